This is an optimization exercise on Yosys and OpenROAD, whose aim is a short achievable clock period and few clock cycles, not a production implementation. At most, simulation tests tie the RTL to the original design; equivalence was not proved. Runs are listed by start time; runs that overlapped did not see each other's results, and the first one shown may already differ from the original design. Some runs may be left out. An edit can pass the tests and still lose a function that they never use. Only the layout flow was run in runs 1, 2, 4 and 6 to 12; the RTL was not checked for function there. No activity file was given, so power comes from the tool's default toggle rates.

File: design/flow/config.mk
export PLATFORM = sky130hd
export DESIGN_NAME = computer
export DESIGN_NICKNAME = computer
export VERILOG_FILES = /design/flow/design.v
export SDC_FILE = /design/flow/constraint.sdc
export NUM_CORES = 4
export LEC_CHECK = 0
export CAP_MARGIN = 20
export CORE_MARGIN = 2
export CORE_UTILIZATION = 40
export SLEW_MARGIN = 20
File: design/flow/constraint.sdc
create_clock -name core_clock -period 10.0 [get_ports {clk}]
set_input_delay 2.0000 -clock core_clock [delete_from_list [all_inputs] [get_ports {clk}]]
set_output_delay 2.0000 -clock core_clock [all_outputs]
set_load 0.01 [all_outputs]
File: design/flow/design.v
module execute(
    input clk,
    input [31:0] ins, pc, reg1, reg2,  
    output [4:0] wra,  
    output [31:0] result, nextpc,
    output [7:0] dm_address,
    output [31:0] dm_wdata,
    output [3:0] dm_we,
    input [31:0] dm_r_data
);
    wire [5:0] op;
    wire [4:0] shift, operation;
    wire [25:0] addr;
    wire [31:0] dpl_imm, operand2, alu_result, nonbranch, branch, mem_address;
    wire [3:0] wren;
    function [4:0] opr_gen;
        input [5:0] op;
        input [4:0] operation;
        case (op)
            6'd0:    opr_gen = operation;
            6'd1:    opr_gen = 5'd0;
            6'd4:    opr_gen = 5'd8;
            6'd5:    opr_gen = 5'd9;
            6'd6:    opr_gen = 5'd10;
            default: opr_gen = 5'h1f;
        endcase
    endfunction
    function [31:0] alu;
        input [4:0] opr, shift;
        input [31:0] operand1, operand2;
        case(opr)
            5'd0:    alu = operand1 + operand2;
            5'd1:    alu = operand1 - operand2;
            5'd8:    alu = operand1 & operand2;
            5'd9:    alu = operand1 | operand2;
            5'd10:   alu = operand1 ^ operand2;
            5'd11:   alu = ~(operand1 & operand2);
            5'd16:   alu = operand1 << shift;
            5'd17:   alu = operand1 >> shift;
            5'd18:   alu = operand1 >>> shift;
            default: alu = 32'hffffffff;
        endcase
    endfunction
    function [31:0] calc;
        input [5:0] op;
        input [31:0] alu_result, dpl_imm, dm_r_data, pc;
        case(op)
            6'd0, 6'd1, 6'd4, 6'd5, 6'd6: calc = alu_result;
            6'd3:                         calc = dpl_imm << 16;
            6'd16:                        calc = dm_r_data;
            6'd18:                        calc = {{16{dm_r_data[15]}}, dm_r_data[15:0]};
            6'd20:                        calc = {{24{dm_r_data[7]}}, dm_r_data[7:0]};
            6'd41:                        calc = pc + 32'd1;
            default:                      calc = 32'hffffffff;
        endcase
    endfunction
    function [31:0] npc;
        input [5:0] op;
        input [31:0] reg1, reg2, branch, nonbranch, addr;
        case(op)
            6'd32:        npc = (reg1 == reg2) ? branch : nonbranch;
            6'd33:        npc = (reg1 != reg2) ? branch : nonbranch;
            6'd34:        npc = (reg1 < reg2) ? branch : nonbranch;
            6'd35:        npc = (reg1 <= reg2) ? branch : nonbranch;
            6'd40, 6'd41: npc = addr;
            6'd42:        npc = reg1;
            default:      npc = nonbranch;
        endcase
    endfunction
    function [4:0] wreg;
        input [5:0] op;
        input [4:0] rt, rd;
        case(op)
            6'd0:                                              wreg = rd;
            6'd1, 6'd3, 6'd4, 6'd5, 6'd6, 6'd16, 6'd18, 6'd20: wreg = rt;
            6'd41:                                             wreg = 5'd31;
            default:                                           wreg = 5'd0;
        endcase
    endfunction
    function [3:0] wrengen;
        input [5:0] op;
        case(op)
            6'd24:   wrengen = 4'b0000;
            6'd26:   wrengen = 4'b1100;
            6'd28:   wrengen = 4'b1110;
            default: wrengen = 4'b1111;
        endcase
    endfunction
    assign op         = ins [31:26];  
    assign shift      = ins [10:6];
    assign operation  = ins [4:0];
    assign dpl_imm    = {{16{ins[15]}}, ins[15:0]};
    assign operand2   = (op == 6'd0) ? reg2 : dpl_imm;  
    assign alu_result = alu(opr_gen(op, operation), shift, reg1, operand2);
    assign mem_address = (reg1 + dpl_imm) >>> 2;
    assign wren = wrengen(op);
    assign dm_address = mem_address[7:0];
    assign dm_wdata   = reg2;
    assign dm_we      = ~wren;
    assign wra       = wreg(op, ins[20:16], ins[15:11]);
    assign result    = calc(op, alu_result, dpl_imm, dm_r_data, pc);
    assign addr      = ins[25:0];
    assign nonbranch = pc + 32'd1;
    assign branch    = nonbranch + dpl_imm;
    assign nextpc    = npc(op, reg1, reg2, branch, nonbranch, addr);
endmodule
module writeback(
    input clk, rstd,
    input [31:0] nextpc,
    output reg [31:0] pc
);
    always @(negedge rstd or posedge clk)
        begin
            if(rstd == 0) pc <= 32'h00000000;
            else pc <= nextpc;
        end
endmodule
module reg_file(
    input clk, rstd,
    input [31:0] wr,
    input [4:0] ra1, ra2, wa,
    input wren,
    output [31:0] rr1, rr2
);
    reg [31:0] rf [1:31];
    assign rr1 = (ra1 == 5'd0) ? 32'h00000000 : rf [ra1];
    assign rr2 = (ra2 == 5'd0) ? 32'h00000000 : rf [ra2];
    always @(posedge clk)
        if (wren == 0 && wa != 5'd0) rf [wa] <= wr;
endmodule
module computer(
    input clk, rstd,
    output [7:0]  imem_addr,
    input  [31:0] imem_data,
    output [7:0]  dmem_addr,
    output [31:0] dmem_wdata,
    output [3:0]  dmem_we,
    input  [31:0] dmem_rdata
);
    wire [31:0] pc, ins, reg1, reg2, result, nextpc;
    wire [4:0]  wra;
    wire [3:0]  wren;
    assign imem_addr = pc[7:0];
    assign ins = imem_data;
    execute execute_body(.clk(clk), .ins(ins), .pc(pc), .reg1(reg1), .reg2(reg2), .wra(wra), .result(result), .nextpc(nextpc),
                         .dm_address(dmem_addr), .dm_wdata(dmem_wdata), .dm_we(dmem_we), .dm_r_data(dmem_rdata));
    writeback writeback_body(.clk(clk), .rstd(rstd), .nextpc(nextpc), .pc(pc));
    reg_file rf_body(.clk(clk), .rstd(rstd), .wr(result), .ra1(ins[25:21]), .ra2(ins[20:16]), .wa(wra), .wren((~|wra)), .rr1(reg1), .rr2(reg2));
endmodule
File: design/flow/run.sh
#!/bin/bash
# synth_recipe.tcl (not shown) runs the flow's synth.tcl, then flattens the netlist and writes it again
# the make line also repeats each setting of config.mk as NAME=value (left out here)
make -C /OpenROAD-flow-scripts/flow DESIGN_CONFIG=/design/flow/config.mk WORK_HOME=/design/flow/orfs CLKGATE_MAP_FILE= SYNTH_SCRIPT=/design/flow/synth_recipe.tcl finish
==> reports/qor.csv, run 1 <==
metric;value;unit
Synth async-reset ratio;0.0313;
Fin Setup TNS;0;ns
TritonRoute pass-1 iters;6;
Clock Tree Root;clkbuf_16;
count of cell types in the netlist;97;
Multi-input gate area;0.0282;mm^2
endpoints failing setup;0;
DR WL/cell;37.2;um
Finished Layout Cells;6904;
Crit-path slowest cell;nand2b_1;
Initial DRC Count;7348;
clk_skew;0.103;ns
fin nets;5028;
area added between synthesis and finish;13.6;%
leading cell type in the layout, fill and taps excluded;edfxtp_1;
CTS buffer count;109;
Pleak;25.4;nW
Mapped Area;0.0605;mm^2
setup bufs post-CTS;0;
CP max FO;44;
RSZ-0062 raised after global routing;false;
core area;0.150;mm^2
Max Slew Vio Count;0;
H-tree Lvls;3;
via count;47200;
critical path, cell by cell;buf_6 -> nand2b_1 -> a21oi_1 -> nand3_1 -> nand3b_1 -> and2_1 -> ha_1 -> a31oi_1 -> o21ai_0 -> and2_1 -> o21a_1 -> o21ai_0 -> nor2b_1 -> xnor2_1 -> clkdlybuf4s50_1;
P per Cell Area;163;mW/mm^2
# DRC;0;
clk latency of the worst-skew pair;0.78;ns
DIE WIDTH;393;um
clk sinks;1024;
layout cells sized above 1;0.197;
Required @ worst endpoint;8.00;ns
gr ovfl total;0;
largest net degree at the start of global routing;97;
Synth Instances;4620;
Starting Density;0.403;
Die ar.;0.154;mm^2
kind of end point of the critical path;output port;
EDFF count, synth;992;
FILL cells;13500;
hold_buf cts;0;
slowest stage delay, CP;0.75;ns
FF+latch area;0.0306;mm^2
crit path kind;in -> out;
Worst-path clk slew;0.06;ns
Rel. slew slack;0.169;
die height;393;um
antenna violations before repair;11;
placed instance count;6697;
Vias per Instance;6.83;
Synth Flop Type;edfxtp_1;
fin crit period;8.88;ns
Avg Cell Area, Syn;13.1;um^2
worst-case clock buffer depth;3;
# resized after CTS;0;
Hold Fails Final Rpt;0;
outcome;complete, no violations;
CTS tree;yes;
Max Freq;0.113;GHz
I/O pin cnt;118;
most frequent cells in the layout;992 x edfxtp_1, 360 x mux4_2, 332 x mux2i_1;
Startpoint Class;primary input;
sequential fraction of the synthesis area;0.506;
FP Rows;142;
number of global-route vias before repair;44400;
Worst-Margin Slew;1.24;ns
synthesized flop and latch total;1024;
total wire length;257;mm
syn nets;4856;
port buffer count;117;
# Max-Cap Violations;0;
Overall Global Routing Usage;0.328;
Yosys warnings;3;
Worst IR Drop VDD;0.000148;V
class of the worst hold path;reg -> reg;
placer's final routability congestion estimate;1.05;
hpwl dp;180;mm
ANT nets after route;0;
first-pass GRT wire length;353;mm
crit share post-route;0.888;
WP data arrival;6.88;ns
-- state kept, by name, indices dropped and copies added, names as in the netlist --
name	count
rf_body.rf	992
writeback_body.pc	32
-- per-layer routing --
metal  wire length [um]  GRT usage  share of wire  vias up
met5                 86          0        0.00033        -
met1              96900      0.436           0.38    23800
met2             109000      0.476           0.43     3694
li1                   -          -              -    19000
met3              35400      0.111           0.14      715
met4              15300      0.166          0.059       14
-- synthesized netlist by cell type, types with 18 or more instances --
cell type | count | area (um^2)
o21a_1 | 20 | 150
a222oi_1 | 18 | 180
o211ai_1 | 52 | 390
mux4_2 | 360 | 8110
ha_1 | 168 | 2100
buf_2 | 66 | 330
mux2_2 | 59 | 664
a221oi_1 | 46 | 403
buf_4 | 38 | 285
a211o_1 | 22 | 193
a22oi_1 | 137 | 1030
a211oi_1 | 69 | 518
xnor2_1 | 86 | 753
a22o_1 | 27 | 236
nor3_1 | 68 | 340
buf_1 | 35 | 131
nand2_1 | 262 | 983
clkbuf_1 | 164 | 616
and3_1 | 22 | 138
o221ai_1 | 28 | 245
a21oi_1 | 231 | 1160
inv_1 | 133 | 499
nor2b_1 | 42 | 263
a221o_1 | 34 | 340
and2_1 | 30 | 188
nand4_1 | 46 | 288
o22ai_1 | 32 | 200
mux2i_1 | 332 | 3320
o21ai_0 | 193 | 966
nor2_1 | 306 | 1150
xor2_1 | 32 | 280
nand3_1 | 78 | 390
edfxtp_1 | 992 | 29800
a31oi_1 | 37 | 231
nand2b_1 | 34 | 213
dfrtp_1 | 32 | 801
a21o_1 | 41 | 308
-- cells by family after synthesis --
family / after synthesis / synth area share
adder cells (fa/ha/maj): 170 / 0.0354
multiplexers: 761 / 0.204
buffers and inverters: 461 / 0.0345
XOR/XNOR: 118 / 0.0171
AO/OA/AOI/OAI: 1112 / 0.127
AND/OR/NAND/NOR: 974 / 0.0760
flip-flops: 1024 / 0.506
-- area by class of cell --
class	count	share of cell area
repair buffers	380	0.0483
clock buffers	130	0.0409
diodes	5	0.000182
inverters	142	0.00776
multi-input cells	3135	0.410
flip-flops and latches	1024	0.445
well taps	2016	0.0367
clock inverters	72	0.0103
-- per-stage QoR --
| stage | utilization | setup WS, ns | hold slack [ns] | power, mW | instance area, um^2 |
|---|---|---|---|---|---|
| 4_1_cts | 0.458 | 1.16 | 0.712 | 11.1 | 68700 |
| 3_5_place_dp | 0.434 | 0.819 | 0.699 | 7.16 | 65100 |
| 3_3_place_gp | 0.434 | 0.803 | 0.687 | 7.14 | 65100 |
| 2_1_floorplan | - | 1.19 | 0.585 | 6.31 | 60500 |
| 6_report | 0.458 | 1.12 | 0.706 | 11.2 | 68700 |
| 5_1_grt | 0.458 | 0.864 | 0.751 | 11.5 | 68700 |
-- report_power, final --
group	internal [mW]	switching [mW]	leakage, nW
Clock	2.25	1.78	1.72
Sequential	4.83	0.0692	11.1
Combinational	0.792	1.45	12.6
-- worst max-delay path: cells and delay by family --
kind                       cells  cell delay, ns
AOI/OAI and AO/OA              5            1.15
xor gates and xnor gates       1            0.13
adders and majority gates      1            0.27
buffers and inverters          2            0.90
and+or+nand+nor                6            2.24
-- path summary, 6_finish.rpt --
kind,startpoint,end,slack [ns],depth (start not counted)
hold / removal,writeback_body.pc[21],writeback_body.pc[21],0.71,3
setup / recovery,imem_data[22],dmem_addr[5],1.12,15
min in group asynchronous,rstd,writeback_body.pc[3],1.67,2
max in group asynchronous,rstd,writeback_body.pc[31],7.99,2
hold reg to reg,writeback_body.pc[21],writeback_body.pc[21],0.71,3
setup reg to reg,rf_body.rf[21][1],rf_body.rf[28][31],2.74,21
==> run 2: changes to the inputs <==
==> design/flow/design.v (replaced) <==
module alu(
    input [31:0] a, b,
    input [4:0] sh,
    input s_add, s_sub, s_and, s_or, s_xor, s_nand, s_sll, s_srl, s_ones, s_const,
    input [31:0] cval,
    output [31:0] y
);
    wire [31:0] sum  = a + b;
    wire [31:0] diff = a - b;
    wire [31:0] shl  = a << sh;
    wire [31:0] shr  = a >> sh;
    assign y = ({32{s_add}}  & sum)
             | ({32{s_sub}}  & diff)
             | ({32{s_and}}  & (a & b))
             | ({32{s_or}}   & (a | b))
             | ({32{s_xor}}  & (a ^ b))
             | ({32{s_nand}} & ~(a & b))
             | ({32{s_sll}}  & shl)
             | ({32{s_srl}}  & shr)
             | ({32{s_ones}})
             | ({32{s_const}} & cval);
endmodule
module reg_file(
    input clk,
    input [4:0] ra1, ra2, wa,
    input we,
    input [31:0] wd,
    output [31:0] rr1, rr2
);
    reg [31:0] rf [1:31];
    assign rr1 = (ra1 == 5'd0) ? 32'h00000000 : rf[ra1];
    assign rr2 = (ra2 == 5'd0) ? 32'h00000000 : rf[ra2];
    always @(posedge clk)
        if (we && wa != 5'd0) rf[wa] <= wd;
endmodule
module computer(
    input clk, rstd,
    output [7:0]  imem_addr,
    input  [31:0] imem_data,
    output [7:0]  dmem_addr,
    output [31:0] dmem_wdata,
    output [3:0]  dmem_we,
    input  [31:0] dmem_rdata
);
    reg  [7:0]  fa;           
    reg  [31:0] fpc;          
    reg  [7:0]  ras;          
    reg         d_valid;
    reg  [31:0] d_ins, d_pc;
    reg  [1:0]  d_pk;         
    reg  [7:0]  d_pred8;      
    reg         e_valid, e_rw;
    reg  [4:0]  e_rd;
    reg  [31:0] e_a, e_b, e_imm, e_pcp1, e_btgt, e_pnext, e_cval;
    reg  [4:0]  e_sh;
    reg         e_fa_m, e_fa_w, e_fb_m, e_fb_w;
    reg         e_s_add, e_s_sub, e_s_and, e_s_or, e_s_xor, e_s_nand, e_s_sll, e_s_srl, e_s_ones, e_s_const;
    reg         e_load, e_cbr, e_jr, e_jal;
    reg  [1:0]  e_bop;        
    reg  [1:0]  e_ltype;      
    reg  [3:0]  e_swe;
    reg         e_mis_t, e_mis_nt;
    reg         m_rw, m_load;
    reg  [4:0]  m_rd;
    reg  [31:0] m_res, m_sdata;
    reg  [7:0]  m_daddr;
    reg  [3:0]  m_swe;
    reg  [1:0]  m_ltype;
    reg         w_rw;
    reg  [4:0]  w_rd;
    reg  [31:0] w_val;
    wire [5:0]  fop    = imem_data[31:26];
    wire        f_j    = (fop == 6'd40) || (fop == 6'd41);
    wire        f_jr   = (fop == 6'd42);
    wire        f_cbr  = (fop[5:2] == 4'b1000);
    wire        f_bt   = f_cbr && ((fop[1:0] == 2'b01) || imem_data[15]);
    wire [7:0]  fa1    = fa + 8'd1;
    wire [7:0]  f_btgt = fa1 + imem_data[7:0];
    wire [1:0]  f_pk   = f_bt ? 2'd1 : f_j ? 2'd2 : f_jr ? 2'd3 : 2'd0;
    wire [7:0]  f_next = f_bt ? f_btgt : f_j ? imem_data[7:0] : f_jr ? ras : fa1;
    assign imem_addr = fa;
    wire [5:0]  dop  = d_ins[31:26];
    wire [4:0]  d_rs = d_ins[25:21];
    wire [4:0]  d_rt = d_ins[20:16];
    wire [4:0]  d_rdf = d_ins[15:11];
    wire [4:0]  d_fn = d_ins[4:0];
    wire [31:0] d_imm = {{16{d_ins[15]}}, d_ins[15:0]};
    wire d_rtype = (dop == 6'd0);
    wire d_addi  = (dop == 6'd1);
    wire d_lui   = (dop == 6'd3);
    wire d_andi  = (dop == 6'd4);
    wire d_ori   = (dop == 6'd5);
    wire d_xori  = (dop == 6'd6);
    wire d_ld    = (dop == 6'd16) || (dop == 6'd18) || (dop == 6'd20);
    wire d_st    = (dop == 6'd24) || (dop == 6'd26) || (dop == 6'd28);
    wire d_cbr   = (dop[5:2] == 4'b1000);
    wire d_jal   = (dop == 6'd41);
    wire d_jr    = (dop == 6'd42);
    wire d_iimm  = d_addi || d_andi || d_ori || d_xori;
    wire [4:0] d_wa = d_rtype ? d_rdf : (d_iimm || d_lui || d_ld) ? d_rt : d_jal ? 5'd31 : 5'd0;
    wire d_rwr = (d_wa != 5'd0);
    wire d_use_rs = d_rtype || d_iimm || d_ld || d_st || d_cbr || d_jr;
    wire d_use_rt = d_rtype || d_st || d_cbr;
    wire [31:0] rf_a, rf_b;
    reg_file rf_body(.clk(clk), .ra1(d_rs), .ra2(d_rt), .wa(w_rd), .we(w_rw), .wd(w_val), .rr1(rf_a), .rr2(rf_b));
    wire [31:0] d_a = (w_rw && w_rd == d_rs && d_rs != 5'd0) ? w_val : rf_a;
    wire [31:0] d_b = (w_rw && w_rd == d_rt && d_rt != 5'd0) ? w_val : rf_b;
    wire [31:0] d_pcp1 = d_pc + 32'd1;
    wire [31:0] d_btgt = d_pcp1 + d_imm;
    wire [23:0] d_up   = (d_pk == 2'd1) ? d_btgt[31:8]
                       : (d_pk == 2'd2) ? {6'b0, d_ins[25:8]}
                       : (d_pk == 2'd3) ? d_pc[31:8]
                       : d_pcp1[31:8];
    wire [31:0] d_pnext = {d_up, d_pred8};
    wire stall = d_valid && e_valid && e_load && e_rw &&
                 ((d_use_rs && d_rs == e_rd) || (d_use_rt && d_rt == e_rd));
    wire [4:0] d_opr = d_rtype ? d_fn : d_addi ? 5'd0 : d_andi ? 5'd8 : d_ori ? 5'd9 : d_xori ? 5'd10 : 5'h1f;
    wire d_alu = d_rtype || d_iimm;
    wire [31:0] ea = e_fa_m ? m_res : e_fa_w ? w_val : e_a;
    wire [31:0] eb = e_fb_m ? m_res : e_fb_w ? w_val : e_b;
    wire [31:0] e_res;
    alu alu_body(.a(ea), .b(eb), .sh(e_sh),
                 .s_add(e_s_add), .s_sub(e_s_sub), .s_and(e_s_and), .s_or(e_s_or), .s_xor(e_s_xor),
                 .s_nand(e_s_nand), .s_sll(e_s_sll), .s_srl(e_s_srl), .s_ones(e_s_ones), .s_const(e_s_const),
                 .cval(e_cval), .y(e_res));
    wire [31:0] e_maddr = ea + e_imm;
    wire e_eq = (ea == eb);
    wire e_lt = (ea < eb);
    wire e_cond = (e_bop == 2'd0) ? e_eq : (e_bop == 2'd1) ? !e_eq : (e_bop == 2'd2) ? e_lt : (e_lt || e_eq);
    wire e_redir_b  = e_valid && e_cbr && (e_cond ? e_mis_t : e_mis_nt);
    wire e_redir_jr = e_valid && e_jr && (ea != e_pnext);
    wire redirect   = e_redir_b || e_redir_jr;
    wire [31:0] e_target = e_jr ? ea : e_cond ? e_btgt : e_pcp1;
    assign dmem_addr  = m_daddr;
    assign dmem_wdata = m_sdata;
    assign dmem_we    = m_swe;
    wire [31:0] m_ld = (m_ltype == 2'd0) ? dmem_rdata
                     : (m_ltype == 2'd1) ? {{16{dmem_rdata[15]}}, dmem_rdata[15:0]}
                     : {{24{dmem_rdata[7]}}, dmem_rdata[7:0]};
    wire [31:0] m_val = m_load ? m_ld : m_res;
    always @(posedge clk or negedge rstd) begin
        if (!rstd) begin
            fa <= 8'd0;
            fpc <= 32'd0;
            ras <= 8'd0;
            d_valid <= 1'b0;
            e_valid <= 1'b0;
            e_rw <= 1'b0;
            e_swe <= 4'd0;
            m_rw <= 1'b0;
            m_swe <= 4'd0;
            w_rw <= 1'b0;
        end else begin
            if (redirect) begin
                fa <= e_target[7:0];
                fpc <= e_target;
            end else if (!stall) begin
                fa <= f_next;
            end
            if (e_valid && e_jal) ras <= e_pcp1[7:0];
            if (redirect) d_valid <= 1'b0;
            else if (!stall) d_valid <= 1'b1;
            if (redirect || stall) begin
                e_valid <= 1'b0;
                e_rw <= 1'b0;
                e_swe <= 4'd0;
            end else begin
                e_valid <= d_valid;
                e_rw <= d_valid && d_rwr;
                e_swe <= !d_valid ? 4'd0 : (dop == 6'd24) ? 4'b1111 : (dop == 6'd26) ? 4'b0011 : (dop == 6'd28) ? 4'b0001 : 4'b0000;
            end
            m_rw <= e_rw;
            m_swe <= e_swe;
            w_rw <= m_rw;
        end
    end
    always @(posedge clk) begin
        if (!stall) begin
            d_ins <= imem_data;
            d_pc <= d_valid ? d_pnext : fpc;
            d_pk <= f_pk;
            d_pred8 <= f_next;
        end
        e_rd <= d_wa;
        e_a <= d_a;
        e_b <= d_iimm ? d_imm : d_b;
        e_imm <= d_imm;
        e_sh <= d_ins[10:6];
        e_pcp1 <= d_pcp1;
        e_btgt <= d_btgt;
        e_pnext <= d_pnext;
        e_mis_t <= (d_btgt != d_pnext);
        e_mis_nt <= (d_pcp1 != d_pnext);
        e_cval <= d_jal ? d_pcp1 : {d_ins[15:0], 16'h0000};
        e_fa_m <= e_rw && e_rd == d_rs;
        e_fa_w <= m_rw && m_rd == d_rs;
        e_fb_m <= !d_iimm && e_rw && e_rd == d_rt;
        e_fb_w <= !d_iimm && m_rw && m_rd == d_rt;
        e_s_add  <= d_alu && d_opr == 5'd0;
        e_s_sub  <= d_alu && d_opr == 5'd1;
        e_s_and  <= d_alu && d_opr == 5'd8;
        e_s_or   <= d_alu && d_opr == 5'd9;
        e_s_xor  <= d_alu && d_opr == 5'd10;
        e_s_nand <= d_alu && d_opr == 5'd11;
        e_s_sll  <= d_alu && d_opr == 5'd16;
        e_s_srl  <= d_alu && (d_opr == 5'd17 || d_opr == 5'd18);
        e_s_ones <= d_alu && !(d_opr == 5'd0 || d_opr == 5'd1 || d_opr == 5'd8 || d_opr == 5'd9 || d_opr == 5'd10 ||
                               d_opr == 5'd11 || d_opr == 5'd16 || d_opr == 5'd17 || d_opr == 5'd18);
        e_s_const <= d_lui || d_jal;
        e_load <= d_ld;
        e_cbr <= d_cbr;
        e_jr <= d_jr;
        e_jal <= d_jal;
        e_bop <= dop[1:0];
        e_ltype <= (dop == 6'd16) ? 2'd0 : (dop == 6'd18) ? 2'd1 : 2'd2;
        m_rd <= e_rd;
        m_res <= e_res;
        m_load <= e_load;
        m_ltype <= e_ltype;
        m_daddr <= e_maddr[9:2];
        m_sdata <= eb;
        w_rd <= m_rd;
        w_val <= m_val;
    end
endmodule
--- a/design/flow/config.mk
+++ b/design/flow/config.mk
@@ -5,7 +5,9 @@
 export SDC_FILE = /design/flow/constraint.sdc
 export NUM_CORES = 4
 export LEC_CHECK = 0
+export ABC_CLOCK_PERIOD_IN_PS = 2500
 export CAP_MARGIN = 20
 export CORE_MARGIN = 2
 export CORE_UTILIZATION = 40
+export SETUP_SLACK_MARGIN = 5
 export SLEW_MARGIN = 20
==> run 2 against run 1 <==
Die area rose by 29%. Combinational power grew to 2.7 times the previous value. Largest cell class unchanged. Sequential share of layout area up 0.72 points. Total power is 80% higher. Synthesized area up 30%.
==> reports/qor.csv, run 2 <==
metric;value;unit;change
die height;447;um;+14%
syn nets;6134;;+26%
Max Slew Vio Count;0;;unchanged
total wire length;288;mm;+12%
via count;55800;;+18%
Fin Setup TNS;0;ns;unchanged
crit path kind;reg -> reg;;
most frequent cells in the layout;1066 x edfxtp_1, 591 x mux4_2, 416 x nor2_1;;
core area;0.195;mm^2;+30%
sequential fraction of the synthesis area;0.519;;+0.0129
end of the worst register-to-register path;e_mis_t;;
largest net degree at the start of global routing;123;;+27%
placer's final routability congestion estimate;1.05;;about the same
class of the worst hold path;reg -> reg;;
top post-synthesis cells by count;1066 x edfxtp_1, 591 x mux4_2, 460 x nor2_1;;
clk_skew;0.0740;ns;-0.0294 ns
most frequent CP cell;nand4_1;;
I/O pin cnt;118;;unchanged
post-synthesis mux area share;0.230;;+0.0252
Finished Layout Cells;8758;;+27%
Synth async-reset ratio;0.0398;;+0.00851
Die ar.;0.200;mm^2;+29%
fin crit period;5.18;ns;-3.71 ns
area share of the largest cell type after synthesis;0.408;;-0.0844
slowest stage delay, CP;0.49;ns;-0.26 ns
area added between synthesis and finish;15.0;%;
kind of end point of the critical path;register;;
WP data arrival;5.89;ns;-0.99 ns
XOR/XNOR share of the synthesized area;0.0219;;+0.00479
DR WL/cell;32.8;um;-12%
CTS buffer count;160;;+47%
hold_buf cts;0;;unchanged
max FFs per register;992;;unchanged
reg2reg path depth;20;;-4.8%
largest family of logic cells by synthesized area;multiplexers;;
first-pass GRT wire length;401;mm;+14%
cell with the most instances after synthesis;edfxtp_1;;
Synth Area in Compound Gates;0.100;;-0.0263
adder-cell area share of the yosys netlist;0.0251;;-0.0103
antenna violations before repair;13;;+2
TritonRoute pass-1 iters;9;;+3
Synth Flop Type;edfxtp_1;;
FP Rows;162;;+14%
crit share post-route;0.518;;-0.371
leading cell type in the layout, fill and taps excluded;edfxtp_1;;
critical path, cell by cell;nand4_1 -> buf_4 -> nor2_4 -> nand4_1 -> xor2_2 -> inv_1 -> ha_1 -> and4_1 -> o21ai_1 -> nand2_1 -> a311o_1 -> nand4_1 -> buf_4 -> inv_2 -> xnor2_1 -> a22o_1 -> a2111oi_2 -> nand4_1 -> nor4_2 -> or4b_1;;
Pleak;31.3;nW;+23%
Worst path depth;20;;+5
number of global-route vias before repair;53900;;+21%
# Max-Cap Violations;0;;unchanged
Crit-path slowest cell;a2111oi_2;;
CP max FO;6;;-86%
port buffer count;117;;unchanged
hpwl dp;184;mm;+2.3%
ANT nets after route;0;;unchanged
delay-heaviest family, CP;simple AND/OR/NAND/NOR gates;;
Starting Density;0.402;;-0.000730
Worst IR Drop VDD;0.000197;V;+33%
Critical path buffers and inverters;4;;+2
Clock Tree Root;clkbuf_16;;
placed instance count;8351;;+25%
Rel. slew slack;0.236;;+0.0674
count of cell types in the netlist;104;;+7.2%
Worst-Margin Slew;1.15;ns;-0.0981 ns
Synth Instances;5913;;+28%
Hold Fails Final Rpt;0;;unchanged
Vias per Instance;6.37;;-6.8%
endpoints failing setup;0;;unchanged
Max Freq;0.193;GHz;+72%
Yosys top cell by area;edfxtp_1;;
Worst-path clk slew;0.06;ns;about the same
clk latency of the worst-skew pair;0.86;ns;+0.08 ns
Mapped Area;0.0784;mm^2;+30%
RSZ-0062 raised after global routing;true;;
Yosys warnings;2;;-1
hold path cells;0;;-3
layout cells sized above 1;0.249;;+0.0521
Required @ worst endpoint;10.71;ns;+2.71 ns
fin nets;6218;;+24%
largest cells by area after synthesis;edfxtp_1 41%, mux4_2 17%, dfxtp_1 9.2%, mux2i_1 3.8%, ha_1 2.4%;;
synthesized flop and latch total;1484;;+45%
Setup crit start;d_pc[2];;
Avg Cell Area, Syn;13.3;um^2;+1.3%
CTS tree;yes;;
Biggest register;rf_body.rf;;
FF-to-FF Start;d_pc[2];;
Initial DRC Count;7089;;-3.5%
clk sinks;1484;;+45%
Worst Setup EP;e_mis_t;;
gr ovfl total;0;;unchanged
Overall Global Routing Usage;0.282;;-0.0462
DIE WIDTH;447;um;+14%
P per Cell Area;224;mW/mm^2;+38%
H-tree Lvls;4;;+1
Startpoint Class;register;;
reg-to-reg slack, setup;4.82;ns;+2.08 ns
EDFF count, synth;1066;;+7.5%
worst-case clock buffer depth;3;;unchanged
# DRC;0;;unchanged
post-synthesis simple-gate area fraction;0.0735;;-0.00246
outcome;complete, no violations;;
==> run 2: logic make-up after synthesis <==
group / after synthesis
AO/OA/AOI/OAI: 1179
XOR/XNOR: 190
adder cells (fa/ha/maj): 155
buffers and inverters: 628
flip-flops: 1484
multiplexers: 1040
AND/OR/NAND/NOR: 1237
==> run 2: timing repair <==
| item | CTS | global route |
|---|---|---|
| endpoints found under the hold margin | 0 | 0 |
| gates cloned | 1 | 2 |
| gates resized for setup | 166 | 145 |
| endpoints found under the setup margin | 90 | 64 |
| buffers inserted | 61 | 44 |
| pin swaps | 24 | 48 |
==> run 2: through the flow <==
stage / power (mW) / instance area, um^2 / util / worst slack (ns) / hold WS [ns]
6_report: 20.2 / 90100 / 0.463 / 4.82 / 0.351
5_1_grt: 20.8 / 90100 / 0.463 / 4.69 / 0.355
3_3_place_gp: 13.4 / 82600 / 0.424 / 3.61 / 0.336
4_1_cts: 19.7 / 89000 / 0.457 / 4.97 / 0.349
2_1_floorplan: 11.4 / 78400 / - / 5.30 / 0.310
3_5_place_dp: 13.4 / 82600 / 0.424 / 3.53 / 0.340
==> run 2: how the worst min path moves through the flow <==
stage / slack, ns / end / from
2_1_floorplan: 0.31 / m_ltype[0] / e_ltype[0]
3_3_place_gp: 0.34 / m_load / e_load
3_5_place_dp: 0.34 / m_load / e_load
4_1_cts: 0.35 / m_load / e_load
5_1_grt: 0.35 / m_load / e_load
6_report: 0.35 / m_load / e_load
==> run 2: cell type report <==
class / count / area (um^2)
Tap cell: 2624 / 3280
Multi-Input combinational cell: 3802 / 36900
Clock buffer: 214 / 4350
Sequential cell: 1484 / 40800
Fill cell: 17100 / 105000
Timing Repair Buffer: 372 / 3270
Clock inverter: 79 / 821
Inverter: 177 / 677
Antenna cell: 6 / 15.0
==> run 2: power breakdown <==
group	internal (mW)	switching, mW
registers	7.40	0.683
clock network	3.31	2.60
logic	2.44	3.72
total	13.2	7.00
==> run 2: per-layer routing <==
| metal | up-vias | part of all wire | GRT usage | routed length [um] |
|---|---|---|---|---|
| met5 | - | 0.00016 | 0 | 45 |
| met4 | 6 | 0.064 | 0.154 | 18400 |
| met3 | 757 | 0.096 | 0.0613 | 27600 |
| met2 | 3252 | 0.46 | 0.446 | 133000 |
| met1 | 28400 | 0.38 | 0.360 | 108000 |
| li1 | 23300 | - | - | - |
==> run 3: changes to the inputs <==
--- a/design/flow/design.v
+++ b/design/flow/design.v
@@ -45,6 +45,7 @@
     reg  [7:0]  fa;           
     reg  [31:0] fpc;          
     reg  [7:0]  ras;          
+    reg  [255:0] bht;         
     reg         d_valid;
     reg  [31:0] d_ins, d_pc;
     reg  [1:0]  d_pk;         
@@ -60,6 +61,10 @@
     reg  [1:0]  e_ltype;      
     reg  [3:0]  e_swe;
     reg         e_mis_t, e_mis_nt;
+    reg         e_st;         
+    reg  [7:0]  e_pc8;
+    reg         u_we, u_flip;    
+    reg  [7:0]  u_idx;
     reg         m_rw, m_load;
     reg  [4:0]  m_rd;
     reg  [31:0] m_res, m_sdata;
@@ -73,7 +78,9 @@
     wire        f_j    = (fop == 6'd40) || (fop == 6'd41);
     wire        f_jr   = (fop == 6'd42);
     wire        f_cbr  = (fop[5:2] == 4'b1000);
-    wire        f_bt   = f_cbr && ((fop[1:0] == 2'b01) || imem_data[15]);
+    wire        f_st   = (fop[1:0] == 2'b01) || imem_data[15];    
+    wire        f_flip = bht[fa];
+    wire        f_bt   = f_cbr && (f_st ^ f_flip);
     wire [7:0]  fa1    = fa + 8'd1;
     wire [7:0]  f_btgt = fa1 + imem_data[7:0];
     wire [1:0]  f_pk   = f_bt ? 2'd1 : f_j ? 2'd2 : f_jr ? 2'd3 : 2'd0;
@@ -106,7 +113,7 @@
     wire [31:0] d_a = (w_rw && w_rd == d_rs && d_rs != 5'd0) ? w_val : rf_a;
     wire [31:0] d_b = (w_rw && w_rd == d_rt && d_rt != 5'd0) ? w_val : rf_b;
     wire [31:0] d_pcp1 = d_pc + 32'd1;
-    wire [31:0] d_btgt = d_pcp1 + d_imm;
+    wire [31:0] d_btgt = d_pc + d_imm + 32'd1;
     wire [23:0] d_up   = (d_pk == 2'd1) ? d_btgt[31:8]
                        : (d_pk == 2'd2) ? {6'b0, d_ins[25:8]}
                        : (d_pk == 2'd3) ? d_pc[31:8]
@@ -143,6 +150,8 @@
             fa <= 8'd0;
             fpc <= 32'd0;
             ras <= 8'd0;
+            bht <= 256'd0;
+            u_we <= 1'b0;
             d_valid <= 1'b0;
             e_valid <= 1'b0;
             e_rw <= 1'b0;
@@ -158,6 +167,8 @@
                 fa <= f_next;
             end
             if (e_valid && e_jal) ras <= e_pcp1[7:0];
+            u_we <= e_valid && e_cbr;
+            if (u_we) bht[u_idx] <= u_flip;
             if (redirect) d_valid <= 1'b0;
             else if (!stall) d_valid <= 1'b1;
             if (redirect || stall) begin
@@ -189,8 +200,8 @@
         e_pcp1 <= d_pcp1;
         e_btgt <= d_btgt;
         e_pnext <= d_pnext;
-        e_mis_t <= (d_btgt != d_pnext);
-        e_mis_nt <= (d_pcp1 != d_pnext);
+        e_mis_t <= (d_pk != 2'd1) && (d_ins[15:0] != 16'h0000);
+        e_mis_nt <= (d_pk == 2'd1) && (d_ins[15:0] != 16'h0000);
         e_cval <= d_jal ? d_pcp1 : {d_ins[15:0], 16'h0000};
         e_fa_m <= e_rw && e_rd == d_rs;
         e_fa_w <= m_rw && m_rd == d_rs;
@@ -208,11 +219,15 @@
                                d_opr == 5'd11 || d_opr == 5'd16 || d_opr == 5'd17 || d_opr == 5'd18);
         e_s_const <= d_lui || d_jal;
         e_load <= d_ld;
+        e_st <= (dop[1:0] == 2'b01) || d_ins[15];
+        e_pc8 <= d_pc[7:0];
         e_cbr <= d_cbr;
         e_jr <= d_jr;
         e_jal <= d_jal;
         e_bop <= dop[1:0];
         e_ltype <= (dop == 6'd16) ? 2'd0 : (dop == 6'd18) ? 2'd1 : 2'd2;
+        u_idx <= e_pc8;
+        u_flip <= e_cond ^ e_st;
         m_rd <= e_rd;
         m_res <= e_res;
         m_load <= e_load;
==> run 3 against run 2 <==
Highest routed layer unchanged. Count of clock-buffer cells in the layout increased by 33. Utilization decreased by 0.79 points. Design area increased by 9.7%. Total power increased by 6.3%. Sequential cell count increased by 275. Critical path type unchanged. Still clean on timing, DRC and antenna. Clock skew decreased by 0.037 ns. First-iteration DRC count increased by 12%. Worst setup slack improved by 0.20 ns.
==> reports/qor.csv, run 3 <==
metric;value;unit;change
Synth Flop Type;edfxtp_1;;
crit share post-route;0.497;;-0.0202
min-delay src;e_pc8[3];;
Seq pwr share;0.434;;+0.033
Max Freq;0.201;GHz;+4.1%
clock group share of total power;0.333;;+0.040
hold path cells;0;;unchanged
DR WL/cell;33.0;um;+0.59%
H-tree Lvls;4;;unchanged
Yosys warnings;2;;unchanged
Worst-path clk slew;0.06;ns;about the same
count of cell types in the netlist;91;;-13%
largest cells by area after synthesis;edfxtp_1 37%, mux4_2 16%, dfrtp_1 9.0%, dfxtp_1 8.6%, mux2i_1 3.4%;;
Worst-Margin Slew;1.33;ns;+0.180 ns
number of global-route vias before repair;59100;;+9.6%
gr ovfl total;0;;unchanged
Fin Setup TNS;0;ns;unchanged
Rel. slew slack;0.107;;-0.129
P per Cell Area;217;mW/mm^2;-3.1%
ANT nets after route;0;;unchanged
leading cell type in the layout, fill and taps excluded;edfxtp_1;;
Yosys top cell by area;edfxtp_1;;
Worst IR Drop VDD;0.000185;V;-5.8%
# DRC;0;;unchanged
outcome;complete, no violations;;
largest registers;rf_body.rf x992, bht x256;;
Startpoint Class;register;;
Synth Instances;6476;;+9.5%
Multi-input gate area;0.0381;mm^2;+3.3%
EDFF count, synth;1066;;unchanged
Synth async-reset ratio;0.180;;+0.140
RSZ-0062 raised after global routing;true;;
worst-case clock buffer depth;3;;unchanged
Initial DRC Count;7947;;+12%
NetSw;6.87;mW;-1.9%
class of the worst hold path;reg -> reg;;
final worst slack;5.03;ns;+0.202 ns
most frequent cells in the layout;1066 x edfxtp_1, 638 x mux4_2, 565 x o21ai_0;;
area share of the largest cell type after synthesis;0.365;;-0.0430
WP data arrival;5.69;ns;-0.20 ns
Required @ worst endpoint;10.71;ns;about the same
Starting Density;0.403;;+0.000594
Biggest register;rf_body.rf;;
Die ar.;0.223;mm^2;+12%
Setup crit start;e_fa_w;;
first-pass GRT wire length;441;mm;+10%
Clock Tree Root;clkbuf_16;;
FF+latch area;0.0476;mm^2;+17%
clk_skew;0.0368;ns;-0.0372 ns
Internal Power;14.6;mW;+11%
FP Rows;171;;+5.6%
top post-synthesis cells by count;1066 x edfxtp_1, 638 x mux4_2, 572 x o21ai_0;;
max FFs per register;992;;unchanged
sequential fraction of the synthesis area;0.542;;+0.0229
clk latency of the worst-skew pair;0.85;ns;about the same
Vias per Instance;6.36;;-0.19%
DP Worst Slack;3.71;ns;+0.179 ns
TritonRoute pass-1 iters;6;;-3
fin crit period;4.97;ns;-0.202 ns
syn nets;6694;;+9.1%
# Max-Cap Violations;0;;unchanged
die height;472;um;+5.7%
crit path kind;reg -> reg;;
I/O pin cnt;118;;unchanged
hpwl dp;202;mm;+9.5%
FILL cells;19100;;+12%
Pwr Total;21.4;mW;+6.3%
core area;0.217;mm^2;+12%
switching part of the total;0.321;;-0.0269
area added between synthesis and finish;12.8;%;
Logic pwr share;0.233;;-0.073
endpoints failing setup;0;;unchanged
fin nets;6711;;+7.9%
layout cells sized above 1;0.218;;-0.0312
CP max FO;19;;+13
Max Slew Vio Count;0;;unchanged
Overall Global Routing Usage;0.276;;-0.00533
antenna violations before repair;27;;+14
DIE WIDTH;472;um;+5.7%
Pleak;35.6;nW;+14%
port buffer count;117;;unchanged
total wire length;314;mm;+9.3%
kind of end point of the critical path;register;;
synthesized flop and latch total;1759;;+19%
Hold Fails Final Rpt;0;;unchanged
final core occ;0.455;;-0.00792
Mapped Area;0.0876;mm^2;+12%
cell with the most instances after synthesis;edfxtp_1;;
clk sinks;1759;;+19%
hold_buf cts;0;;unchanged
FF-to-FF Start;e_fa_w;;
largest net degree at the start of global routing;134;;+8.9%
reg2reg path depth;14;;-30%
Avg Cell Area, Syn;13.5;um^2;+2.0%
CTS buffer count;185;;+16%
CTS tree;yes;;
placer's final routability congestion estimate;1.01;;-3.7%
via count;60500;;+8.4%
run 3: cell types whose count changed after synthesis, sizes merged, moves of 16 or more:
cell | previous run | this run
nor2 | 460 | 509
nand2 | 323 | 374
inv | 172 | 143
dfrtp | 59 | 316
nand4 | 51 | 30
a21oi | 327 | 283
nand3 | 80 | 55
nor3 | 74 | 58
o21ai | 207 | 579
mux4 | 591 | 660
dfxtp | 359 | 377
mux2 | 151 | 195
o211ai | 36 | 20
a31oi | 48 | 22
run 3: worst paths after layout:
check,to,slack [ns]
worst max-delay path,fpc[31],5.03
worst min-delay path,u_idx[3],0.33
worst max register to register,fpc[31],5.03
worst min register to register,u_idx[3],0.33
max in group asynchronous,bht[125],7.21
min in group asynchronous,bht[227],1.02
run 3: cell type report:
type,count,area share
Timing Repair Buffer,294,0.0277
Antenna cell,10,0.000253
Sequential cell,1759,0.481
Clock buffer,247,0.0517
Inverter,147,0.00560
Clock inverter,96,0.0115
Multi-Input combinational cell,4106,0.386
Tap cell,2854,0.0361
run 3: cell families after synthesis:
group / after synthesis / share of synthesized area
AO/OA/AOI/OAI: 1398 / 0.0989
XOR/XNOR: 165 / 0.0165
adder cells (fa/ha/maj): 152 / 0.0221
buffers and inverters: 612 / 0.0283
flip-flops: 1759 / 0.542
multiplexers: 1154 / 0.230
AND/OR/NAND/NOR: 1236 / 0.0624
run 3: critical path, stage by stage (launching register included):
cell and delay [ns]:
dfxtp_4 0.42, clkbuf_16 0.24, mux2_2 0.35, mux2i_1 0.71, inv_1 0.54, ha_1 0.43, nor2_1 0.13, a221oi_1 0.14
o41ai_4 0.35, buf_4 0.20, mux2_2 0.42, a21oi_4 0.23, buf_12 0.14, buf_12 0.15, mux2_2 0.34
run 3: repair_timing:
action,in CTS,in global routing
cloned,1,2
resized for setup,42,37
endpoints found under the setup margin,65,50
pin swaps,2,2
buffers inserted,2,10
run 3: power groups by stage:
stage,registers [mW],clock network (mW),logic [mW]
CTS,9.28,7.23,4.88
finish,9.30,7.15,4.99
detailed placement,9.42,0,4.83
global placement,9.41,0,4.82
floorplan,9.07,0,3.21
global route,9.36,7.50,5.29
run 3: per-stage QoR:
step	hold WS (ns)	cells	area (um^2)
after floorplan	0.310	6476	87600
after global placement	0.312	9144	92100
after detailed placement	0.314	9144	92100
after CTS	0.325	9490	98500
after global routing	0.330	9503	98800
final	0.328	9513	98800
run 3: layer usage:
metal  global-route usage  part of all wire  up-vias
met4                0.127             0.053       26
li1                     -                 -    25200
met1                0.375              0.40    31300
met2                0.424              0.45     3273
met3               0.0601             0.095      674
met5                    0           0.00054        -
Testbench counts for the RTL of run 3, summed over its fixed seeds: cycles 18,174.
==> run 4: changes to the inputs <==
--- a/design/flow/design.v
+++ b/design/flow/design.v
@@ -43,7 +43,9 @@
     input  [31:0] dmem_rdata
 );
     reg  [7:0]  fa;           
-    reg  [31:0] fpc;          
+    reg         boot;         
+    reg  [31:0] r_a, r_btgt, r_pcp1;    
+    reg         r_jr, r_cond;
     reg  [7:0]  ras;          
     reg  [255:0] bht;         
     reg         d_valid;
@@ -54,7 +56,6 @@
     reg  [4:0]  e_rd;
     reg  [31:0] e_a, e_b, e_imm, e_pcp1, e_btgt, e_pnext, e_cval;
     reg  [4:0]  e_sh;
-    reg         e_fa_m, e_fa_w, e_fb_m, e_fb_w;
     reg         e_s_add, e_s_sub, e_s_and, e_s_or, e_s_xor, e_s_nand, e_s_sll, e_s_srl, e_s_ones, e_s_const;
     reg         e_load, e_cbr, e_jr, e_jal;
     reg  [1:0]  e_bop;        
@@ -110,8 +111,17 @@
     wire d_use_rt = d_rtype || d_st || d_cbr;
     wire [31:0] rf_a, rf_b;
     reg_file rf_body(.clk(clk), .ra1(d_rs), .ra2(d_rt), .wa(w_rd), .we(w_rw), .wd(w_val), .rr1(rf_a), .rr2(rf_b));
-    wire [31:0] d_a = (w_rw && w_rd == d_rs && d_rs != 5'd0) ? w_val : rf_a;
-    wire [31:0] d_b = (w_rw && w_rd == d_rt && d_rt != 5'd0) ? w_val : rf_b;
+    wire [31:0] e_res, m_val;
+    wire d_fa_e = e_rw && e_rd == d_rs;
+    wire d_fa_m = m_rw && m_rd == d_rs;
+    wire d_fa_w = w_rw && w_rd == d_rs;
+    wire d_fb_e = e_rw && e_rd == d_rt;
+    wire d_fb_m = m_rw && m_rd == d_rt;
+    wire d_fb_w = w_rw && w_rd == d_rt;
+    wire [31:0] d_a0 = d_fa_m ? m_val : d_fa_w ? w_val : rf_a;
+    wire [31:0] d_b0 = d_fb_m ? m_val : d_fb_w ? w_val : rf_b;
+    wire [31:0] d_a  = d_fa_e ? e_res : d_a0;
+    wire [31:0] d_b  = d_iimm ? d_imm : d_fb_e ? e_res : d_b0;
     wire [31:0] d_pcp1 = d_pc + 32'd1;
     wire [31:0] d_btgt = d_pc + d_imm + 32'd1;
     wire [23:0] d_up   = (d_pk == 2'd1) ? d_btgt[31:8]
@@ -123,9 +133,8 @@
                  ((d_use_rs && d_rs == e_rd) || (d_use_rt && d_rt == e_rd));
     wire [4:0] d_opr = d_rtype ? d_fn : d_addi ? 5'd0 : d_andi ? 5'd8 : d_ori ? 5'd9 : d_xori ? 5'd10 : 5'h1f;
     wire d_alu = d_rtype || d_iimm;
-    wire [31:0] ea = e_fa_m ? m_res : e_fa_w ? w_val : e_a;
-    wire [31:0] eb = e_fb_m ? m_res : e_fb_w ? w_val : e_b;
-    wire [31:0] e_res;
+    wire [31:0] ea = e_a;
+    wire [31:0] eb = e_b;
     alu alu_body(.a(ea), .b(eb), .sh(e_sh),
                  .s_add(e_s_add), .s_sub(e_s_sub), .s_and(e_s_and), .s_or(e_s_or), .s_xor(e_s_xor),
                  .s_nand(e_s_nand), .s_sll(e_s_sll), .s_srl(e_s_srl), .s_ones(e_s_ones), .s_const(e_s_const),
@@ -137,18 +146,19 @@
     wire e_redir_b  = e_valid && e_cbr && (e_cond ? e_mis_t : e_mis_nt);
     wire e_redir_jr = e_valid && e_jr && (ea != e_pnext);
     wire redirect   = e_redir_b || e_redir_jr;
-    wire [31:0] e_target = e_jr ? ea : e_cond ? e_btgt : e_pcp1;
+    wire [7:0]  e_target = e_jr ? ea[7:0] : e_cond ? e_btgt[7:0] : e_pcp1[7:0];
+    wire [31:0] fpc = boot ? 32'd0 : r_jr ? r_a : r_cond ? r_btgt : r_pcp1;
     assign dmem_addr  = m_daddr;
     assign dmem_wdata = m_sdata;
     assign dmem_we    = m_swe;
     wire [31:0] m_ld = (m_ltype == 2'd0) ? dmem_rdata
                      : (m_ltype == 2'd1) ? {{16{dmem_rdata[15]}}, dmem_rdata[15:0]}
                      : {{24{dmem_rdata[7]}}, dmem_rdata[7:0]};
-    wire [31:0] m_val = m_load ? m_ld : m_res;
+    assign m_val = m_load ? m_ld : m_res;
     always @(posedge clk or negedge rstd) begin
         if (!rstd) begin
             fa <= 8'd0;
-            fpc <= 32'd0;
+            boot <= 1'b1;
             ras <= 8'd0;
             bht <= 256'd0;
             u_we <= 1'b0;
@@ -160,9 +170,9 @@
             m_swe <= 4'd0;
             w_rw <= 1'b0;
         end else begin
+            boot <= 1'b0;
             if (redirect) begin
-                fa <= e_target[7:0];
-                fpc <= e_target;
+                fa <= e_target;
             end else if (!stall) begin
                 fa <= f_next;
             end
@@ -194,7 +204,7 @@
         end
         e_rd <= d_wa;
         e_a <= d_a;
-        e_b <= d_iimm ? d_imm : d_b;
+        e_b <= d_b;
         e_imm <= d_imm;
         e_sh <= d_ins[10:6];
         e_pcp1 <= d_pcp1;
@@ -203,10 +213,6 @@
         e_mis_t <= (d_pk != 2'd1) && (d_ins[15:0] != 16'h0000);
         e_mis_nt <= (d_pk == 2'd1) && (d_ins[15:0] != 16'h0000);
         e_cval <= d_jal ? d_pcp1 : {d_ins[15:0], 16'h0000};
-        e_fa_m <= e_rw && e_rd == d_rs;
-        e_fa_w <= m_rw && m_rd == d_rs;
-        e_fb_m <= !d_iimm && e_rw && e_rd == d_rt;
-        e_fb_w <= !d_iimm && m_rw && m_rd == d_rt;
         e_s_add  <= d_alu && d_opr == 5'd0;
         e_s_sub  <= d_alu && d_opr == 5'd1;
         e_s_and  <= d_alu && d_opr == 5'd8;
@@ -226,6 +232,11 @@
         e_jal <= d_jal;
         e_bop <= dop[1:0];
         e_ltype <= (dop == 6'd16) ? 2'd0 : (dop == 6'd18) ? 2'd1 : 2'd2;
+        r_a <= ea;
+        r_btgt <= e_btgt;
+        r_pcp1 <= e_pcp1;
+        r_jr <= e_jr;
+        r_cond <= e_cond;
         u_idx <= e_pc8;
         u_flip <= e_cond ^ e_st;
         m_rd <= e_rd;
==> design/flow/flow/run.sh (new file) <==
#!/bin/bash
set -euo pipefail
MARGIN=${MARGIN:-7}
bash standard.sh SETUP_SLACK_MARGIN=$MARGIN finish > orfs_flow.log 2>&1
==> design/flow/standard.sh (new file) <==
#!/bin/bash
# synth_recipe.tcl (not shown) runs the flow's synth.tcl, then flattens the netlist and writes it again
# the make line also repeats each setting of config.mk as NAME=value (left out here)
make -C /OpenROAD-flow-scripts/flow DESIGN_CONFIG=/design/flow/config.mk WORK_HOME=/design/flow/orfs CLKGATE_MAP_FILE= SYNTH_SCRIPT=/design/flow/synth_recipe.tcl "${@:-finish}"
--- a/design/flow/config.mk
+++ b/design/flow/config.mk
@@ -9,5 +9,4 @@
 export CAP_MARGIN = 20
 export CORE_MARGIN = 2
 export CORE_UTILIZATION = 40
-export SETUP_SLACK_MARGIN = 5
 export SLEW_MARGIN = 20
removed: design/flow/run.sh
==> run 4 against run 3 <==
Hold slack lost 0.033 ns. Utilization increased by 4.6 points. Combinational power is 37% higher. Fmax grew 34%. Synthesized area grew 0.99%. Clock power up 4.6%. Critical path depth decreased by 1. Design area increased by 11%. Final cell count increased by 6.4%. Die area grew 0.98%. Largest power group unchanged.
==> reports/qor.csv, run 4 <==
metric;value;unit;change
outcome;complete, no violations;;
Worst-Margin Slew;1.33;ns;+0.00230 ns
most frequent cells in the layout;1066 x edfxtp_1, 667 x mux4_2, 487 x o21ai_0;;
area share of the largest cell type after synthesis;0.362;;-0.00357
Initial DRC Count;9116;;+15%
# Max-Cap Violations;0;;unchanged
Yosys top cell by area;edfxtp_1;;
hold_buf cts;0;;unchanged
gr ovfl total;0;;unchanged
number of global-route vias before repair;62200;;+5.2%
Vias per Instance;6.35;;about the same
Mapped Area;0.0885;mm^2;+0.99%
EDFF count, synth;1066;;unchanged
Worst IR Drop VDD;0.000199;V;+7.6%
hpwl dp;196;mm;-2.9%
total wire length;336;mm;+7.0%
Synth Flop Type;edfxtp_1;;
layout cells sized above 1;0.354;;+0.137
CTS tree;yes;;
Yosys warnings;2;;unchanged
met3 global-route usage;0.0654;;+0.00528
Seq pwr share;0.405;;-0.029
clk latency of the worst-skew pair;0.88;ns;+0.03 ns
Rel. slew slack;0.108;;+0.00145
area added between synthesis and finish;24.2;%;
ANT nets after route;0;;unchanged
M2 GR Usage;0.446;;+0.0215
Starting Density;0.403;;about the same
DP Worst Slack;5.05;ns;+1.34 ns
kind of end point of the critical path;register;;
Internal Power;16.3;mW;+12%
largest net degree at the start of global routing;153;;+14%
Synth Instances;6530;;+0.83%
CP max FO;5;;-14
Worst-path clk slew;0.07;ns;about the same
Required @ worst endpoint;10.72;ns;about the same
clk sinks;1822;;+3.6%
reg-to-reg slack, setup;6.30;ns;+1.27 ns
Pleak;40.0;nW;+13%
Fin Setup TNS;0;ns;unchanged
sequential fraction of the synthesis area;0.549;;+0.00722
max FFs per register;992;;unchanged
GR Layer Usage met1;0.380;;+0.00459
crit path kind;reg -> reg;;
Clock Tree Root;clkbuf_16;;
fin crit period;3.70;ns;-1.27 ns
first-pass GRT wire length;465;mm;+5.3%
slowest stage delay, CP;0.53;ns;-0.18 ns
die height;474;um;+0.49%
Biggest register;rf_body.rf;;
leading cell type in the layout, fill and taps excluded;edfxtp_1;;
critical path, cell by cell;buf_8 -> buf_4 -> mux4_2 -> mux2i_4 -> o22ai_1 -> nor4_1 -> and4bb_1 -> nor4_4 -> mux2i_4 -> buf_12 -> mux2_4 -> mux2i_1 -> mux2i_1;;
Max Freq;0.270;GHz;+34%
Startpoint Class;register;;
switching part of the total;0.325;;+0.00425
# DRC;0;;unchanged
core area;0.220;mm^2;+1.1%
antenna violations before repair;21;;-22%
Crit-path slowest cell;dfrtp_4;;
Overall Global Routing Usage;0.289;;+0.0128
placer's final routability congestion estimate;0.991;;-1.8%
cell with the most instances after synthesis;edfxtp_1;;
Die ar.;0.225;mm^2;+0.98%
Logic pwr share;0.284;;+0.051
port buffer count;117;;unchanged
DR WL/cell;33.2;um;+0.60%
via count;64300;;+6.3%
largest cells by area after synthesis;edfxtp_1 36%, mux4_2 17%, dfxtp_1 11%, dfrtp_1 8.0%, o21ai_0 3.2%;;
fin nets;7208;;+7.4%
class of the worst hold path;reg -> reg;;
Avg Cell Area, Syn;13.5;um^2;+0.15%
Synth async-reset ratio;0.156;;-0.0232
H-tree Lvls;4;;unchanged
synthesized flop and latch total;1822;;+3.6%
count of cell types in the netlist;92;;+1.1%
largest registers;rf_body.rf x992, bht x256;;
clk_skew;0.0919;ns;+0.0551 ns
I/O pin cnt;118;;unchanged
delay-heaviest family, CP;multiplexers;;
clock group share of total power;0.310;;-0.023
Hold Fails Final Rpt;0;;unchanged
top post-synthesis cells by count;1066 x edfxtp_1, 665 x mux4_2, 569 x o21ai_0;;
P per Cell Area;219;mW/mm^2;+1.1%
FP Rows;172;;+0.58%
global route hottest layer;met2;;
Critical path buffers and inverters;3;;-2
final worst slack;6.30;ns;+1.27 ns
RSZ-0062 raised after global routing;true;;
DIE WIDTH;474;um;+0.49%
endpoints failing setup;0;;unchanged
NetSw;7.83;mW;+14%
worst-case clock buffer depth;3;;unchanged
crit share post-route;0.370;;-0.127
syn nets;6748;;+0.81%
Max Slew Vio Count;0;;unchanged
CTS buffer count;188;;+1.6%
TritonRoute pass-1 iters;8;;+2
WP data arrival;4.42;ns;-1.27 ns
[run 4: power groups by stage]
stage                     Clock (mW)  Sequential [mW]  Combinational, mW
final                           7.48             9.77               6.85
after global routing            7.83             9.83               7.16
after CTS                       7.54             9.73               6.05
after detailed placement           0             10.0               4.64
after global placement             0             10.0               4.63
after floorplan                    0             9.48               3.31
[run 4: final cells by class]
type | instances | area [um^2]
tap | 2958 | 3700
clock buffer | 257 | 5400
clock inverter | 96 | 1200
timing repair buffer | 752 | 8360
sequential | 1822 | 48900
antenna | 7 | 17.5
multi-input combinational | 4053 | 41600
fill | 18300 | 110000
inverter | 173 | 688
[run 4: path summary, 6_finish.rpt]
kind,from,end,cells after the start
setup / recovery,fa[0],fa[1],13
hold reg to reg,e_pcp1[23],r_pcp1[23],0
min in group asynchronous,rstd,bht[72],1
hold / removal,e_pcp1[23],r_pcp1[23],0
max in group asynchronous,rstd,fa[0],2
setup reg to reg,fa[0],fa[1],13
[run 4: metrics by stage]
| stage | instances | hold slack (ns) | cell area, um^2 | util | power (mW) |
|---|---|---|---|---|---|
| 6_report | 10100 | 0.296 | 110000 | 0.500 | 24.1 |
| 5_1_grt | 10100 | 0.299 | 110000 | 0.500 | 24.8 |
| 4_1_cts | 9941 | 0.294 | 107000 | 0.486 | 23.3 |
| 3_5_place_dp | 9245 | 0.312 | 93200 | 0.424 | 14.7 |
| 3_3_place_gp | 9245 | 0.310 | 93200 | 0.424 | 14.6 |
| 2_1_floorplan | 6530 | 0.310 | 89000 | - | 12.8 |
[run 4: repair_timing]
item	CTS	global route
pin swaps	177	191
gates resized for setup	1035	354
setup endpoints to repair	686	487
hold endpoints to repair	0	0
buffers inserted	295	154
gates cloned	48	15
[run 4: cells by family after synthesis]
kind of cell / Yosys count / share of synthesized area
flip-flops: 1822 / 0.549
AO/OA/AOI/OAI: 1467 / 0.103
AND/OR/NAND/NOR: 1177 / 0.0602
multiplexers: 1086 / 0.220
buffers and inverters: 662 / 0.0294
XOR/XNOR: 163 / 0.0161
adder cells (fa/ha/maj): 152 / 0.0218
other: 1 / 0.0000424
[run 4: layer usage]
metal / wire, um / share of wire
met1: 127000 / 0.38
met2: 153000 / 0.46
met3: 34900 / 0.10
met4: 21000 / 0.063
met5: 67 / 0.00020
==> run 5: changes to the inputs <==
--- a/design/flow/design.v
+++ b/design/flow/design.v
@@ -47,7 +47,7 @@
     reg  [31:0] r_a, r_btgt, r_pcp1;    
     reg         r_jr, r_cond;
     reg  [7:0]  ras;          
-    reg  [255:0] bht;         
+    reg  [63:0]  bht;           
     reg         d_valid;
     reg  [31:0] d_ins, d_pc;
     reg  [1:0]  d_pk;         
@@ -65,7 +65,7 @@
     reg         e_st;         
     reg  [7:0]  e_pc8;
     reg         u_we, u_flip;    
-    reg  [7:0]  u_idx;
+    reg  [5:0]  u_idx;
     reg         m_rw, m_load;
     reg  [4:0]  m_rd;
     reg  [31:0] m_res, m_sdata;
@@ -80,12 +80,17 @@
     wire        f_jr   = (fop == 6'd42);
     wire        f_cbr  = (fop[5:2] == 4'b1000);
     wire        f_st   = (fop[1:0] == 2'b01) || imem_data[15];    
-    wire        f_flip = bht[fa];
-    wire        f_bt   = f_cbr && (f_st ^ f_flip);
+    wire        f_flip = bht[fa[5:0]];
     wire [7:0]  fa1    = fa + 8'd1;
     wire [7:0]  f_btgt = fa1 + imem_data[7:0];
-    wire [1:0]  f_pk   = f_bt ? 2'd1 : f_j ? 2'd2 : f_jr ? 2'd3 : 2'd0;
-    wire [7:0]  f_next = f_bt ? f_btgt : f_j ? imem_data[7:0] : f_jr ? ras : fa1;
+    wire [7:0]  f_oth  = f_j ? imem_data[7:0] : f_jr ? ras : fa1;
+    wire [1:0]  f_opk  = f_j ? 2'd2 : f_jr ? 2'd3 : 2'd0;
+    wire [7:0]  f_tk   = f_cbr ? f_btgt : f_oth;
+    wire [7:0]  f_nt   = f_cbr ? fa1 : f_oth;
+    wire [1:0]  f_pktk = f_cbr ? 2'd1 : f_opk;
+    wire [1:0]  f_pknt = f_cbr ? 2'd0 : f_opk;
+    wire [7:0]  f_next = f_flip ? (f_st ? f_nt : f_tk) : (f_st ? f_tk : f_nt);
+    wire [1:0]  f_pk   = f_flip ? (f_st ? f_pknt : f_pktk) : (f_st ? f_pktk : f_pknt);
     assign imem_addr = fa;
     wire [5:0]  dop  = d_ins[31:26];
     wire [4:0]  d_rs = d_ins[25:21];
@@ -112,10 +117,10 @@
     wire [31:0] rf_a, rf_b;
     reg_file rf_body(.clk(clk), .ra1(d_rs), .ra2(d_rt), .wa(w_rd), .we(w_rw), .wd(w_val), .rr1(rf_a), .rr2(rf_b));
     wire [31:0] e_res, m_val;
-    wire d_fa_e = e_rw && e_rd == d_rs;
+    wire d_fa_e = e_valid && e_rw && e_rd == d_rs;
     wire d_fa_m = m_rw && m_rd == d_rs;
     wire d_fa_w = w_rw && w_rd == d_rs;
-    wire d_fb_e = e_rw && e_rd == d_rt;
+    wire d_fb_e = e_valid && e_rw && e_rd == d_rt;
     wire d_fb_m = m_rw && m_rd == d_rt;
     wire d_fb_w = w_rw && w_rd == d_rt;
     wire [31:0] d_a0 = d_fa_m ? m_val : d_fa_w ? w_val : rf_a;
@@ -160,12 +165,10 @@
             fa <= 8'd0;
             boot <= 1'b1;
             ras <= 8'd0;
-            bht <= 256'd0;
+            bht <= 64'd0;
             u_we <= 1'b0;
             d_valid <= 1'b0;
             e_valid <= 1'b0;
-            e_rw <= 1'b0;
-            e_swe <= 4'd0;
             m_rw <= 1'b0;
             m_swe <= 4'd0;
             w_rw <= 1'b0;
@@ -181,17 +184,9 @@
             if (u_we) bht[u_idx] <= u_flip;
             if (redirect) d_valid <= 1'b0;
             else if (!stall) d_valid <= 1'b1;
-            if (redirect || stall) begin
-                e_valid <= 1'b0;
-                e_rw <= 1'b0;
-                e_swe <= 4'd0;
-            end else begin
-                e_valid <= d_valid;
-                e_rw <= d_valid && d_rwr;
-                e_swe <= !d_valid ? 4'd0 : (dop == 6'd24) ? 4'b1111 : (dop == 6'd26) ? 4'b0011 : (dop == 6'd28) ? 4'b0001 : 4'b0000;
-            end
-            m_rw <= e_rw;
-            m_swe <= e_swe;
+            e_valid <= d_valid && !redirect && !stall;
+            m_rw <= e_valid && e_rw;
+            m_swe <= e_valid ? e_swe : 4'd0;
             w_rw <= m_rw;
         end
     end
@@ -203,6 +198,8 @@
             d_pred8 <= f_next;
         end
         e_rd <= d_wa;
+        e_rw <= d_rwr;
+        e_swe <= (dop == 6'd24) ? 4'b1111 : (dop == 6'd26) ? 4'b0011 : (dop == 6'd28) ? 4'b0001 : 4'b0000;
         e_a <= d_a;
         e_b <= d_b;
         e_imm <= d_imm;
@@ -237,7 +234,7 @@
         r_pcp1 <= e_pcp1;
         r_jr <= e_jr;
         r_cond <= e_cond;
-        u_idx <= e_pc8;
+        u_idx <= e_pc8[5:0];
         u_flip <= e_cond ^ e_st;
         m_rd <= e_rd;
         m_res <= e_res;
==> run 5 against run 4 <==
Die area shrank 10%. Hold slack improved by 0.0033 ns. Synthesized area is 10% lower. Count of clock-buffer cells in the layout shrank 23. Register-to-register slack gained 0.14 ns. Final cell count shrank 12%. First-iteration DRC count shrank 25%. Critical path type unchanged. Critical endpoint is now fa[5]. Largest cell class unchanged.
==> reports/qor.csv, run 5 <==
metric;value;unit;change
Pleak;34.8;nW;-13%
Rel. slew slack;0.247;;+0.138
post-synthesis simple-gate area fraction;0.0597;;-0.000534
Hold Fails Final Rpt;0;;unchanged
Die ar.;0.202;mm^2;-10%
Worst IR Drop VDD;0.000211;V;+5.6%
RSZ-0062 raised after global routing;true;;
hpwl dp;169;mm;-14%
Internal Power;14.6;mW;-10%
Worst-path clk slew;0.06;ns;about the same
Logic pwr share;0.266;;-0.018
# DRC;0;;unchanged
Initial DRC Count;6799;;-25%
layout cells sized above 1;0.338;;-0.0166
Synth Area in Compound Gates;0.0937;;-0.00949
leading cell type in the layout, fill and taps excluded;edfxtp_1;;
Clock Tree Root;clkbuf_16;;
critical path, cell by cell;inv_1 -> ha_1 -> nor2_1 -> nand3_1 -> nor2_2 -> and3_2 -> and4_2 -> mux2i_4 -> and2_4 -> mux2_2 -> a211oi_2 -> a21oi_1;;
reg2reg path depth;12;;-1
max FFs per register;992;;unchanged
WP data arrival;4.29;ns;-0.13 ns
core area;0.197;mm^2;-10%
switching part of the total;0.318;;-0.00656
kind of end point of the critical path;register;;
NetSw;6.80;mW;-13%
FF-to-FF Start;e_b[26];;
Post-DP Area;0.0837;mm^2;-10%
Startpoint Class;register;;
syn nets;5942;;-12%
Seq pwr share;0.419;;+0.014
class of the worst hold path;reg -> reg;;
I/O pin cnt;118;;unchanged
Synth Instances;5724;;-12%
via count;55700;;-13%
XOR/XNOR share of the synthesized area;0.0188;;+0.00271
outcome;complete, no violations;;
clk_skew;0.0670;ns;-0.0249 ns
endpoints failing setup;0;;unchanged
Max Freq;0.281;GHz;+3.9%
TritonRoute pass-1 iters;6;;-2
Synth async-reset ratio;0.0547;;-0.102
Hold Path Sink;m_ltype[1];;
number of global-route vias before repair;55300;;-11%
cell with the most instances after synthesis;edfxtp_1;;
largest cells by area after synthesis;edfxtp_1 40%, mux4_2 18%, dfxtp_1 12%, mux2i_1 3.1%, dfrtp_1 2.8%;;
reg-to-reg slack, setup;6.44;ns;+0.14 ns
die height;450;um;-5.2%
antenna violations before repair;9;;-57%
Pwr Total;21.4;mW;-11%
count of cell types in the netlist;97;;+5.4%
Mapped Area;0.0794;mm^2;-10%
placer's final routability congestion estimate;0.976;;-1.5%
largest family of logic cells by synthesized area;multiplexers;;
largest net degree at the start of global routing;84;;-45%
H-tree Lvls;4;;unchanged
top post-synthesis cells by count;1066 x edfxtp_1, 631 x mux4_2, 471 x dfxtp_1;;
first-pass GRT wire length;407;mm;-12%
fin crit period;3.56;ns;-0.140 ns
crit share post-route;0.356;;-0.0140
hold slack;0.299;ns;+0.00334 ns
worst-case clock buffer depth;3;;unchanged
fin nets;6313;;-12%
placed instance count;8173;;-12%
Yosys warnings;2;;unchanged
port buffer count;117;;unchanged
post-synthesis mux area share;0.224;;+0.00398
Required @ worst endpoint;10.73;ns;about the same
crit path kind;reg -> reg;;
synthesized flop and latch total;1626;;-11%
sequential fraction of the synthesis area;0.550;;+0.000913
most frequent cells in the layout;1066 x edfxtp_1, 631 x mux4_2, 354 x dfxtp_1;;
# Max-Cap Violations;0;;unchanged
DIE WIDTH;450;um;-5.2%
adder-cell area share of the yosys netlist;0.0243;;+0.00249
Vias per Instance;6.27;;-1.3%
CTS tree;yes;;
Fin Setup TNS;0;ns;unchanged
area added between synthesis and finish;22.2;%;
min-delay src;e_ltype[1];;
Max Slew Vio Count;0;;unchanged
EDFF count, synth;1066;;unchanged
Starting Density;0.403;;about the same
FILL cells;16600;;-9.4%
CTS buffer count;176;;-6.4%
Finished Layout Cells;8884;;-12%
Worst-Margin Slew;1.13;ns;-0.200 ns
Yosys top cell by area;edfxtp_1;;
P per Cell Area;220;mW/mm^2;+0.55%
Synth Flop Type;edfxtp_1;;
post-route cell area;0.0970;mm^2;-12%
end of the worst register-to-register path;fa[5];;
area share of the largest cell type after synthesis;0.403;;+0.0413
Avg Cell Area, Syn;13.9;um^2;+2.4%
clk sinks;1626;;-11%
Biggest register;rf_body.rf;;
Crit-path slowest cell;dfxtp_1;;
clk latency of the worst-skew pair;0.87;ns;about the same
hold path cells;0;;unchanged
slowest stage delay, CP;0.48;ns;-0.05 ns
FP Rows;163;;-5.2%
hold_buf cts;0;;unchanged
DR WL/cell;32.9;um;-0.88%
clock group share of total power;0.314;;+0.004
largest registers;rf_body.rf x992, bht x64;;
ANT nets after route;0;;unchanged
total wire length;293;mm;-13%
Overall Global Routing Usage;0.279;;-0.00992
CP max FO;8;;+3
gr ovfl total;0;;unchanged
[run 5: cell count changes after synthesis, moves of 34 or more]
| cell | previous run | this run |
|---|---|---|
| clkbuf_1 | 344 | 277 |
| dfrtp_1 | 284 | 88 |
| mux2_2 | 155 | 102 |
| mux4_2 | 665 | 631 |
| nand2_1 | 291 | 338 |
| nor2_1 | 498 | 389 |
| o211ai_1 | 26 | 62 |
| o21ai_0 | 569 | 317 |
[run 5: metrics by stage]
step	util	setup slack, ns
finish	0.492	6.44
global route	0.492	6.34
CTS	0.479	6.42
detailed placement	0.424	5.41
global placement	0.424	5.39
floorplan	-	6.30
[run 5: final cells by class]
class                   count  area [um^2]  area share
flip-flops and latches   1626        43900       0.453
multi-input cells        3521        36400       0.376
repair buffers            603         6710      0.0692
clock buffers             234         4910      0.0507
well taps                2640         3300      0.0341
clock inverters            89         1030      0.0106
inverters                 167          651     0.00671
diodes                      4         10.0    0.000103
[run 5: per-layer routing]
layer  share of wire  global-route usage
met5        0.000024                   0
met4           0.063               0.150
met3           0.090              0.0559
met2            0.48               0.457
met1            0.37               0.349
[run 5: worst max-delay path, delay by kind of cell (launching register included)]
family,cells,cell delay [ns]
DFF,1,0.48
AOI/OAI and AO/OA,2,0.29
and+or+nand+nor,6,1.48
muxes,2,0.67
buffers and inverters,1,0.11
adders and majority gates,1,0.43
[run 5: timing repair]
action                                  CTS  global route
endpoints found under the setup margin  378           262
hold endpoints to repair                  0             0
gates cloned                             30            17
gates resized for setup                 817           266
pin swaps                               164           144
buffers inserted                        221           115
[run 5: cell families (layout without fill, tap and decap cells)]
kind of cell | after synthesis | in the layout
XOR/XNOR | 170 | 171
adder cells (fa/ha/maj) | 152 | 152
buffers and inverters | 584 | 1093
other | 1 | 5
multiplexers | 976 | 976
flip-flops | 1626 | 1626
AO/OA/AOI/OAI | 1154 | 1156
AND/OR/NAND/NOR | 1061 | 1065
[run 5: power by group through the flow]
stage                     registers (mW)  clock network [mW]  logic, mW
after floorplan                     8.67                   0       2.86
after global routing                9.03                7.05       6.04
after detailed placement            9.14                   0       4.02
after CTS                           8.94                6.77       5.04
final                               8.96                6.72       5.70
after global placement              9.12                   0       4.02
[run 5: worst max-delay path by stage]
stage,start,to,slack (ns),cells after the start
finish,e_b[26],fa[5],6.44,12
global route,e_a[0],fa[2],6.34,16
CTS,e_a[0],fa[3],6.42,16
detailed placement,e_a[27],fa[7],5.41,12
global placement,e_a[27],fa[7],5.39,12
floorplan,imem_data[0],fa[6],6.30,12
Testbench counts for the RTL of run 5, summed over its fixed seeds: cycles 18,236.
==> run 6: changes to the inputs <==
--- a/design/flow/design.v
+++ b/design/flow/design.v
@@ -1,14 +1,45 @@
+module ks_add #(parameter N = 32) (
+    input  [N-1:0] a, b,
+    input          ci,
+    output [N-1:0] s,
+    output         co
+);
+    localparam L = $clog2(N);
+    reg [N-1:0] g [0:L];
+    reg [N-1:0] p [0:L];
+    integer k, i;
+    always @* begin
+        g[0] = a & b;
+        p[0] = a ^ b;
+        g[0][0] = (a[0] & b[0]) | ((a[0] ^ b[0]) & ci);
+        for (k = 0; k < L; k = k + 1)
+            for (i = 0; i < N; i = i + 1)
+                if (i >= (1 << k)) begin
+                    g[k+1][i] = g[k][i] | (p[k][i] & g[k][i-(1<<k)]);
+                    p[k+1][i] = p[k][i] & p[k][i-(1<<k)];
+                end else begin
+                    g[k+1][i] = g[k][i];
+                    p[k+1][i] = p[k][i];
+                end
+    end
+    assign s  = p[0] ^ {g[L][N-2:0], ci};
+    assign co = g[L][N-1];
+endmodule
 module alu(
     input [31:0] a, b,
     input [4:0] sh,
     input s_add, s_sub, s_and, s_or, s_xor, s_nand, s_sll, s_srl, s_ones, s_const,
     input [31:0] cval,
-    output [31:0] y
-);
-    wire [31:0] sum  = a + b;
-    wire [31:0] diff = a - b;
+    output [31:0] y,
+    output lt
+);
+    wire [31:0] sum, diff;
+    wire co_sum, co_diff;
+    ks_add #(32) add_u(.a(a), .b(b),  .ci(1'b0), .s(sum),  .co(co_sum));
+    ks_add #(32) sub_u(.a(a), .b(~b), .ci(1'b1), .s(diff), .co(co_diff));
     wire [31:0] shl  = a << sh;
     wire [31:0] shr  = a >> sh;
+    assign lt = !co_diff;
     assign y = ({32{s_add}}  & sum)
              | ({32{s_sub}}  & diff)
              | ({32{s_and}}  & (a & b))
@@ -43,11 +74,12 @@
     input  [31:0] dmem_rdata
 );
     reg  [7:0]  fa;           
+    reg  [7:0]  fa_o;         
+    reg  [7:0]  ras;          
+    reg  [63:0] bht;          
     reg         boot;         
     reg  [31:0] r_a, r_btgt, r_pcp1;    
     reg         r_jr, r_cond;
-    reg  [7:0]  ras;          
-    reg  [63:0]  bht;           
     reg         d_valid;
     reg  [31:0] d_ins, d_pc;
     reg  [1:0]  d_pk;         
@@ -58,7 +90,7 @@
     reg  [4:0]  e_sh;
     reg         e_s_add, e_s_sub, e_s_and, e_s_or, e_s_xor, e_s_nand, e_s_sll, e_s_srl, e_s_ones, e_s_const;
     reg         e_load, e_cbr, e_jr, e_jal;
-    reg  [1:0]  e_bop;        
+    reg         e_c_eq, e_c_ne, e_c_lt, e_c_le;    
     reg  [1:0]  e_ltype;      
     reg  [3:0]  e_swe;
     reg         e_mis_t, e_mis_nt;
@@ -82,7 +114,9 @@
     wire        f_st   = (fop[1:0] == 2'b01) || imem_data[15];    
     wire        f_flip = bht[fa[5:0]];
     wire [7:0]  fa1    = fa + 8'd1;
-    wire [7:0]  f_btgt = fa1 + imem_data[7:0];
+    wire [7:0]  f_btgt;
+    wire        f_btco;
+    ks_add #(8) fadd(.a(fa1), .b(imem_data[7:0]), .ci(1'b0), .s(f_btgt), .co(f_btco));
     wire [7:0]  f_oth  = f_j ? imem_data[7:0] : f_jr ? ras : fa1;
     wire [1:0]  f_opk  = f_j ? 2'd2 : f_jr ? 2'd3 : 2'd0;
     wire [7:0]  f_tk   = f_cbr ? f_btgt : f_oth;
@@ -91,7 +125,7 @@
     wire [1:0]  f_pknt = f_cbr ? 2'd0 : f_opk;
     wire [7:0]  f_next = f_flip ? (f_st ? f_nt : f_tk) : (f_st ? f_tk : f_nt);
     wire [1:0]  f_pk   = f_flip ? (f_st ? f_pknt : f_pktk) : (f_st ? f_pktk : f_pknt);
-    assign imem_addr = fa;
+    assign imem_addr = fa_o;
     wire [5:0]  dop  = d_ins[31:26];
     wire [4:0]  d_rs = d_ins[25:21];
     wire [4:0]  d_rt = d_ins[20:16];
@@ -128,7 +162,9 @@
     wire [31:0] d_a  = d_fa_e ? e_res : d_a0;
     wire [31:0] d_b  = d_iimm ? d_imm : d_fb_e ? e_res : d_b0;
     wire [31:0] d_pcp1 = d_pc + 32'd1;
-    wire [31:0] d_btgt = d_pc + d_imm + 32'd1;
+    wire [31:0] d_btgt;
+    wire        d_btco;
+    ks_add #(32) badd(.a(d_pc), .b(d_imm), .ci(1'b1), .s(d_btgt), .co(d_btco));
     wire [23:0] d_up   = (d_pk == 2'd1) ? d_btgt[31:8]
                        : (d_pk == 2'd2) ? {6'b0, d_ins[25:8]}
                        : (d_pk == 2'd3) ? d_pc[31:8]
@@ -140,18 +176,24 @@
     wire d_alu = d_rtype || d_iimm;
     wire [31:0] ea = e_a;
     wire [31:0] eb = e_b;
+    wire        e_lt;
     alu alu_body(.a(ea), .b(eb), .sh(e_sh),
                  .s_add(e_s_add), .s_sub(e_s_sub), .s_and(e_s_and), .s_or(e_s_or), .s_xor(e_s_xor),
                  .s_nand(e_s_nand), .s_sll(e_s_sll), .s_srl(e_s_srl), .s_ones(e_s_ones), .s_const(e_s_const),
-                 .cval(e_cval), .y(e_res));
-    wire [31:0] e_maddr = ea + e_imm;
+                 .cval(e_cval), .y(e_res), .lt(e_lt));
+    wire [9:0]  e_maddr;
+    wire        e_maco;
+    ks_add #(10) madd(.a(ea[9:0]), .b(e_imm[9:0]), .ci(1'b0), .s(e_maddr), .co(e_maco));
     wire e_eq = (ea == eb);
-    wire e_lt = (ea < eb);
-    wire e_cond = (e_bop == 2'd0) ? e_eq : (e_bop == 2'd1) ? !e_eq : (e_bop == 2'd2) ? e_lt : (e_lt || e_eq);
-    wire e_redir_b  = e_valid && e_cbr && (e_cond ? e_mis_t : e_mis_nt);
-    wire e_redir_jr = e_valid && e_jr && (ea != e_pnext);
-    wire redirect   = e_redir_b || e_redir_jr;
-    wire [7:0]  e_target = e_jr ? ea[7:0] : e_cond ? e_btgt[7:0] : e_pcp1[7:0];
+    wire e_cond = (e_c_eq && e_eq) || (e_c_ne && !e_eq) || (e_c_lt && e_lt) || (e_c_le && (e_lt || e_eq));
+    wire e_r1 = e_valid && e_cbr && e_mis_t;     
+    wire e_r0 = e_valid && e_cbr && e_mis_nt;    
+    wire e_rj = e_valid && e_jr && (ea != e_pnext);
+    wire redirect = e_rj || (e_cond ? e_r1 : e_r0);
+    wire [7:0] f_ns  = stall ? fa : f_next;
+    wire [7:0] fa_c1 = e_r1 ? e_btgt[7:0] : f_ns;
+    wire [7:0] fa_c0 = e_r0 ? e_pcp1[7:0] : f_ns;
+    wire [7:0] fa_n  = e_rj ? ea[7:0] : e_cond ? fa_c1 : fa_c0;
     wire [31:0] fpc = boot ? 32'd0 : r_jr ? r_a : r_cond ? r_btgt : r_pcp1;
     assign dmem_addr  = m_daddr;
     assign dmem_wdata = m_sdata;
@@ -163,6 +205,7 @@
     always @(posedge clk or negedge rstd) begin
         if (!rstd) begin
             fa <= 8'd0;
+            fa_o <= 8'd0;
             boot <= 1'b1;
             ras <= 8'd0;
             bht <= 64'd0;
@@ -174,11 +217,8 @@
             w_rw <= 1'b0;
         end else begin
             boot <= 1'b0;
-            if (redirect) begin
-                fa <= e_target;
-            end else if (!stall) begin
-                fa <= f_next;
-            end
+            fa <= fa_n;
+            fa_o <= fa_n;
             if (e_valid && e_jal) ras <= e_pcp1[7:0];
             u_we <= e_valid && e_cbr;
             if (u_we) bht[u_idx] <= u_flip;
@@ -227,7 +267,10 @@
         e_cbr <= d_cbr;
         e_jr <= d_jr;
         e_jal <= d_jal;
-        e_bop <= dop[1:0];
+        e_c_eq <= (dop[1:0] == 2'd0);
+        e_c_ne <= (dop[1:0] == 2'd1);
+        e_c_lt <= (dop[1:0] == 2'd2);
+        e_c_le <= (dop[1:0] == 2'd3);
         e_ltype <= (dop == 6'd16) ? 2'd0 : (dop == 6'd18) ? 2'd1 : 2'd2;
         r_a <= ea;
         r_btgt <= e_btgt;
==> run 6 against run 5 <==
Routed wire length increased by 3.0%. Highest routed layer unchanged. Hold slack improved by 0.027 ns. Count of clock-buffer cells in the layout shrank 12. Register-to-register slack about the same. Design area increased by 2.3%. Largest cell class unchanged.
==> reports/qor.csv, run 6 <==
metric;value;unit;change
largest registers;rf_body.rf x992, bht x64;;
Internal Power;14.9;mW;+1.9%
EDFF count, synth;1066;;unchanged
CTS buffer count;175;;-0.57%
fin nets;6466;;+2.4%
Max Slew Vio Count;0;;unchanged
Mapped Area;0.0796;mm^2;+0.23%
Vias per Instance;6.33;;+0.92%
Logic pwr share;0.289;;+0.023
CTS tree;yes;;
Starting Density;0.403;;about the same
# DRC;0;;unchanged
number of global-route vias before repair;55700;;+0.75%
Seq pwr share;0.412;;-0.007
Yosys top cell by area;edfxtp_1;;
worst-case clock buffer depth;3;;unchanged
Hold Fails Final Rpt;0;;unchanged
sequential fraction of the synthesis area;0.549;;-0.000742
Required @ worst endpoint;8.00;ns;-2.73 ns
Worst-Margin Slew;1.18;ns;+0.0498 ns
Synth Instances;5752;;+0.49%
count of cell types in the netlist;90;;-7.2%
area added between synthesis and finish;24.7;%;
clk latency of the worst-skew pair;0.85;ns;-0.02 ns
clock group share of total power;0.299;;-0.015
I/O pin cnt;118;;unchanged
largest net degree at the start of global routing;65;;-23%
area share of the largest cell type after synthesis;0.402;;-0.000913
CP max FO;2;;-6
met1 WL;114;mm;+5.4%
crit share post-route;0.363;;+0.00705
Synth Flop Type;edfxtp_1;;
hpwl dp;179;mm;+6.0%
FP Rows;163;;unchanged
via count;57200;;+2.7%
Worst-path clk slew;0.06;ns;about the same
Startpoint Class;register;;
fin crit period;3.63;ns;+0.0705 ns
Finished Layout Cells;9041;;+1.8%
TritonRoute pass-1 iters;6;;unchanged
RSZ-0062 raised after global routing;true;;
Die ar.;0.203;mm^2;+0.22%
layout cells sized above 1;0.365;;+0.0273
endpoints failing setup;0;;unchanged
placer's final routability congestion estimate;0.998;;+2.3%
Yosys warnings;11;;+9
Biggest register;rf_body.rf;;
antenna violations before repair;7;;-2
Pwr Total;22.0;mW;+3.0%
clk sinks;1628;;+0.12%
class of the worst hold path;reg -> reg;;
largest cells by area after synthesis;edfxtp_1 40%, mux4_2 18%, dfxtp_1 12%, mux2i_1 3.1%, dfrtp_1 2.8%;;
Fin Setup TNS;0;ns;unchanged
outcome;complete, no violations;;
placed instance count;8223;;+0.61%
cell with the most instances after synthesis;edfxtp_1;;
syn nets;5970;;+0.47%
port buffer count;117;;unchanged
max layer used;met5;;
total wire length;301;mm;+3.0%
Max Freq;0.275;GHz;-1.9%
hold_buf cts;0;;unchanged
P per Cell Area;222;mW/mm^2;+0.63%
DIE WIDTH;450;um;+0.11%
max FFs per register;992;;unchanged
die height;450;um;+0.11%
WP data arrival;1.63;ns;-2.66 ns
kind of end point of the critical path;output port;;
gr ovfl total;0;;unchanged
Synth async-reset ratio;0.0547;;-0.0000672
DR WL met2;138;mm;-1.4%
ANT nets after route;0;;unchanged
H-tree Lvls;4;;unchanged
clk_skew;0.0431;ns;-0.0238 ns
leading cell type in the layout, fill and taps excluded;edfxtp_1;;
core area;0.198;mm^2;+0.21%
switching part of the total;0.325;;+0.00719
first-pass GRT wire length;419;mm;+2.9%
Pleak;35.7;nW;+2.5%
crit path kind;reg -> out;;
DR WL/cell;33.3;um;+1.2%
Clock Tree Root;clkbuf_16;;
Worst IR Drop VDD;0.000216;V;+2.6%
synthesized flop and latch total;1628;;+0.12%
met3 WL;26.5;mm;+0.80%
# Max-Cap Violations;0;;unchanged
Rel. slew slack;0.214;;-0.0332
Avg Cell Area, Syn;13.8;um^2;-0.26%
Overall Global Routing Usage;0.288;;+0.00849
NetSw;7.16;mW;+5.3%
most frequent cells in the layout;1066 x edfxtp_1, 628 x mux4_2, 410 x buf_4;;
top post-synthesis cells by count;1066 x edfxtp_1, 628 x mux4_2, 473 x dfxtp_1;;
Initial DRC Count;7664;;+13%
==> run 6: changes by cell type after synthesis, sizes merged, moves of 11 or more <==
cell | before | now
a211oi | 81 | 96
a21oi | 307 | 340
a22o | 11 | 52
mux2 | 103 | 87
nand2b | 38 | 24
nor2 | 389 | 420
nor4 | 25 | 38
o2111ai | 9 | 20
o21ai | 326 | 205
o221ai | 9 | 21
o31ai | 11 | 25
xnor2 | 115 | 71
xor2 | 55 | 86
==> run 6: kinds of logic (layout without fill, tap and decap cells) <==
kind of cell / Yosys count / in the layout / share of synthesized area
other cells: 1 / 4 / 0.0000471
buf+inv: 587 / 1233 / 0.0287
mux: 965 / 965 / 0.221
fa+ha+maj: 152 / 152 / 0.0243
simple gates: 1109 / 1109 / 0.0622
flops: 1628 / 1628 / 0.549
xor+xnor: 157 / 157 / 0.0173
compound gates: 1153 / 1153 / 0.0968
==> run 6: critical path, cell delays in order (launching register included) <==
cell,delay [ns]
dfrtp_1,0.41
buf_12,0.14
buf_12,0.12
buf_6,0.11
==> run 6: final timing paths <==
path                            from            to  slack, ns  depth (start not counted)
max in group asynchronous       rstd       fa_o[2]       7.65                          2
setup reg to reg            d_ins[0]      d_pc[12]       6.44                         16
min in group asynchronous       rstd          m_rw       1.12                          1
hold reg to reg            e_btgt[8]     r_btgt[8]       0.33                          0
hold / removal             e_btgt[8]     r_btgt[8]       0.33                          0
setup / recovery             fa_o[0]  imem_addr[0]       6.37                          3
==> run 6: per-stage QoR <==
step / hold slack [ns] / util / cell area [um^2] / setup slack, ns
finish: 0.326 / 0.502 / 99200 / 6.37
global route: 0.328 / 0.502 / 99200 / 6.32
CTS: 0.325 / 0.486 / 96100 / 6.42
global placement: 0.310 / 0.426 / 84100 / 5.36
detailed placement: 0.312 / 0.426 / 84200 / 5.33
floorplan: 0.310 / - / 80000 / 6.28
==> run 6: final cells by class <==
type                    instances  area [um^2]
repair buffers                742         8200
flip-flops and latches       1628        44000
well taps                    2640         3300
multi-input cells            3537        37200
clock inverters               105         1020
inverters                     164          677
diodes                          3         7.51
clock buffers                 222         4780
fillers                     16500        98400
==> run 6: per-layer routing <==
layer  vias to the layer above  GRT usage
li1                      23600          -
met1                     29500      0.371
met2                      3235      0.449
met3                       843     0.0532
met4                         6      0.182
met5                         -          0
==> run 6: repair_timing <==
item                                    CTS  global route
buffers inserted                        271           177
gates cloned                             28            12
endpoints found under the setup margin  324           248
gates resized for setup                 981           322
pin swaps                               140           161
==> run 6: power by group through the flow <==
stage / logic, mW / clock network (mW) / registers, mW
2_1_floorplan: 2.98 / 0 / 8.73
3_3_place_gp: 4.24 / 0 / 9.20
3_5_place_dp: 4.23 / 0 / 9.23
4_1_cts: 5.51 / 6.65 / 9.05
5_1_grt: 6.66 / 6.91 / 9.14
6_report: 6.36 / 6.59 / 9.07
==> run 7: changes to the inputs <==
--- a/design/flow/design.v
+++ b/design/flow/design.v
@@ -83,7 +83,6 @@
     reg         d_valid;
     reg  [31:0] d_ins, d_pc;
     reg  [1:0]  d_pk;         
-    reg  [7:0]  d_pred8;      
     reg         e_valid, e_rw;
     reg  [4:0]  e_rd;
     reg  [31:0] e_a, e_b, e_imm, e_pcp1, e_btgt, e_pnext, e_cval;
@@ -107,6 +106,7 @@
     reg         w_rw;
     reg  [4:0]  w_rd;
     reg  [31:0] w_val;
+    wire        stall;        
     wire [5:0]  fop    = imem_data[31:26];
     wire        f_j    = (fop == 6'd40) || (fop == 6'd41);
     wire        f_jr   = (fop == 6'd42);
@@ -117,37 +117,34 @@
     wire [7:0]  f_btgt;
     wire        f_btco;
     ks_add #(8) fadd(.a(fa1), .b(imem_data[7:0]), .ci(1'b0), .s(f_btgt), .co(f_btco));
-    wire [7:0]  f_oth  = f_j ? imem_data[7:0] : f_jr ? ras : fa1;
-    wire [1:0]  f_opk  = f_j ? 2'd2 : f_jr ? 2'd3 : 2'd0;
-    wire [7:0]  f_tk   = f_cbr ? f_btgt : f_oth;
-    wire [7:0]  f_nt   = f_cbr ? fa1 : f_oth;
-    wire [1:0]  f_pktk = f_cbr ? 2'd1 : f_opk;
-    wire [1:0]  f_pknt = f_cbr ? 2'd0 : f_opk;
-    wire [7:0]  f_next = f_flip ? (f_st ? f_nt : f_tk) : (f_st ? f_tk : f_nt);
-    wire [1:0]  f_pk   = f_flip ? (f_st ? f_pknt : f_pktk) : (f_st ? f_pktk : f_pknt);
+    wire        f_take = f_cbr && (f_st ^ f_flip);
+    wire        f_seq  = !f_take && !f_j && !f_jr;
+    wire [1:0]  f_pk   = f_take ? 2'd1 : f_j ? 2'd2 : f_jr ? 2'd3 : 2'd0;
+    wire [7:0]  f_ns   = ({8{!stall && f_take}} & f_btgt)
+                       | ({8{!stall && f_j}}    & imem_data[7:0])
+                       | ({8{!stall && f_jr}}   & ras)
+                       | ({8{!stall && f_seq}}  & fa1)
+                       | ({8{stall}}            & fa);
     assign imem_addr = fa_o;
+    wire        p_rtype = (fop == 6'd0);
+    wire        p_iimm  = (fop == 6'd1) || (fop == 6'd4) || (fop == 6'd5) || (fop == 6'd6);
+    wire        p_lui   = (fop == 6'd3);
+    wire        p_ld    = (fop == 6'd16) || (fop == 6'd18) || (fop == 6'd20);
+    wire        p_st    = (fop == 6'd24) || (fop == 6'd26) || (fop == 6'd28);
+    wire        p_jal   = (fop == 6'd41);
+    wire [4:0]  p_wa    = p_rtype ? imem_data[15:11] : (p_iimm || p_lui || p_ld) ? imem_data[20:16] : p_jal ? 5'd31 : 5'd0;
+    reg         d_rtype, d_iimm, d_lui, d_ld, d_st, d_cbr, d_jal, d_jr, d_rwr, d_use_rs, d_use_rt;
+    reg  [4:0]  d_wa;
     wire [5:0]  dop  = d_ins[31:26];
     wire [4:0]  d_rs = d_ins[25:21];
     wire [4:0]  d_rt = d_ins[20:16];
     wire [4:0]  d_rdf = d_ins[15:11];
     wire [4:0]  d_fn = d_ins[4:0];
     wire [31:0] d_imm = {{16{d_ins[15]}}, d_ins[15:0]};
-    wire d_rtype = (dop == 6'd0);
     wire d_addi  = (dop == 6'd1);
-    wire d_lui   = (dop == 6'd3);
     wire d_andi  = (dop == 6'd4);
     wire d_ori   = (dop == 6'd5);
     wire d_xori  = (dop == 6'd6);
-    wire d_ld    = (dop == 6'd16) || (dop == 6'd18) || (dop == 6'd20);
-    wire d_st    = (dop == 6'd24) || (dop == 6'd26) || (dop == 6'd28);
-    wire d_cbr   = (dop[5:2] == 4'b1000);
-    wire d_jal   = (dop == 6'd41);
-    wire d_jr    = (dop == 6'd42);
-    wire d_iimm  = d_addi || d_andi || d_ori || d_xori;
-    wire [4:0] d_wa = d_rtype ? d_rdf : (d_iimm || d_lui || d_ld) ? d_rt : d_jal ? 5'd31 : 5'd0;
-    wire d_rwr = (d_wa != 5'd0);
-    wire d_use_rs = d_rtype || d_iimm || d_ld || d_st || d_cbr || d_jr;
-    wire d_use_rt = d_rtype || d_st || d_cbr;
     wire [31:0] rf_a, rf_b;
     reg_file rf_body(.clk(clk), .ra1(d_rs), .ra2(d_rt), .wa(w_rd), .we(w_rw), .wd(w_val), .rr1(rf_a), .rr2(rf_b));
     wire [31:0] e_res, m_val;
@@ -169,8 +166,8 @@
                        : (d_pk == 2'd2) ? {6'b0, d_ins[25:8]}
                        : (d_pk == 2'd3) ? d_pc[31:8]
                        : d_pcp1[31:8];
-    wire [31:0] d_pnext = {d_up, d_pred8};
-    wire stall = d_valid && e_valid && e_load && e_rw &&
+    wire [31:0] d_pnext = {d_up, fa};
+    assign stall = d_valid && e_valid && e_load && e_rw &&
                  ((d_use_rs && d_rs == e_rd) || (d_use_rt && d_rt == e_rd));
     wire [4:0] d_opr = d_rtype ? d_fn : d_addi ? 5'd0 : d_andi ? 5'd8 : d_ori ? 5'd9 : d_xori ? 5'd10 : 5'h1f;
     wire d_alu = d_rtype || d_iimm;
@@ -190,10 +187,8 @@
     wire e_r0 = e_valid && e_cbr && e_mis_nt;    
     wire e_rj = e_valid && e_jr && (ea != e_pnext);
     wire redirect = e_rj || (e_cond ? e_r1 : e_r0);
-    wire [7:0] f_ns  = stall ? fa : f_next;
-    wire [7:0] fa_c1 = e_r1 ? e_btgt[7:0] : f_ns;
-    wire [7:0] fa_c0 = e_r0 ? e_pcp1[7:0] : f_ns;
-    wire [7:0] fa_n  = e_rj ? ea[7:0] : e_cond ? fa_c1 : fa_c0;
+    wire [7:0] e_tgt = e_rj ? ea[7:0] : e_cond ? e_btgt[7:0] : e_pcp1[7:0];
+    wire [7:0] fa_n  = redirect ? e_tgt : f_ns;
     wire [31:0] fpc = boot ? 32'd0 : r_jr ? r_a : r_cond ? r_btgt : r_pcp1;
     assign dmem_addr  = m_daddr;
     assign dmem_wdata = m_sdata;
@@ -233,9 +228,20 @@
     always @(posedge clk) begin
         if (!stall) begin
             d_ins <= imem_data;
+            d_rtype <= p_rtype;
+            d_iimm <= p_iimm;
+            d_lui <= p_lui;
+            d_ld <= p_ld;
+            d_st <= p_st;
+            d_cbr <= f_cbr;
+            d_jal <= p_jal;
+            d_jr <= f_jr;
+            d_wa <= p_wa;
+            d_rwr <= (p_wa != 5'd0);
+            d_use_rs <= p_rtype || p_iimm || p_ld || p_st || f_cbr || f_jr;
+            d_use_rt <= p_rtype || p_st || f_cbr;
             d_pc <= d_valid ? d_pnext : fpc;
             d_pk <= f_pk;
-            d_pred8 <= f_next;
         end
         e_rd <= d_wa;
         e_rw <= d_rwr;
==> run 7 against run 6 <==
Design area increased by 0.55%. Sequential power decreased by 0.8%. Utilization down 0.19 points. Non-clock buffer count decreased by 74. Critical path type is now reg -> reg.
==> reports/qor.csv, run 7 <==
metric;value;unit;change
Overall Global Routing Usage;0.287;;-0.000355
via count;57600;;+0.57%
Biggest register;rf_body.rf;;
kind of end point of the critical path;register;;
FP Rows;164;;+0.61%
CP max FO;8;;+6
Yosys top cell by area;edfxtp_1;;
DIE WIDTH;452;um;+0.34%
Mapped Area;0.0801;mm^2;+0.68%
most frequent cells in the layout;1073 x edfxtp_1, 636 x mux4_2, 373 x dfxtp_1;;
top post-synthesis cells by count;1073 x edfxtp_1, 636 x mux4_2, 473 x dfxtp_1;;
Synth Flop Type;edfxtp_1;;
clk sinks;1635;;+0.43%
gr ovfl total;0;;unchanged
Synth Area in Compound Gates;0.0949;;-0.00183
slowest stage delay, CP;0.37;ns;-0.04 ns
synthesized flop and latch total;1635;;+0.43%
leading cell type in the layout, fill and taps excluded;edfxtp_1;;
count of cell types in the netlist;101;;+12%
Max Slew Vio Count;0;;unchanged
post-synthesis mux area share;0.224;;+0.00204
XOR/XNOR share of the synthesized area;0.0165;;-0.000773
Worst IR Drop VDD;0.000156;V;-28%
Avg Cell Area, Syn;14.0;um^2;+1.1%
Pwr Total;21.7;mW;-1.4%
RSZ-0062 raised after global routing;true;;
port buffer count;117;;unchanged
Hold Fails Final Rpt;0;;unchanged
Die ar.;0.204;mm^2;+0.68%
worst-case clock buffer depth;3;;unchanged
Startpoint Class;register;;
final worst slack;6.34;ns;-0.0305 ns
hpwl dp;173;mm;-3.5%
DP Worst Slack;4.42;ns;-0.908 ns
area share of the largest cell type after synthesis;0.402;;about the same
CTS buffer count;173;;-1.1%
# Max-Cap Violations;0;;unchanged
hold slack;0.318;ns;-0.00737 ns
EDFF count, synth;1073;;+0.66%
WP data arrival;4.41;ns;+2.78 ns
sequential fraction of the synthesis area;0.548;;-0.00111
max FFs per register;992;;unchanged
antenna violations before repair;6;;-1
total wire length;305;mm;+1.1%
Critical path buffers and inverters;3;;unchanged
crit share post-route;0.366;;+0.00305
Finished Layout Cells;8943;;-1.1%
layout cells sized above 1;0.372;;+0.00724
Worst-path clk slew;0.06;ns;about the same
Rel. slew slack;0.219;;+0.00572
post-synthesis simple-gate area fraction;0.0600;;-0.00220
clk_skew;0.0449;ns;+0.00174 ns
# DRC;0;;unchanged
syn nets;5944;;-0.44%
largest family of logic cells by synthesized area;multiplexers;;
Inserted Diodes;0;;-3
Vias per Instance;6.44;;+1.7%
placer's final routability congestion estimate;1.00;;+0.23%
class of the worst hold path;reg -> reg;;
I/O pin cnt;118;;unchanged
fin crit period;3.66;ns;+0.0305 ns
largest net degree at the start of global routing;83;;+28%
Fin Setup TNS;0;ns;unchanged
adder-cell area share of the yosys netlist;0.0241;;-0.000165
Worst-Margin Slew;1.17;ns;-0.00857 ns
area added between synthesis and finish;24.5;%;
TritonRoute pass-1 iters;6;;unchanged
P per Cell Area;218;mW/mm^2;-1.9%
CTS tree;yes;;
largest cells by area after synthesis;edfxtp_1 40%, mux4_2 18%, dfxtp_1 12%, mux2i_1 2.9%, dfrtp_1 2.7%;;
Pleak;35.7;nW;about the same
Crit-path slowest cell;dfxtp_4;;
crit path kind;reg -> reg;;
Yosys warnings;11;;unchanged
Max Freq;0.273;GHz;-0.83%
outcome;complete, no violations;;
endpoints failing setup;0;;unchanged
reg-to-reg slack, setup;6.34;ns;-0.10 ns
hold_buf cts;0;;unchanged
Clock Tree Root;clkbuf_16;;
critical path, cell by cell;inv_4 -> ha_4 -> inv_2 -> fa_2 -> nor3b_4 -> o31ai_4 -> a311oi_4 -> nand4b_1 -> and3b_2 -> or3_4 -> a22o_4 -> mux2_4 -> a21oi_4 -> buf_12 -> mux2i_1;;
Initial DRC Count;7574;;-1.2%
ANT nets after route;0;;unchanged
largest registers;rf_body.rf x992, bht x64;;
number of global-route vias before repair;55700;;+0.083%
delay-heaviest family, CP;simple AND/OR/NAND/NOR gates;;
core area;0.199;mm^2;+0.92%
clk latency of the worst-skew pair;0.86;ns;about the same
Starting Density;0.402;;-0.000962
die height;452;um;+0.34%
H-tree Lvls;4;;unchanged
fin nets;6353;;-1.7%
Synth async-reset ratio;0.0544;;-0.000234
Required @ worst endpoint;10.75;ns;+2.75 ns
first-pass GRT wire length;419;mm;+0.14%
cell with the most instances after synthesis;edfxtp_1;;
DR WL/cell;34.1;um;+2.2%
Synth Instances;5726;;-0.45%
placed instance count;8187;;-0.44%
==> run 7: cell count changes after synthesis, sizes merged, moves of 24 or more <==
cell | before | now
o211ai | 57 | 19
a211oi | 96 | 150
nand2 | 335 | 262
o21ai | 205 | 170
a221o | 46 | 15
a22o | 52 | 76
a221oi | 27 | 53
xor2 | 86 | 52
xnor2 | 71 | 99
a21oi | 340 | 301
inv | 161 | 207
==> run 7: through the flow <==
stage / utilization / instance area (um^2)
CTS: 0.482 / 96100
finish: 0.500 / 99800
floorplan: - / 80600
detailed placement: 0.424 / 84500
global route: 0.500 / 99800
global placement: 0.424 / 84500
==> run 7: cell families (layout without fill, tap and decap cells) <==
family                   count (synthesis)  count (layout)
XOR/XNOR                               151             151
adder cells (fa/ha/maj)                152             152
flip-flops                            1635            1635
AO/OA/AOI/OAI                         1115            1115
AND/OR/NAND/NOR                       1048            1048
other                                    1               1
buffers and inverters                  644            1205
multiplexers                           980             980
==> run 7: worst paths after layout <==
path,startpoint,cells past startpoint,to
worst min register to register,e_pcp1[28],0,r_pcp1[28]
worst max-delay path,e_a[0],15,fa_o[2]
worst max register to register,e_a[0],15,fa_o[2]
min in group asynchronous,rstd,1,w_rw
worst min-delay path,e_pcp1[28],0,r_pcp1[28]
max in group asynchronous,rstd,2,fa_o[3]
==> run 7: per-layer routing <==
layer	vias to the layer above	global-route usage	wire length [um]
met5	-	0	27
met4	4	0.167	20900
met3	853	0.0574	29300
met2	3676	0.465	144000
met1	29700	0.359	110000
li1	23300	-	-
==> run 7: power breakdown <==
group | internal [mW] | switching (mW) | total [mW]
logic | 2.73 | 3.20 | 5.93
registers | 8.17 | 0.829 | 9.00
clock network | 3.91 | 2.88 | 6.79
total | 14.8 | 6.91 | 21.7
==> run 7: cell type report <==
cell class | instances | area [um^2]
Clock buffer | 223 | 4780
Clock inverter | 104 | 1210
Fill cell | 16700 | 99700
Inverter | 210 | 822
Multi-Input combinational cell | 3447 | 37600
Sequential cell | 1635 | 44200
Tap cell | 2656 | 3320
Timing Repair Buffer | 668 | 7870
==> run 7: timing repair <==
item	4_1_cts	5_1_grt
pin swaps	125	164
endpoints found under the setup margin	233	255
buffers inserted	199	171
gates cloned	36	22
gates resized for setup	950	367
==> run 8: changes to the inputs <==
--- a/design/flow/design.v
+++ b/design/flow/design.v
@@ -200,7 +200,6 @@
     always @(posedge clk or negedge rstd) begin
         if (!rstd) begin
             fa <= 8'd0;
-            fa_o <= 8'd0;
             boot <= 1'b1;
             ras <= 8'd0;
             bht <= 64'd0;
@@ -208,12 +207,10 @@
             d_valid <= 1'b0;
             e_valid <= 1'b0;
             m_rw <= 1'b0;
-            m_swe <= 4'd0;
             w_rw <= 1'b0;
         end else begin
             boot <= 1'b0;
             fa <= fa_n;
-            fa_o <= fa_n;
             if (e_valid && e_jal) ras <= e_pcp1[7:0];
             u_we <= e_valid && e_cbr;
             if (u_we) bht[u_idx] <= u_flip;
@@ -221,9 +218,12 @@
             else if (!stall) d_valid <= 1'b1;
             e_valid <= d_valid && !redirect && !stall;
             m_rw <= e_valid && e_rw;
-            m_swe <= e_valid ? e_swe : 4'd0;
             w_rw <= m_rw;
         end
+    end
+    always @(posedge clk) begin
+        fa_o <= rstd ? fa_n : 8'd0;
+        m_swe <= (rstd && e_valid) ? e_swe : 4'd0;
     end
     always @(posedge clk) begin
         if (!stall) begin
==> run 8 against run 7 <==
Still clean. Register-to-register slack about the same. Clock skew up 0.0022 ns. Largest cell class unchanged. Routed wire length shrank 1.2%. Non-clock buffer count fell by 62. First-iteration DRC count is 0.91% higher. Critical path type unchanged. Count of clock-buffer cells in the layout up 13. Worst setup slack improved by 0.0026 ns. Via count is 0.58% lower. Clock power shrank 3%.
==> reports/qor.csv, run 8 <==
metric;value;unit;change
Max Slew Vio Count;0;;unchanged
Synth Instances;5837;;+1.9%
largest registers;rf_body.rf x992, bht x64;;
core area;0.200;mm^2;+0.10%
RSZ-0062 raised after global routing;true;;
Pleak;35.0;nW;-2.0%
Worst IR Drop VDD;0.000136;V;-13%
layout cells sized above 1;0.329;;-0.0436
Logic pwr share;0.260;;-0.013
clk latency of the worst-skew pair;0.88;ns;+0.02 ns
DP Worst Slack;5.05;ns;+0.631 ns
Worst Setup EP;fa[7];;
Rel. slew slack;0.227;;+0.00717
worst-case clock buffer depth;3;;unchanged
area share of the largest cell type after synthesis;0.401;;-0.000808
FILL cells;17000;;+2.0%
final core occ;0.488;;-0.0119
CP max FO;6;;-2
Worst-path clk slew;0.07;ns;about the same
largest cells by area after synthesis;edfxtp_1 40%, mux4_2 17%, dfxtp_1 12%, mux2i_1 3.5%, dfrtp_1 2.6%;;
gr ovfl total;0;;unchanged
Hold Fails Final Rpt;0;;unchanged
H-tree Lvls;4;;unchanged
reg-to-reg slack, setup;6.34;ns;about the same
Yosys warnings;11;;unchanged
synthesized flop and latch total;1643;;+0.49%
M2 GR Usage;0.454;;-0.0116
Die ar.;0.204;mm^2;+0.20%
top post-synthesis cells by count;1073 x edfxtp_1, 609 x mux4_2, 484 x dfxtp_1;;
DIE WIDTH;452;um;about the same
largest net degree at the start of global routing;61;;-27%
first-pass GRT wire length;418;mm;-0.35%
CTS tree;yes;;
count of cell types in the netlist;92;;-8.9%
Seq pwr share;0.428;;+0.014
Internal Power;14.4;mW;-2.4%
Synth Flop Type;edfxtp_1;;
hpwl dp;177;mm;+2.3%
EDFF count, synth;1073;;unchanged
crit share post-route;0.366;;about the same
Fin Setup TNS;0;ns;unchanged
kind of end point of the critical path;register;;
Biggest register;rf_body.rf;;
WP data arrival;4.43;ns;+0.02 ns
endpoints failing setup;0;;unchanged
sequential fraction of the synthesis area;0.549;;+0.000706
GR Layer Usage met1;0.369;;+0.0102
area added between synthesis and finish;21.5;%;
Yosys top cell by area;edfxtp_1;;
outcome;complete, no violations;;
switching part of the total;0.318;;about the same
Mapped Area;0.0803;mm^2;+0.20%
class of the worst hold path;reg -> reg;;
Worst-Margin Slew;1.16;ns;-0.0104 ns
crit path kind;reg -> reg;;
cell with the most instances after synthesis;edfxtp_1;;
FP Rows;164;;unchanged
end of the worst register-to-register path;fa[7];;
antenna violations before repair;11;;+5
TritonRoute pass-1 iters;6;;unchanged
DR WL/cell;33.5;um;-1.7%
Synth async-reset ratio;0.0523;;-0.00209
FF-to-FF Start;e_b[13];;
Required @ worst endpoint;10.78;ns;+0.03 ns
leading cell type in the layout, fill and taps excluded;edfxtp_1;;
fin crit period;3.66;ns;-0.00263 ns
Starting Density;0.402;;about the same
Max Freq;0.273;GHz;about the same
number of global-route vias before repair;55500;;-0.44%
post-route cell area;0.0975;mm^2;-2.3%
Vias per Instance;6.36;;-1.2%
clock group share of total power;0.312;;about the same
Post-DP Area;0.0849;mm^2;+0.47%
syn nets;6055;;+1.9%
P per Cell Area;217;mW/mm^2;-0.19%
Setup crit start;e_b[13];;
clk sinks;1643;;+0.49%
clk_skew;0.0471;ns;+0.00216 ns
via count;57200;;-0.58%
Clock Tree Root;clkbuf_16;;
final worst slack;6.34;ns;+0.00263 ns
CTS buffer count;174;;+0.58%
max FFs per register;992;;unchanged
Overall Global Routing Usage;0.286;;-0.00183
port buffer count;117;;unchanged
placer's final routability congestion estimate;1.00;;about the same
Startpoint Class;register;;
Initial DRC Count;7643;;+0.91%
most frequent cells in the layout;1073 x edfxtp_1, 609 x mux4_2, 378 x nor2_1;;
# DRC;0;;unchanged
I/O pin cnt;118;;unchanged
die height;452;um;about the same
NetSw;6.73;mW;-2.5%
global route hottest layer;met2;;
met3 global-route usage;0.0557;;-0.00166
ANT nets after route;0;;unchanged
fin nets;6400;;+0.74%
reg2reg path depth;14;;-1
Avg Cell Area, Syn;13.8;um^2;-1.7%
# Max-Cap Violations;0;;unchanged
total wire length;301;mm;-1.2%
## run 8: changes by cell type after synthesis, moves of 25 or more
cell      before  now
o211ai_1      19   47
nand2_1      262  336
mux4_2       636  609
buf_2         74   49
mux2i_1      235  277
clkbuf_1     276  307
inv_1        205  178
a211oi_1     149   98
o21ai_0      165  211
a221oi_1      51   25
a221o_1       15   54
## run 8: worst max-delay path: stages, from the launching register on
cell,delay (ns)
dfxtp_1,0.39
inv_1,0.10
ha_4,0.25
or4_4,0.51
nor3_4,0.16
and2_1,0.16
a21bo_4,0.25
a2111oi_4,0.38
o21ai_2,0.16
a2bb2oi_4,0.18
buf_12,0.14
mux2i_4,0.28
buf_6,0.19
mux2_4,0.30
o21ai_1,0.11
## run 8: how the worst min path moves through the flow
stage,start,to,slack [ns],depth (start not counted)
2_1_floorplan,e_ltype[0],m_ltype[0],0.31,0
3_3_place_gp,e_pcp1[11],r_pcp1[11],0.31,0
3_5_place_dp,e_btgt[14],r_btgt[14],0.31,0
4_1_cts,e_btgt[10],r_btgt[10],0.32,0
5_1_grt,e_pcp1[12],r_pcp1[12],0.33,0
6_report,e_pcp1[23],r_pcp1[23],0.32,0
## run 8: cell families after synthesis
| kind of cell | Yosys count | synth area share |
|---|---|---|
| AOI/OAI and AO/OA | 1154 | 0.0976 |
| buffers and inverters | 623 | 0.0302 |
| other | 1 | 0.0000467 |
| and+or+nand+nor | 1124 | 0.0630 |
| xor gates and xnor gates | 156 | 0.0170 |
| muxes | 984 | 0.219 |
| DFF | 1643 | 0.549 |
| adders and majority gates | 152 | 0.0241 |
## run 8: layer usage
metal / vias to the layer above / share of wire
met5: - / 0.00016
met4: 8 / 0.063
met3: 781 / 0.092
met2: 3474 / 0.47
met1: 29400 / 0.38
li1: 23600 / -
## run 8: power by group through the flow
stage | Clock (mW) | Sequential, mW | Combinational (mW)
2_1_floorplan | 0 | 8.73 | 2.98
3_3_place_gp | 0 | 9.22 | 4.15
3_5_place_dp | 0 | 9.24 | 4.16
4_1_cts | 6.65 | 9.06 | 4.97
5_1_grt | 6.92 | 9.14 | 5.81
6_report | 6.60 | 9.07 | 5.51
## run 8: layout make-up
class                      count  area [um^2]  area share
sequential                  1643        44400       0.455
multi-input combinational   3572        36600       0.375
timing repair buffer         606         6760      0.0693
clock buffer                 236         4860      0.0498
tap                         2656         3320      0.0341
clock inverter                91          892     0.00915
inverter                     185          729     0.00748
antenna                        6         15.0    0.000154
## run 8: repair_timing
item                       CTS  global route
gates resized for setup    805           246
setup endpoints to repair  343           224
setup buffers              200           107
pin swaps                  137           124
hold buffers                 0             0
cloned                      34             9
## run 8: per-stage QoR
| stage | hold slack [ns] | std cells | total power [mW] |
|---|---|---|---|
| after floorplan | 0.310 | 5837 | 11.7 |
| final | 0.321 | 8995 | 21.2 |
| after CTS | 0.321 | 8872 | 20.7 |
| after detailed placement | 0.312 | 8311 | 13.4 |
| after global routing | 0.330 | 8989 | 21.9 |
| after global placement | 0.310 | 8311 | 13.4 |
==> run 9: changes to the inputs <==
--- a/design/flow/design.v
+++ b/design/flow/design.v
@@ -77,22 +77,23 @@
     reg  [7:0]  fa_o;         
     reg  [7:0]  ras;          
     reg  [63:0] bht;          
-    reg         boot;         
-    reg  [31:0] r_a, r_btgt, r_pcp1;    
-    reg         r_jr, r_cond;
+    reg  [23:0] pc_hi;        
+    reg         r_redir;      
+    reg  [23:0] r_thi;
     reg         d_valid;
-    reg  [31:0] d_ins, d_pc;
-    reg  [1:0]  d_pk;         
+    reg  [31:0] d_ins;
+    reg  [7:0]  d_pc8;        
     reg         e_valid, e_rw;
     reg  [4:0]  e_rd;
-    reg  [31:0] e_a, e_b, e_imm, e_pcp1, e_btgt, e_pnext, e_cval;
+    reg  [31:0] e_a, e_b, e_imm, e_pcp1, e_btgt, e_pnext, e_cval, e_jtgt;
     reg  [4:0]  e_sh;
     reg         e_s_add, e_s_sub, e_s_and, e_s_or, e_s_xor, e_s_nand, e_s_sll, e_s_srl, e_s_ones, e_s_const;
     reg         e_load, e_cbr, e_jr, e_jal;
     reg         e_c_eq, e_c_ne, e_c_lt, e_c_le;    
     reg  [1:0]  e_ltype;      
     reg  [3:0]  e_swe;
-    reg         e_mis_t, e_mis_nt;
+    reg         e_mis_t, e_mis_nt, e_mis_j;
+    reg         e_j, e_oth;
     reg         e_st;         
     reg  [7:0]  e_pc8;
     reg         u_we, u_flip;    
@@ -119,7 +120,6 @@
     ks_add #(8) fadd(.a(fa1), .b(imem_data[7:0]), .ci(1'b0), .s(f_btgt), .co(f_btco));
     wire        f_take = f_cbr && (f_st ^ f_flip);
     wire        f_seq  = !f_take && !f_j && !f_jr;
-    wire [1:0]  f_pk   = f_take ? 2'd1 : f_j ? 2'd2 : f_jr ? 2'd3 : 2'd0;
     wire [7:0]  f_ns   = ({8{!stall && f_take}} & f_btgt)
                        | ({8{!stall && f_j}}    & imem_data[7:0])
                        | ({8{!stall && f_jr}}   & ras)
@@ -133,7 +133,7 @@
     wire        p_st    = (fop == 6'd24) || (fop == 6'd26) || (fop == 6'd28);
     wire        p_jal   = (fop == 6'd41);
     wire [4:0]  p_wa    = p_rtype ? imem_data[15:11] : (p_iimm || p_lui || p_ld) ? imem_data[20:16] : p_jal ? 5'd31 : 5'd0;
-    reg         d_rtype, d_iimm, d_lui, d_ld, d_st, d_cbr, d_jal, d_jr, d_rwr, d_use_rs, d_use_rt;
+    reg         d_rtype, d_iimm, d_lui, d_ld, d_st, d_cbr, d_jal, d_jr, d_j, d_rwr, d_use_rs, d_use_rt;
     reg  [4:0]  d_wa;
     wire [5:0]  dop  = d_ins[31:26];
     wire [4:0]  d_rs = d_ins[25:21];
@@ -158,15 +158,20 @@
     wire [31:0] d_b0 = d_fb_m ? m_val : d_fb_w ? w_val : rf_b;
     wire [31:0] d_a  = d_fa_e ? e_res : d_a0;
     wire [31:0] d_b  = d_iimm ? d_imm : d_fb_e ? e_res : d_b0;
+    wire [31:0] d_pc   = {pc_hi, d_pc8};
     wire [31:0] d_pcp1 = d_pc + 32'd1;
     wire [31:0] d_btgt;
     wire        d_btco;
     ks_add #(32) badd(.a(d_pc), .b(d_imm), .ci(1'b1), .s(d_btgt), .co(d_btco));
-    wire [23:0] d_up   = (d_pk == 2'd1) ? d_btgt[31:8]
-                       : (d_pk == 2'd2) ? {6'b0, d_ins[25:8]}
-                       : (d_pk == 2'd3) ? d_pc[31:8]
-                       : d_pcp1[31:8];
-    wire [31:0] d_pnext = {d_up, fa};
+    wire [31:0] d_pnext = {pc_hi, fa};
+    wire [7:0]  d_lo1 = d_pc8 + 8'd1;
+    wire [7:0]  d_bt8;
+    wire        d_c8;
+    ks_add #(8) badd8(.a(d_pc8), .b(d_ins[7:0]), .ci(1'b1), .s(d_bt8), .co(d_c8));
+    wire d_mis_nt = (d_lo1 != fa) || (d_pc8 == 8'hff);
+    wire d_bthi_same = (d_ins[15:8] == 8'h00 && !d_c8) || (d_ins[15:8] == 8'hff && d_c8);
+    wire d_mis_t  = (d_bt8 != fa) || !d_bthi_same;
+    wire d_mis_j  = ({6'b0, d_ins[25:8]} != pc_hi);
     assign stall = d_valid && e_valid && e_load && e_rw &&
                  ((d_use_rs && d_rs == e_rd) || (d_use_rt && d_rt == e_rd));
     wire [4:0] d_opr = d_rtype ? d_fn : d_addi ? 5'd0 : d_andi ? 5'd8 : d_ori ? 5'd9 : d_xori ? 5'd10 : 5'h1f;
@@ -185,11 +190,12 @@
     wire e_cond = (e_c_eq && e_eq) || (e_c_ne && !e_eq) || (e_c_lt && e_lt) || (e_c_le && (e_lt || e_eq));
     wire e_r1 = e_valid && e_cbr && e_mis_t;     
     wire e_r0 = e_valid && e_cbr && e_mis_nt;    
+    wire e_ro = e_valid && e_oth && e_mis_nt;    
+    wire e_rjj = e_valid && e_j && e_mis_j;      
     wire e_rj = e_valid && e_jr && (ea != e_pnext);
-    wire redirect = e_rj || (e_cond ? e_r1 : e_r0);
-    wire [7:0] e_tgt = e_rj ? ea[7:0] : e_cond ? e_btgt[7:0] : e_pcp1[7:0];
-    wire [7:0] fa_n  = redirect ? e_tgt : f_ns;
-    wire [31:0] fpc = boot ? 32'd0 : r_jr ? r_a : r_cond ? r_btgt : r_pcp1;
+    wire redirect = e_rj || e_rjj || e_ro || (e_cond ? e_r1 : e_r0);
+    wire [31:0] e_tgt = e_rj ? ea : e_rjj ? e_jtgt : (e_cbr && e_cond) ? e_btgt : e_pcp1;
+    wire [7:0]  fa_n  = redirect ? e_tgt[7:0] : f_ns;
     assign dmem_addr  = m_daddr;
     assign dmem_wdata = m_sdata;
     assign dmem_we    = m_swe;
@@ -200,7 +206,8 @@
     always @(posedge clk or negedge rstd) begin
         if (!rstd) begin
             fa <= 8'd0;
-            boot <= 1'b1;
+            pc_hi <= 24'd0;
+            r_redir <= 1'b0;
             ras <= 8'd0;
             bht <= 64'd0;
             u_we <= 1'b0;
@@ -209,7 +216,8 @@
             m_rw <= 1'b0;
             w_rw <= 1'b0;
         end else begin
-            boot <= 1'b0;
+            r_redir <= redirect;
+            if (r_redir) pc_hi <= r_thi;
             fa <= fa_n;
             if (e_valid && e_jal) ras <= e_pcp1[7:0];
             u_we <= e_valid && e_cbr;
@@ -240,8 +248,8 @@
             d_rwr <= (p_wa != 5'd0);
             d_use_rs <= p_rtype || p_iimm || p_ld || p_st || f_cbr || f_jr;
             d_use_rt <= p_rtype || p_st || f_cbr;
-            d_pc <= d_valid ? d_pnext : fpc;
-            d_pk <= f_pk;
+            d_pc8 <= fa;
+            d_j <= f_j;
         end
         e_rd <= d_wa;
         e_rw <= d_rwr;
@@ -253,8 +261,12 @@
         e_pcp1 <= d_pcp1;
         e_btgt <= d_btgt;
         e_pnext <= d_pnext;
-        e_mis_t <= (d_pk != 2'd1) && (d_ins[15:0] != 16'h0000);
-        e_mis_nt <= (d_pk == 2'd1) && (d_ins[15:0] != 16'h0000);
+        e_mis_t <= d_mis_t;
+        e_mis_nt <= d_mis_nt;
+        e_mis_j <= d_mis_j;
+        e_jtgt <= {6'b0, d_ins[25:0]};
+        e_j <= d_j;
+        e_oth <= !(d_cbr || d_j || d_jr);
         e_cval <= d_jal ? d_pcp1 : {d_ins[15:0], 16'h0000};
         e_s_add  <= d_alu && d_opr == 5'd0;
         e_s_sub  <= d_alu && d_opr == 5'd1;
@@ -269,7 +281,7 @@
         e_s_const <= d_lui || d_jal;
         e_load <= d_ld;
         e_st <= (dop[1:0] == 2'b01) || d_ins[15];
-        e_pc8 <= d_pc[7:0];
+        e_pc8 <= d_pc8;
         e_cbr <= d_cbr;
         e_jr <= d_jr;
         e_jal <= d_jal;
@@ -278,11 +290,7 @@
         e_c_lt <= (dop[1:0] == 2'd2);
         e_c_le <= (dop[1:0] == 2'd3);
         e_ltype <= (dop == 6'd16) ? 2'd0 : (dop == 6'd18) ? 2'd1 : 2'd2;
-        r_a <= ea;
-        r_btgt <= e_btgt;
-        r_pcp1 <= e_pcp1;
-        r_jr <= e_jr;
-        r_cond <= e_cond;
+        r_thi <= e_tgt[31:8];
         u_idx <= e_pc8[5:0];
         u_flip <= e_cond ^ e_st;
         m_rd <= e_rd;
==> run 9 against run 8 <==
Critical endpoint is now fa_o[3]. Count of clock-buffer cells in the layout shrank 22. Worst setup slack better by 0.085 ns. Sequential share of layout area down 1.5 points. Sequential power fell by 6.0%. Critical path type unchanged. Fmax grew 2.4%. Clock power fell by 2%. Combinational power hardly changed. Largest power group unchanged.
==> reports/qor.csv, run 9 <==
metric;value;unit;change
clk latency of the worst-skew pair;0.88;ns;about the same
Yosys top cell by area;edfxtp_1;;
FILL cells;16300;;-3.9%
reg-to-reg slack, setup;6.43;ns;+0.08 ns
TritonRoute pass-1 iters;5;;-1
H-tree Lvls;4;;unchanged
post-synthesis mux area share;0.221;;+0.00214
crit path kind;reg -> reg;;
max FFs per register;992;;unchanged
area share of the largest cell type after synthesis;0.399;;-0.00233
Synth Flop Type;edfxtp_1;;
Avg Cell Area, Syn;13.8;um^2;+0.36%
antenna violations before repair;4;;-7
largest cells by area after synthesis;edfxtp_1 40%, mux4_2 18%, dfxtp_1 11%, dfrtp_1 3.5%, mux2i_1 3.1%;;
largest net degree at the start of global routing;74;;+21%
port buffer count;117;;unchanged
Required @ worst endpoint;10.76;ns;-0.02 ns
Max Slew Vio Count;0;;unchanged
clk sinks;1586;;-3.5%
fin nets;6348;;-0.81%
WP data arrival;4.34;ns;-0.09 ns
reg2reg path depth;13;;-1
EDFF count, synth;1048;;-2.3%
via count;56700;;-0.91%
hold slack;0.326;ns;+0.00529 ns
cell with the most instances after synthesis;edfxtp_1;;
I/O pin cnt;118;;unchanged
first-pass GRT wire length;416;mm;-0.43%
DR WL/cell;33.5;um;about the same
Worst-path clk slew;0.07;ns;about the same
CTS tree;yes;;
CTS buffer count;171;;-1.7%
largest family of logic cells by synthesized area;multiplexers;;
Finished Layout Cells;8898;;-1.1%
outcome;complete, no violations;;
worst-case clock buffer depth;3;;unchanged
Mapped Area;0.0789;mm^2;-1.8%
hpwl dp;174;mm;-1.4%
count of cell types in the netlist;88;;-4.3%
Pwr Total;20.5;mW;-3.3%
Rel. slew slack;0.248;;+0.0215
end of the worst register-to-register path;fa_o[3];;
crit share post-route;0.357;;-0.00850
Biggest register;rf_body.rf;;
top post-synthesis cells by count;1048 x edfxtp_1, 616 x mux4_2, 428 x dfxtp_1;;
syn nets;5932;;-2.0%
post-synthesis simple-gate area fraction;0.0644;;+0.00146
hold path cells;0;;unchanged
clk_skew;0.0652;ns;+0.0182 ns
gr ovfl total;0;;unchanged
# DRC;0;;unchanged
leading cell type in the layout, fill and taps excluded;edfxtp_1;;
Pleak;35.0;nW;+0.27%
Overall Global Routing Usage;0.290;;+0.00461
ANT nets after route;0;;unchanged
Die ar.;0.201;mm^2;-1.7%
placer's final routability congestion estimate;1.00;;-0.11%
Fin Setup TNS;0;ns;unchanged
Hold Fails Final Rpt;0;;unchanged
fin crit period;3.57;ns;-0.0850 ns
most frequent cells in the layout;1048 x edfxtp_1, 616 x mux4_2, 371 x nor2_1;;
Synth Instances;5714;;-2.1%
die height;448;um;-0.88%
FF-to-FF Start;e_b[13];;
core area;0.195;mm^2;-2.1%
XOR/XNOR share of the synthesized area;0.0195;;+0.00253
largest registers;rf_body.rf x992, bht x64;;
synthesized flop and latch total;1586;;-3.5%
# Max-Cap Violations;0;;unchanged
Vias per Instance;6.37;;+0.17%
Worst IR Drop VDD;0.000203;V;+50%
RSZ-0062 raised after global routing;true;;
endpoints failing setup;0;;unchanged
Synth Area in Compound Gates;0.0976;;about the same
Synth async-reset ratio;0.0694;;+0.0170
total wire length;298;mm;-1.1%
Worst-Margin Slew;1.13;ns;-0.0325 ns
DIE WIDTH;448;um;-0.88%
Worst Setup EP;fa_o[3];;
Initial DRC Count;7503;;-1.8%
FP Rows;162;;-1.2%
Clock Tree Root;clkbuf_16;;
CP max FO;7;;+1
number of global-route vias before repair;55900;;+0.76%
class of the worst hold path;reg -> reg;;
P per Cell Area;209;mW/mm^2;-3.9%
kind of end point of the critical path;register;;
Yosys warnings;11;;unchanged
Startpoint Class;register;;
placed instance count;8155;;-1.9%
Setup crit start;e_b[13];;
layout cells sized above 1;0.368;;+0.0393
Max Freq;0.280;GHz;+2.4%
adder-cell area share of the yosys netlist;0.0244;;+0.000336
sequential fraction of the synthesis area;0.543;;-0.00630
area added between synthesis and finish;24.5;%;
Starting Density;0.404;;+0.00154
run 9: worst min path at each step:
stage               slack, ns         end       start
floorplan                0.31  m_ltype[0]  e_ltype[0]
global placement         0.31  m_ltype[1]  e_ltype[1]
detailed placement       0.31    u_idx[2]    e_pc8[2]
CTS                      0.32    u_idx[1]    e_pc8[1]
global route             0.33    u_idx[1]    e_pc8[1]
finish                   0.33    u_idx[1]    e_pc8[1]
run 9: cell families after synthesis:
kind of cell	after synthesis
AO/OA/AOI/OAI	1120
XOR/XNOR	176
adder cells (fa/ha/maj)	152
buffers and inverters	613
flip-flops	1586
multiplexers	962
AND/OR/NAND/NOR	1105
run 9: cell type report:
| type | instances | area (um^2) | share of cell area |
|---|---|---|---|
| clock inverters | 100 | 1050 | 0.0107 |
| multi-input cells | 3517 | 37400 | 0.381 |
| inverters | 184 | 741 | 0.00755 |
| repair buffers | 670 | 7890 | 0.0804 |
| diodes | 3 | 7.51 | 0.0000765 |
| flip-flops and latches | 1586 | 43100 | 0.439 |
| clock buffers | 214 | 4620 | 0.0470 |
| well taps | 2624 | 3280 | 0.0334 |
run 9: layer usage:
layer  vias up  GRT usage  wire [um]
met2      3333      0.479     144000
met1     29300      0.361     107000
met4         0      0.159      18500
met3       731     0.0538      28100
li1      23400          -          -
met5         -          0          0
run 9: worst max-delay path, stage by stage, from the launching register on:
cell and delay (ns):
dfxtp_4 0.36, inv_1 0.17, ha_4 0.24, or3_4 0.35
or4_4 0.52, or4_4 0.44, a32oi_4 0.21, buf_6 0.13
buf_6 0.11, o2111ai_4 0.21, o211ai_4 0.23, buf_12 0.20
a21oi_4 0.04, a221oi_2 0.23
run 9: repair_timing:
item                        CTS  global route
setup buffers               255           113
pin swaps                   154           154
gates cloned                 44            14
hold buffers                  0             0
gates resized for setup    1067           282
setup endpoints to repair   301           204
run 9: where the power goes:
group,switching (mW),internal [mW],leakage (nW)
Sequential,0.792,7.74,14.8
Combinational,3.05,2.47,17.5
Clock,2.82,3.62,2.74
Total,6.66,13.8,35.0
run 9: stage by stage:
step | setup WS, ns | util | area, um^2
after floorplan | 6.42 | - | 79500
after global placement | 4.98 | 0.427 | 83500
after detailed placement | 4.98 | 0.427 | 83500
after CTS | 6.47 | 0.490 | 95700
after global routing | 6.43 | 0.502 | 98200
final | 6.43 | 0.502 | 98200
==> run 10: changes to the inputs <==
--- a/design/flow/design.v
+++ b/design/flow/design.v
@@ -78,8 +78,8 @@
     reg  [7:0]  ras;          
     reg  [63:0] bht;          
     reg  [23:0] pc_hi;        
-    reg         r_redir;      
-    reg  [23:0] r_thi;
+    reg         rq;           
+    reg  [31:0] rq_tgt;       
     reg         d_valid;
     reg  [31:0] d_ins;
     reg  [7:0]  d_pc8;        
@@ -188,14 +188,16 @@
     ks_add #(10) madd(.a(ea[9:0]), .b(e_imm[9:0]), .ci(1'b0), .s(e_maddr), .co(e_maco));
     wire e_eq = (ea == eb);
     wire e_cond = (e_c_eq && e_eq) || (e_c_ne && !e_eq) || (e_c_lt && e_lt) || (e_c_le && (e_lt || e_eq));
-    wire e_r1 = e_valid && e_cbr && e_mis_t;     
-    wire e_r0 = e_valid && e_cbr && e_mis_nt;    
-    wire e_ro = e_valid && e_oth && e_mis_nt;    
-    wire e_rjj = e_valid && e_j && e_mis_j;      
-    wire e_rj = e_valid && e_jr && (ea != e_pnext);
-    wire redirect = e_rj || e_rjj || e_ro || (e_cond ? e_r1 : e_r0);
+    wire e_ok = e_valid && !rq;                  
+    wire e_r1 = e_ok && e_cbr && e_mis_t;        
+    wire e_r0 = e_ok && e_cbr && e_mis_nt;       
+    wire e_ro = e_ok && e_oth && e_mis_nt;       
+    wire e_rjj = e_ok && e_j && e_mis_j;         
+    wire e_rj = e_ok && e_jr && (ea != e_pnext);
+    wire e_mis = e_rj || e_rjj || e_ro || (e_cond ? e_r1 : e_r0);
+    wire redirect = rq;
     wire [31:0] e_tgt = e_rj ? ea : e_rjj ? e_jtgt : (e_cbr && e_cond) ? e_btgt : e_pcp1;
-    wire [7:0]  fa_n  = redirect ? e_tgt[7:0] : f_ns;
+    wire [7:0]  fa_n  = rq ? rq_tgt[7:0] : f_ns;
     assign dmem_addr  = m_daddr;
     assign dmem_wdata = m_sdata;
     assign dmem_we    = m_swe;
@@ -207,7 +209,7 @@
         if (!rstd) begin
             fa <= 8'd0;
             pc_hi <= 24'd0;
-            r_redir <= 1'b0;
+            rq <= 1'b0;
             ras <= 8'd0;
             bht <= 64'd0;
             u_we <= 1'b0;
@@ -216,22 +218,22 @@
             m_rw <= 1'b0;
             w_rw <= 1'b0;
         end else begin
-            r_redir <= redirect;
-            if (r_redir) pc_hi <= r_thi;
+            rq <= e_mis;
+            if (rq) pc_hi <= rq_tgt[31:8];
             fa <= fa_n;
-            if (e_valid && e_jal) ras <= e_pcp1[7:0];
-            u_we <= e_valid && e_cbr;
+            if (e_ok && e_jal) ras <= e_pcp1[7:0];
+            u_we <= e_ok && e_cbr;
             if (u_we) bht[u_idx] <= u_flip;
             if (redirect) d_valid <= 1'b0;
             else if (!stall) d_valid <= 1'b1;
             e_valid <= d_valid && !redirect && !stall;
-            m_rw <= e_valid && e_rw;
+            m_rw <= e_ok && e_rw;
             w_rw <= m_rw;
         end
     end
     always @(posedge clk) begin
         fa_o <= rstd ? fa_n : 8'd0;
-        m_swe <= (rstd && e_valid) ? e_swe : 4'd0;
+        m_swe <= (rstd && e_ok) ? e_swe : 4'd0;
     end
     always @(posedge clk) begin
         if (!stall) begin
@@ -290,7 +292,7 @@
         e_c_lt <= (dop[1:0] == 2'd2);
         e_c_le <= (dop[1:0] == 2'd3);
         e_ltype <= (dop == 6'd16) ? 2'd0 : (dop == 6'd18) ? 2'd1 : 2'd2;
-        r_thi <= e_tgt[31:8];
+        rq_tgt <= e_tgt;
         u_idx <= e_pc8[5:0];
         u_flip <= e_cond ^ e_st;
         m_rd <= e_rd;
==> run 10 against run 9 <==
Final cell count is 1.8% lower. Sequential cell count up 8. Highest routed layer is now met5. Clock power up 2%. Sequential power is 0.7% higher. Critical path depth up 1. Synthesized area hardly changed. Total power decreased by 0.82%. Still clean. Fmax rose by 0.79%. Via count is 2.9% lower. Register-to-register slack better by 0.03 ns.
==> reports/qor.csv, run 10 <==
metric;value;unit;change
Worst-Margin Slew;1.17;ns;+0.0464 ns
DR WL/cell;33.2;um;-0.83%
Starting Density;0.401;;-0.00261
crit share post-route;0.355;;-0.00280
hold slack;0.321;ns;-0.00501 ns
fin crit period;3.55;ns;-0.0280 ns
syn nets;5827;;-1.8%
H-tree Lvls;4;;unchanged
NetSw;6.46;mW;-3.1%
top post-synthesis cells by count;1048 x edfxtp_1, 611 x mux4_2, 436 x dfxtp_1;;
Synth Flop Type;edfxtp_1;;
TritonRoute pass-1 iters;6;;+1
Mapped Area;0.0789;mm^2;about the same
Initial DRC Count;6676;;-11%
gr ovfl total;0;;unchanged
CTS buffer count;169;;-1.2%
largest cells by area after synthesis;edfxtp_1 40%, mux4_2 17%, dfxtp_1 11%, dfrtp_1 3.5%, mux2i_1 3.0%;;
outcome;complete, no violations;;
worst-case clock buffer depth;3;;unchanged
die height;448;um;about the same
largest registers;rf_body.rf x992, bht x64;;
most frequent cells in the layout;1048 x edfxtp_1, 611 x mux4_2, 335 x nor2_1;;
CTS tree;yes;;
Avg Cell Area, Syn;14.1;um^2;+1.9%
WP data arrival;4.31;ns;-0.03 ns
core area;0.197;mm^2;+0.72%
placer's final routability congestion estimate;0.970;;-3.0%
area added between synthesis and finish;21.9;%;
largest net degree at the start of global routing;69;;-6.8%
Yosys warnings;11;;unchanged
Overall Global Routing Usage;0.286;;-0.00444
crit path kind;reg -> reg;;
Hold Fails Final Rpt;0;;unchanged
Max Slew Vio Count;0;;unchanged
number of global-route vias before repair;54500;;-2.6%
ANT nets after route;0;;unchanged
Fin Setup TNS;0;ns;unchanged
endpoints failing setup;0;;unchanged
kind of end point of the critical path;register;;
synthesized flop and latch total;1594;;+0.50%
EDFF count, synth;1048;;unchanged
cell with the most instances after synthesis;edfxtp_1;;
port buffer count;117;;unchanged
FP Rows;163;;+0.62%
Biggest register;rf_body.rf;;
Die ar.;0.201;mm^2;about the same
CP max FO;6;;-1
switching part of the total;0.318;;-0.00739
Logic pwr share;0.255;;-0.015
clock group share of total power;0.322;;+0.008
hpwl dp;176;mm;+1.3%
Yosys top cell by area;edfxtp_1;;
Required @ worst endpoint;10.76;ns;about the same
# DRC;0;;unchanged
Synth async-reset ratio;0.0690;;-0.000348
Synth Instances;5609;;-1.8%
area share of the largest cell type after synthesis;0.399;;about the same
Rel. slew slack;0.208;;-0.0399
Worst-path clk slew;0.07;ns;about the same
Clock Tree Root;clkbuf_16;;
via count;55100;;-2.9%
layout cells sized above 1;0.351;;-0.0167
total wire length;290;mm;-2.6%
min-delay src;e_pc8[2];;
Max Freq;0.282;GHz;+0.79%
fin nets;6173;;-2.8%
clk_skew;0.0575;ns;-0.00769 ns
P per Cell Area;211;mW/mm^2;+1.2%
FF-to-FF Start;e_a[4];;
sequential fraction of the synthesis area;0.544;;+0.00165
I/O pin cnt;118;;unchanged
class of the worst hold path;reg -> reg;;
Setup crit start;e_a[4];;
leading cell type in the layout, fill and taps excluded;edfxtp_1;;
Worst IR Drop VDD;0.000190;V;-6.4%
Internal Power;13.9;mW;+0.27%
max FFs per register;992;;unchanged
Seq pwr share;0.423;;+0.007
clk latency of the worst-skew pair;0.88;ns;about the same
DIE WIDTH;448;um;about the same
RSZ-0062 raised after global routing;true;;
antenna violations before repair;7;;+3
clk sinks;1594;;+0.50%
first-pass GRT wire length;408;mm;-2.0%
Vias per Instance;6.30;;-1.2%
# Max-Cap Violations;0;;unchanged
count of cell types in the netlist;99;;+13%
Pleak;34.1;nW;-2.7%
Pwr Total;20.3;mW;-0.82%
Startpoint Class;register;;
## run 10: cell count changes in the layout (fill, tap and decap cells not counted), sizes merged, moves of 31 or more
cell and delta:
nand2 -47, buf -71, o21ai +39, nand3 -34
nor2 -37, a21oi -32, a221oi +33, mux2 +31
nor3 +53
## run 10: per-layer routing
metal	routed length, um	track usage
met1	109000	0.361
met2	138000	0.459
met3	24900	0.0580
met4	18300	0.162
met5	64	0
## run 10: worst max-delay path: stages, from the launching register on
cell and delay [ns]:
dfxtp_2 0.35, buf_12 0.14, clkinvlp_4 0.13, ha_4 0.27
nor4_4 0.30, o31a_1 0.26, o311a_4 0.22, o21ai_4 0.06
buf_12 0.15, a21oi_4 0.23, buf_6 0.14, o211ai_1 0.13
mux2_4 0.34, a211o_4 0.36, a221o_1 0.32
## run 10: through the flow
stage	instances	area [um^2]	util	setup WS [ns]
final	8742	96200	0.489	6.45
after detailed placement	8089	83400	0.424	5.18
after CTS	8644	94400	0.480	6.50
after global placement	8089	83400	0.424	5.12
after global routing	8741	96200	0.489	6.43
after floorplan	5609	79400	-	6.27
## run 10: repair_timing
item	CTS	global route
hold endpoints to repair	0	0
endpoints found under the setup margin	237	210
buffers inserted	212	90
resized for setup	915	214
pin swaps	144	101
gates cloned	28	5
hold buffers	0	0
## run 10: power by group through the flow
stage	sequential, mW	combinational (mW)	clock [mW]
2_1_floorplan	8.24	2.79	0
3_3_place_gp	8.69	3.87	0
3_5_place_dp	8.70	3.87	0
4_1_cts	8.55	4.73	6.61
5_1_grt	8.64	5.46	6.88
6_report	8.59	5.19	6.54
## run 10: path summary, 6_finish.rpt
path                                   to  slack [ns]  cells after the start
worst max-delay path              e_b[27]        6.45                     14
worst min-delay path             u_idx[2]        0.32                      0
worst max register to register    e_b[27]        6.45                     14
worst min register to register   u_idx[2]        0.32                      0
max in group asynchronous       pc_hi[15]        7.65                      2
min in group asynchronous        pc_hi[7]        1.22                      1
## run 10: cells by family (layout without fill, tap and decap cells)
group | Yosys count | count (layout) | synth area share
flops | 1594 | 1594 | 0.544
compound gates | 1075 | 1076 | 0.0955
simple gates | 1040 | 1040 | 0.0619
mux | 980 | 980 | 0.223
buf+inv | 586 | 1075 | 0.0306
xor+xnor | 182 | 182 | 0.0202
fa+ha+maj | 152 | 152 | 0.0244
other cells | 0 | 3 | 0
## run 10: layout make-up
class | instances | area (um^2)
fillers | 16700 | 101000
flip-flops and latches | 1594 | 43200
multi-input cells | 3430 | 36700
repair buffers | 587 | 6520
clock buffers | 223 | 4660
well taps | 2640 | 3300
clock inverters | 92 | 1120
inverters | 173 | 749
diodes | 3 | 7.51
==> run 11: changes to the inputs <==
==> design/flow/design.v: back to that of run 9 <==
--- a/design/flow/config.mk
+++ b/design/flow/config.mk
@@ -8,5 +8,5 @@
 export ABC_CLOCK_PERIOD_IN_PS = 2500
 export CAP_MARGIN = 20
 export CORE_MARGIN = 2
-export CORE_UTILIZATION = 40
+export CORE_UTILIZATION = 55
 export SLEW_MARGIN = 20
==> run 11 against run 10 <==
Register-to-register slack got worse by 0.05 ns. Routed wire length increased by 1.7%. Sequential share of layout area decreased by 0.35 points. Fmax decreased by 1.3%. Combinational power increased by 7.1%. Via count increased by 3.4%.
==> reports/qor.csv, run 11 <==
metric;value;unit;change
post-synthesis simple-gate area fraction;0.0644;;+0.00253
largest net degree at the start of global routing;77;;+12%
CTS buffer count;166;;-1.8%
Worst-Margin Slew;1.13;ns;-0.0453 ns
TritonRoute pass-1 iters;6;;unchanged
clk_skew;0.0771;ns;+0.0196 ns
Crit-path slowest cell;or4_4;;
sequential fraction of the synthesis area;0.543;;-0.00165
Avg Cell Area, Syn;13.8;um^2;-1.9%
antenna violations before repair;15;;+8
Startpoint Class;register;;
FILL cells;9811;;-41%
final core occ;0.681;;+0.192
area share of the largest cell type after synthesis;0.399;;about the same
FP Rows;138;;-15%
top post-synthesis cells by count;1048 x edfxtp_1, 616 x mux4_2, 428 x dfxtp_1;;
outcome;complete, no violations;;
CP max FO;8;;+2
DIE WIDTH;383;um;-15%
Multi-input gate area;0.0377;mm^2;+2.9%
Yosys warnings;11;;unchanged
class of the worst hold path;reg -> reg;;
die height;383;um;-15%
synthesized flop and latch total;1586;;-0.50%
Synth Area in Compound Gates;0.0976;;+0.00208
CTS tree;yes;;
Required @ worst endpoint;10.74;ns;-0.02 ns
H-tree Lvls;4;;unchanged
# Max-Cap Violations;0;;unchanged
layout cells sized above 1;0.363;;+0.0117
hold_buf cts;0;;unchanged
WP data arrival;4.33;ns;+0.02 ns
EDFF count, synth;1048;;unchanged
Finished Layout Cells;8122;;-7.1%
Overall Global Routing Usage;0.399;;+0.113
RSZ-0062 raised after global routing;true;;
DR WL/cell;36.4;um;+9.5%
worst-case clock buffer depth;3;;unchanged
fin crit period;3.59;ns;+0.0474 ns
crit path kind;reg -> reg;;
number of global-route vias before repair;55600;;+2.1%
largest registers;rf_body.rf x992, bht x64;;
first-pass GRT wire length;414;mm;+1.4%
Worst IR Drop VDD;0.000223;V;+17%
Synth async-reset ratio;0.0694;;+0.000348
fin nets;6313;;+2.3%
Max Slew Vio Count;0;;unchanged
via count;56900;;+3.4%
ANT nets after route;0;;unchanged
gr ovfl total;0;;unchanged
syn nets;5932;;+1.8%
Pwr Total;20.2;mW;-0.83%
XOR/XNOR share of the synthesized area;0.0195;;-0.000652
Worst-path clk slew;0.06;ns;about the same
Synth Flop Type;edfxtp_1;;
Biggest register;rf_body.rf;;
core area;0.142;mm^2;-28%
Starting Density;0.556;;+0.155
cell with the most instances after synthesis;edfxtp_1;;
DP Worst Slack;4.94;ns;-0.240 ns
Yosys top cell by area;edfxtp_1;;
Rel. slew slack;0.247;;+0.0391
Vias per Instance;7.01;;+11%
port buffer count;117;;unchanged
FF+latch area;0.0431;mm^2;-0.36%
placed instance count;7411;;-8.4%
Synth Instances;5714;;+1.9%
largest family of logic cells by synthesized area;multiplexers;;
I/O pin cnt;118;;unchanged
Fin Setup TNS;0;ns;unchanged
final worst slack;6.41;ns;-0.0474 ns
clk sinks;1586;;-0.50%
total wire length;295;mm;+1.7%
Max Freq;0.278;GHz;-1.3%
crit share post-route;0.359;;+0.00474
post-synthesis mux area share;0.221;;-0.00183
Hold Fails Final Rpt;0;;unchanged
largest cells by area after synthesis;edfxtp_1 40%, mux4_2 18%, dfxtp_1 11%, dfrtp_1 3.5%, mux2i_1 3.1%;;
Initial DRC Count;7631;;+14%
adder-cell area share of the yosys netlist;0.0244;;about the same
P per Cell Area;209;mW/mm^2;-1.2%
area added between synthesis and finish;22.5;%;
hpwl dp;168;mm;-4.7%
critical path, cell by cell;buf_12 -> inv_4 -> ha_4 -> or3_4 -> or4_4 -> or4_4 -> a32oi_4 -> buf_6 -> buf_6 -> o21a_4 -> buf_12 -> o21ai_1 -> a311oi_2 -> a21o_1;;
Pleak;34.7;nW;+1.7%
# DRC;0;;unchanged
slowest stage delay, CP;0.54;ns;+0.18 ns
max FFs per register;992;;unchanged
leading cell type in the layout, fill and taps excluded;edfxtp_1;;
placer's final routability congestion estimate;1.02;;+5.3%
Die ar.;0.146;mm^2;-27%
most frequent cells in the layout;1048 x edfxtp_1, 616 x mux4_2, 362 x nor2_1;;
kind of end point of the critical path;register;;
clk latency of the worst-skew pair;0.82;ns;-0.06 ns
count of cell types in the netlist;88;;-11%
Mapped Area;0.0789;mm^2;about the same
Clock Tree Root;clkbuf_16;;
endpoints failing setup;0;;unchanged
## run 11: cell count changes in the layout (fill, tap and decap cells not counted), moves of 26 or more
cell      previous run  this run
o21ai_0            161       101
nand2_1            222       272
nor3_1              85        37
nand3_1             58        91
a221oi_2            42        10
dfxtp_1            326       296
dfxtp_2             63        93
nand2b_1            45        16
nor2_1             335       362
mux2_2             119        93
## run 11: final cells by class
cell class                      count  area share
Tap cell                         1890      0.0245
Timing Repair Buffer              636      0.0767
Sequential cell                  1586       0.446
Multi-Input combinational cell   3521       0.391
Clock buffer                      220      0.0462
Inverter                          184     0.00785
Clock inverter                     81     0.00875
Antenna cell                        4    0.000104
## run 11: kinds of logic after synthesis
logic type / Yosys count
flops: 1586
compound gates: 1120
simple gates: 1105
mux: 962
buf+inv: 613
xor+xnor: 176
fa+ha+maj: 152
## run 11: through the flow
stage          area, um^2  hold WS [ns]
2_1_floorplan       79500         0.310
3_3_place_gp        82500         0.311
3_5_place_dp        82500         0.312
4_1_cts             94600         0.329
5_1_grt             96600         0.334
6_report            96600         0.330
## run 11: worst paths after layout
check	startpoint	endpoint	slack, ns	cells after the start
min	e_pc8[0]	u_idx[0]	0.33	0
max	e_a[13]	r_thi[13]	6.41	14
max in group asynchronous	rstd	fa[0]	7.59	2
max reg2reg	e_a[13]	r_thi[13]	6.41	14
min reg2reg	e_pc8[0]	u_idx[0]	0.33	0
min in group asynchronous	rstd	ras[4]	1.24	1
## run 11: layer usage
layer  vias up  share of wire  GRT usage
met2      3639           0.46      0.621
met3       918           0.10     0.0862
met4         6          0.071      0.224
met5         -        0.00014          0
li1      23300              -          -
met1     29100           0.37      0.523
## run 11: repair_timing
action                                  4_1_cts  5_1_grt
endpoints found under the setup margin      308      199
hold endpoints to repair                      0        0
cloned                                       43        7
buffers inserted                            269       87
gates resized for setup                    1061      278
pin swaps                                   133      141
## run 11: power breakdown
group	switching (mW)	total [mW]	internal, mW
registers	0.781	8.51	7.73
logic	3.08	5.56	2.48
clock network	2.70	6.09	3.39
## run 11: critical path: cells and delay by family (launching register included)
kind | cells | cell delay, ns
AND/OR/NAND/NOR | 3 | 1.40
buffers and inverters | 5 | 0.60
AO/OA/AOI/OAI | 5 | 0.99
flip-flops | 1 | 0.33
adder cells (fa/ha/maj) | 1 | 0.20
==> run 12: changes to the inputs <==
--- a/design/flow/config.mk
+++ b/design/flow/config.mk
@@ -9,4 +9,6 @@
 export CAP_MARGIN = 20
 export CORE_MARGIN = 2
 export CORE_UTILIZATION = 55
+export CTS_CLUSTER_DIAMETER = 80
+export CTS_CLUSTER_SIZE = 30
 export SLEW_MARGIN = 20
==> run 12 against run 11 <==
Largest power group unchanged. Fmax is 0.76% lower. Die area stayed put. Worst setup slack worse by 0.027 ns.
==> reports/qor.csv, run 12 <==
metric;value;unit;change
crit path kind;reg -> reg;;
synthesized flop and latch total;1586;;unchanged
CP max FO;5;;-3
antenna violations before repair;15;;unchanged
cell with the most instances after synthesis;edfxtp_1;;
Synth Instances;5714;;unchanged
EDFF count, synth;1048;;unchanged
WP data arrival;4.24;ns;-0.09 ns
Vias per Instance;7.07;;+0.84%
largest cells by area after synthesis;edfxtp_1 40%, mux4_2 18%, dfxtp_1 11%, dfrtp_1 3.5%, mux2i_1 3.1%;;
total wire length;290;mm;-1.6%
leading cell type in the layout, fill and taps excluded;edfxtp_1;;
hold path cells;0;;unchanged
clk_skew;0.0630;ns;-0.0141 ns
fin nets;6202;;-1.8%
layout cells sized above 1;0.352;;-0.0108
clk sinks;1586;;unchanged
Max Freq;0.276;GHz;-0.76%
# Max-Cap Violations;0;;unchanged
Yosys top cell by area;edfxtp_1;;
Fin Setup TNS;0;ns;unchanged
die height;383;um;unchanged
Mapped Area;0.0789;mm^2;unchanged
most frequent cells in the layout;1048 x edfxtp_1, 616 x mux4_2, 366 x nor2_1;;
via count;56100;;-1.5%
Startpoint Class;register;;
Worst IR Drop VDD;0.000193;V;-14%
hpwl dp;168;mm;unchanged
Biggest register;rf_body.rf;;
H-tree Lvls;3;;-1
Required @ worst endpoint;10.62;ns;-0.12 ns
crit share post-route;0.362;;+0.00274
reg2reg path depth;10;;-4
Worst-Margin Slew;1.20;ns;+0.0773 ns
Hold Fails Final Rpt;0;;unchanged
max FFs per register;992;;unchanged
TritonRoute pass-1 iters;8;;+2
syn nets;5932;;unchanged
largest registers;rf_body.rf x992, bht x64;;
P per Cell Area;193;mW/mm^2;-7.3%
Hold Path Sink;m_ltype[1];;
reg-to-reg slack, setup;6.38;ns;-0.03 ns
slowest stage delay, CP;0.70;ns;+0.16 ns
CTS buffer count;80;;-52%
port buffer count;117;;unchanged
count of cell types in the netlist;88;;unchanged
FP Rows;138;;unchanged
fin crit period;3.62;ns;+0.0274 ns
core area;0.142;mm^2;unchanged
Synth async-reset ratio;0.0694;;unchanged
CTS tree;yes;;
first-pass GRT wire length;405;mm;-2.0%
worst-case clock buffer depth;3;;unchanged
DR WL/cell;36.6;um;+0.67%
placer's final routability congestion estimate;1.02;;unchanged
DIE WIDTH;383;um;unchanged
area share of the largest cell type after synthesis;0.399;;unchanged
kind of end point of the critical path;register;;
Worst path depth;10;;-4
Avg Cell Area, Syn;13.8;um^2;unchanged
Max Slew Vio Count;0;;unchanged
Pleak;33.2;nW;-4.2%
Critical path buffers and inverters;2;;-3
# DRC;0;;unchanged
Clock Tree Root;clkbuf_16;;
Die ar.;0.146;mm^2;unchanged
critical path, cell by cell;buf_4 -> xnor2_1 -> nand4_1 -> nor4_2 -> a21oi_4 -> a311oi_4 -> o211ai_4 -> buf_12 -> a2111oi_4 -> a211oi_1;;
end of the worst register-to-register path;fa_o[5];;
clk latency of the worst-skew pair;0.76;ns;-0.06 ns
hold slack;0.335;ns;+0.00494 ns
Initial DRC Count;7321;;-4.1%
top post-synthesis cells by count;1048 x edfxtp_1, 616 x mux4_2, 428 x dfxtp_1;;
min-delay src;e_ltype[1];;
largest net degree at the start of global routing;77;;unchanged
sequential fraction of the synthesis area;0.543;;unchanged
Worst-path clk slew;0.11;ns;+0.05 ns
Yosys warnings;11;;unchanged
I/O pin cnt;118;;unchanged
outcome;complete, no violations;;
Rel. slew slack;0.194;;-0.0535
gr ovfl total;0;;unchanged
Starting Density;0.556;;unchanged
area added between synthesis and finish;18.7;%;
RSZ-0062 raised after global routing;true;;
number of global-route vias before repair;54400;;-2.2%
Overall Global Routing Usage;0.390;;-0.00912
class of the worst hold path;reg -> reg;;
ANT nets after route;0;;unchanged
endpoints failing setup;0;;unchanged
delay-heaviest family, CP;compound AO/OA/AOI/OAI gates;;
Crit-path slowest cell;nor4_2;;
FF-to-FF Start;e_a[8];;
Synth Flop Type;edfxtp_1;;
run 12: layer usage:
layer | global-route usage | wire (um) | share of wire | up-vias
li1 | - | - | - | 23000
met1 | 0.517 | 106000 | 0.37 | 28700
met2 | 0.612 | 135000 | 0.47 | 3596
met3 | 0.0773 | 29700 | 0.10 | 815
met4 | 0.205 | 19300 | 0.067 | 8
met5 | 0 | 53 | 0.00018 | -
run 12: what timing repair did:
item,in CTS,in global routing
setup buffers,234,97
hold buffers,0,0
gates cloned,37,12
pin swaps,145,117
gates resized for setup,1071,241
hold endpoints to repair,0,0
setup endpoints to repair,308,198
run 12: cell type report:
class                           count  area, um^2
Antenna cell                        4        10.0
Tap cell                         1890        2360
Fill cell                       10200       48300
Sequential cell                  1586       43000
Multi-Input combinational cell   3523       37700
Inverter                          184         751
Timing Repair Buffer              609        6930
Clock buffer                       86        2030
Clock inverter                     54         759
run 12: power by group:
group	internal [mW]	total, mW	switching, mW
combinational	2.45	5.52	3.07
sequential	7.72	8.50	0.780
clock	1.67	4.08	2.40
run 12: worst max path at each step:
stage / from / to
6_report: e_a[8] / fa_o[5]
5_1_grt: e_b[22] / fa_o[5]
4_1_cts: e_a[15] / fa_o[5]
3_5_place_dp: e_a[26] / fa_o[4]
3_3_place_gp: e_a[26] / fa_o[4]
2_1_floorplan: imem_data[0] / fa_o[6]
run 12: cells by family after synthesis:
group / after synthesis / share of synthesized area
mux: 962 / 0.221
compound gates: 1120 / 0.0976
xor+xnor: 176 / 0.0195
flops: 1586 / 0.543
buf+inv: 613 / 0.0301
simple gates: 1105 / 0.0644
fa+ha+maj: 152 / 0.0244
run 12: worst reg2reg max path: cells and delay by family (launching register included):
family	cells	cell delay [ns]
buffers and inverters	2	0.38
AOI/OAI and AO/OA	5	1.35
DFF	1	0.38
xor gates and xnor gates	1	0.40
and+or+nand+nor	2	1.03
run 12: per-stage QoR:
stage          utilization  setup WS (ns)  cell area [um^2]  total power, mW  instances
2_1_floorplan            -           6.42             79500             11.1       5714
3_3_place_gp         0.581           4.93             82500             12.6       7411
3_5_place_dp         0.581           4.94             82500             12.7       7411
4_1_cts              0.645           6.42             91600             17.6       7822
5_1_grt              0.660           6.36             93600             18.6       7935
6_report             0.660           6.38             93600             18.1       7936
==> run 13: changes to the inputs <==
--- a/design/flow/design.v
+++ b/design/flow/design.v
@@ -4,7 +4,7 @@
     output [N-1:0] s,
     output         co
 );
-    localparam L = $clog2(N);
+    localparam L = (N > 16) ? 5 : (N > 8) ? 4 : (N > 4) ? 3 : (N > 2) ? 2 : 1;    
     reg [N-1:0] g [0:L];
     reg [N-1:0] p [0:L];
     integer k, i;
@@ -77,23 +77,23 @@
     reg  [7:0]  fa_o;         
     reg  [7:0]  ras;          
     reg  [63:0] bht;          
-    reg  [23:0] pc_hi;        
-    reg         r_redir;      
-    reg  [23:0] r_thi;
+    reg         boot;         
+    reg  [31:0] r_a, r_btgt, r_pcp1;    
+    reg         r_jr, r_cond;
     reg         d_valid;
-    reg  [31:0] d_ins;
-    reg  [7:0]  d_pc8;        
+    reg  [31:0] d_ins, d_pc;
+    reg  [1:0]  d_pk;         
+    reg  [7:0]  d_pred8;      
     reg         e_valid, e_rw;
     reg  [4:0]  e_rd;
-    reg  [31:0] e_a, e_b, e_imm, e_pcp1, e_btgt, e_pnext, e_cval, e_jtgt;
+    reg  [31:0] e_a, e_b, e_imm, e_pcp1, e_btgt, e_pnext, e_cval;
     reg  [4:0]  e_sh;
     reg         e_s_add, e_s_sub, e_s_and, e_s_or, e_s_xor, e_s_nand, e_s_sll, e_s_srl, e_s_ones, e_s_const;
     reg         e_load, e_cbr, e_jr, e_jal;
     reg         e_c_eq, e_c_ne, e_c_lt, e_c_le;    
     reg  [1:0]  e_ltype;      
     reg  [3:0]  e_swe;
-    reg         e_mis_t, e_mis_nt, e_mis_j;
-    reg         e_j, e_oth;
+    reg         e_mis_t, e_mis_nt;
     reg         e_st;         
     reg  [7:0]  e_pc8;
     reg         u_we, u_flip;    
@@ -107,7 +107,6 @@
     reg         w_rw;
     reg  [4:0]  w_rd;
     reg  [31:0] w_val;
-    wire        stall;        
     wire [5:0]  fop    = imem_data[31:26];
     wire        f_j    = (fop == 6'd40) || (fop == 6'd41);
     wire        f_jr   = (fop == 6'd42);
@@ -118,33 +117,37 @@
     wire [7:0]  f_btgt;
     wire        f_btco;
     ks_add #(8) fadd(.a(fa1), .b(imem_data[7:0]), .ci(1'b0), .s(f_btgt), .co(f_btco));
-    wire        f_take = f_cbr && (f_st ^ f_flip);
-    wire        f_seq  = !f_take && !f_j && !f_jr;
-    wire [7:0]  f_ns   = ({8{!stall && f_take}} & f_btgt)
-                       | ({8{!stall && f_j}}    & imem_data[7:0])
-                       | ({8{!stall && f_jr}}   & ras)
-                       | ({8{!stall && f_seq}}  & fa1)
-                       | ({8{stall}}            & fa);
+    wire [7:0]  f_oth  = f_j ? imem_data[7:0] : f_jr ? ras : fa1;
+    wire [1:0]  f_opk  = f_j ? 2'd2 : f_jr ? 2'd3 : 2'd0;
+    wire [7:0]  f_tk   = f_cbr ? f_btgt : f_oth;
+    wire [7:0]  f_nt   = f_cbr ? fa1 : f_oth;
+    wire [1:0]  f_pktk = f_cbr ? 2'd1 : f_opk;
+    wire [1:0]  f_pknt = f_cbr ? 2'd0 : f_opk;
+    wire [7:0]  f_next = f_flip ? (f_st ? f_nt : f_tk) : (f_st ? f_tk : f_nt);
+    wire [1:0]  f_pk   = f_flip ? (f_st ? f_pknt : f_pktk) : (f_st ? f_pktk : f_pknt);
     assign imem_addr = fa_o;
-    wire        p_rtype = (fop == 6'd0);
-    wire        p_iimm  = (fop == 6'd1) || (fop == 6'd4) || (fop == 6'd5) || (fop == 6'd6);
-    wire        p_lui   = (fop == 6'd3);
-    wire        p_ld    = (fop == 6'd16) || (fop == 6'd18) || (fop == 6'd20);
-    wire        p_st    = (fop == 6'd24) || (fop == 6'd26) || (fop == 6'd28);
-    wire        p_jal   = (fop == 6'd41);
-    wire [4:0]  p_wa    = p_rtype ? imem_data[15:11] : (p_iimm || p_lui || p_ld) ? imem_data[20:16] : p_jal ? 5'd31 : 5'd0;
-    reg         d_rtype, d_iimm, d_lui, d_ld, d_st, d_cbr, d_jal, d_jr, d_j, d_rwr, d_use_rs, d_use_rt;
-    reg  [4:0]  d_wa;
     wire [5:0]  dop  = d_ins[31:26];
     wire [4:0]  d_rs = d_ins[25:21];
     wire [4:0]  d_rt = d_ins[20:16];
     wire [4:0]  d_rdf = d_ins[15:11];
     wire [4:0]  d_fn = d_ins[4:0];
     wire [31:0] d_imm = {{16{d_ins[15]}}, d_ins[15:0]};
+    wire d_rtype = (dop == 6'd0);
     wire d_addi  = (dop == 6'd1);
+    wire d_lui   = (dop == 6'd3);
     wire d_andi  = (dop == 6'd4);
     wire d_ori   = (dop == 6'd5);
     wire d_xori  = (dop == 6'd6);
+    wire d_ld    = (dop == 6'd16) || (dop == 6'd18) || (dop == 6'd20);
+    wire d_st    = (dop == 6'd24) || (dop == 6'd26) || (dop == 6'd28);
+    wire d_cbr   = (dop[5:2] == 4'b1000);
+    wire d_jal   = (dop == 6'd41);
+    wire d_jr    = (dop == 6'd42);
+    wire d_iimm  = d_addi || d_andi || d_ori || d_xori;
+    wire [4:0] d_wa = d_rtype ? d_rdf : (d_iimm || d_lui || d_ld) ? d_rt : d_jal ? 5'd31 : 5'd0;
+    wire d_rwr = (d_wa != 5'd0);
+    wire d_use_rs = d_rtype || d_iimm || d_ld || d_st || d_cbr || d_jr;
+    wire d_use_rt = d_rtype || d_st || d_cbr;
     wire [31:0] rf_a, rf_b;
     reg_file rf_body(.clk(clk), .ra1(d_rs), .ra2(d_rt), .wa(w_rd), .we(w_rw), .wd(w_val), .rr1(rf_a), .rr2(rf_b));
     wire [31:0] e_res, m_val;
@@ -158,21 +161,16 @@
     wire [31:0] d_b0 = d_fb_m ? m_val : d_fb_w ? w_val : rf_b;
     wire [31:0] d_a  = d_fa_e ? e_res : d_a0;
     wire [31:0] d_b  = d_iimm ? d_imm : d_fb_e ? e_res : d_b0;
-    wire [31:0] d_pc   = {pc_hi, d_pc8};
     wire [31:0] d_pcp1 = d_pc + 32'd1;
     wire [31:0] d_btgt;
     wire        d_btco;
     ks_add #(32) badd(.a(d_pc), .b(d_imm), .ci(1'b1), .s(d_btgt), .co(d_btco));
-    wire [31:0] d_pnext = {pc_hi, fa};
-    wire [7:0]  d_lo1 = d_pc8 + 8'd1;
-    wire [7:0]  d_bt8;
-    wire        d_c8;
-    ks_add #(8) badd8(.a(d_pc8), .b(d_ins[7:0]), .ci(1'b1), .s(d_bt8), .co(d_c8));
-    wire d_mis_nt = (d_lo1 != fa) || (d_pc8 == 8'hff);
-    wire d_bthi_same = (d_ins[15:8] == 8'h00 && !d_c8) || (d_ins[15:8] == 8'hff && d_c8);
-    wire d_mis_t  = (d_bt8 != fa) || !d_bthi_same;
-    wire d_mis_j  = ({6'b0, d_ins[25:8]} != pc_hi);
-    assign stall = d_valid && e_valid && e_load && e_rw &&
+    wire [23:0] d_up   = (d_pk == 2'd1) ? d_btgt[31:8]
+                       : (d_pk == 2'd2) ? {6'b0, d_ins[25:8]}
+                       : (d_pk == 2'd3) ? d_pc[31:8]
+                       : d_pcp1[31:8];
+    wire [31:0] d_pnext = {d_up, d_pred8};
+    wire stall = d_valid && e_valid && e_load && e_rw &&
                  ((d_use_rs && d_rs == e_rd) || (d_use_rt && d_rt == e_rd));
     wire [4:0] d_opr = d_rtype ? d_fn : d_addi ? 5'd0 : d_andi ? 5'd8 : d_ori ? 5'd9 : d_xori ? 5'd10 : 5'h1f;
     wire d_alu = d_rtype || d_iimm;
@@ -190,12 +188,13 @@
     wire e_cond = (e_c_eq && e_eq) || (e_c_ne && !e_eq) || (e_c_lt && e_lt) || (e_c_le && (e_lt || e_eq));
     wire e_r1 = e_valid && e_cbr && e_mis_t;     
     wire e_r0 = e_valid && e_cbr && e_mis_nt;    
-    wire e_ro = e_valid && e_oth && e_mis_nt;    
-    wire e_rjj = e_valid && e_j && e_mis_j;      
     wire e_rj = e_valid && e_jr && (ea != e_pnext);
-    wire redirect = e_rj || e_rjj || e_ro || (e_cond ? e_r1 : e_r0);
-    wire [31:0] e_tgt = e_rj ? ea : e_rjj ? e_jtgt : (e_cbr && e_cond) ? e_btgt : e_pcp1;
-    wire [7:0]  fa_n  = redirect ? e_tgt[7:0] : f_ns;
+    wire redirect = e_rj || (e_cond ? e_r1 : e_r0);
+    wire [7:0] f_ns  = stall ? fa : f_next;
+    wire [7:0] fa_c1 = e_r1 ? e_btgt[7:0] : f_ns;
+    wire [7:0] fa_c0 = e_r0 ? e_pcp1[7:0] : f_ns;
+    wire [7:0] fa_n  = e_rj ? ea[7:0] : e_cond ? fa_c1 : fa_c0;
+    wire [31:0] fpc = boot ? 32'd0 : r_jr ? r_a : r_cond ? r_btgt : r_pcp1;
     assign dmem_addr  = m_daddr;
     assign dmem_wdata = m_sdata;
     assign dmem_we    = m_swe;
@@ -206,19 +205,20 @@
     always @(posedge clk or negedge rstd) begin
         if (!rstd) begin
             fa <= 8'd0;
-            pc_hi <= 24'd0;
-            r_redir <= 1'b0;
+            fa_o <= 8'd0;
+            boot <= 1'b1;
             ras <= 8'd0;
             bht <= 64'd0;
             u_we <= 1'b0;
             d_valid <= 1'b0;
             e_valid <= 1'b0;
             m_rw <= 1'b0;
+            m_swe <= 4'd0;
             w_rw <= 1'b0;
         end else begin
-            r_redir <= redirect;
-            if (r_redir) pc_hi <= r_thi;
+            boot <= 1'b0;
             fa <= fa_n;
+            fa_o <= fa_n;
             if (e_valid && e_jal) ras <= e_pcp1[7:0];
             u_we <= e_valid && e_cbr;
             if (u_we) bht[u_idx] <= u_flip;
@@ -226,30 +226,16 @@
             else if (!stall) d_valid <= 1'b1;
             e_valid <= d_valid && !redirect && !stall;
             m_rw <= e_valid && e_rw;
+            m_swe <= e_valid ? e_swe : 4'd0;
             w_rw <= m_rw;
         end
     end
     always @(posedge clk) begin
-        fa_o <= rstd ? fa_n : 8'd0;
-        m_swe <= (rstd && e_valid) ? e_swe : 4'd0;
-    end
-    always @(posedge clk) begin
         if (!stall) begin
             d_ins <= imem_data;
-            d_rtype <= p_rtype;
-            d_iimm <= p_iimm;
-            d_lui <= p_lui;
-            d_ld <= p_ld;
-            d_st <= p_st;
-            d_cbr <= f_cbr;
-            d_jal <= p_jal;
-            d_jr <= f_jr;
-            d_wa <= p_wa;
-            d_rwr <= (p_wa != 5'd0);
-            d_use_rs <= p_rtype || p_iimm || p_ld || p_st || f_cbr || f_jr;
-            d_use_rt <= p_rtype || p_st || f_cbr;
-            d_pc8 <= fa;
-            d_j <= f_j;
+            d_pc <= d_valid ? d_pnext : fpc;
+            d_pk <= f_pk;
+            d_pred8 <= f_next;
         end
         e_rd <= d_wa;
         e_rw <= d_rwr;
@@ -261,12 +247,8 @@
         e_pcp1 <= d_pcp1;
         e_btgt <= d_btgt;
         e_pnext <= d_pnext;
-        e_mis_t <= d_mis_t;
-        e_mis_nt <= d_mis_nt;
-        e_mis_j <= d_mis_j;
-        e_jtgt <= {6'b0, d_ins[25:0]};
-        e_j <= d_j;
-        e_oth <= !(d_cbr || d_j || d_jr);
+        e_mis_t <= (d_pk != 2'd1) && (d_ins[15:0] != 16'h0000);
+        e_mis_nt <= (d_pk == 2'd1) && (d_ins[15:0] != 16'h0000);
         e_cval <= d_jal ? d_pcp1 : {d_ins[15:0], 16'h0000};
         e_s_add  <= d_alu && d_opr == 5'd0;
         e_s_sub  <= d_alu && d_opr == 5'd1;
@@ -281,7 +263,7 @@
         e_s_const <= d_lui || d_jal;
         e_load <= d_ld;
         e_st <= (dop[1:0] == 2'b01) || d_ins[15];
-        e_pc8 <= d_pc8;
+        e_pc8 <= d_pc[7:0];
         e_cbr <= d_cbr;
         e_jr <= d_jr;
         e_jal <= d_jal;
@@ -290,7 +272,11 @@
         e_c_lt <= (dop[1:0] == 2'd2);
         e_c_le <= (dop[1:0] == 2'd3);
         e_ltype <= (dop == 6'd16) ? 2'd0 : (dop == 6'd18) ? 2'd1 : 2'd2;
-        r_thi <= e_tgt[31:8];
+        r_a <= ea;
+        r_btgt <= e_btgt;
+        r_pcp1 <= e_pcp1;
+        r_jr <= e_jr;
+        r_cond <= e_cond;
         u_idx <= e_pc8[5:0];
         u_flip <= e_cond ^ e_st;
         m_rd <= e_rd;
--- a/design/flow/config.mk
+++ b/design/flow/config.mk
@@ -8,7 +8,5 @@
 export ABC_CLOCK_PERIOD_IN_PS = 2500
 export CAP_MARGIN = 20
 export CORE_MARGIN = 2
-export CORE_UTILIZATION = 55
-export CTS_CLUSTER_DIAMETER = 80
-export CTS_CLUSTER_SIZE = 30
+export CORE_UTILIZATION = 40
 export SLEW_MARGIN = 20
==> run 13 against run 12 <==
Still clean on timing, DRC and antenna. Worst setup slack got worse by 0.010 ns. Register-to-register slack gained 0.06 ns. Routed wire length is 3.8% higher. Clock power increased by 62%. Utilization is 16 points lower. Critical endpoint is now imem_addr[0]. Largest cell class unchanged.
==> reports/qor.csv, run 13 <==
metric;value;unit;change
outcome;complete, no violations;;
# Max-Cap Violations;0;;unchanged
H-tree Lvls;4;;+1
most frequent CP cell;buf_12;;
clk sinks;1628;;+2.6%
gr ovfl total;0;;unchanged
Initial DRC Count;7664;;+4.7%
Hold Fails Final Rpt;0;;unchanged
ANT nets after route;0;;unchanged
layout cells sized above 1;0.365;;+0.0129
DR WL/cell;33.3;um;-8.9%
max FFs per register;992;;unchanged
CTS tree;yes;;
Die ar.;0.203;mm^2;+38%
Yosys warnings;11;;unchanged
post-synthesis mux area share;0.221;;about the same
core area;0.198;mm^2;+39%
cell with the most instances after synthesis;edfxtp_1;;
port buffer count;117;;unchanged
Mapped Area;0.0796;mm^2;+0.90%
XOR/XNOR share of the synthesized area;0.0173;;-0.00226
largest net degree at the start of global routing;65;;-16%
Max Freq;0.275;GHz;-0.28%
largest registers;rf_body.rf x992, bht x64;;
Crit-path slowest cell;dfrtp_1;;
total wire length;301;mm;+3.8%
EDFF count, synth;1066;;+1.7%
I/O pin cnt;118;;unchanged
Required @ worst endpoint;8.00;ns;-2.62 ns
Vias per Instance;6.33;;-10%
adder-cell area share of the yosys netlist;0.0243;;-0.000122
placer's final routability congestion estimate;0.998;;-2.3%
clk latency of the worst-skew pair;0.85;ns;+0.09 ns
Synth async-reset ratio;0.0547;;-0.0147
via count;57200;;+2.0%
Yosys top cell by area;edfxtp_1;;
CP max FO;2;;-3
Avg Cell Area, Syn;13.8;um^2;+0.23%
leading cell type in the layout, fill and taps excluded;edfxtp_1;;
Startpoint Class;register;;
top post-synthesis cells by count;1066 x edfxtp_1, 628 x mux4_2, 473 x dfxtp_1;;
WP data arrival;1.63;ns;-2.61 ns
Rel. slew slack;0.214;;+0.0198
Synth Instances;5752;;+0.67%
area share of the largest cell type after synthesis;0.402;;+0.00325
RSZ-0062 raised after global routing;true;;
# DRC;0;;unchanged
sequential fraction of the synthesis area;0.549;;+0.00671
synthesized flop and latch total;1628;;+2.6%
TritonRoute pass-1 iters;6;;-2
kind of end point of the critical path;output port;;
Clock Tree Root;clkbuf_16;;
Fin Setup TNS;0;ns;unchanged
crit path kind;reg -> out;;
Worst-Margin Slew;1.18;ns;-0.0269 ns
slowest stage delay, CP;0.41;ns;-0.29 ns
Pleak;35.7;nW;+7.3%
Pwr Total;22.0;mW;+22%
FP Rows;163;;+18%
Overall Global Routing Usage;0.288;;-0.102
die height;450;um;+18%
critical path, cell by cell;buf_12 -> buf_12 -> buf_6;;
count of cell types in the netlist;90;;+2.3%
hpwl dp;179;mm;+6.5%
Synth Flop Type;edfxtp_1;;
number of global-route vias before repair;55700;;+2.4%
area added between synthesis and finish;24.7;%;
Starting Density;0.403;;-0.153
P per Cell Area;222;mW/mm^2;+15%
most frequent cells in the layout;1066 x edfxtp_1, 628 x mux4_2, 410 x buf_4;;
clk_skew;0.0431;ns;-0.0199 ns
fin crit period;3.63;ns;+0.0103 ns
antenna violations before repair;7;;-8
largest cells by area after synthesis;edfxtp_1 40%, mux4_2 18%, dfxtp_1 12%, mux2i_1 3.1%, dfrtp_1 2.8%;;
crit share post-route;0.363;;+0.00103
Worst-path clk slew;0.06;ns;-0.05 ns
fin nets;6466;;+4.3%
worst-case clock buffer depth;3;;unchanged
Worst IR Drop VDD;0.000216;V;+12%
post-synthesis simple-gate area fraction;0.0622;;-0.00225
Biggest register;rf_body.rf;;
largest family of logic cells by synthesized area;multiplexers;;
CTS buffer count;175;;+120%
syn nets;5970;;+0.64%
first-pass GRT wire length;419;mm;+3.3%
Synth Area in Compound Gates;0.0968;;-0.000804
DIE WIDTH;450;um;+18%
endpoints failing setup;0;;unchanged
Max Slew Vio Count;0;;unchanged
class of the worst hold path;reg -> reg;;
-- run 13: changes by cell type in the layout (fill, tap and decap cells not counted), moves of 24 or more --
| cell | before | now |
|---|---|---|
| buf_4 | 306 | 410 |
| clkbuf_16 | 90 | 189 |
| a21oi_1 | 202 | 258 |
| nand2_1 | 272 | 325 |
| xnor2_1 | 106 | 55 |
| dfxtp_1 | 299 | 346 |
| clkinv_2 | 5 | 44 |
| o21ai_2 | 56 | 25 |
| nand3_1 | 78 | 51 |
| dfrtp_1 | 107 | 83 |
-- run 13: logic make-up after synthesis --
| logic type | Yosys count |
|---|---|
| DFF | 1628 |
| and+or+nand+nor | 1109 |
| buffers and inverters | 587 |
| adders and majority gates | 152 |
| xor gates and xnor gates | 157 |
| AOI/OAI and AO/OA | 1153 |
| muxes | 965 |
| other | 1 |
-- run 13: area by class of cell --
| class | count | area, um^2 |
|---|---|---|
| clock buffer | 222 | 4780 |
| clock inverter | 105 | 1020 |
| multi-input combinational | 3537 | 37200 |
| tap | 2640 | 3300 |
| sequential | 1628 | 44000 |
| timing repair buffer | 742 | 8200 |
| antenna | 3 | 7.51 |
| fill | 16500 | 98400 |
| inverter | 164 | 677 |
-- run 13: metrics by stage --
step                hold slack (ns)  cell area, um^2  cells   util  setup WS, ns
finish                        0.326            99200   9041  0.502          6.37
global route                  0.328            99200   9039  0.502          6.32
CTS                           0.325            96100   8849  0.486          6.42
detailed placement            0.312            84200   8223  0.426          5.33
global placement              0.310            84100   8223  0.426          5.36
floorplan                     0.310            80000   5752      -          6.28
-- run 13: power by group --
part | switching [mW] | total [mW] | internal [mW]
Sequential | 0.881 | 9.07 | 8.19
Combinational | 3.42 | 6.36 | 2.94
Clock | 2.86 | 6.59 | 3.72
Total | 7.16 | 22.0 | 14.9
-- run 13: path summary, 6_finish.rpt --
kind	start	to	slack (ns)	cells after the start
min in group asynchronous	rstd	m_rw	1.12	1
setup / recovery	fa_o[0]	imem_addr[0]	6.37	3
hold / removal	e_btgt[8]	r_btgt[8]	0.33	0
setup reg to reg	d_ins[0]	d_pc[12]	6.44	16
max in group asynchronous	rstd	fa_o[2]	7.65	2
hold reg to reg	e_btgt[8]	r_btgt[8]	0.33	0
-- run 13: routing by layer --
| layer | share of wire | GRT usage |
|---|---|---|
| met4 | 0.077 | 0.182 |
| met3 | 0.088 | 0.0532 |
| met1 | 0.38 | 0.371 |
| met5 | 0.00017 | 0 |
| met2 | 0.46 | 0.449 |
-- run 13: timing repair --
item / CTS / global route
resized for setup: 981 / 322
gates cloned: 28 / 12
hold buffers: 0 / 0
pin swaps: 140 / 161
buffers inserted: 271 / 177
setup endpoints to repair: 324 / 248
endpoints found under the hold margin: 0 / 0
-- run 13: critical path: cells and delay by family (launching register included) --
kind	cells	cell delay, ns
flops	1	0.41
buf+inv	3	0.37
Testbench counts for the RTL of run 13, summed over its fixed seeds: cycles 18,236.
==> run 14: changes to the inputs <==
--- a/design/flow/design.v
+++ b/design/flow/design.v
@@ -76,28 +76,28 @@
     reg  [7:0]  fa;           
     reg  [7:0]  fa_o;         
     reg  [7:0]  ras;          
-    reg  [63:0] bht;          
-    reg         boot;         
-    reg  [31:0] r_a, r_btgt, r_pcp1;    
-    reg         r_jr, r_cond;
+    reg  [127:0] bht;         
+    reg  [23:0] pc_hi;        
+    reg         r_redir;      
+    reg  [23:0] r_thi;
     reg         d_valid;
-    reg  [31:0] d_ins, d_pc;
-    reg  [1:0]  d_pk;         
-    reg  [7:0]  d_pred8;      
+    reg  [31:0] d_ins;
+    reg  [7:0]  d_pc8;        
     reg         e_valid, e_rw;
     reg  [4:0]  e_rd;
-    reg  [31:0] e_a, e_b, e_imm, e_pcp1, e_btgt, e_pnext, e_cval;
+    reg  [31:0] e_a, e_b, e_imm, e_pcp1, e_btgt, e_pnext, e_cval, e_jtgt;
     reg  [4:0]  e_sh;
     reg         e_s_add, e_s_sub, e_s_and, e_s_or, e_s_xor, e_s_nand, e_s_sll, e_s_srl, e_s_ones, e_s_const;
     reg         e_load, e_cbr, e_jr, e_jal;
     reg         e_c_eq, e_c_ne, e_c_lt, e_c_le;    
     reg  [1:0]  e_ltype;      
     reg  [3:0]  e_swe;
-    reg         e_mis_t, e_mis_nt;
+    reg         e_mis_t, e_mis_nt, e_mis_j;
+    reg         e_j, e_oth;
     reg         e_st;         
     reg  [7:0]  e_pc8;
     reg         u_we, u_flip;    
-    reg  [5:0]  u_idx;
+    reg  [6:0]  u_idx;
     reg         m_rw, m_load;
     reg  [4:0]  m_rd;
     reg  [31:0] m_res, m_sdata;
@@ -107,47 +107,44 @@
     reg         w_rw;
     reg  [4:0]  w_rd;
     reg  [31:0] w_val;
+    wire        stall;        
     wire [5:0]  fop    = imem_data[31:26];
     wire        f_j    = (fop == 6'd40) || (fop == 6'd41);
     wire        f_jr   = (fop == 6'd42);
     wire        f_cbr  = (fop[5:2] == 4'b1000);
     wire        f_st   = (fop[1:0] == 2'b01) || imem_data[15];    
-    wire        f_flip = bht[fa[5:0]];
+    wire        f_flip = bht[fa[6:0]];
     wire [7:0]  fa1    = fa + 8'd1;
     wire [7:0]  f_btgt;
     wire        f_btco;
     ks_add #(8) fadd(.a(fa1), .b(imem_data[7:0]), .ci(1'b0), .s(f_btgt), .co(f_btco));
-    wire [7:0]  f_oth  = f_j ? imem_data[7:0] : f_jr ? ras : fa1;
-    wire [1:0]  f_opk  = f_j ? 2'd2 : f_jr ? 2'd3 : 2'd0;
-    wire [7:0]  f_tk   = f_cbr ? f_btgt : f_oth;
-    wire [7:0]  f_nt   = f_cbr ? fa1 : f_oth;
-    wire [1:0]  f_pktk = f_cbr ? 2'd1 : f_opk;
-    wire [1:0]  f_pknt = f_cbr ? 2'd0 : f_opk;
-    wire [7:0]  f_next = f_flip ? (f_st ? f_nt : f_tk) : (f_st ? f_tk : f_nt);
-    wire [1:0]  f_pk   = f_flip ? (f_st ? f_pknt : f_pktk) : (f_st ? f_pktk : f_pknt);
+    wire        f_take = f_cbr && (f_st ^ f_flip);
+    wire        f_seq  = !f_take && !f_j && !f_jr;
+    wire [7:0]  f_ns   = ({8{!stall && f_take}} & f_btgt)
+                       | ({8{!stall && f_j}}    & imem_data[7:0])
+                       | ({8{!stall && f_jr}}   & ras)
+                       | ({8{!stall && f_seq}}  & fa1)
+                       | ({8{stall}}            & fa);
     assign imem_addr = fa_o;
+    wire        p_rtype = (fop == 6'd0);
+    wire        p_iimm  = (fop == 6'd1) || (fop == 6'd4) || (fop == 6'd5) || (fop == 6'd6);
+    wire        p_lui   = (fop == 6'd3);
+    wire        p_ld    = (fop == 6'd16) || (fop == 6'd18) || (fop == 6'd20);
+    wire        p_st    = (fop == 6'd24) || (fop == 6'd26) || (fop == 6'd28);
+    wire        p_jal   = (fop == 6'd41);
+    wire [4:0]  p_wa    = p_rtype ? imem_data[15:11] : (p_iimm || p_lui || p_ld) ? imem_data[20:16] : p_jal ? 5'd31 : 5'd0;
+    reg         d_rtype, d_iimm, d_lui, d_ld, d_st, d_cbr, d_jal, d_jr, d_j, d_rwr, d_use_rs, d_use_rt;
+    reg  [4:0]  d_wa;
     wire [5:0]  dop  = d_ins[31:26];
     wire [4:0]  d_rs = d_ins[25:21];
     wire [4:0]  d_rt = d_ins[20:16];
     wire [4:0]  d_rdf = d_ins[15:11];
     wire [4:0]  d_fn = d_ins[4:0];
     wire [31:0] d_imm = {{16{d_ins[15]}}, d_ins[15:0]};
-    wire d_rtype = (dop == 6'd0);
     wire d_addi  = (dop == 6'd1);
-    wire d_lui   = (dop == 6'd3);
     wire d_andi  = (dop == 6'd4);
     wire d_ori   = (dop == 6'd5);
     wire d_xori  = (dop == 6'd6);
-    wire d_ld    = (dop == 6'd16) || (dop == 6'd18) || (dop == 6'd20);
-    wire d_st    = (dop == 6'd24) || (dop == 6'd26) || (dop == 6'd28);
-    wire d_cbr   = (dop[5:2] == 4'b1000);
-    wire d_jal   = (dop == 6'd41);
-    wire d_jr    = (dop == 6'd42);
-    wire d_iimm  = d_addi || d_andi || d_ori || d_xori;
-    wire [4:0] d_wa = d_rtype ? d_rdf : (d_iimm || d_lui || d_ld) ? d_rt : d_jal ? 5'd31 : 5'd0;
-    wire d_rwr = (d_wa != 5'd0);
-    wire d_use_rs = d_rtype || d_iimm || d_ld || d_st || d_cbr || d_jr;
-    wire d_use_rt = d_rtype || d_st || d_cbr;
     wire [31:0] rf_a, rf_b;
     reg_file rf_body(.clk(clk), .ra1(d_rs), .ra2(d_rt), .wa(w_rd), .we(w_rw), .wd(w_val), .rr1(rf_a), .rr2(rf_b));
     wire [31:0] e_res, m_val;
@@ -161,16 +158,21 @@
     wire [31:0] d_b0 = d_fb_m ? m_val : d_fb_w ? w_val : rf_b;
     wire [31:0] d_a  = d_fa_e ? e_res : d_a0;
     wire [31:0] d_b  = d_iimm ? d_imm : d_fb_e ? e_res : d_b0;
+    wire [31:0] d_pc   = {pc_hi, d_pc8};
     wire [31:0] d_pcp1 = d_pc + 32'd1;
     wire [31:0] d_btgt;
     wire        d_btco;
     ks_add #(32) badd(.a(d_pc), .b(d_imm), .ci(1'b1), .s(d_btgt), .co(d_btco));
-    wire [23:0] d_up   = (d_pk == 2'd1) ? d_btgt[31:8]
-                       : (d_pk == 2'd2) ? {6'b0, d_ins[25:8]}
-                       : (d_pk == 2'd3) ? d_pc[31:8]
-                       : d_pcp1[31:8];
-    wire [31:0] d_pnext = {d_up, d_pred8};
-    wire stall = d_valid && e_valid && e_load && e_rw &&
+    wire [31:0] d_pnext = {pc_hi, fa};
+    wire [7:0]  d_lo1 = d_pc8 + 8'd1;
+    wire [7:0]  d_bt8;
+    wire        d_c8;
+    ks_add #(8) badd8(.a(d_pc8), .b(d_ins[7:0]), .ci(1'b1), .s(d_bt8), .co(d_c8));
+    wire d_mis_nt = (d_lo1 != fa) || (d_pc8 == 8'hff);
+    wire d_bthi_same = (d_ins[15:8] == 8'h00 && !d_c8) || (d_ins[15:8] == 8'hff && d_c8);
+    wire d_mis_t  = (d_bt8 != fa) || !d_bthi_same;
+    wire d_mis_j  = ({6'b0, d_ins[25:8]} != pc_hi);
+    assign stall = d_valid && e_valid && e_load && e_rw &&
                  ((d_use_rs && d_rs == e_rd) || (d_use_rt && d_rt == e_rd));
     wire [4:0] d_opr = d_rtype ? d_fn : d_addi ? 5'd0 : d_andi ? 5'd8 : d_ori ? 5'd9 : d_xori ? 5'd10 : 5'h1f;
     wire d_alu = d_rtype || d_iimm;
@@ -188,13 +190,12 @@
     wire e_cond = (e_c_eq && e_eq) || (e_c_ne && !e_eq) || (e_c_lt && e_lt) || (e_c_le && (e_lt || e_eq));
     wire e_r1 = e_valid && e_cbr && e_mis_t;     
     wire e_r0 = e_valid && e_cbr && e_mis_nt;    
+    wire e_ro = e_valid && e_oth && e_mis_nt;    
+    wire e_rjj = e_valid && e_j && e_mis_j;      
     wire e_rj = e_valid && e_jr && (ea != e_pnext);
-    wire redirect = e_rj || (e_cond ? e_r1 : e_r0);
-    wire [7:0] f_ns  = stall ? fa : f_next;
-    wire [7:0] fa_c1 = e_r1 ? e_btgt[7:0] : f_ns;
-    wire [7:0] fa_c0 = e_r0 ? e_pcp1[7:0] : f_ns;
-    wire [7:0] fa_n  = e_rj ? ea[7:0] : e_cond ? fa_c1 : fa_c0;
-    wire [31:0] fpc = boot ? 32'd0 : r_jr ? r_a : r_cond ? r_btgt : r_pcp1;
+    wire redirect = e_rj || e_rjj || e_ro || (e_cond ? e_r1 : e_r0);
+    wire [31:0] e_tgt = e_rj ? ea : e_rjj ? e_jtgt : (e_cbr && e_cond) ? e_btgt : e_pcp1;
+    wire [7:0]  fa_n  = redirect ? e_tgt[7:0] : f_ns;
     assign dmem_addr  = m_daddr;
     assign dmem_wdata = m_sdata;
     assign dmem_we    = m_swe;
@@ -205,20 +206,19 @@
     always @(posedge clk or negedge rstd) begin
         if (!rstd) begin
             fa <= 8'd0;
-            fa_o <= 8'd0;
-            boot <= 1'b1;
+            pc_hi <= 24'd0;
+            r_redir <= 1'b0;
             ras <= 8'd0;
-            bht <= 64'd0;
+            bht <= 128'd0;
             u_we <= 1'b0;
             d_valid <= 1'b0;
             e_valid <= 1'b0;
             m_rw <= 1'b0;
-            m_swe <= 4'd0;
             w_rw <= 1'b0;
         end else begin
-            boot <= 1'b0;
+            r_redir <= redirect;
+            if (r_redir) pc_hi <= r_thi;
             fa <= fa_n;
-            fa_o <= fa_n;
             if (e_valid && e_jal) ras <= e_pcp1[7:0];
             u_we <= e_valid && e_cbr;
             if (u_we) bht[u_idx] <= u_flip;
@@ -226,16 +226,30 @@
             else if (!stall) d_valid <= 1'b1;
             e_valid <= d_valid && !redirect && !stall;
             m_rw <= e_valid && e_rw;
-            m_swe <= e_valid ? e_swe : 4'd0;
             w_rw <= m_rw;
         end
     end
     always @(posedge clk) begin
+        fa_o <= rstd ? fa_n : 8'd0;
+        m_swe <= (rstd && e_valid) ? e_swe : 4'd0;
+    end
+    always @(posedge clk) begin
         if (!stall) begin
             d_ins <= imem_data;
-            d_pc <= d_valid ? d_pnext : fpc;
-            d_pk <= f_pk;
-            d_pred8 <= f_next;
+            d_rtype <= p_rtype;
+            d_iimm <= p_iimm;
+            d_lui <= p_lui;
+            d_ld <= p_ld;
+            d_st <= p_st;
+            d_cbr <= f_cbr;
+            d_jal <= p_jal;
+            d_jr <= f_jr;
+            d_wa <= p_wa;
+            d_rwr <= (p_wa != 5'd0);
+            d_use_rs <= p_rtype || p_iimm || p_ld || p_st || f_cbr || f_jr;
+            d_use_rt <= p_rtype || p_st || f_cbr;
+            d_pc8 <= fa;
+            d_j <= f_j;
         end
         e_rd <= d_wa;
         e_rw <= d_rwr;
@@ -247,8 +261,12 @@
         e_pcp1 <= d_pcp1;
         e_btgt <= d_btgt;
         e_pnext <= d_pnext;
-        e_mis_t <= (d_pk != 2'd1) && (d_ins[15:0] != 16'h0000);
-        e_mis_nt <= (d_pk == 2'd1) && (d_ins[15:0] != 16'h0000);
+        e_mis_t <= d_mis_t;
+        e_mis_nt <= d_mis_nt;
+        e_mis_j <= d_mis_j;
+        e_jtgt <= {6'b0, d_ins[25:0]};
+        e_j <= d_j;
+        e_oth <= !(d_cbr || d_j || d_jr);
         e_cval <= d_jal ? d_pcp1 : {d_ins[15:0], 16'h0000};
         e_s_add  <= d_alu && d_opr == 5'd0;
         e_s_sub  <= d_alu && d_opr == 5'd1;
@@ -263,7 +281,7 @@
         e_s_const <= d_lui || d_jal;
         e_load <= d_ld;
         e_st <= (dop[1:0] == 2'b01) || d_ins[15];
-        e_pc8 <= d_pc[7:0];
+        e_pc8 <= d_pc8;
         e_cbr <= d_cbr;
         e_jr <= d_jr;
         e_jal <= d_jal;
@@ -272,12 +290,8 @@
         e_c_lt <= (dop[1:0] == 2'd2);
         e_c_le <= (dop[1:0] == 2'd3);
         e_ltype <= (dop == 6'd16) ? 2'd0 : (dop == 6'd18) ? 2'd1 : 2'd2;
-        r_a <= ea;
-        r_btgt <= e_btgt;
-        r_pcp1 <= e_pcp1;
-        r_jr <= e_jr;
-        r_cond <= e_cond;
-        u_idx <= e_pc8[5:0];
+        r_thi <= e_tgt[31:8];
+        u_idx <= e_pc8[6:0];
         u_flip <= e_cond ^ e_st;
         m_rd <= e_rd;
         m_res <= e_res;
==> run 14 against run 13 <==
Still clean. Clock power barely moved. Combinational power fell by 6.8%. Utilization barely moved. Design area rose by 2.3%. Critical path depth fell by 2. Register-to-register slack improved by 0.22 ns. First-iteration DRC count rose by 1.0%. Via count rose by 1.5%.
==> reports/qor.csv, run 14 <==
metric;value;unit;change
outcome;complete, no violations;;
ANT nets after route;0;;unchanged
kind of end point of the critical path;output port;;
placed instance count;8348;;+1.5%
endpoints failing setup;0;;unchanged
Hold Fails Final Rpt;0;;unchanged
Internal Power;14.4;mW;-3.0%
delay-heaviest family, CP;flip-flops;;
Mapped Area;0.0815;mm^2;+2.4%
worst-case clock buffer depth;3;;unchanged
fin crit period;3.40;ns;-0.233 ns
WP data arrival;1.40;ns;-0.23 ns
FP Rows;165;;+1.2%
clk_skew;0.0588;ns;+0.0157 ns
CP max FO;1;;-1
crit path kind;reg -> out;;
hpwl dp;177;mm;-0.89%
Worst path depth;1;;-2
Synth async-reset ratio;0.105;;+0.0507
largest registers;rf_body.rf x992, bht x128;;
core area;0.202;mm^2;+2.4%
clock group share of total power;0.308;;+0.009
antenna violations before repair;6;;-1
Rel. slew slack;0.232;;+0.0182
Critical path buffers and inverters;1;;-2
EDFF count, synth;1048;;-1.7%
gr ovfl total;0;;unchanged
Worst Setup EP;dmem_wdata[0];;
Yosys top cell by area;edfxtp_1;;
cell with the most instances after synthesis;edfxtp_1;;
most frequent cells in the layout;1048 x edfxtp_1, 647 x mux4_2, 374 x nor2_1;;
Vias per Instance;6.34;;+0.15%
Crit-path slowest cell;dfxtp_4;;
Overall Global Routing Usage;0.287;;-0.000408
Yosys warnings;11;;unchanged
Avg Cell Area, Syn;13.8;um^2;about the same
NetSw;6.91;mW;-3.6%
clk sinks;1652;;+1.5%
largest net degree at the start of global routing;75;;+15%
Synth Flop Type;edfxtp_1;;
via count;58100;;+1.5%
Seq pwr share;0.413;;about the same
top post-synthesis cells by count;1048 x edfxtp_1, 646 x mux4_2, 430 x dfxtp_1;;
switching part of the total;0.324;;-0.00128
area added between synthesis and finish;24.5;%;
Worst IR Drop VDD;0.000195;V;-9.6%
Startpoint Class;register;;
Max Freq;0.294;GHz;+6.8%
slowest stage delay, CP;0.44;ns;+0.03 ns
class of the worst hold path;reg -> reg;;
reg-to-reg slack, setup;6.66;ns;+0.22 ns
Pleak;36.4;nW;+1.9%
FF-to-FF Start;fa[0];;
count of cell types in the netlist;101;;+12%
min-delay src;e_pc8[0];;
hold slack;0.325;ns;-0.000828 ns
DR WL/cell;33.2;um;-0.33%
largest cells by area after synthesis;edfxtp_1 39%, mux4_2 18%, dfxtp_1 11%, dfrtp_1 5.3%, mux2i_1 2.6%;;
max FFs per register;992;;unchanged
end of the worst register-to-register path;fa_o[2];;
I/O pin cnt;118;;unchanged
Max Slew Vio Count;0;;unchanged
Synth Instances;5893;;+2.5%
layout cells sized above 1;0.369;;+0.00420
RSZ-0062 raised after global routing;true;;
TritonRoute pass-1 iters;6;;unchanged
Finished Layout Cells;9160;;+1.3%
CTS buffer count;176;;+0.57%
area share of the largest cell type after synthesis;0.386;;-0.0161
crit share post-route;0.340;;-0.0233
Clock Tree Root;clkbuf_16;;
Starting Density;0.403;;about the same
Initial DRC Count;7742;;+1.0%
fin nets;6558;;+1.4%
die height;455;um;+1.2%
Setup crit start;m_sdata[0];;
leading cell type in the layout, fill and taps excluded;edfxtp_1;;
total wire length;304;mm;+0.98%
Worst-Margin Slew;1.15;ns;-0.0300 ns
final core occ;0.502;;about the same
H-tree Lvls;4;;unchanged
synthesized flop and latch total;1652;;+1.5%
Die ar.;0.207;mm^2;+2.4%
hold_buf cts;0;;unchanged
critical path, cell by cell;buf_6;;
placer's final routability congestion estimate;0.991;;-0.75%
sequential fraction of the synthesis area;0.545;;-0.00404
P per Cell Area;210;mW/mm^2;-5.4%
reg2reg path depth;12;;-4
clk latency of the worst-skew pair;0.85;ns;about the same
syn nets;6111;;+2.4%
number of global-route vias before repair;57100;;+2.5%
Required @ worst endpoint;8.00;ns;about the same
port buffer count;117;;unchanged
Logic pwr share;0.278;;-0.011
Fin Setup TNS;0;ns;unchanged
DIE WIDTH;455;um;+1.2%
# DRC;0;;unchanged
# Max-Cap Violations;0;;unchanged
CTS tree;yes;;
Worst-path clk slew;0.07;ns;about the same
Biggest register;rf_body.rf;;
first-pass GRT wire length;424;mm;+1.2%
==> run 14: cell count changes after synthesis, sizes merged, moves of 26 or more <==
cell   change
o21ai    +175
dfrtp     +86
nand2     -72
xnor2     +59
a21oi     -48
a22o      -48
dfxtp     -43
mux2      +41
mux2i     -41
nand4     +26
==> run 14: worst min path at each step <==
stage,cells after the start,slack [ns],to
after CTS,0,0.33,u_idx[1]
after global placement,0,0.31,u_idx[5]
after floorplan,0,0.31,m_ltype[0]
final,0,0.33,u_idx[0]
after global routing,0,0.33,u_idx[1]
after detailed placement,0,0.31,u_idx[1]
==> run 14: logic make-up after synthesis <==
| family | share of synthesized area |
|---|---|
| flip-flops | 0.545 |
| AO/OA/AOI/OAI | 0.0945 |
| AND/OR/NAND/NOR | 0.0608 |
| multiplexers | 0.224 |
| buffers and inverters | 0.0308 |
| XOR/XNOR | 0.0208 |
| adder cells (fa/ha/maj) | 0.0236 |
==> run 14: metal layers <==
layer	wire (um)	global-route usage
met1	111000	0.357
met2	145000	0.465
met3	28400	0.0609
met4	20300	0.166
met5	23	0
==> run 14: layout make-up <==
cell class | count | area [um^2]
fill | 16900 | 101000
clock buffer | 233 | 4760
timing repair inverter | 1 | 8.76
antenna | 3 | 7.51
clock inverter | 90 | 962
timing repair buffer | 721 | 8580
inverter | 174 | 698
tap | 2672 | 3340
sequential | 1652 | 44800
multi-input combinational | 3614 | 38400
==> run 14: power by group through the flow <==
stage	combinational (mW)	clock, mW	sequential [mW]
finish	5.93	6.56	8.81
global route	6.23	6.91	8.86
CTS	5.39	6.63	8.78
detailed placement	4.28	0	8.98
global placement	4.28	0	8.97
floorplan	3.05	0	8.49
==> run 14: what timing repair did <==
item	CTS	global route
pin swaps	179	147
gates resized for setup	1038	296
cloned	56	14
endpoints found under the setup margin	310	316
setup buffers	300	116
==> run 14: metrics by stage <==
step / instance area (um^2) / total power, mW / setup slack, ns
final: 102000 / 21.3 / 6.60
after global routing: 101000 / 22.0 / 6.56
after CTS: 98900 / 20.8 / 6.55
after detailed placement: 86000 / 13.3 / 5.10
after global placement: 86000 / 13.3 / 5.17
after floorplan: 82300 / 11.5 / 6.05
Testbench counts for the RTL of run 14, summed over its fixed seeds: cycles 18,176.

separate check: timing with driven ports:
No port has a modelled driver above. Below, the same layouts with a new extraction and two added sets of constraints.
Step 1: set_driving_cell puts a clkbuf_16 on clk and a buf_2 on each other input, an assumption about the parent block.
Step 2 times the ports against the registers' clock, not the clock port: input delays grow and output delays shrink by t, the midpoint of the rising clock arrivals with the driver on.
Slacks: no drivers / after step 1 / after step 2; pairs: no drivers / after step 1.
run | t, ns | setup slack, ns | worst setup path at the end | worst data-port slew with drivers (ns)
run 1 | 0.810 | 1.116 / 1.080 / 0.391 | input to register | 0.15
run 2 | 0.905 | 4.824 / 4.824 / 4.824 | register to register | 0.08
run 3 | 0.920 | 5.026 / 5.026 / 4.751 | input to register | 0.14
run 4 | 0.921 | 6.300 / 6.300 / 5.612 | input to register | 0.28
run 5 | 0.937 | 6.440 / 6.373 / 5.818 | input to register | 0.13
run 6 | 0.920 | 6.369 / 6.282 / 5.672 | input to register | 0.07
run 7 | 0.933 | 6.339 / 6.339 / 5.610 | input to register | 0.06
run 8 | 0.939 | 6.342 / 6.342 / 5.572 | input to register | 0.05
run 9 | 0.926 | 6.426 / 6.426 / 5.746 | input to register | 0.09
run 10 | 0.936 | 6.454 / 6.454 / 5.870 | input to register | 0.07
run 11 | 0.862 | 6.407 / 6.407 / 5.886 | input to register | 0.13
run 12 | 0.805 | 6.380 / 6.380 / 5.839 | input to register | 0.12
run 13 | 0.920 | 6.369 / 6.282 / 5.672 | input to register | 0.07
run 14 | 0.908 | 6.602 / 6.517 / 5.778 | input to register | 0.08
After both steps setup and hold are still met in every run listed. The setup slack of run 14, which loses most, moves by -0.085 ns with the drivers and by -0.824 ns with both steps.
